This is an optimization exercise on Yosys and OpenROAD, whose aim is small area, a short achievable clock period and few clock cycles, not a production implementation. RTL that was checked went through simulation tests only; none was proved equivalent to the original. Order is by start time. A run may have started before the one above it ended, and the first run may already hold edits. Some runs may be left out. An edit can pass the tests and still lose a function that they never use. Function not checked in runs 3 to 6: the RTL went through the layout flow alone. Power figures rest on the tool's default switching activity, not on a simulated workload.

## flow/design.v

```verilog
module MUX(
input[31:0] input1,
input[31:0] input2,
input select,
output reg[31:0] output1
);
always @ (*)
begin
	if (select == 1)
	begin
		output1 = input2;
	end
	else begin
		output1 = input1;
	end
end
endmodule
module adder(
input[31:0] input1,
input[31:0] input2,
output[31:0] output1
);
assign output1 = input1 + input2;
endmodule
`timescale 1ns / 1ps
module alu(
	input [5:0] Func_in, 
	input [31:0] A_in, 
	input [31:0] B_in,
	input upper,
	output reg [31:0] O_out,
	output reg Branch_out, 
	output reg Jump_out
);
	reg [31:0]	AdderInputB;
	reg			AdderCarryIn;
	reg [31:0]	AdderOut;
	reg [31:0] LogicOut;
	reg [31:0] SltOut;
	reg [31:0] ShiftOut;
	reg [31:0] BranchOut;
	reg Sign;
	reg Zero;
	reg LTZ;
	reg LEZ;
	reg GTZ;
	reg GEZ;
	reg Eq;
	reg DoBranch,DoJump;
	always @(*) begin
		if (Func_in[1]) begin
			AdderInputB = ~B_in;
		end else begin
			AdderInputB = B_in;
		end
		AdderOut = A_in + AdderInputB + Func_in[1];
		case (Func_in[1:0])
			2'b00:
			LogicOut = A_in & B_in;
			2'b01:
			LogicOut = A_in | B_in;
			2'b10:
			LogicOut = A_in ^ B_in;
			2'b11:
			LogicOut = ~(A_in | B_in);
		endcase
		if (Func_in[0]) begin
			SltOut = A_in < B_in;
		end else begin
			SltOut = $signed(A_in) < $signed(B_in);
		end
		BranchOut = A_in;
		Sign = A_in[31];
		Zero = A_in[31:0] == 32'b0;
		LTZ = Sign;
		LEZ = Sign || Zero;
		GTZ = ~Sign && ~Zero;
		GEZ = ~Sign;
		Eq = A_in == B_in;
		DoBranch = 1'b0;
		DoJump = 1'b0;
		case (Func_in[2:0])
			3'b000:  
				DoBranch = LTZ;
			3'b001:  
				DoBranch = GEZ;
			3'b010:  
				DoJump = 1'b1;
			3'b011:  
				DoJump = 1'b1;
			3'b100:  
				DoBranch = Eq;
			3'b101:  
				DoBranch = ~Eq;
			3'b110:  
				DoBranch = LEZ;
			3'b111:  
				DoBranch = GTZ;
			default:
				DoBranch = 1'b0;
		endcase
		case (Func_in[1:0])
			2'b00:  
				ShiftOut = B_in << A_in[4:0];
			2'b01:  
				ShiftOut = B_in >> A_in[4:0];
			2'b11:  
				ShiftOut = $signed(B_in) >>> A_in[4:0];
			default:
				ShiftOut = B_in;
		endcase
		Branch_out = 1'b0;
		Jump_out = 1'b0;
		if (Func_in[5:2] == 4'b1000) begin
			O_out = AdderOut;
		end else if (Func_in[5:2] == 4'b1001) begin
			O_out = LogicOut;
		end else if (Func_in[5:3] == 3'b101) begin
			O_out = SltOut;
		end else if (Func_in[5:3] == 3'b110) begin
			O_out = ShiftOut;
		end else if (Func_in[5:3] == 3'b111) begin
			O_out = BranchOut;
			Branch_out = DoBranch;
			Jump_out = DoJump;
		end else begin
			O_out = B_in;
		end
		if (upper)
		begin
			O_out = AdderOut << 16;
		end
	end
endmodule
module controlunit(
	input[31:0] instruction,
	output reg[5:0] Func_in,
	output reg mux1Select,
	output reg mux2Select,
	output reg mux3Select,
	output reg muxShiftSelect,
	output reg re_in,
	output reg we_in,
	output reg i_Write_Enable,
	output reg linkReg,
	output reg jumpReg,
	output reg upper,
	output reg lhunsigned_out,
	output reg lhsigned_out,
	output reg lbunsigned_out,
	output reg lbsigned_out,
	output reg signExtendEnable,
	output reg [1:0] size_in
);
wire [5:0] Opcode = instruction[31:26];
wire [5:0] Func = instruction[5:0];
always @ (*)
begin
	jumpReg <= 0;
	re_in <= 0;
	we_in <= 0;
	i_Write_Enable <= 1;
	linkReg <= 0;
	mux1Select <= 0;
	mux2Select <= 0;
	mux3Select <= 0;
	Func_in <= 6'b000000;
	muxShiftSelect <= 0;
	upper <= 0;
	lhunsigned_out <= 0;
	lhsigned_out <= 0;
	lbunsigned_out <= 0;
	lbsigned_out <= 0;
	signExtendEnable <= 1;
	size_in <= 3;
	case(Opcode)
		6'h0:   
		begin
		case (Func)
				6'h20:  
				begin
					Func_in <= 6'b100000;
					mux1Select <= 1;
					mux2Select <= 0;
					mux3Select <= 0;
				end
				6'h21:  
				begin
					Func_in <= 6'b100000;
					mux1Select <= 1;
					mux2Select <= 0;
					mux3Select <= 0;
				end
				6'h22:  
				begin
					Func_in <= 6'b100010;
					mux1Select <= 1;
					mux2Select <= 0;
					mux3Select <= 0;
				end
				6'h23:  
				begin
					Func_in <= 6'b100010;
					mux1Select <= 1;
					mux2Select <= 0;
					mux3Select <= 0;				
				end
				6'h24:  
				begin
					Func_in <= 6'b100100;
					mux1Select <= 1;
					mux2Select <= 0;
					mux3Select <= 0;
				end
				6'h25:  
				begin
					Func_in <= 6'b100101;
					mux1Select <= 1;
					mux2Select <= 0;
					mux3Select <= 0;
				end
				6'h26:  
				begin
					Func_in <= 6'b100110;
					mux1Select <= 1;
					mux2Select <= 0;
					mux3Select <= 0;
				end
				6'h27:  
				begin
					Func_in <= 6'b100111;
					mux1Select <= 1;
					mux2Select <= 0;
					mux3Select <= 0;
				end
				6'h00:  
				begin
					if (instruction != 0)
					begin
						Func_in <= 6'b110000;
						mux1Select <= 1;
						mux2Select <= 0;
						mux3Select <= 0;
						muxShiftSelect <= 1;
					end
				end
				6'h02:  
				begin
					Func_in <= 6'b110001;
					mux1Select <= 1;
					mux2Select <= 0;
					mux3Select <= 0;
					muxShiftSelect <= 1;
				end
				6'h03:  
				begin
					Func_in <= 6'b110011;
					mux1Select <= 1;
					mux2Select <= 0;
					mux3Select <= 0;
					muxShiftSelect <= 1;
				end
				6'h04:  
				begin
					Func_in <= 6'b110000;
					mux1Select <= 1;
					mux2Select <= 0;
					mux3Select <= 0;				
				end
				6'h06:  
				begin
					Func_in <= 6'b110001;
					mux1Select <= 1;
					mux2Select <= 0;
					mux3Select <= 0;					
				end
				6'h07:  
				begin
					Func_in <= 6'b110011;
					mux1Select <= 1;
					mux2Select <= 0;
					mux3Select <= 0;						
				end
				6'h2a:  
				begin
					Func_in <= 6'b101000;
					mux1Select <= 1;
					mux2Select <= 0;
					mux3Select <= 0;
				end
				6'h2b:  
				begin
					Func_in <= 6'b101001;
					mux1Select <= 1;
					mux2Select <= 0;
					mux3Select <= 0;
				end
				6'h08: 	 
				begin
					jumpReg <= 1;
					Func_in <= 6'b111010;
					i_Write_Enable <= 0;
				end
				6'h09: 
				begin   
					mux1Select <= 1;
					mux2Select <= 0;
					mux3Select <= 0;
					jumpReg <= 1;
					Func_in <= 6'b111010;
					linkReg <= 1;
				end
				6'h18:   
				begin
				end
				6'h19:   
				begin
				end
				6'h1a:   
				begin
				end
				6'h1b:   
				begin
				end
				default:
				begin
					i_Write_Enable <= 0;
				end
			endcase
		end
		6'h08:  		 
		begin
			Func_in <= 6'b100000;
			mux1Select <= 0;
			mux2Select <= 1;
			mux3Select <= 0;
		end
		6'h09:   
		begin
			Func_in <= 6'b100000;
			mux1Select <= 0;
			mux2Select <= 1;
			mux3Select <= 0;
		end	
		6'h0c:   
		begin
			Func_in <= 6'b100100;
			signExtendEnable <= 0;
			mux1Select <= 0;
			mux2Select <= 1;
			mux3Select <= 0;
		end							
		6'h0d:   
		begin
			Func_in <= 6'b100101;
			signExtendEnable <= 0;
			mux1Select <= 0;
			mux2Select <= 1;
			mux3Select <= 0;
		end			
		6'h0e:   
		begin
			Func_in <= 6'b100110;
			signExtendEnable <= 0;
			mux1Select <= 0;
			mux2Select <= 1;
			mux3Select <= 0;
		end			
		6'h0a:   
		begin
			Func_in <= 6'b101000;
			mux1Select <= 0;
			mux2Select <= 1;
			mux3Select <= 0;
		end			
		6'h0b:   
		begin
			Func_in <= 6'b101001;
			mux1Select <= 0;
			mux2Select <= 1;
			mux3Select <= 0;
		end	
		6'h0f:   
		begin
			Func_in <= 6'b100000;
			mux1Select <= 0;
			mux2Select <= 1;
			mux3Select <= 0;
			upper <= 1;
		end			
		6'h04:   
		begin
			Func_in <= 6'b111100;
			mux1Select <= 0;
			mux2Select <= 0;
			mux3Select <= 0;
			i_Write_Enable <= 0;
		end
		6'h05:   
		begin
			Func_in <= 6'b111101;
			mux1Select <= 0;
			mux2Select <= 0;
			mux3Select <= 0;
			i_Write_Enable <= 0;
		end
		6'h06:   
		begin
			Func_in <= 6'b111110;
			mux1Select <= 0;
			mux2Select <= 0;
			mux3Select <= 0;
			i_Write_Enable <= 0;
		end
		6'h01:   
		begin	
			mux1Select <= 0;
			mux2Select <= 0;
			mux3Select <= 0;
			i_Write_Enable <= 0;
			if (instruction[19:16] == 1) begin
				Func_in <= 6'b111001;
			end
			else begin
				Func_in <= 6'b111000;
			end
		end
		6'h07:   
		begin
			Func_in <= 6'b111111;
			mux1Select <= 0;
			mux2Select <= 0;
			mux3Select <= 0;
			i_Write_Enable <= 0;
		end				
		6'h02:   
		begin
			Func_in <= 6'b111010;
			i_Write_Enable <= 0;
		end
		6'h03:   
		begin
			Func_in <= 6'b111010;
			linkReg <= 1;
		end
		6'h20:  
		begin
			Func_in <= 6'b100000;
			mux1Select <= 0;
			mux2Select <= 1;
			mux3Select <= 1;
			re_in <= 1;
			we_in <= 0;
			lbsigned_out <= 1;
		end
		6'h24:  
		begin
			Func_in <= 6'b100000;
			mux1Select <= 0;
			mux2Select <= 1;
			mux3Select <= 1;
			re_in <= 1;
			we_in <= 0;
			lbunsigned_out <= 1;
		end
		6'h21:  
		begin
			Func_in <= 6'b100000;
			mux1Select <= 0;
			mux2Select <= 1;
			mux3Select <= 1;
			re_in <= 1;
			we_in <= 0;
			lhsigned_out <= 1;
		end
		6'h25:  
		begin
			Func_in <= 6'b100000;
			mux1Select <= 0;
			mux2Select <= 1;
			mux3Select <= 1;
			re_in <= 1;
			we_in <= 0;
			lhunsigned_out <= 1;
		end
		6'h23:  
		begin
			Func_in <= 6'b100000;
			mux1Select <= 0;
			mux2Select <= 1;
			mux3Select <= 1;
			re_in <= 1;
			we_in <= 0;
		end
		6'h28:   
		begin
			Func_in <= 6'b100000;
			mux1Select <= 0;
			mux2Select <= 1;
			mux3Select <= 0;
			re_in <= 0;
			we_in <= 1;
			i_Write_Enable <= 0;
			size_in <= 0;
		end
		6'h29:   
		begin
			Func_in <= 6'b100000;
			mux1Select <= 0;
			mux2Select <= 1;
			mux3Select <= 0;
			re_in <= 0;
			we_in <= 1;
			i_Write_Enable <= 0;
			size_in <= 1;
		end
		6'h2b:   
		begin
			Func_in <= 6'b100000;
			mux1Select <= 0;
			mux2Select <= 1;
			mux3Select <= 0;
			re_in <= 0;
			we_in <= 1;
			i_Write_Enable <= 0;
		end
	endcase
end
endmodule
module regfile	#(	parameter DATA_WIDTH = 32,
					parameter REG_ADDR_WIDTH = 5
			)
			(	 
				input i_Clk,
				input reset,
				input [REG_ADDR_WIDTH-1:0] i_RS_Addr,
				input [REG_ADDR_WIDTH-1:0] i_RT_Addr,
				input i_Write_Enable,
				input [REG_ADDR_WIDTH-1:0] i_Write_Addr,
				input [DATA_WIDTH-1:0] i_Write_Data,
				output [DATA_WIDTH-1:0] o_RS_Data,
				output [DATA_WIDTH-1:0] o_RT_Data
			);
	reg [DATA_WIDTH-1:0] Register[0:(2**REG_ADDR_WIDTH)-1];
	assign o_RS_Data = (i_RS_Addr == 0) ? 0 : Register[i_RS_Addr];
	assign o_RT_Data = (i_RT_Addr == 0) ? 0 : Register[i_RT_Addr];
	always @(posedge i_Clk)
	begin
		if( i_Write_Enable && (i_Write_Addr != 0) )
		begin
			Register[i_Write_Addr] <= i_Write_Data;
		end
	end
endmodule
module signextender(
input enable,
input[15:0] input1,
output reg [31:0] output1
);
always @ (*)
begin
	output1[15:0] = input1;
	output1[31:16] = 0;
	if (enable)
	begin
		output1[31:16] = {16{input1[15]}};
	end
end
endmodule
module hazardDetectionNoStall(
input[4:0] writeReg2,
input[4:0] writeReg3,
input[4:0] reg1,
input[4:0] reg2,
input[5:0] opcode,
input[5:0] func,
output reg hazardReg1,
output reg hazardReg2
);
wire[4:0] writeRegI = (opcode == 6'h03) ? 5'd31 : writeReg2;
always @(*)
begin
	hazardReg1 <= 0;
	hazardReg2 <= 0;
	if (opcode == 0) begin
		if (func != 0) begin
			if (func != 8) begin
				if (writeReg3 != 0 && reg1 == writeReg3)
				begin
					hazardReg1 <= 1;
				end
				if (writeReg3 != 0 && reg2 == writeReg3)
				begin
					hazardReg2 <= 1;
				end
			end
		end
		else begin
			if (writeReg3 != 0 && reg1 == writeReg3)
			begin
				hazardReg1 <= 1;
			end
			if (writeReg3 != 0 && reg2 == writeReg3)
			begin
				hazardReg2 <= 1;
			end
		end
	end
	else begin
		if (	opcode[5:2] != 4'b1010 && opcode != 6'h02 && 
				opcode != 6'h04 && opcode != 6'h05 && opcode != 6'h06 && 
				opcode != 6'h07 && opcode != 6'h01) 
		begin
			if (writeRegI != 0 && reg1 == writeRegI)
			begin
				hazardReg1 <= 1;
			end
			if (writeRegI != 0 && reg2 == writeRegI)
			begin
				hazardReg2 <= 1;
			end
		end
	end
end
endmodule
module hazardDetectionStall(
input[4:0] reg2write,
input[4:0] reg1,
input[4:0] reg2,
input[5:0] opcodeWrite,
input[5:0] opcodeRead,
input[5:0] funcRead,
output reg stall
);
wire loadWrite = (opcodeWrite == 6'h20) || (opcodeWrite == 6'h21) || (opcodeWrite == 6'h23) ||
                 (opcodeWrite == 6'h24) || (opcodeWrite == 6'h25);
wire readsRT = (opcodeRead == 6'h00) || (opcodeRead[5:3] == 3'b101) ||
               (opcodeRead == 6'h04) || (opcodeRead == 6'h05);
always @(*)
begin
	stall = 0;
	if (loadWrite) 
	begin
		if (reg1 == reg2write)
		begin
			stall = 1;
		end
		if (readsRT)
		begin
			if (reg2 == reg2write)
			begin
				stall = 1;
			end
		end
	end
end
endmodule
module programcounter(
input clock,
input reset,
input stall,
input[31:0] input1,
output reg[31:0] output1
);
always @(posedge clock or posedge reset)
begin
	if (reset == 1)
	begin
		output1 <= 32'h003FFFFC;
	end
	else
	begin
		if (!stall) begin
			output1 <= input1;
		end
		else
		begin
			output1 <= output1;
		end
	end
end
endmodule
`timescale 1ns / 1ps
module inst_rom #(
	parameter ADDR_WIDTH=8,
	parameter INIT_PROGRAM=""
)
(
	input	clock,
	input reset,
	input stall,
	input [31:0] addr_in,
	output [31:0] data_out,
	output [ADDR_WIDTH+1:2] rom_addr,
	input [31:0] rom_data
);
	reg [31:0] out;
	wire[31:0] addr_inMinus4;
	assign data_out = {out[7:0],out[15:8],out[23:16],out[31:24]}; 
	assign addr_inMinus4 = addr_in - 4;
	assign rom_addr = stall ? addr_inMinus4[ADDR_WIDTH+1:2] : addr_in[ADDR_WIDTH+1:2];
	always @(posedge clock) begin
		if (reset) begin
			out <= 32'h00000000;
		end else begin
			out <= rom_data;
		end
	end
endmodule
`timescale 1ns / 1ps
module data_memory(
	input clock,
	input reset,
	input		[31:0]	addr_in,
	input		[31:0]	writedata_in,
	input					re_in,
	input					we_in,
	input		[1:0]		size_in,
	input 				lhunsigned_outEXMEM,
	input 				lhsigned_outEXMEM,
	input 				lbunsigned_outEXMEM,
	input 				lbsigned_outEXMEM,
	output	reg [31:0]	readdata_out,
	output	[31:0]	mem_addr,
	output	[31:0]	mem_wdata,
	output	[3:0]		mem_wstrb,
	input		[31:0]	mem_rdata
);
	wire [1:0] lsbs = addr_in[1:0];
	assign mem_addr = addr_in;
	always @(*) begin
		readdata_out = mem_rdata;
		if (lhunsigned_outEXMEM)
		begin
			readdata_out = readdata_out >> (16 * lsbs[1]);
			readdata_out[31:16] = 0;
		end
		if (lhsigned_outEXMEM) 
		begin
			readdata_out = readdata_out >> (16 * lsbs[1]);
			readdata_out[31:16] = {16{readdata_out[15]}};
		end
		if (lbunsigned_outEXMEM) 
		begin
			readdata_out = readdata_out >> (8 * lsbs);
			readdata_out[31:8] = 0;
		end
		if (lbsigned_outEXMEM) 
		begin
			readdata_out = readdata_out >> (8 * lsbs);
			readdata_out[31:8] = {24{readdata_out[7]}};
		end
	end
	reg [3:0] rowWE;
	always @(*) begin
		case(size_in)
			2'b00: rowWE = { addr_in[1:0] == 3, addr_in[1:0] == 2, addr_in[1:0] == 1, addr_in[1:0] == 0 };
			2'b01: rowWE = { {2{addr_in[1:0] == 2}}, {2{addr_in[1:0]==0}}};
			2'b10: rowWE = 4'b0000;  
			2'b11: rowWE = { {4{addr_in[1:0] == 0}} };
		endcase
	end
	reg	[31:0]	write_data;
	always @(*) begin
		case(size_in)
			2'b00: write_data = {writedata_in[7:0], writedata_in[7:0], writedata_in[7:0], writedata_in[7:0]};
			2'b01: write_data = {writedata_in[15:0], writedata_in[15:0]};
			default: write_data = writedata_in[31:0];
		endcase
	end
	assign mem_wdata = write_data;
	assign mem_wstrb = we_in ? rowWE : 4'b0000;
endmodule
module IFIDPipe(
input clock,
input reset,
input stall,
input[31:0] instructionROMOut,
input[31:0] pcPlus4,
input Branch_out,
input Jump_out,
input prediction,
output reg[31:0] instructionROMOutIFID,
output reg[31:0] pcPlus4IFID,
output reg predictionIFID
);
always @(posedge clock or posedge reset)
begin
	if (reset == 1)
	begin
		instructionROMOutIFID <= 0;
		pcPlus4IFID <= 0;
		predictionIFID <= 0;
	end
	else begin 
		if (Branch_out == 1)
		begin
			instructionROMOutIFID <= 0;
			pcPlus4IFID <= 0;
			predictionIFID <= 0;
		end
		else begin
			if (Jump_out == 1)
			begin
				instructionROMOutIFID <= 0;
				pcPlus4IFID <= 0;
				predictionIFID <= 0;
			end
			else
			begin
				if (!stall) begin
					instructionROMOutIFID <= instructionROMOut;
					pcPlus4IFID <= pcPlus4;
					predictionIFID <= prediction;
				end
			end
		end
	end
end
endmodule
module IDEXPipe(
input clock,
input reset,
input stall,
input[31:0] pcPlus4IFID,
input[5:0] Func_in,
input mux1Select,
input mux2Select,
input mux3Select,
input re_in,
input we_in,
input i_Write_Enable,
input linkReg,
input jumpReg,
input[31:0] o_RS_Data,
input[31:0] o_RT_Data,
input [4:0] reg1,
input [4:0] reg2,
input [4:0] reg3,
input[31:0] signextended,
input[31:0] jumpAddress,
input[31:0] branchAddress,
input[31:0] instructionROMOutIFID,
input Branch_out,
input Jump_out,
input muxShiftSelect,
input upper,
input predictionIFID,
input lhunsigned_out,
input lhsigned_out,
input lbunsigned_out,
input lbsigned_out,
input [1:0] size_in,
output reg[31:0] pcPlus4IDEX,
output reg[5:0] Func_inIDEX,
output reg mux1SelectIDEX,
output reg mux2SelectIDEX,
output reg mux3SelectIDEX,
output reg re_inIDEX,
output reg we_inIDEX,
output reg i_Write_EnableIDEX,
output reg linkRegIDEX,
output reg jumpRegIDEX,
output reg[31:0] o_RS_DataIDEX,
output reg[31:0] o_RT_DataIDEX,
output reg[4:0] reg1IDEX,
output reg[4:0] reg2IDEX,
output reg[4:0] reg3IDEX,
output reg[31:0] signextendedIDEX,
output reg[31:0] jumpAddressIDEX,
output reg[31:0] branchAddressIDEX,
output reg[31:0] instructionROMOutIDEX,
output reg muxShiftSelectIDEX,
output reg upperIDEX,
output reg predictionIDEX,
output reg lhunsigned_outIDEX,
output reg lhsigned_outIDEX,
output reg lbunsigned_outIDEX,
output reg lbsigned_outIDEX,
output reg [1:0] size_inIDEX
);
parameter DELAY_SLOT_ENABLE = 0;
always @(posedge clock or posedge reset)
begin
	if (reset)
	begin
		pcPlus4IDEX <= 0;
		Func_inIDEX <= 0;
		mux1SelectIDEX <= 0;
		mux2SelectIDEX <= 0;
		mux3SelectIDEX <= 0;
		re_inIDEX <= 0;
		we_inIDEX <= 0;
		i_Write_EnableIDEX <= 0;
		linkRegIDEX <= 0;
		jumpRegIDEX <= 0;
		o_RS_DataIDEX <= 0;
		o_RT_DataIDEX <= 0;
		reg1IDEX <= 0;
		reg2IDEX <= 0;
		reg3IDEX <= 0;
		signextendedIDEX <= 0;
		jumpAddressIDEX <= 0;
		branchAddressIDEX <= 0;
		instructionROMOutIDEX <= 0;
		muxShiftSelectIDEX <= 0;
		upperIDEX <= 0;
		predictionIDEX <= 0;
		lhunsigned_outIDEX <= 0;
		lhsigned_outIDEX <= 0;
		lbunsigned_outIDEX <= 0;
		lbsigned_outIDEX <= 0;
		size_inIDEX <= 0;
	end
	else begin 
		if (stall)
		begin
			pcPlus4IDEX <= 0;
			Func_inIDEX <= 0;
			mux1SelectIDEX <= 0;
			mux2SelectIDEX <= 0;
			mux3SelectIDEX <= 0;
			re_inIDEX <= 0;
			we_inIDEX <= 0;
			i_Write_EnableIDEX <= 0;
			linkRegIDEX <= 0;
			jumpRegIDEX <= 0;
			o_RS_DataIDEX <= 0;
			o_RT_DataIDEX <= 0;
			reg1IDEX <= 0;
			reg2IDEX <= 0;
			reg3IDEX <= 0;
			signextendedIDEX <= 0;
			jumpAddressIDEX <= 0;
			branchAddressIDEX <= 0;
			instructionROMOutIDEX <= 0;
			muxShiftSelectIDEX <= 0;
			upperIDEX <= 0;
			predictionIDEX <= 0;
			lhunsigned_outIDEX <= 0;
			lhsigned_outIDEX <= 0;
			lbunsigned_outIDEX <= 0;
			lbsigned_outIDEX <= 0;
			size_inIDEX <= 0;
		end
		else begin
			if (Branch_out && !DELAY_SLOT_ENABLE)
			begin
				pcPlus4IDEX <= 0;
				Func_inIDEX <= 0;
				mux1SelectIDEX <= 0;
				mux2SelectIDEX <= 0;
				mux3SelectIDEX <= 0;
				re_inIDEX <= 0;
				we_inIDEX <= 0;
				i_Write_EnableIDEX <= 0;
				linkRegIDEX <= 0;
				jumpRegIDEX <= 0;
				o_RS_DataIDEX <= 0;
				o_RT_DataIDEX <= 0;
				reg1IDEX <= 0;
				reg2IDEX <= 0;
				reg3IDEX <= 0;
				signextendedIDEX <= 0;
				jumpAddressIDEX <= 0;
				branchAddressIDEX <= 0;
				instructionROMOutIDEX <= 0;
				muxShiftSelectIDEX <= 0;
				upperIDEX <= 0;
				predictionIDEX <= 0;
				lhunsigned_outIDEX <= 0;
				lhsigned_outIDEX <= 0;
				lbunsigned_outIDEX <= 0;
				lbsigned_outIDEX <= 0;
				size_inIDEX <= 0;
			end
			else begin
				if (Jump_out && !DELAY_SLOT_ENABLE)
				begin
					pcPlus4IDEX <= 0;
					Func_inIDEX <= 0;
					mux1SelectIDEX <= 0;
					mux2SelectIDEX <= 0;
					mux3SelectIDEX <= 0;
					re_inIDEX <= 0;
					we_inIDEX <= 0;
					i_Write_EnableIDEX <= 0;
					linkRegIDEX <= 0;
					jumpRegIDEX <= 0;
					o_RS_DataIDEX <= 0;
					o_RT_DataIDEX <= 0;
					reg1IDEX <= 0;
					reg2IDEX <= 0;
					reg3IDEX <= 0;
					signextendedIDEX <= 0;
					jumpAddressIDEX <= 0;
					branchAddressIDEX <= 0;
					instructionROMOutIDEX <= 0;
					muxShiftSelectIDEX <= 0;
					upperIDEX <= 0;
					predictionIDEX <= 0;
					lhunsigned_outIDEX <= 0;
					lhsigned_outIDEX <= 0;
					lbunsigned_outIDEX <= 0;
					lbsigned_outIDEX <= 0;
					size_inIDEX <= 0;
				end
				else begin
					pcPlus4IDEX <= pcPlus4IFID;
					Func_inIDEX <= Func_in;
					mux1SelectIDEX <= mux1Select;
					mux2SelectIDEX <= mux2Select;
					mux3SelectIDEX <= mux3Select;
					re_inIDEX <= re_in;
					we_inIDEX <= we_in;
					i_Write_EnableIDEX <= i_Write_Enable;
					linkRegIDEX <= linkReg;
					jumpRegIDEX <= jumpReg;
					o_RS_DataIDEX <= o_RS_Data;
					o_RT_DataIDEX <= o_RT_Data;
					reg1IDEX <= reg1;
					reg2IDEX <= reg2;
					reg3IDEX <= reg3;
					signextendedIDEX <= signextended;
					jumpAddressIDEX <= jumpAddress;
					branchAddressIDEX <= branchAddress;
					instructionROMOutIDEX <= instructionROMOutIFID;
					muxShiftSelectIDEX <= muxShiftSelect;
					upperIDEX <= upper;
					predictionIDEX <= predictionIFID;
					lhunsigned_outIDEX <= lhunsigned_out;
					lhsigned_outIDEX <= lhsigned_out;
					lbunsigned_outIDEX <= lbunsigned_out;
					lbsigned_outIDEX <= lbsigned_out;
					size_inIDEX <= size_in;
				end
			end
	end
	end
end
endmodule
module EXMEMPipe(
input clock,
input reset,
input[31:0] O_out,
input[31:0] o_RT_DataIDEX,
input re_inIDEX,
input we_inIDEX,
input[4:0] reg2IDEX,
input[4:0] reg3IDEX,
input mux1SelectIDEX,
input mux3SelectIDEX,
input linkRegIDEX,
input[31:0] pcPlus4IDEX,
input[31:0] instructionROMOutIDEX,
input i_Write_EnableIDEX,
input lhunsigned_outIDEX,
input lhsigned_outIDEX,
input lbunsigned_outIDEX,
input lbsigned_outIDEX,
input [1:0] size_inIDEX,
output reg[31:0] O_outEXMEM,
output reg[31:0] o_RT_DataEXMEM,
output reg re_inEXMEM,
output reg we_inEXMEM,
output reg[4:0] reg2EXMEM,
output reg[4:0] reg3EXMEM,
output reg mux1SelectEXMEM,
output reg mux3SelectEXMEM,
output reg linkRegEXMEM,
output reg[31:0] pcPlus4EXMEM,
output reg[31:0] instructionROMOutEXMEM,
output reg i_Write_EnableEXMEM,
output reg lhunsigned_outEXMEM,
output reg lhsigned_outEXMEM,
output reg lbunsigned_outEXMEM,
output reg lbsigned_outEXMEM,
output reg[1:0] size_inEXMEM
);
always @(posedge clock or posedge reset)
begin
	if (reset)
	begin
		O_outEXMEM <= 0;
		o_RT_DataEXMEM <= 0;
		re_inEXMEM <= 0;
		we_inEXMEM <= 0;
		reg2EXMEM <= 0;
		reg3EXMEM <= 0;
		mux1SelectEXMEM <= 0;
		mux3SelectEXMEM <= 0;
		linkRegEXMEM <= 0;
		pcPlus4EXMEM <= 0;
		instructionROMOutEXMEM <= 0;
		i_Write_EnableEXMEM <= 0;
		lhunsigned_outEXMEM <= 0;
		lhsigned_outEXMEM <= 0;
		lbunsigned_outEXMEM <= 0;
		lbsigned_outEXMEM <= 0;
		size_inEXMEM <= 0;
	end
	else 
	begin
		O_outEXMEM <= O_out;
		o_RT_DataEXMEM <= o_RT_DataIDEX;
		re_inEXMEM <= re_inIDEX;
		we_inEXMEM <= we_inIDEX;
		reg2EXMEM <= reg2IDEX;
		reg3EXMEM <= reg3IDEX;
		mux1SelectEXMEM <= mux1SelectIDEX;
		mux3SelectEXMEM <= mux3SelectIDEX;
		linkRegEXMEM <= linkRegIDEX;
		pcPlus4EXMEM <= pcPlus4IDEX;
		instructionROMOutEXMEM <= instructionROMOutIDEX;
		i_Write_EnableEXMEM <= i_Write_EnableIDEX;
		lhunsigned_outEXMEM <= lhunsigned_outIDEX;
		lhsigned_outEXMEM <= lhsigned_outIDEX;
		lbunsigned_outEXMEM <= lbunsigned_outIDEX;
		lbsigned_outEXMEM <= lbsigned_outIDEX;
		size_inEXMEM <= size_inIDEX;
	end
end
endmodule
module MEMWBPipe(
input clock,
input reset,
input[31:0] O_outEXMEM,
input[31:0] o_RT_DataEXMEM,
input[4:0] reg2EXMEM,
input[4:0] reg3EXMEM,
input mux1SelectEXMEM,
input mux3SelectEXMEM,
input linkRegEXMEM,
input[31:0] pcPlus4EXMEM,
input[31:0] instructionROMOutEXMEM,
input i_Write_EnableEXMEM,
input[31:0] readdata_out,
output reg[31:0] O_outMEMWB,
output reg[31:0] o_RT_DataMEMWB,
output reg[4:0] reg2MEMWB,
output reg[4:0] reg3MEMWB,
output reg mux1SelectMEMWB,
output reg mux3SelectMEMWB,
output reg linkRegMEMWB,
output reg[31:0] pcPlus4MEMWB,
output reg[31:0] instructionROMOutMEMWB,
output reg i_Write_EnableMEMWB,
output reg[31:0] readdata_outMEMWB
);
always @(posedge clock or posedge reset)
begin
	if (reset)
	begin
		O_outMEMWB <= 0;
		o_RT_DataMEMWB <= 0;
		reg2MEMWB <= 0;
		reg3MEMWB <= 0;
		mux1SelectMEMWB <= 0;
		mux3SelectMEMWB <= 0;
		linkRegMEMWB <= 0;
		pcPlus4MEMWB <= 0;
		instructionROMOutMEMWB <= 0;
		i_Write_EnableMEMWB <= 0;
		readdata_outMEMWB <= 0;
	end
	else
	begin
		O_outMEMWB <= O_outEXMEM;
		o_RT_DataMEMWB <= o_RT_DataEXMEM;
		reg2MEMWB <= reg2EXMEM;
		reg3MEMWB <= reg3EXMEM;
		mux1SelectMEMWB <= mux1SelectEXMEM;
		mux3SelectMEMWB <= mux3SelectEXMEM;
		linkRegMEMWB <= linkRegEXMEM;
		pcPlus4MEMWB <= pcPlus4EXMEM;
		instructionROMOutMEMWB <= instructionROMOutEXMEM;
		i_Write_EnableMEMWB <= i_Write_EnableEXMEM;
		readdata_outMEMWB <= readdata_out;
	end
end
endmodule
module processor(
input clock,
input reset,
output [11:2] imem_addr,
input [31:0] imem_rdata,
output [31:0] dmem_addr,
output [31:0] dmem_wdata,
output [3:0] dmem_wstrb,
input [31:0] dmem_rdata,
output wb_en,
output [4:0] wb_reg,
output [31:0] wb_data
);
localparam DELAY_SLOT_ENABLE = 1;
wire stall;
wire EXhazardReg1;
wire EXhazardReg2;
wire[31:0] forwardReg1;
wire[31:0] forwardReg2;
wire[31:0] memForwardReg1;
wire[31:0] memForwardReg2;
wire[31:0] pcIn;
wire[31:0] pcPlus4;
wire[31:0] pcOut;
wire[31:0] instructionROMOut;
wire[4:0] reg1;
wire[4:0] reg2;
wire[4:0] reg3;
wire mux1Select;
wire mux2Select;
wire mux3Select;
wire muxShiftSelect;
wire muxShiftSelectIDEX;
wire[4:0] writeReg;
wire[4:0] writeRegOr31;
wire[31:0] writeData;
wire[31:0] writeDataOrPC;
wire[31:0] o_RT_Data;
wire[31:0] o_RS_Data;
wire[31:0] signextended;
wire[31:0] aluInput2;
wire[31:0] aluInput1;
wire[31:0] readdata_out;
wire[31:0] O_out;
wire[5:0] Func_in;
wire Branch_out;
wire Jump_out;
wire re_in;
wire we_in;
wire[1:0] size_in;
wire[1:0] size_inIDEX;
wire[1:0] size_inEXMEM;
wire i_Write_Enable;
wire[31:0] branchAddress;
wire[31:0] mux5in;
wire linkReg;
wire jumpReg;
wire[31:0] mux8out;
wire lhunsigned_out;
wire lhsigned_out;
wire lbunsigned_out;
wire lbsigned_out;
wire[31:0] pcPlus4IFID;
wire[31:0] instructionROMOutIFID;
wire[31:0] pcPlus4IDEX;
wire[5:0] Func_inIDEX;
wire mux1SelectIDEX;
wire mux2SelectIDEX;
wire mux3SelectIDEX;
wire re_inIDEX;
wire we_inIDEX;
wire i_Write_EnableIDEX;
wire linkRegIDEX;
wire jumpRegIDEX;
wire[31:0] o_RS_DataIDEX;
wire[31:0] o_RT_DataIDEX;
wire[4:0] reg1IDEX;
wire[4:0] reg2IDEX;
wire[4:0] reg3IDEX;
wire[31:0] signextendedIDEX;
wire[31:0] jumpAddressIDEX;
wire[31:0] branchAddressIDEX;
wire[31:0] instructionROMOutIDEX;
wire lhunsigned_outIDEX;
wire lhsigned_outIDEX;
wire lbunsigned_outIDEX;
wire lbsigned_outIDEX;
wire[31:0] O_outEXMEM;
wire[31:0] o_RT_DataEXMEM;
wire re_inEXMEM;
wire we_inEXMEM;
wire[4:0] reg2EXMEM;
wire[4:0] reg3EXMEM;
wire mux1SelectEXMEM;
wire mux3SelectEXMEM;
wire linkRegEXMEM;
wire[31:0] pcPlus4EXMEM;
wire[31:0] instructionROMOutEXMEM;
wire i_Write_EnableEXMEM;
wire lhunsigned_outEXMEM;
wire lhsigned_outEXMEM;
wire lbunsigned_outEXMEM;
wire lbsigned_outEXMEM;
wire[31:0] O_outMEMWB;
wire[31:0] o_RT_DataMEMWB;
wire[4:0] reg2MEMWB;
wire[4:0] reg3MEMWB;
wire mux1SelectMEMWB;
wire mux3SelectMEMWB;
wire linkRegMEMWB;
wire[31:0] pcPlus4MEMWB;
wire[31:0] instructionROMOutMEMWB;
wire i_Write_EnableMEMWB;
wire[31:0] readdata_outMEMWB;
wire MEMHazardReg1;
wire MEMHazardReg2;
wire WBHazardReg1;
wire WBHazardReg2;
wire[31:0] forwardFromMemReg1;
wire[31:0] forwardFromMemReg2;
wire[31:0] forwardFromWBReg1;
wire[31:0] forwardFromWBReg2;
wire upper;
wire upperIDEX;
assign reg1 = instructionROMOutIFID[25:21];
assign reg2 = instructionROMOutIFID[20:16];
assign reg3 = instructionROMOutIFID[15:11];
programcounter pc(
.clock(clock),
.reset(reset),
.stall(stall),
.input1(pcIn),
.output1(pcOut)
);
adder adder(
.input1(pcOut),
.input2(4),
.output1(pcPlus4)
);
inst_rom #(
	.ADDR_WIDTH(10)
) myInstructionROM(
	.clock(clock),
	.reset(reset),
	.stall(stall),
	.addr_in(pcIn),
	.data_out(instructionROMOut),
	.rom_addr(imem_addr),
	.rom_data(imem_rdata)
);
wire prediction;
wire predictionIFID;
wire predictionIDEX;
wire branchoutcome;
wire signExtendEnable;
assign prediction = 1'b0;
MUX mux4(
	.input1(pcPlus4),
	.input2(branchAddressIDEX),
	.select(Branch_out),
	.output1(mux5in)
);
MUX mux8(
	.input1(jumpAddressIDEX),
	.input2(aluInput1),
	.select(jumpRegIDEX),
	.output1(mux8out)
);
MUX mux5(
	.input1(mux5in),
	.input2(mux8out),
	.select(Jump_out),
	.output1(pcIn)
);
IFIDPipe IFIDPipe(
	.clock(clock),
	.reset(reset),
	.stall(stall),
	.instructionROMOut(instructionROMOut),
	.pcPlus4(pcPlus4),
	.Jump_out(Jump_out),
	.Branch_out(Branch_out),
	.prediction(prediction),
	.instructionROMOutIFID(instructionROMOutIFID),
	.pcPlus4IFID(pcPlus4IFID),
	.predictionIFID(predictionIFID)
);
controlunit controlunit(
	.instruction(instructionROMOutIFID),
	.Func_in(Func_in),
	.mux1Select(mux1Select),
	.mux2Select(mux2Select),
	.mux3Select(mux3Select),
	.muxShiftSelect(muxShiftSelect),
	.re_in(re_in),
	.we_in(we_in),
	.i_Write_Enable(i_Write_Enable),
	.linkReg(linkReg),
	.jumpReg(jumpReg),
	.upper(upper),
	.lhunsigned_out(lhunsigned_out),
	.lhsigned_out(lhsigned_out),
	.lbunsigned_out(lbunsigned_out),
	.lbsigned_out(lbsigned_out),
	.signExtendEnable(signExtendEnable),
	.size_in(size_in)
);
regfile regfile(
	.i_Clk(clock),
	.reset(reset),
	.i_RS_Addr(reg1),
	.i_RT_Addr(reg2),
	.i_Write_Addr(writeRegOr31),
	.i_Write_Data(writeDataOrPC),
	.i_Write_Enable(i_Write_EnableMEMWB),
	.o_RS_Data(o_RS_Data),
	.o_RT_Data(o_RT_Data)
);
signextender signextender(
	.enable(signExtendEnable),
	.input1(instructionROMOutIFID[15:0]),
	.output1(signextended)
);
adder adder2(
.input1(pcPlus4IFID),
.input2({signextended[29:0], 2'b00}),
.output1(branchAddress)
);
hazardDetectionNoStall hdns(
	.writeReg2(writeRegOr31),
	.writeReg3(writeRegOr31),
	.reg1(reg1),
	.reg2(reg2),
	.opcode(instructionROMOutMEMWB[31:26]),
	.func(instructionROMOutMEMWB[5:0]),
	.hazardReg1(EXhazardReg1),
	.hazardReg2(EXhazardReg2)
);
MUX mux9(
	.input1(o_RS_Data),
	.input2(writeDataOrPC),
	.select(EXhazardReg1),
	.output1(forwardReg1)
);
MUX mux10(
	.input1(o_RT_Data),
	.input2(writeDataOrPC),
	.select(EXhazardReg2),
	.output1(forwardReg2)
);
hazardDetectionStall hds(
	.reg2write(reg2IDEX),
	.reg1(reg1),
	.reg2(reg2),
	.opcodeWrite(instructionROMOutIDEX[31:26]),
	.opcodeRead(instructionROMOutIFID[31:26]),
	.funcRead(instructionROMOutIFID[5:0]),
	.stall(stall)
);
IDEXPipe#(
	.DELAY_SLOT_ENABLE(DELAY_SLOT_ENABLE)
) IDEXPipe(
	.clock(clock),
	.reset(reset),
	.stall(stall),
	.pcPlus4IFID(pcPlus4IFID),
	.Func_in(Func_in),
	.mux1Select(mux1Select),
	.mux2Select(mux2Select),
	.mux3Select(mux3Select),
	.re_in(re_in),
	.we_in(we_in),
	.i_Write_Enable(i_Write_Enable),
	.linkReg(linkReg),
	.jumpReg(jumpReg),
	.o_RS_Data(forwardReg1),
	.o_RT_Data(forwardReg2),
	.reg1(reg1),
	.reg2(reg2),
	.reg3(reg3),
	.signextended(signextended),
	.jumpAddress({{4{instructionROMOutIFID[25]}}, instructionROMOutIFID[25:0], 2'b00}),
	.branchAddress(branchAddress),
	.instructionROMOutIFID(instructionROMOutIFID),
	.muxShiftSelect(muxShiftSelect),
	.upper(upper),
	.predictionIFID(predictionIFID),
	.lhunsigned_out(lhunsigned_out),
	.lhsigned_out(lhsigned_out),
	.lbunsigned_out(lbunsigned_out),
	.lbsigned_out(lbsigned_out),
	.size_in(size_in),
	.Branch_out(Branch_out),
	.Jump_out(Jump_out),
	.pcPlus4IDEX(pcPlus4IDEX),
	.Func_inIDEX(Func_inIDEX),
	.mux1SelectIDEX(mux1SelectIDEX),
	.mux2SelectIDEX(mux2SelectIDEX),
	.mux3SelectIDEX(mux3SelectIDEX),
	.re_inIDEX(re_inIDEX),
	.we_inIDEX(we_inIDEX),
	.i_Write_EnableIDEX(i_Write_EnableIDEX),
	.linkRegIDEX(linkRegIDEX),
	.jumpRegIDEX(jumpRegIDEX),
	.o_RS_DataIDEX(o_RS_DataIDEX),
	.o_RT_DataIDEX(o_RT_DataIDEX),
	.reg1IDEX(reg1IDEX),
	.reg2IDEX(reg2IDEX),
	.reg3IDEX(reg3IDEX),
	.signextendedIDEX(signextendedIDEX),
	.jumpAddressIDEX(jumpAddressIDEX),
	.branchAddressIDEX(branchAddressIDEX),
	.instructionROMOutIDEX(instructionROMOutIDEX),
	.muxShiftSelectIDEX(muxShiftSelectIDEX),
	.upperIDEX(upperIDEX),
	.predictionIDEX(predictionIDEX),
	.lhunsigned_outIDEX(lhunsigned_outIDEX),
	.lhsigned_outIDEX(lhsigned_outIDEX),
	.lbunsigned_outIDEX(lbunsigned_outIDEX),
	.lbsigned_outIDEX(lbsigned_outIDEX),
	.size_inIDEX(size_inIDEX)
);
hazardDetectionNoStall hdnsWB(
	.writeReg2(writeRegOr31),
	.writeReg3(writeRegOr31),
	.reg1(reg1IDEX),
	.reg2(reg2IDEX),
	.opcode(instructionROMOutMEMWB[31:26]),
	.func(instructionROMOutMEMWB[5:0]),
	.hazardReg1(WBHazardReg1),
	.hazardReg2(WBHazardReg2)
);
MUX mux102(
	.input1(o_RS_DataIDEX),
	.input2(writeDataOrPC),
	.select(WBHazardReg1),
	.output1(forwardFromWBReg1)
);
MUX mux103(
	.input1(o_RT_DataIDEX),
	.input2(writeDataOrPC),
	.select(WBHazardReg2),
	.output1(forwardFromWBReg2)
);
hazardDetectionNoStall hdnsMEM(
	.writeReg2(reg2EXMEM),
	.writeReg3(reg3EXMEM),
	.reg1(reg1IDEX),
	.reg2(reg2IDEX),
	.opcode(instructionROMOutEXMEM[31:26]),
	.func(instructionROMOutEXMEM[5:0]),
	.hazardReg1(MEMHazardReg1),
	.hazardReg2(MEMHazardReg2)
);
MUX mux100(
	.input1(forwardFromWBReg1),
	.input2(O_outEXMEM),
	.select(MEMHazardReg1),
	.output1(forwardFromMemReg1)
);
MUX mux101(
	.input1(forwardFromWBReg2),
	.input2(O_outEXMEM),
	.select(MEMHazardReg2),
	.output1(forwardFromMemReg2)
);
MUX mux2(
	.input1(forwardFromMemReg2),
	.input2(signextendedIDEX),
	.select(mux2SelectIDEX),
	.output1(aluInput2)
);
wire [26:0] zero;
assign zero = 0;
MUX muxShift1(
	.input1(forwardFromMemReg1),
	.input2({zero,instructionROMOutIDEX[10:6]}),
	.select(muxShiftSelectIDEX),
	.output1(aluInput1)
);
alu alu(
	.Func_in(Func_inIDEX),
	.A_in(aluInput1),
	.B_in(aluInput2),
	.upper(upperIDEX),
	.O_out(O_out),
	.Branch_out(branchoutcome),
	.Jump_out(Jump_out)
);
assign Branch_out = branchoutcome; 
wire[31:0] O_outLink;
assign O_outLink = linkRegIDEX ? (pcPlus4IDEX + 4) : O_out;
EXMEMPipe EXMEMPipe(	
	.clock(clock),
	.reset(reset),
	.O_out(O_outLink),
	.o_RT_DataIDEX(forwardFromMemReg2),
	.re_inIDEX(re_inIDEX),
	.we_inIDEX(we_inIDEX),
	.reg2IDEX(reg2IDEX),
	.reg3IDEX(reg3IDEX),
	.mux1SelectIDEX(mux1SelectIDEX),
	.mux3SelectIDEX(mux3SelectIDEX),
	.linkRegIDEX(linkRegIDEX),
	.pcPlus4IDEX(pcPlus4IDEX),
	.instructionROMOutIDEX(instructionROMOutIDEX),
	.i_Write_EnableIDEX(i_Write_EnableIDEX),
	.lhunsigned_outIDEX(lhunsigned_outIDEX),
	.lhsigned_outIDEX(lhsigned_outIDEX),
	.lbunsigned_outIDEX(lbunsigned_outIDEX),
	.lbsigned_outIDEX(lbsigned_outIDEX),
	.size_inIDEX(size_inIDEX),
	.O_outEXMEM(O_outEXMEM),
	.o_RT_DataEXMEM(o_RT_DataEXMEM),
	.re_inEXMEM(re_inEXMEM),
	.we_inEXMEM(we_inEXMEM),
	.reg2EXMEM(reg2EXMEM),
	.reg3EXMEM(reg3EXMEM),
	.mux1SelectEXMEM(mux1SelectEXMEM),
	.mux3SelectEXMEM(mux3SelectEXMEM),
	.linkRegEXMEM(linkRegEXMEM),
	.pcPlus4EXMEM(pcPlus4EXMEM),
	.instructionROMOutEXMEM(instructionROMOutEXMEM),
	.i_Write_EnableEXMEM(i_Write_EnableEXMEM),
	.lhunsigned_outEXMEM(lhunsigned_outEXMEM),
	.lhsigned_outEXMEM(lhsigned_outEXMEM),
	.lbunsigned_outEXMEM(lbunsigned_outEXMEM),
	.lbsigned_outEXMEM(lbsigned_outEXMEM),
	.size_inEXMEM(size_inEXMEM)
);
data_memory dmem
(
	.clock(clock),
	.reset(reset),
	.addr_in(O_outEXMEM),
	.writedata_in(o_RT_DataEXMEM),
	.re_in(re_inEXMEM),
	.we_in(we_inEXMEM),
	.size_in(size_inEXMEM),
	.readdata_out(readdata_out),
	.lhunsigned_outEXMEM(lhunsigned_outEXMEM),
	.lhsigned_outEXMEM(lhsigned_outEXMEM),
	.lbunsigned_outEXMEM(lbunsigned_outEXMEM),
	.lbsigned_outEXMEM(lbsigned_outEXMEM),
	.mem_addr(dmem_addr),
	.mem_wdata(dmem_wdata),
	.mem_wstrb(dmem_wstrb),
	.mem_rdata(dmem_rdata)
);
MEMWBPipe MEMWBPipe(
	.clock(clock),
	.reset(reset),
	.O_outEXMEM(O_outEXMEM),
	.o_RT_DataEXMEM(o_RT_DataEXMEM),
	.reg2EXMEM(reg2EXMEM),
	.reg3EXMEM(reg3EXMEM),
	.mux1SelectEXMEM(mux1SelectEXMEM),
	.mux3SelectEXMEM(mux3SelectEXMEM),
	.linkRegEXMEM(linkRegEXMEM),
	.pcPlus4EXMEM(pcPlus4EXMEM),
	.instructionROMOutEXMEM(instructionROMOutEXMEM),
	.i_Write_EnableEXMEM(i_Write_EnableEXMEM),
	.readdata_out(readdata_out),
	.O_outMEMWB(O_outMEMWB),
	.o_RT_DataMEMWB(o_RT_DataMEMWB),
	.reg2MEMWB(reg2MEMWB),
	.reg3MEMWB(reg3MEMWB),
	.mux1SelectMEMWB(mux1SelectMEMWB),
	.mux3SelectMEMWB(mux3SelectMEMWB),
	.linkRegMEMWB(linkRegMEMWB),
	.pcPlus4MEMWB(pcPlus4MEMWB),
	.instructionROMOutMEMWB(instructionROMOutMEMWB),
	.i_Write_EnableMEMWB(i_Write_EnableMEMWB),
	.readdata_outMEMWB(readdata_outMEMWB)
);
MUX mux1(
	.input1(reg2MEMWB),
	.input2(reg3MEMWB),
	.select(mux1SelectMEMWB),
	.output1(writeReg)
);
MUX mux3(
	.input1(O_outMEMWB),
	.input2(readdata_outMEMWB),
	.select(mux3SelectMEMWB),
	.output1(writeData)
);
MUX mux6(
	.input1(writeReg),
	.input2(31),
	.select(linkRegMEMWB && (instructionROMOutMEMWB[31:26] != 0)),
	.output1(writeRegOr31)
);
reg [31:0] pcPlus8MEMWB;
always @(*)
begin
	if (DELAY_SLOT_ENABLE)
	begin
		pcPlus8MEMWB = pcPlus4MEMWB + 4;
	end
	else
	begin
		pcPlus8MEMWB = pcPlus4MEMWB;
	end
end
MUX mux7(
	.input1(writeData),
	.input2(pcPlus8MEMWB),
	.select(linkRegMEMWB),
	.output1(writeDataOrPC)
);
assign wb_en = i_Write_EnableMEMWB && (writeRegOr31 != 0);
assign wb_reg = writeRegOr31;
assign wb_data = writeDataOrPC;
endmodule
```

## flow/run.sh

```bash
#!/bin/bash
# synth_recipe.tcl (not shown) runs the flow's synth.tcl, then flattens the netlist and writes it again
# the make line also repeats each setting of config.mk as NAME=value (left out here)
make -C /OpenROAD-flow-scripts/flow DESIGN_CONFIG=/design/flow/config.mk WORK_HOME=/design/flow/orfs CLKGATE_MAP_FILE= SYNTH_SCRIPT=/design/flow/synth_recipe.tcl finish
```

## flow/config.mk

```make
export PLATFORM = sky130hd
export DESIGN_NAME = processor
export DESIGN_NICKNAME = processor
export VERILOG_FILES = /design/flow/design.v
export SDC_FILE = /design/flow/constraint.sdc
export NUM_CORES = 4
export LEC_CHECK = 0
export CAP_MARGIN = 20
export CORE_MARGIN = 2
export CORE_UTILIZATION = 40
export PLACE_DENSITY = 0.6
export SLEW_MARGIN = 20
```

## flow/constraint.sdc

```tcl
create_clock -name core_clock -period 10.5 [get_ports {clock}]
set_input_delay 2.1000 -clock core_clock [delete_from_list [all_inputs] [get_ports {clock}]]
set_output_delay 2.1000 -clock core_clock [all_outputs]
set_load 0.01 [all_outputs]
```

==> results of run 1 <==
## cell families after synthesis
group,count (synthesis)
AND/OR/NAND/NOR,1576
AO/OA/AOI/OAI,1295
flip-flops,1583
multiplexers,985
XOR/XNOR,211
buffers and inverters,632
other,1
adder cells (fa/ha/maj),160
## flip-flops by register name, indices dropped and copies added (netlist names), 22 cells and up
| register | cells |
|---|---|
| IDEXPipe.branchAddressIDEX | 32 |
| MEMWBPipe.pcPlus4MEMWB | 32 |
| EXMEMPipe.pcPlus4EXMEM | 32 |
| regfile.Register | 1024 |
| IFIDPipe.instructionROMOutIFID | 32 |
| IDEXPipe.o_RS_DataIDEX | 32 |
| IDEXPipe.o_RT_DataIDEX | 32 |
| pc.output1 | 32 |
| EXMEMPipe.O_outEXMEM | 32 |
| IDEXPipe.pcPlus4IDEX | 30 |
| IFIDPipe.pcPlus4IFID | 32 |
| EXMEMPipe.o_RT_DataEXMEM | 32 |
| myInstructionROM.out | 32 |
| MEMWBPipe.O_outMEMWB | 32 |
| MEMWBPipe.readdata_outMEMWB | 32 |
| MEMWBPipe.instructionROMOutMEMWB | 22 |
## power groups by stage
stage               logic [uW]  registers (uW)  clock network, uW
finish                    8930            8860               6250
floorplan                 4720            8410                  0
CTS                       8560            8820               6310
global route              9260            8870               6560
global placement          8490            8930                  0
detailed placement        8490            8940                  0
## how the worst max path moves through the flow
stage | from | end | slack (ns) | depth (start not counted)
after floorplan | MEMWBPipe.mux3SelectMEMWB | imem_addr[11] | 0.76 | 25
after global placement | MEMWBPipe.mux1SelectMEMWB | imem_addr[11] | 0.40 | 27
after detailed placement | MEMWBPipe.mux1SelectMEMWB | imem_addr[11] | 0.35 | 27
after CTS | MEMWBPipe.instructionROMOutMEMWB[29] | imem_addr[11] | 0.008 | 27
after global routing | MEMWBPipe.instructionROMOutMEMWB[29] | imem_addr[11] | -0.008 | 26
final | MEMWBPipe.instructionROMOutMEMWB[29] | imem_addr[11] | 0.29 | 18
## worst register-to-register path: cells and delay by family, from the launching register on
kind                       cells  cell delay, ns
buffers and inverters          6            2.77
adders and majority gates      1            0.46
DFF                            1            0.45
AOI/OAI and AO/OA             14            4.65
xor gates and xnor gates       1            0.23
and+or+nand+nor                2            0.26
## routing by layer
metal  GRT usage  share of wire  up-vias
met1       0.457           0.41    32300
met5           0        0.00035        -
met2       0.471           0.43     4033
met4       0.140          0.050       20
met3      0.0782           0.11      752
li1            -              -    25300
## per-stage QoR
stage                     hold slack [ns]  instances
after global routing                0.360       9573
after floorplan                     0.331       6474
after global placement              0.336       9246
final                               0.349       9590
after CTS                           0.341       9562
after detailed placement            0.337       9246
## placed cells by master (no fill, tap or decap), drive strengths merged, types with 32 or more instances in the layout
| cell type | count |
|---|---|
| mux2 | 121 |
| a211oi | 110 |
| nor3 | 112 |
| nor2b | 116 |
| mux4 | 612 |
| a31oi | 38 |
| o211ai | 39 |
| nand3 | 113 |
| nor4 | 35 |
| o21ai | 340 |
| nand2 | 438 |
| clkbuf | 224 |
| xnor2 | 146 |
| inv | 150 |
| nand4 | 33 |
| clkinv | 59 |
| and3 | 36 |
| o221ai | 33 |
| a221oi | 48 |
| xor2 | 65 |
| a21oi | 348 |
| o22ai | 64 |
| a22oi | 42 |
| edfxtp | 1024 |
| ha | 158 |
| mux2i | 252 |
| and2 | 87 |
| dfrtp | 507 |
| conb | 32 |
| dfxtp | 32 |
| clkdlybuf4s50 | 181 |
| buf | 283 |
| nor2 | 483 |
## cell type report
type / count / area, sq um / share of cell area
well taps: 2805 / 3510 / 0.0362
diodes: 18 / 45.0 / 0.000464
multi-input cells: 4260 / 38300 / 0.395
inverters: 145 / 548 / 0.00565
repair buffers: 466 / 4150 / 0.0428
flip-flops and latches: 1583 / 44600 / 0.460
clock buffers: 222 / 4650 / 0.0480
clock inverters: 91 / 1090 / 0.0113
## what timing repair did
item                                    in CTS  in global routing
setup buffers                                2                  7
gates cloned                                 1                  1
resized for setup                            9                 56
pin swaps                                    3                  6
endpoints found under the setup margin      10                 10
==> impl_metrics.env, run 1 <==
export IMPL_fillCellCount=18600
export IMPL_r2r_end="EXMEMPipe.O_outEXMEM[30]"
export IMPL_p_int_uw=14500
export IMPL_peakVddDrop_mv=0.239
export IMPL_synth_adder_area_share=0.0239
export IMPL_worstSetupPathType="reg -> out"
export IMPL_cp_max_fo=10
export IMPL_synth_top_area_share=0.365
export IMPL_drtIter0Drc=9046
export IMPL_clock_sinks=1583
export IMPL_r2r_start="MEMWBPipe.linkRegMEMWB"
export IMPL_power_density_nw_per_um2=248
export IMPL_core_area_sq_um=210000
export IMPL_synthMuxAreaShare=0.210
export IMPL_grt_total_usage=0.322
export IMPL_pre_cts_slack_ns=0.354
export IMPL_fin_crit_sh=0.973
export IMPL_viasPerCell=6.51
export IMPL_syn_inst=6443
export IMPL_cp_cell_sequence="or4_4 > or2_4 > a31oi_1 > a31oi_4 > or4_4 > buf_4 > and4_1 > or3_2 > nor3_2 > o211a_2 > nand4_1 > mux2i_1 > o21ai_0 > a211oi_2 > nand3_1 > nor4_2 > xnor2_1 > clkdlybuf4s50_1"
export IMPL_finalPower_uw=24000
export IMPL_drt_antenna_violating_nets=0
export IMPL_power_leakage_uw=0.0345
export IMPL_fin_setup_tns_ns=0
export IMPL_syn_cell_area_sq_um=84300
export IMPL_finalCriticalPeriod_ns=10.21
export IMPL_cts_root_buf="clkbuf_16"
export IMPL_r2r_cells=24
export IMPL_status="timing/DRC/antenna clean"
export IMPL_hold_path_class="reg -> reg"
export IMPL_grt_max_degree=138
export IMPL_crit_required_ns=8.40
export IMPL_yosysTopAreaCell="edfxtp_1"
export IMPL_hold_viol_final=0
export IMPL_slowest_stage="nor3_2"
export IMPL_end_kind="output pin"
export IMPL_path_clk_slew_ns=0.06
export IMPL_synth_simple_area_share=0.0881
export IMPL_async_reset_ff_frac=0.333
export IMPL_max_freq_ghz=0.0979
export IMPL_cts_buffers=170
export IMPL_wl_per_cell_microns=36.7
export IMPL_wirelength_mm=352
export IMPL_synth_compound_area_frac=0.0980
export IMPL_cts_htree_levels=4
export IMPL_cpPeakStageDelay_ns=0.75
export IMPL_swShare=0.397
export IMPL_areaGrowthSynthToFinish_pct=15.1
export IMPL_vias=62400
export IMPL_ctsLongestPathBuffers=3
export IMPL_crit_path_frequent_cell="or4_4"
export IMPL_synth_warnings=20
export IMPL_cts_tree="done"
export IMPL_insertion_delay_ns=0.85
export IMPL_synth_seq_area_share=0.529
export IMPL_placed_area_sq_um=90700
export IMPL_holdBufCountCts=0
export IMPL_hold_depth=0
export IMPL_path_buf_inv=2
export IMPL_start_util=0.402
export IMPL_dieWidth_microns=463
export IMPL_rows=168
export IMPL_setup_ws_ns=0.288
export IMPL_dp_hpwl_mm=238
export IMPL_synth_edf_count=1024
export IMPL_yosysMostFrequentCell="edfxtp_1"
export IMPL_crit_arrival_ns=8.11
export IMPL_combinationalPowerShare=0.371
export IMPL_grt_overflow=0
export IMPL_dieArea_sq_um=214000
export IMPL_synth_xor_area_share=0.0219
export IMPL_portBuffers=181
export IMPL_clkPwrFrac=0.260
export IMPL_fin_nets=6852
export IMPL_worst_clock_skew_ns=0.0534
export IMPL_start_kind="flip-flop"
export IMPL_ys_flop_type="edfxtp_1"
export IMPL_crit_family="simple AND/OR/NAND/NOR gates"
export IMPL_finalSetupViolCount=0
export IMPL_synth_cell_type_count=97
export IMPL_drc=0
export IMPL_grt_pass1_vias=60400
export IMPL_r2r_setup_slack_ns=1.55
export IMPL_drv_cap=0
export IMPL_synth_seq_cells=1583
export IMPL_place_congestion=1.05
export IMPL_grt_pass1_wl_mm=487
export IMPL_dr_pass1_iters=6
export IMPL_final_util=0.463
export IMPL_tightest_slew_ns=1.28
export IMPL_seq_power_share=0.369
export IMPL_relSlewSlack=0.144
export IMPL_pin_count=182
export IMPL_drive_gt1_frac=0.219
export IMPL_whs_endpoint="MEMWBPipe.i_Write_EnableMEMWB"
export IMPL_maxSlewViolCount=0
export IMPL_synth_top_family_by_area="multiplexers"
export IMPL_p_switching_uw=9560
export IMPL_syn_avg_cell_area_sq_um=13.1
export IMPL_antenna_found_initial=37
export IMPL_worstHoldStart="EXMEMPipe.i_Write_EnableEXMEM"
export IMPL_yosys_top_cells_count="1024 x edfxtp_1, 612 x mux4_2, 507 x dfrtp_1"
export IMPL_fin_area_sq_um=97000
export IMPL_die_h_microns=463
export IMPL_synthTopCellsByArea="edfxtp_1 36%, mux4_2 16%, dfrtp_1 15%"
Testbench counts, summed over its fixed seeds: cycles 105,376.
==> run 2, diff against run 1 <==
==> flow/design.v (replaced) <==
module processor(
input clock,
input reset,
output [11:2] imem_addr,
input [31:0] imem_rdata,
output [31:0] dmem_addr,
output [31:0] dmem_wdata,
output [3:0] dmem_wstrb,
input [31:0] dmem_rdata,
output wb_en,
output [4:0] wb_reg,
output [31:0] wb_data
);
reg  [31:0] ir;         
reg         vD;         
reg  [31:2] pcD;        
reg  [31:0] aE, bE;     
reg  [31:0] immE;       
reg  [31:2] tgtE;       
reg  [4:0]  rdE;        
reg         weE;        
reg         fwdA, fwdB; 
reg         useImmE;    
reg         subE;       
reg         unsE;       
reg         selAdd, selLogic, selSlt, selShift, selLink, selLoad;
reg  [1:0]  logicE;     
reg         shLeftE, shArithE, shVarE;
reg         stE;        
reg  [1:0]  sizeE;      
reg         ldSignE;    
reg         jE;         
reg         jrE;        
reg         beqE, bneE, blezE, bgtzE, bltzE, bgezE;
reg         wEn;
reg  [4:0]  wReg;
reg  [31:0] wData;
reg  [31:0] rf [1:31];
wire [5:0] op  = ir[31:26];
wire [4:0] rs  = ir[25:21];
wire [4:0] rt  = ir[20:16];
wire [4:0] rd  = ir[15:11];
wire [5:0] fn  = ir[5:0];
wire [15:0] imm = ir[15:0];
wire rtype   = (op == 6'h00);
wire regimm  = (op == 6'h01);
wire isJ     = (op == 6'h02);
wire isJal   = (op == 6'h03);
wire isBeq   = (op == 6'h04);
wire isBne   = (op == 6'h05);
wire isBlez  = (op == 6'h06);
wire isBgtz  = (op == 6'h07);
wire isAddi  = (op == 6'h08) || (op == 6'h09);
wire isSlti  = (op == 6'h0a);
wire isSltiu = (op == 6'h0b);
wire isAndi  = (op == 6'h0c);
wire isOri   = (op == 6'h0d);
wire isXori  = (op == 6'h0e);
wire isLui   = (op == 6'h0f);
wire isLoad  = (op[5:3] == 3'b100);
wire isStore = (op[5:3] == 3'b101);
wire rAdd   = rtype && (fn[5:2] == 4'b1000);             
wire rLogic = rtype && (fn[5:2] == 4'b1001);             
wire rSlt   = rtype && (fn[5:1] == 5'b10101);            
wire rShift = rtype && (fn[5:3] == 3'b000) && (fn != 6'h01) && (fn != 6'h05);
wire rJr    = rtype && (fn == 6'h08);
wire rJalr  = rtype && (fn == 6'h09);
wire immOp  = isAddi || isSlti || isSltiu || isAndi || isOri || isXori || isLui || isLoad || isStore;
wire zext   = isAndi || isOri || isXori;
reg  [4:0] dst;
always @(*) begin
	dst = 5'd0;
	if (rAdd || rLogic || rSlt || rShift || rJalr) dst = rd;
	else if (isAddi || isSlti || isSltiu || isAndi || isOri || isXori || isLui || isLoad) dst = rt;
	else if (isJal) dst = 5'd31;
end
wire we = vD && (dst != 5'd0);
wire [31:0] rsRf = (rs == 5'd0) ? 32'd0 : rf[rs];
wire [31:0] rtRf = (rt == 5'd0) ? 32'd0 : rf[rt];
wire [31:0] rsVal = (wEn && wReg == rs) ? wData : rsRf;
wire [31:0] rtVal = (wEn && wReg == rt) ? wData : rtRf;
wire [31:0] immX = isLui ? {imm, 16'd0} : zext ? {16'd0, imm} : {{16{imm[15]}}, imm};
wire [31:2] brTgt = pcD + 30'd1 + {{14{imm[15]}}, imm};
wire [31:2] jTgt  = {{4{ir[25]}}, ir[25:0]};
wire [31:0] A  = fwdA ? wData : aE;
wire [31:0] Bv = fwdB ? wData : bE;
wire [31:0] B  = useImmE ? immE : Bv;
wire [31:0] Bx = subE ? ~B : B;
wire [32:0] sum = {1'b0, A} + {1'b0, Bx} + {32'd0, subE};
wire ltu = ~sum[32];
wire lts = (A[31] ^ B[31]) ? A[31] : sum[31];
wire lt  = unsE ? ltu : lts;
reg [31:0] logicR;
always @(*) begin
	case (logicE)
		2'd0: logicR = A & B;
		2'd1: logicR = A | B;
		2'd2: logicR = A ^ B;
		default: logicR = ~(A | B);
	endcase
end
wire [4:0] shamt = shVarE ? A[4:0] : immE[10:6];
wire [31:0] shIn, shR;
wire [32:0] shOut = $signed({shArithE & Bv[31], shIn}) >>> shamt;
genvar gi;
generate for (gi = 0; gi < 32; gi = gi + 1) begin : rev
	assign shIn[gi] = shLeftE ? Bv[31-gi] : Bv[gi];
	assign shR[gi]  = shLeftE ? shOut[31-gi] : shOut[gi];
end endgenerate
wire [31:2] pcInc = pcD + 30'd1;    
wire [1:0] ba = sum[1:0];
wire [31:0] ldW = dmem_rdata;
wire [15:0] ldH = ba[1] ? ldW[31:16] : ldW[15:0];
wire [7:0]  ldB = ba[0] ? ldH[15:8] : ldH[7:0];
reg  [31:0] ldR;
always @(*) begin
	case (sizeE)
		2'd0: ldR = {{24{ldSignE & ldB[7]}}, ldB};
		2'd1: ldR = {{16{ldSignE & ldH[15]}}, ldH};
		default: ldR = ldW;
	endcase
end
wire [31:0] res = ({32{selAdd}}   & sum[31:0])
                | ({32{selLogic}} & logicR)
                | ({32{selSlt}}   & {31'd0, lt})
                | ({32{selShift}} & shR)
                | ({32{selLink}}  & {pcInc, 2'b00})
                | ({32{selLoad}}  & ldR);
reg [3:0] strb;
always @(*) begin
	case (sizeE)
		2'd0: strb = 4'b0001 << ba;
		2'd1: strb = ba[1] ? 4'b1100 : 4'b0011;
		default: strb = 4'b1111;
	endcase
end
assign dmem_addr  = sum[31:0];
assign dmem_wdata = (sizeE == 2'd0) ? {4{Bv[7:0]}} : (sizeE == 2'd1) ? {2{Bv[15:0]}} : Bv;
assign dmem_wstrb = stE ? strb : 4'b0000;
wire eq = (A == Bv);
wire taken = jE | jrE | (beqE & eq) | (bneE & ~eq) | (blezE & (A[31] | eq)) |
             (bgtzE & ~A[31] & ~eq) | (bltzE & A[31]) | (bgezE & ~A[31]);
wire [31:2] nf = taken ? (jrE ? A[31:2] : tgtE) : pcInc;
assign imem_addr = nf[11:2];
assign wb_en   = wEn;
assign wb_reg  = wReg;
assign wb_data = wData;
always @(posedge clock)
	if (wEn) rf[wReg] <= wData;
always @(posedge clock or posedge reset) begin
	if (reset) begin
		vD  <= 1'b0;
		pcD <= 30'h000FFFFF;    
		weE <= 1'b0; stE <= 1'b0;
		jE <= 1'b0; jrE <= 1'b0;
		beqE <= 1'b0; bneE <= 1'b0; blezE <= 1'b0; bgtzE <= 1'b0; bltzE <= 1'b0; bgezE <= 1'b0;
		wEn <= 1'b0;
	end else begin
		vD  <= 1'b1;
		pcD <= nf;
		weE <= we;
		stE <= vD && isStore;
		jE  <= vD && (isJ || isJal);
		jrE <= vD && (rJr || rJalr);
		beqE  <= vD && isBeq;
		bneE  <= vD && isBne;
		blezE <= vD && isBlez;
		bgtzE <= vD && isBgtz;
		bltzE <= vD && regimm && !rt[0];
		bgezE <= vD && regimm && rt[0];
		wEn <= weE;
	end
end
always @(posedge clock) begin
	ir <= {imem_rdata[7:0], imem_rdata[15:8], imem_rdata[23:16], imem_rdata[31:24]};
	aE <= rsVal;
	bE <= rtVal;
	immE <= immX;
	tgtE <= (isJ || isJal) ? jTgt : brTgt;
	rdE <= dst;
	fwdA <= weE && (rdE == rs);
	fwdB <= weE && (rdE == rt);
	useImmE <= immOp;
	subE <= (rAdd && fn[1]) || rSlt || isSlti || isSltiu;
	unsE <= (rSlt && fn[0]) || isSltiu;
	selAdd <= rAdd || isAddi;
	selLogic <= rLogic || isAndi || isOri || isXori || isLui;
	logicE <= rLogic ? fn[1:0] : isAndi ? 2'd0 : isXori ? 2'd2 : 2'd1;
	selSlt <= rSlt || isSlti || isSltiu;
	selShift <= rShift;
	selLink <= isJal || rJalr;
	selLoad <= isLoad;
	shLeftE <= (fn[1:0] == 2'b00);
	shArithE <= fn[0];
	shVarE <= fn[2];
	sizeE <= op[1:0];
	ldSignE <= !op[2];
	wReg <= rdE;
	wData <= res;
end
endmodule
==> run 2 against run 1 <==
Still clean. Sequential power down 33%. Critical path depth down 3. Global-route usage down 3.7 points. Wire length down 31%. Power down 40%. First-iteration DRC count down 30%. Flip-flop and latch count down 330. Utilization down 0.59 points. Largest power group is now sequential cells.
==> impl_metrics.env, run 2 <==
export IMPL_maxSlewViolCount=0
export IMPL_place_congestion=0.971
export IMPL_relSlewSlack=0.134
export IMPL_final_common_cell="edfxtp_1"
export IMPL_die_h_microns=411
export IMPL_drv_cap=0
export IMPL_met1_usage=0.380
export IMPL_hold_path_class="reg -> reg"
export IMPL_holdBufCountCts=0
export IMPL_cts_tree="done"
export IMPL_worstSetupPathType="reg -> out"
export IMPL_dr_pass1_iters=9
export IMPL_grt_pass1_wl_mm=337
export IMPL_area_sequential_sq_um=35300
export IMPL_insertion_delay_ns=0.83
export IMPL_synth_cell_type_count=88
export IMPL_worst_clock_skew_ns=0.0594
export IMPL_r2r_end="wData[9]"
export IMPL_ys_flop_type="edfxtp_1"
export IMPL_synth_seq_area_share=0.532
export IMPL_r2r_cells=13
export IMPL_path_clk_slew_ns=0.06
export IMPL_wl_per_cell_microns=34.7
export IMPL_rsz0062_at_grt="no"
export IMPL_startpoint="fwdB"
export IMPL_drt_antenna_violating_nets=0
export IMPL_yosysMostFrequentCell="edfxtp_1"
export IMPL_hold_viol_final=0
export IMPL_core_area_sq_um=165000
export IMPL_cts_htree_levels=4
export IMPL_rows=149
export IMPL_async_reset_ff_frac=0.0335
export IMPL_finalPower_uw=14400
export IMPL_synth_seq_cells=1253
export IMPL_fin_crit_sh=0.781
export IMPL_post_cts_buffers=0
export IMPL_synth_edf_count=992
export IMPL_synth_top_area_share=0.450
export IMPL_largest_reg_flops=992
export IMPL_viasPerCell=6.37
export IMPL_fin_setup_tns_ns=0
export IMPL_yosys_top_cells_count="992 x edfxtp_1, 581 x mux4_2, 297 x nor2_1"
export IMPL_top_register="rf"
export IMPL_tightest_slew_ns=1.28
export IMPL_peakVddDrop_mv=0.193
export IMPL_max_freq_ghz=0.122
export IMPL_grt_met3_usage=0.0649
export IMPL_syn_cell_area_sq_um=66300
export IMPL_grtUsageMet2=0.443
export IMPL_crit_required_ns=8.40
export IMPL_yosysTopAreaCell="edfxtp_1"
export IMPL_cts_root_buf="clkbuf_16"
export IMPL_clock_sinks=1253
export IMPL_grt_pass1_vias=43500
export IMPL_ctsLongestPathBuffers=3
export IMPL_drive_gt1_frac=0.230
export IMPL_drtIter0Drc=6322
export IMPL_syn_avg_cell_area_sq_um=14.4
export IMPL_drc=0
export IMPL_fillCellCount=14500
export IMPL_fin_nets=4895
export IMPL_antenna_found_initial=11
export IMPL_finalCriticalPeriod_ns=8.20
export IMPL_worstHoldStart="rdE[4]"
export IMPL_power_density_nw_per_um2=192
export IMPL_crit_arrival_ns=6.10
export IMPL_grt_max_degree=120
export IMPL_fin_area_sq_um=75300
export IMPL_grt_total_usage=0.285
export IMPL_dieArea_sq_um=169000
export IMPL_dp_hpwl_mm=158
export IMPL_grt_overflow=0
export IMPL_placed_area_sq_um=70800
export IMPL_end_kind="output pin"
export IMPL_synth_warnings=1
export IMPL_busiest_layer="met2"
export IMPL_setup_worst_path_end="dmem_addr[30]"
export IMPL_r2r_start="fwdB"
export IMPL_pin_count=182
export IMPL_cts_resized=0
export IMPL_syn_inst=4589
export IMPL_finalSetupViolCount=0
export IMPL_dieWidth_microns=411
export IMPL_final_cell_mix="992 x edfxtp_1, 581 x mux4_2, 296 x mux2i_1"
export IMPL_wirelength_mm=243
export IMPL_areaGrowthSynthToFinish_pct=13.6
export IMPL_holdWs_ns=0.395
export IMPL_power_leakage_uw=0.0262
export IMPL_status="timing/DRC/antenna clean"
export IMPL_start_kind="flip-flop"
export IMPL_r2r_setup_slack_ns=4.12
export IMPL_cp_max_fo=50
export IMPL_vias=44700
export IMPL_synthTopCellsByArea="edfxtp_1 45%, mux4_2 20%, dfxtp_1 6.6%"
export IMPL_multiInputGateArea_sq_um=29300
export IMPL_portBuffers=181
export IMPL_start_util=0.402
export IMPL_cts_buffers=140
[run 2: cell types whose count changed after synthesis, sizes merged, moves of 51 or more]
cell,change
nor2,-186
o21ai,-118
nor2b,-73
clkbuf,-114
nand3,-72
and2,-79
nor3,-85
a21oi,-121
mux2i,+51
dfrtp,-485
nand2,-220
a211oi,-59
dfxtp,+187
[run 2: power by group]
part / total [uW] / switching [uW] / leakage [uW] / internal (uW)
Combinational: 3700 / 2280 / 0.0125 / 1420
Sequential: 5900 / 228 / 0.0115 / 5670
Clock: 4850 / 2140 / 0.00221 / 2710
Total: 14400 / 4650 / 0.0262 / 9800
[run 2: layer usage]
metal  vias up  wire length [microns]
met5         -                     59
met4         8                  12600
met3       490                  23200
met2      2496                 112000
met1     23300                  95300
li1      18400                      -
[run 2: worst min-delay path by stage]
stage	endpoint	slack, ns	cells past startpoint
5_1_grt	wReg[4]	0.40	0
6_report	wReg[4]	0.39	0
3_3_place_gp	wReg[2]	0.38	0
2_1_floorplan	sizeE[0]	0.33	0
3_5_place_dp	wReg[4]	0.38	0
4_1_cts	wReg[4]	0.40	0
[run 2: worst max-delay path, cell delays in order, from the launching register on]
cell,delay [ns]
dfxtp_2,0.54
buf_4,0.61
mux2_2,0.51
or3_1,0.35
and3_1,0.20
fa_1,0.46
a21o_1,0.21
a31oi_1,0.28
o211ai_1,0.26
nand3_1,0.17
a21boi_0,0.23
o21ai_0,0.38
nand2_1,0.16
a21boi_0,0.23
xnor2_1,0.15
clkdlybuf4s50_1,0.56
[run 2: per-stage QoR]
stage,std cells,worst slack (ns),utilization
final,7011,2.30,0.457
after global routing,7009,2.04,0.457
after floorplan,4589,4.26,-
after CTS,7009,2.37,0.457
after detailed placement,6749,3.23,0.429
after global placement,6748,3.24,0.429
[run 2: kinds of logic after synthesis]
logic type | synth area share
other cells | 0.0000566
xor+xnor | 0.0255
buf+inv | 0.0299
simple gates | 0.0510
flops | 0.532
mux | 0.261
fa+ha+maj | 0.0242
compound gates | 0.0766
[run 2: cell type report]
cell class / count / area share
repair buffers: 322 / 0.0389
clock buffers: 179 / 0.0502
multi-input cells: 2853 / 0.389
clock inverters: 81 / 0.00985
flip-flops and latches: 1253 / 0.469
well taps: 2189 / 0.0364
diodes: 2 / 0.0000665
inverters: 132 / 0.00658
Testbench counts for the RTL of run 2, summed over its fixed seeds: cycles 92,298.
==> run 3, diff against run 2 <==
--- a/flow/design.v
+++ b/flow/design.v
@@ -17,7 +17,7 @@
 reg  [31:0] aE, bE;     
-reg  [31:0] immE;       
-reg  [31:2] tgtE;       
+reg  [25:0] iE;         
+reg         luiE;       
+reg         sextE;      
 reg  [4:0]  rdE;        
 reg         weE;        
-reg         fwdA, fwdB; 
 reg         useImmE;    
@@ -77,11 +77,15 @@
 wire we = vD && (dst != 5'd0);
-wire [31:0] rsRf = (rs == 5'd0) ? 32'd0 : rf[rs];
-wire [31:0] rtRf = (rt == 5'd0) ? 32'd0 : rf[rt];
-wire [31:0] rsVal = (wEn && wReg == rs) ? wData : rsRf;
-wire [31:0] rtVal = (wEn && wReg == rt) ? wData : rtRf;
-wire [31:0] immX = isLui ? {imm, 16'd0} : zext ? {16'd0, imm} : {{16{imm[15]}}, imm};
-wire [31:2] brTgt = pcD + 30'd1 + {{14{imm[15]}}, imm};
-wire [31:2] jTgt  = {{4{ir[25]}}, ir[25:0]};
-wire [31:0] A  = fwdA ? wData : aE;
-wire [31:0] Bv = fwdB ? wData : bE;
+reg  [31:0] rsRf, rtRf;
+integer k;
+always @(*) begin
+	rsRf = 32'd0;
+	rtRf = 32'd0;
+	for (k = 1; k < 32; k = k + 1) begin
+		rsRf = rsRf | ({32{rs == k}} & rf[k]);
+		rtRf = rtRf | ({32{rt == k}} & rf[k]);
+	end
+end
+wire [31:0] A  = aE;
+wire [31:0] Bv = bE;
+wire [31:0] immE = luiE ? {iE[15:0], 16'd0} : {{16{sextE & iE[15]}}, iE[15:0]};
 wire [31:0] B  = useImmE ? immE : Bv;
@@ -142,3 +146,5 @@
              (bgtzE & ~A[31] & ~eq) | (bltzE & A[31]) | (bgezE & ~A[31]);
-wire [31:2] nf = taken ? (jrE ? A[31:2] : tgtE) : pcInc;
+wire [31:2] brTgt = pcD + {{14{iE[15]}}, iE[15:0]};
+wire [31:2] jTgt  = {{4{iE[25]}}, iE[25:0]};
+wire [31:2] nf = taken ? (jrE ? A[31:2] : jE ? jTgt : brTgt) : pcInc;
 assign imem_addr = nf[11:2];
@@ -148,3 +154,3 @@
 always @(posedge clock)
-	if (wEn) rf[wReg] <= wData;
+	if (weE) rf[rdE] <= res;
 always @(posedge clock or posedge reset) begin
@@ -175,9 +181,8 @@
 	ir <= {imem_rdata[7:0], imem_rdata[15:8], imem_rdata[23:16], imem_rdata[31:24]};
-	aE <= rsVal;
-	bE <= rtVal;
-	immE <= immX;
-	tgtE <= (isJ || isJal) ? jTgt : brTgt;
+	aE <= (weE && rdE == rs) ? res : rsRf;
+	bE <= (weE && rdE == rt) ? res : rtRf;
+	iE <= ir[25:0];
+	luiE <= isLui;
+	sextE <= !zext;
 	rdE <= dst;
-	fwdA <= weE && (rdE == rs);
-	fwdB <= weE && (rdE == rt);
 	useImmE <= immOp;
==> run 3 against run 2 <==
Wire length is 28% higher. Final area shrank 7.8%. Highest routed layer unchanged. Clock-buffer cell count decreased by 29. Global-route usage increased by 11 points. Die area down 9.4%.
==> impl_metrics.env, run 3 <==
export IMPL_status="timing/DRC/antenna clean"
export IMPL_insertion_delay_ns=0.81
export IMPL_viasPerCell=7.46
export IMPL_stdcell_count=7174
export IMPL_p_switching_uw=4550
export IMPL_grt_max_degree=78
export IMPL_pin_count=182
export IMPL_cp_max_fo=8
export IMPL_ys_flop_type="edfxtp_1"
export IMPL_place_congestion=1.01
export IMPL_pre_cts_slack_ns=3.17
export IMPL_hold_path_class="reg -> reg"
export IMPL_largest_reg_flops=992
export IMPL_path_clk_slew_ns=0.07
export IMPL_placed_cells=6935
export IMPL_start_util=0.401
export IMPL_top_register="rf"
export IMPL_worst_clock_skew_ns=0.103
export IMPL_dr_pass1_iters=8
export IMPL_synth_top_area_share=0.497
export IMPL_clock_sinks=1215
export IMPL_holdBufCountCts=0
export IMPL_swShare=0.325
export IMPL_dieWidth_microns=391
export IMPL_die_h_microns=391
export IMPL_dieArea_sq_um=153000
export IMPL_worstSetupPathType="reg -> out"
export IMPL_fin_setup_tns_ns=0
export IMPL_dp_hpwl_mm=186
export IMPL_start_kind="flip-flop"
export IMPL_grt_total_usage=0.392
export IMPL_drv_cap=0
export IMPL_syn_cell_area_sq_um=60000
export IMPL_core_area_sq_um=149000
export IMPL_synthTopCellsByArea="edfxtp_1 50%, dfxtp_1 6.0%, a221oi_1 5.1%"
export IMPL_clkPwrFrac=0.347
export IMPL_slowest_stage="a2111oi_0"
export IMPL_cts_tree="done"
export IMPL_drtIter0Drc=12000
export IMPL_path_buf_inv=3
export IMPL_drc=0
export IMPL_drive_gt1_frac=0.123
export IMPL_cts_resized=0
export IMPL_grt_pass1_vias=49200
export IMPL_max_freq_ghz=0.121
export IMPL_synth_seq_area_share=0.575
export IMPL_synth_cell_type_count=97
export IMPL_wirelength_mm=310
export IMPL_synth_seq_cells=1215
export IMPL_fin_nets=5236
export IMPL_grt_pass1_wl_mm=413
export IMPL_grt_overflow=0
export IMPL_finalCriticalPeriod_ns=8.25
export IMPL_yosysTopAreaCell="edfxtp_1"
export IMPL_drt_antenna_violating_nets=0
export IMPL_hold_viol_final=0
export IMPL_tightest_slew_ns=1.30
export IMPL_setup_ws_ns=2.25
export IMPL_power_density_nw_per_um2=202
export IMPL_cts_htree_levels=3
export IMPL_areaGrowthSynthToFinish_pct=15.7
export IMPL_highest_layer="met5"
export IMPL_antenna_found_initial=16
export IMPL_dr_wl_met3_mm=50.0
export IMPL_crit_required_ns=8.40
export IMPL_async_reset_ff_frac=0.0346
export IMPL_end_kind="output pin"
export IMPL_fin_crit_sh=0.786
export IMPL_relSlewSlack=0.135
export IMPL_cp_cell_sequence="clkinv_1 > nor2_1 > a22oi_1 > xnor2_1 > ha_1 > a21oi_1 > a31oi_1 > a2111oi_0 > or3_1 > and2_1 > xor2_1 > inv_1 > clkdlybuf4s50_1"
export IMPL_crit_family="compound AO/OA/AOI/OAI gates"
export IMPL_yosys_top_cells_count="992 x edfxtp_1, 351 x a221oi_1, 332 x a22o_1"
export IMPL_rows=142
export IMPL_syn_avg_cell_area_sq_um=12.1
export IMPL_post_cts_buffers=0
export IMPL_portBuffers=181
export IMPL_ctsLongestPathBuffers=3
export IMPL_final_cell_mix="992 x edfxtp_1, 351 x a221oi_1, 332 x a22o_1"
export IMPL_p_int_uw=9460
export IMPL_synth_edf_count=992
export IMPL_yosysMostFrequentCell="edfxtp_1"
export IMPL_peakVddDrop_mv=0.182
export IMPL_crit_arrival_ns=6.15
export IMPL_cpPeakStageDelay_ns=0.75
export IMPL_route_met2_wl_mm=127
export IMPL_m1WireLength_mm=107
export IMPL_cts_buffers=121
export IMPL_vias=53500
export IMPL_seq_power_share=0.412
export IMPL_rsz0062_at_grt="no"
export IMPL_finalSetupViolCount=0
export IMPL_maxSlewViolCount=0
export IMPL_power_leakage_uw=0.0239
export IMPL_synth_warnings=1
export IMPL_cts_root_buf="clkbuf_16"
export IMPL_combinationalPowerShare=0.241
export IMPL_final_common_cell="edfxtp_1"
export IMPL_syn_inst=4951
export IMPL_wl_per_cell_microns=43.3
-- run 3: cell count changes after synthesis, moves of 38 or more --
cell      delta
dfxtp_1     -38
nand4_1    +143
mux2i_1    -197
o21a_1      +42
a222oi_1    +68
mux4_2     -561
o21ai_0     -83
a22oi_1    +242
nor2_1      -59
nor3_1      +72
clkbuf_1    +83
a221oi_1   +340
a22o_1     +329
nand3_1     +54
-- run 3: cell type report --
class | count | area, sq um
fillers | 13300 | 80000
flip-flops and latches | 1215 | 34500
multi-input cells | 3190 | 24100
clock buffers | 150 | 3440
repair buffers | 360 | 3150
well taps | 2016 | 2520
clock inverters | 81 | 1050
inverters | 155 | 582
diodes | 7 | 17.5
-- run 3: logic make-up after synthesis --
family / count (synthesis) / share of synthesized area
xor+xnor: 149 / 0.0218
flops: 1215 / 0.575
simple gates: 1035 / 0.0868
buf+inv: 546 / 0.0361
compound gates: 1715 / 0.221
other cells: 1 / 0.0000625
mux: 163 / 0.0323
fa+ha+maj: 127 / 0.0267
-- run 3: layer usage --
| layer | vias to the layer above | GRT usage |
|---|---|---|
| met3 | 1597 | 0.159 |
| met4 | 20 | 0.261 |
| met5 | - | 0.000319 |
| li1 | 20400 | - |
| met2 | 5662 | 0.563 |
| met1 | 25900 | 0.483 |
-- run 3: stage by stage --
| stage | total power, uW | hold WS (ns) | utilization | instance area (sq um) |
|---|---|---|---|---|
| floorplan | 7610 | 0.310 | - | 60000 |
| detailed placement | 9090 | 0.342 | 0.434 | 64800 |
| global route | 14300 | 0.376 | 0.464 | 69400 |
| finish | 14000 | 0.372 | 0.464 | 69400 |
| global placement | 9090 | 0.377 | 0.434 | 64800 |
| CTS | 13800 | 0.367 | 0.464 | 69300 |
-- run 3: path summary, 6_finish.rpt --
path / startpoint / end / slack, ns / cells past startpoint
setup / recovery: useImmE / dmem_addr[22] / 2.25 / 13
hold reg to reg: ir[7] / iE[7] / 0.37 / 0
min in group asynchronous: reset / weE / 1.82 / 3
max in group asynchronous: reset / jE / 8.18 / 3
setup reg to reg: useImmE / rf[23][21] / 3.84 / 13
hold / removal: ir[7] / iE[7] / 0.37 / 0
-- run 3: power by group through the flow --
stage	combinational, uW	sequential [uW]	clock [uW]
after floorplan	1930	5680	0
after global placement	3240	5850	0
after detailed placement	3230	5850	0
after CTS	3250	5750	4840
after global routing	3520	5770	5020
final	3380	5770	4860
==> run 4, diff against run 3 <==
--- a/flow/config.mk
+++ b/flow/config.mk
@@ -11,2 +11,4 @@
 export PLACE_DENSITY = 0.6
+export SETUP_SLACK_MARGIN = 5
 export SLEW_MARGIN = 20
+export TNS_END_PERCENT = 100
==> run 4 against run 3 <==
Still clean on timing, DRC and antenna. Via count increased by 2.5%. Critical path depth up 2. Clock-buffer cell count rose by 28. Utilization grew 2.1 points. Sequential power hardly changed. Non-clock buffer count increased by 171. Critical path type unchanged. Largest cell class unchanged.
==> impl_metrics.env, run 4 <==
export IMPL_status="timing/DRC/antenna clean"
export IMPL_synth_seq_cells=1215
export IMPL_cts_buffers=130
export IMPL_final_cell_mix="992 x edfxtp_1, 349 x a221oi_1, 332 x a22o_1"
export IMPL_cts_htree_levels=4
export IMPL_wl_per_cell_microns=43.0
export IMPL_ctsLongestPathBuffers=3
export IMPL_placed_area_sq_um=64900
export IMPL_drtIter0Drc=12100
export IMPL_relSlewSlack=0.0994
export IMPL_synth_adder_area_share=0.0267
export IMPL_portBuffers=181
export IMPL_drive_gt1_frac=0.196
export IMPL_dieArea_sq_um=153000
export IMPL_swShare=0.323
export IMPL_grt_met3_usage=0.160
export IMPL_yosysTopAreaCell="edfxtp_1"
export IMPL_holdWs_ns=0.347
export IMPL_drc=0
export IMPL_clock_sinks=1215
export IMPL_antenna_found_initial=14
export IMPL_p_switching_uw=4690
export IMPL_wirelength_mm=317
export IMPL_synth_cell_type_count=97
export IMPL_ys_flop_type="edfxtp_1"
export IMPL_p_int_uw=9850
export IMPL_crit_arrival_ns=4.16
export IMPL_met1_usage=0.490
export IMPL_busiest_layer="met2"
export IMPL_synth_xor_area_share=0.0218
export IMPL_syn_avg_cell_area_sq_um=12.1
export IMPL_start_kind="flip-flop"
export IMPL_power_leakage_uw=0.0253
export IMPL_multiInputGateArea_sq_um=25400
export IMPL_areaGrowthSynthToFinish_pct=20.8
export IMPL_syn_inst=4951
export IMPL_top_register="rf"
export IMPL_insertion_delay_ns=0.81
export IMPL_yosys_top_cells_count="992 x edfxtp_1, 351 x a221oi_1, 332 x a22o_1"
export IMPL_viasPerCell=7.46
export IMPL_maxSlewViolCount=0
export IMPL_hold_path_class="reg -> reg"
export IMPL_dieWidth_microns=391
export IMPL_place_congestion=1.01
export IMPL_rows=142
export IMPL_crit_required_ns=8.40
export IMPL_grt_overflow=0
export IMPL_finalSetupViolCount=0
export IMPL_worst_clock_skew_ns=0.0472
export IMPL_drt_antenna_violating_nets=0
export IMPL_cpPeakStageDelay_ns=0.43
export IMPL_synth_compound_area_frac=0.221
export IMPL_drv_cap=0
export IMPL_yosysMostFrequentCell="edfxtp_1"
export IMPL_slowest_stage="dfxtp_4"
export IMPL_synth_top_family_by_area="compound AO/OA/AOI/OAI gates"
export IMPL_worstSetupPathType="reg -> out"
export IMPL_area_sequential_sq_um=34600
export IMPL_hold_viol_final=0
export IMPL_peakVddDrop_mv=0.177
export IMPL_syn_cell_area_sq_um=60000
export IMPL_fin_area_sq_um=72500
export IMPL_vias=54900
export IMPL_tightest_slew_ns=1.34
export IMPL_seq_power_share=0.396
export IMPL_pre_cts_slack_ns=2.96
export IMPL_cts_tree="done"
export IMPL_dr_pass1_iters=12
export IMPL_finalCriticalPeriod_ns=6.26
export IMPL_fin_crit_sh=0.596
export IMPL_end_kind="output pin"
export IMPL_grtUsageMet2=0.572
export IMPL_clkPwrFrac=0.339
export IMPL_async_reset_ff_frac=0.0346
export IMPL_synth_edf_count=992
export IMPL_cp_cell_sequence="buf_12 > nor3_4 > a21oi_2 > xnor2_2 > inv_1 > fa_2 > nor2b_4 > o21bai_4 > a31oi_4 > a2111oi_4 > or3_4 > a2111o_1 > a21o_1 > and2_4 > buf_6"
export IMPL_path_clk_slew_ns=0.06
export IMPL_combinationalPowerShare=0.265
export IMPL_synth_simple_area_share=0.0868
export IMPL_fin_nets=5419
export IMPL_largest_reg_flops=992
export IMPL_start_util=0.401
export IMPL_synth_warnings=1
export IMPL_fin_setup_tns_ns=0
export IMPL_synth_top_area_share=0.497
export IMPL_placed_cells=6940
export IMPL_grt_pass1_wl_mm=422
export IMPL_core_area_sq_um=149000
export IMPL_rsz0062_at_grt="yes"
export IMPL_synth_seq_area_share=0.575
export IMPL_max_freq_ghz=0.160
export IMPL_grt_total_usage=0.400
export IMPL_setup_ws_ns=4.24
export IMPL_power_density_nw_per_um2=201
export IMPL_fillCellCount=13200
export IMPL_dp_hpwl_mm=184
export IMPL_synthTopCellsByArea="edfxtp_1 50%, dfxtp_1 6.0%, a221oi_1 5.1%"
export IMPL_final_common_cell="edfxtp_1"
export IMPL_grt_pass1_vias=50700
export IMPL_synthMuxAreaShare=0.0323
export IMPL_grt_max_degree=74
export IMPL_pin_count=182
export IMPL_stdcell_count=7359
export IMPL_cp_max_fo=5
export IMPL_cts_root_buf="clkbuf_16"
export IMPL_die_h_microns=391
[run 4: cell counts after synthesis]
No cell type changed its count.
[run 4: worst paths after layout]
| check | start | slack (ns) | end | depth (start not counted) |
|---|---|---|---|---|
| worst max-delay path | luiE | 4.24 | dmem_addr[30] | 15 |
| worst min-delay path | ir[7] | 0.35 | iE[7] | 0 |
| worst max register to register | luiE | 5.16 | rf[27][22] | 11 |
| worst min register to register | ir[7] | 0.35 | iE[7] | 0 |
| max in group asynchronous | reset | 8.21 | jE | 3 |
| min in group asynchronous | reset | 1.81 | wEn | 3 |
[run 4: repair_timing]
item                                    CTS  global route
hold buffers                              0             0
cloned                                    9             1
endpoints found under the setup margin  544           159
pin swaps                                85            66
setup buffers                           100            60
gates resized for setup                 391           119
[run 4: final cells by class]
type                       count  area share
timing repair buffer         531      0.0660
antenna                        8    0.000276
timing repair inverter         2    0.000294
multi-input combinational   3191       0.350
sequential                  1215       0.478
clock buffer                 178      0.0498
clock inverter                63      0.0131
inverter                     155     0.00829
tap                         2016      0.0348
[run 4: metrics by stage]
step	total power, uW	util
6_report	14500	0.485
4_1_cts	14200	0.479
2_1_floorplan	7610	-
3_3_place_gp	9060	0.434
3_5_place_dp	9060	0.435
5_1_grt	14900	0.485
[run 4: logic make-up (layout without fill, tap and decap cells)]
group / Yosys count / after routing
muxes: 163 / 163
other: 1 / 9
and+or+nand+nor: 1035 / 1036
DFF: 1215 / 1215
xor gates and xnor gates: 149 / 149
buffers and inverters: 546 / 929
adders and majority gates: 127 / 127
AOI/OAI and AO/OA: 1715 / 1715
[run 4: power by group through the flow]
stage,Clock (uW),Sequential (uW),Combinational (uW)
global placement,0,5840,3220
global route,5110,5760,4010
CTS,4920,5740,3520
floorplan,0,5680,1930
detailed placement,0,5830,3230
finish,4930,5750,3850
[run 4: critical path, delay by kind of cell, from the launching register on]
kind / cells / cell delay, ns
flip-flops: 1 / 0.43
XOR/XNOR: 1 / 0.16
adder cells (fa/ha/maj): 1 / 0.40
buffers and inverters: 3 / 0.37
AO/OA/AOI/OAI: 6 / 1.29
AND/OR/NAND/NOR: 4 / 0.73
[run 4: metal layers]
| layer | up-vias | wire [microns] |
|---|---|---|
| met5 | - | 819 |
| met4 | 26 | 28900 |
| met3 | 1674 | 50700 |
| met2 | 5879 | 129000 |
| met1 | 26600 | 107000 |
| li1 | 20700 | - |
==> run 5, diff against run 4 <==
==> flow/design.v (replaced) <==
module processor(
input clock,
input reset,
output [11:2] imem_addr,
input [31:0] imem_rdata,
output [31:0] dmem_addr,
output [31:0] dmem_wdata,
output [3:0] dmem_wstrb,
input [31:0] dmem_rdata,
output wb_en,
output [4:0] wb_reg,
output [31:0] wb_data
);
reg  [31:2] pc;         
reg  [31:0] ir;         
reg         vD;         
reg  [31:2] pcD;        
reg  [31:0] aE;         
reg  [31:0] bE;         
reg  [31:0] sE;         
reg  [15:0] iE;         
reg  [4:0]  rdE;        
reg         weE;        
reg         ldE;        
reg         subE;       
reg         unsE;       
reg         selAdd, selLogic, selSlt, selShift, selLink;
reg  [1:0]  logicE;     
reg         shLeftE, shArithE;
reg         stE;        
reg  [1:0]  sizeE;      
reg         ldSignE;    
reg         brE;        
reg         predE;      
reg         beqE, bneE, blezE, bgtzE, bltzE, bgezE;
reg  [31:0] mRes;       
reg  [31:0] mData;      
reg  [3:0]  mStrb;      
reg         mLoad, mSign;
reg  [1:0]  mSize;
reg         mWe;
reg  [4:0]  mRd;
reg         wEn;
reg  [4:0]  wReg;
reg  [31:0] wData;
reg  [31:0] rf [1:31];
wire [31:0] resE;       
wire [31:0] mVal;       
wire        redirect;   
wire [31:2] redirPc;
wire [5:0] op  = ir[31:26];
wire [4:0] rs  = ir[25:21];
wire [4:0] rt  = ir[20:16];
wire [4:0] rd  = ir[15:11];
wire [5:0] fn  = ir[5:0];
wire [15:0] imm = ir[15:0];
wire rtype   = (op == 6'h00);
wire regimm  = (op == 6'h01);
wire isJ     = (op == 6'h02);
wire isJal   = (op == 6'h03);
wire isBeq   = (op == 6'h04);
wire isBne   = (op == 6'h05);
wire isBlez  = (op == 6'h06);
wire isBgtz  = (op == 6'h07);
wire isAddi  = (op == 6'h08) || (op == 6'h09);
wire isSlti  = (op == 6'h0a);
wire isSltiu = (op == 6'h0b);
wire isAndi  = (op == 6'h0c);
wire isOri   = (op == 6'h0d);
wire isXori  = (op == 6'h0e);
wire isLui   = (op == 6'h0f);
wire isLoad  = (op[5:3] == 3'b100);
wire isStore = (op[5:3] == 3'b101);
wire isBr    = regimm || isBeq || isBne || isBlez || isBgtz;
wire rAdd   = rtype && (fn[5:2] == 4'b1000);             
wire rLogic = rtype && (fn[5:2] == 4'b1001);             
wire rSlt   = rtype && (fn[5:1] == 5'b10101);            
wire rShift = rtype && (fn[5:3] == 3'b000) && (fn != 6'h01) && (fn != 6'h05);
wire rShImm = rShift && !fn[2];                          
wire rJr    = rtype && (fn == 6'h08);
wire rJalr  = rtype && (fn == 6'h09);
wire isJr   = rJr || rJalr;
wire immOp  = isAddi || isSlti || isSltiu || isAndi || isOri || isXori || isLui || isLoad || isStore;
wire zext   = isAndi || isOri || isXori;
wire sub    = (rAdd && fn[1]) || rSlt || isSlti || isSltiu;
wire useRs  = !(isJ || isJal || isLui || rShImm);
wire useRt  = rtype || isBeq || isBne || isStore;
reg  [4:0] dst;
always @(*) begin
	dst = 5'd0;
	if (rAdd || rLogic || rSlt || rShift || rJalr) dst = rd;
	else if (isAddi || isSlti || isSltiu || isAndi || isOri || isXori || isLui || isLoad) dst = rt;
	else if (isJal) dst = 5'd31;
end
reg  [31:0] rsRf, rtRf;
integer k;
always @(*) begin
	rsRf = 32'd0;
	rtRf = 32'd0;
	for (k = 1; k < 32; k = k + 1) begin
		rsRf = rsRf | ({32{rs == k}} & rf[k]);
		rtRf = rtRf | ({32{rt == k}} & rf[k]);
	end
end
wire eRs = weE && (rdE == rs);
wire eRt = weE && (rdE == rt);
wire mRs = mWe && (mRd == rs);
wire mRt = mWe && (mRd == rt);
wire stall = vD && ((ldE && ((eRs && useRs) || (eRt && useRt))) || (isJr && eRs));
wire [31:0] rsM   = mRs ? mVal : rsRf;
wire [31:0] rsVal = eRs ? resE : rsM;
wire [31:0] rtVal = eRt ? resE : (mRt ? mVal : rtRf);
wire [31:0] immX = isLui ? {imm, 16'd0} : zext ? {16'd0, imm} : {{16{imm[15]}}, imm};
wire [31:0] opB  = immOp ? immX : rtVal;
wire [31:2] pcInc = pc + 30'd1;
wire [31:2] brTgtD = pcD + 30'd1 + {{14{imm[15]}}, imm};
wire [31:2] jTgtD  = {{4{ir[25]}}, ir[25:0]};
wire predTaken = isBr && imm[15];           
reg  [31:2] nextPc;
always @(*) begin
	if (redirect) nextPc = redirPc;
	else if (stall) nextPc = pc;
	else if (vD && (isJ || isJal)) nextPc = jTgtD;
	else if (vD && isJr) nextPc = rsM[31:2];
	else if (vD && predTaken) nextPc = brTgtD;
	else nextPc = pcInc;
end
assign imem_addr = pc[11:2];
wire [31:0] A = aE;
wire [31:0] B = bE;
wire [32:0] sum;
wire [31:0] pg0 = A ^ B;
wire [31:0] gs [0:5];
wire [31:0] ps [0:5];
assign gs[0] = A & B;
assign ps[0] = pg0;
genvar lv, bi;
generate for (lv = 0; lv < 5; lv = lv + 1) begin : ks
	for (bi = 0; bi < 32; bi = bi + 1) begin : b
		if (bi >= (1 << lv)) begin : c
			assign gs[lv+1][bi] = gs[lv][bi] | (ps[lv][bi] & gs[lv][bi - (1 << lv)]);
			assign ps[lv+1][bi] = ps[lv][bi] & ps[lv][bi - (1 << lv)];
		end else begin : p
			assign gs[lv+1][bi] = gs[lv][bi];
			assign ps[lv+1][bi] = ps[lv][bi];
		end
	end
end endgenerate
wire [31:0] cy = gs[5] | (ps[5] & {32{subE}});
assign sum[31:0] = pg0 ^ {cy[30:0], subE};
assign sum[32] = cy[31];
wire ltu = ~sum[32];
wire lts = (A[31] == B[31]) ? A[31] : sum[31];
wire lt  = unsE ? ltu : lts;
reg [31:0] logicR;
always @(*) begin
	case (logicE)
		2'd0: logicR = A & B;
		2'd1: logicR = A | B;
		2'd2: logicR = A ^ B;
		default: logicR = ~(A | B);
	endcase
end
wire [4:0] shamt = A[4:0];
wire [31:0] shIn, shR;
wire [32:0] shOut = $signed({shArithE & sE[31], shIn}) >>> shamt;
genvar gi;
generate for (gi = 0; gi < 32; gi = gi + 1) begin : rev
	assign shIn[gi] = shLeftE ? sE[31-gi] : sE[gi];
	assign shR[gi]  = shLeftE ? shOut[31-gi] : shOut[gi];
end endgenerate
wire [31:2] pcDInc = pcD + 30'd1;
assign resE = ({32{selAdd}}   & sum[31:0])
            | ({32{selLogic}} & logicR)
            | ({32{selSlt}}   & {31'd0, lt})
            | ({32{selShift}} & shR)
            | ({32{selLink}}  & {pcDInc, 2'b00});
wire eq = (A == sE);
wire taken = (beqE & eq) | (bneE & ~eq) | (blezE & (A[31] | eq)) |
             (bgtzE & ~A[31] & ~eq) | (bltzE & A[31]) | (bgezE & ~A[31]);
assign redirect = brE && (taken != predE);
assign redirPc  = taken ? (pcD + {{14{iE[15]}}, iE}) : pcDInc;
reg [3:0] strb;
always @(*) begin
	case (sizeE)
		2'd0: strb = 4'b0001 << sum[1:0];
		2'd1: strb = sum[1] ? 4'b1100 : 4'b0011;
		default: strb = 4'b1111;
	endcase
end
assign dmem_addr  = mRes;
assign dmem_wdata = mData;
assign dmem_wstrb = mStrb;
wire [31:0] ldW = dmem_rdata;
wire [15:0] ldH = mRes[1] ? ldW[31:16] : ldW[15:0];
wire [7:0]  ldB = mRes[0] ? ldH[15:8] : ldH[7:0];
reg  [31:0] ldR;
always @(*) begin
	case (mSize)
		2'd0: ldR = {{24{mSign & ldB[7]}}, ldB};
		2'd1: ldR = {{16{mSign & ldH[15]}}, ldH};
		default: ldR = ldW;
	endcase
end
assign mVal = mLoad ? ldR : mRes;
always @(posedge clock)
	if (mWe) rf[mRd] <= mVal;
assign wb_en   = wEn;
assign wb_reg  = wReg;
assign wb_data = wData;
wire go = vD && !stall;     
always @(posedge clock or posedge reset) begin
	if (reset) begin
		pc  <= 30'h00100000;    
		vD  <= 1'b0;
		weE <= 1'b0; stE <= 1'b0; ldE <= 1'b0; brE <= 1'b0;
		mStrb <= 4'd0; mWe <= 1'b0; mLoad <= 1'b0;
		wEn <= 1'b0;
	end else begin
		pc  <= nextPc;
		vD  <= !redirect;
		weE <= go && (dst != 5'd0);
		stE <= go && isStore;
		ldE <= go && isLoad;
		brE <= go && isBr;
		mStrb <= stE ? strb : 4'd0;
		mWe <= weE;
		mLoad <= ldE;
		wEn <= mWe;
	end
end
always @(posedge clock) begin
	if (!stall) begin
		ir  <= {imem_rdata[7:0], imem_rdata[15:8], imem_rdata[23:16], imem_rdata[31:24]};
		pcD <= pc;
	end
	aE <= rShImm ? {27'd0, ir[10:6]} : rsVal;
	bE <= sub ? ~opB : opB;
	sE <= rtVal;
	iE <= imm;
	rdE <= dst;
	subE <= sub;
	unsE <= (rSlt && fn[0]) || isSltiu;
	selAdd <= rAdd || isAddi || isLoad || isStore;
	selLogic <= rLogic || isAndi || isOri || isXori || isLui;
	logicE <= rLogic ? fn[1:0] : isAndi ? 2'd0 : isXori ? 2'd2 : 2'd1;
	selSlt <= rSlt || isSlti || isSltiu;
	selShift <= rShift;
	selLink <= isJal || rJalr;
	shLeftE <= (fn[1:0] == 2'b00);
	shArithE <= fn[0];
	sizeE <= op[1:0];
	ldSignE <= !op[2];
	predE <= predTaken;
	beqE  <= isBeq;
	bneE  <= isBne;
	blezE <= isBlez;
	bgtzE <= isBgtz;
	bltzE <= regimm && !rt[0];
	bgezE <= regimm && rt[0];
	mRes  <= resE;
	mData <= (sizeE == 2'd0) ? {4{sE[7:0]}} : (sizeE == 2'd1) ? {2{sE[15:0]}} : sE;
	mSize <= sizeE;
	mSign <= ldSignE;
	mRd   <= rdE;
	wReg  <= mRd;
	wData <= mVal;
end
endmodule
==> run 5 against run 4 <==
Sequential share of layout area is essentially flat. Wire length grew 12%. Non-clock buffer count shrank 113. Die area grew 14%. Largest power group unchanged.
==> impl_metrics.env, run 5 <==
export IMPL_antenna_found_initial=22
export IMPL_drv_cap=0
export IMPL_relSlewSlack=0.0669
export IMPL_grt_pass1_wl_mm=477
export IMPL_peakVddDrop_mv=0.155
export IMPL_synth_cell_type_count=93
export IMPL_rows=151
export IMPL_cpPeakStageDelay_ns=1.02
export IMPL_multiInputGateArea_sq_um=29300
export IMPL_start_util=0.404
export IMPL_stdcell_count=8583
export IMPL_die_h_microns=418
export IMPL_setup_ws_ns=5.09
export IMPL_r2r_setup_slack_ns=5.09
export IMPL_drt_antenna_violating_nets=0
export IMPL_viasPerCell=7.33
export IMPL_place_congestion=1.03
export IMPL_drtIter0Drc=13200
export IMPL_vias=62900
export IMPL_cp_cell_sequence="buf_4 > clkinv_1 > buf_4 > ha_1 > and3_1 > a2111o_1 > a31o_2 > a2111oi_1 > nor4b_1 > o211ai_1 > a211oi_1 > and2_1 > o21ai_0"
export IMPL_grt_total_usage=0.394
export IMPL_grt_max_degree=95
export IMPL_cts_buffers=145
export IMPL_synth_xor_area_share=0.0248
export IMPL_max_freq_ghz=0.185
export IMPL_synth_top_area_share=0.462
export IMPL_hold_viol_final=0
export IMPL_path_buf_inv=3
export IMPL_portBuffers=181
export IMPL_synth_compound_area_frac=0.172
export IMPL_dp_hpwl_mm=218
export IMPL_post_cts_buffers=0
export IMPL_drc=0
export IMPL_final_cell_mix="1054 x edfxtp_1, 568 x a22oi_1, 496 x nand3_1"
export IMPL_dieArea_sq_um=175000
export IMPL_syn_cell_area_sq_um=68500
export IMPL_dieWidth_microns=418
export IMPL_power_leakage_uw=0.0287
export IMPL_end_kind="flip-flop"
export IMPL_finalCriticalPeriod_ns=5.41
export IMPL_pre_cts_slack_ns=4.69
export IMPL_crit_required_ns=11.17
export IMPL_yosys_top_cells_count="1054 x edfxtp_1, 568 x a22oi_1, 497 x nand3_1"
export IMPL_slowest_stage="a2111oi_1"
export IMPL_core_area_sq_um=170000
export IMPL_synth_warnings=1
export IMPL_tightest_slew_ns=1.39
export IMPL_final_common_cell="edfxtp_1"
export IMPL_largest_reg_flops=992
export IMPL_pin_count=182
export IMPL_syn_avg_cell_area_sq_um=11.2
export IMPL_crit_path_frequent_cell="buf_4"
export IMPL_fin_nets=6424
export IMPL_synth_top_family_by_area="compound AO/OA/AOI/OAI gates"
export IMPL_crit_arrival_ns=6.08
export IMPL_grt_pass1_vias=58100
export IMPL_maxSlewViolCount=0
export IMPL_areaGrowthSynthToFinish_pct=15.1
export IMPL_synth_edf_count=1054
export IMPL_path_clk_slew_ns=0.06
export IMPL_power_density_nw_per_um2=217
export IMPL_grt_overflow=0
export IMPL_finalSetupViolCount=0
export IMPL_yosysMostFrequentCell="edfxtp_1"
export IMPL_wirelength_mm=356
export IMPL_dr_pass1_iters=13
export IMPL_drive_gt1_frac=0.123
export IMPL_cts_tree="done"
export IMPL_cts_htree_levels=4
export IMPL_worstSetupPathType="reg -> reg"
export IMPL_wl_per_cell_microns=41.4
export IMPL_syn_inst=6142
export IMPL_placed_cells=8302
export IMPL_top_register="rf"
export IMPL_synth_seq_cells=1342
export IMPL_worst_clock_skew_ns=0.0527
export IMPL_synthTopCellsByArea="edfxtp_1 46%, dfxtp_1 7.2%, a22oi_1 6.2%"
export IMPL_fin_setup_tns_ns=0
export IMPL_fillCellCount=15400
export IMPL_start_kind="flip-flop"
export IMPL_hold_path_class="reg -> reg"
export IMPL_async_reset_ff_frac=0.0313
export IMPL_yosysTopAreaCell="edfxtp_1"
export IMPL_ys_flop_type="edfxtp_1"
export IMPL_area_sequential_sq_um=37600
export IMPL_clock_sinks=1342
export IMPL_holdBufCountCts=0
export IMPL_synth_seq_area_share=0.549
export IMPL_ctsLongestPathBuffers=3
export IMPL_cts_root_buf="clkbuf_16"
export IMPL_synth_simple_area_share=0.155
export IMPL_cp_max_fo=31
export IMPL_rsz0062_at_grt="no"
export IMPL_insertion_delay_ns=0.84
export IMPL_fin_crit_sh=0.516
export IMPL_status="timing/DRC/antenna clean"
export IMPL_synth_adder_area_share=0.0235
export IMPL_synthMuxAreaShare=0.0411
export IMPL_crit_family="compound AO/OA/AOI/OAI gates"
run 5: cell count changes after synthesis, sizes merged, moves of 62 or more:
cell / change
nand2: +127
a221oi: -328
a22oi: +310
nand3: +402
and3: +269
clkbuf: +99
dfxtp: +65
a2111oi: +76
edfxtp: +62
a22o: -310
run 5: logic make-up after synthesis:
family | count (synthesis)
simple gates | 2045
compound gates | 1614
flops | 1342
buf+inv | 618
mux | 202
xor+xnor | 194
fa+ha+maj | 127
run 5: path summary, 6_finish.rpt:
kind	from	end	depth (start not counted)
hold / removal	ldSignE	mSign	0
setup / recovery	aE[3]	sE[25]	13
max in group asynchronous	reset	mStrb[0]	3
min in group asynchronous	reset	stE	3
hold reg to reg	ldSignE	mSign	0
setup reg to reg	aE[3]	sE[25]	13
run 5: area by class of cell:
class                   instances  area share
flip-flops and latches       1342       0.477
multi-input cells            4182       0.372
clock buffers                 188      0.0507
repair buffers                418      0.0458
well taps                    2218      0.0352
clock inverters                77      0.0121
inverters                     142     0.00679
diodes                         16    0.000508
run 5: power breakdown:
part,total (uW),internal (uW),switching (uW)
Combinational,4710,1660,3050
Sequential,6990,6370,619
Clock,5430,3090,2340
run 5: metrics by stage:
step	util	instance area, sq um	hold slack (ns)	power, uW
2_1_floorplan	-	68500	0.310	9500
3_3_place_gp	0.435	73800	0.314	11500
3_5_place_dp	0.435	73800	0.322	11600
4_1_cts	0.464	78800	0.334	16900
5_1_grt	0.465	78800	0.337	17500
6_report	0.465	78900	0.331	17100
run 5: per-layer routing:
layer,global-route usage,share of wire,vias to the layer above
met2,0.564,0.41,6183
met1,0.465,0.33,30500
met3,0.167,0.16,1791
met5,0.00139,0.00061,-
li1,-,-,24400
met4,0.304,0.098,20
run 5: timing repair:
action,in CTS,in global routing
hold endpoints to repair,0,0
endpoints found under the setup margin,0,1
gates resized for setup,0,1
==> run 6, diff against run 5 <==
==> flow/flow/run.sh (new file) <==
#!/bin/bash
set -euo pipefail
MARGIN=$(cat flow/margin.txt)
bash standard.sh SETUP_SLACK_MARGIN="$MARGIN" finish > flow_make.log 2>&1
==> flow/flow/margin.txt (new file) <==
6.5
==> flow/standard.sh (new file) <==
#!/bin/bash
# synth_recipe.tcl (not shown) runs the flow's synth.tcl, then flattens the netlist and writes it again
# the make line also repeats each setting of config.mk as NAME=value (left out here)
make -C /OpenROAD-flow-scripts/flow DESIGN_CONFIG=/design/flow/config.mk WORK_HOME=/design/flow/orfs CLKGATE_MAP_FILE= SYNTH_SCRIPT=/design/flow/synth_recipe.tcl "${@:-finish}"
--- a/flow/config.mk
+++ b/flow/config.mk
@@ -11,3 +11,2 @@
 export PLACE_DENSITY = 0.6
-export SETUP_SLACK_MARGIN = 5
 export SLEW_MARGIN = 20
removed: flow/run.sh
==> run 6 against run 5 <==
Flip-flop and latch count did not move. Clock power fell by 0.7%. Area after synthesis did not move. Clock-buffer cell count rose by 19. Via count rose by 3.0%. Global-route usage rose by 1.1 points. Critical path depth fell by 1. Non-clock buffer count rose by 86. Combinational power rose by 12%. Largest cell class unchanged.
==> impl_metrics.env, run 6 <==
export IMPL_final_util=0.481
export IMPL_combinationalPowerShare=0.298
export IMPL_cp_cell_sequence="buf_6 > nor3b_2 > buf_6 > and2_1 > buf_6 > a22oi_1 > and4_1 > and4_1 > a211oi_2 > o211ai_1 > a211o_1 > nand3_1"
export IMPL_cts_root_buf="clkbuf_16"
export IMPL_hold_path_class="reg -> reg"
export IMPL_relSlewSlack=0.181
export IMPL_drv_cap=0
export IMPL_finalCriticalPeriod_ns=4.18
export IMPL_largest_reg_flops=992
export IMPL_power_leakage_uw=0.0295
export IMPL_place_congestion=0.997
export IMPL_final_cell_mix="1054 x edfxtp_1, 568 x a22oi_1, 493 x nand3_1"
export IMPL_grt_pass1_vias=59500
export IMPL_rows=151
export IMPL_dr_pass1_iters=11
export IMPL_synth_seq_area_share=0.549
export IMPL_grt_overflow=0
export IMPL_drive_gt1_frac=0.167
export IMPL_cts_tree="done"
export IMPL_p_switching_uw=6210
export IMPL_start_util=0.404
export IMPL_start_kind="flip-flop"
export IMPL_antenna_found_initial=26
export IMPL_fin_nets=6535
export IMPL_r2r_start="ir[24]"
export IMPL_crit_required_ns=11.25
export IMPL_yosys_top_cells_count="1054 x edfxtp_1, 568 x a22oi_1, 497 x nand3_1"
export IMPL_synth_cell_type_count=93
export IMPL_dieArea_sq_um=175000
export IMPL_areaGrowthSynthToFinish_pct=19.2
export IMPL_rsz0062_at_grt="yes"
export IMPL_maxSlewViolCount=0
export IMPL_slowest_stage="buf_6"
export IMPL_syn_cell_area_sq_um=68500
export IMPL_cts_htree_levels=4
export IMPL_yosysMostFrequentCell="edfxtp_1"
export IMPL_power_density_nw_per_um2=216
export IMPL_r2r_setup_slack_ns=6.32
export IMPL_synth_seq_cells=1342
export IMPL_worstHoldStart="ldSignE"
export IMPL_startpoint="ir[24]"
export IMPL_grt_pass1_wl_mm=490
export IMPL_ys_flop_type="edfxtp_1"
export IMPL_clock_sinks=1342
export IMPL_path_clk_slew_ns=0.06
export IMPL_swShare=0.353
export IMPL_worst_clock_skew_ns=0.0570
export IMPL_dp_hpwl_mm=215
export IMPL_cp_max_fo=46
export IMPL_grt_max_degree=95
export IMPL_drc=0
export IMPL_clkPwrFrac=0.306
export IMPL_status="timing/DRC/antenna clean"
export IMPL_insertion_delay_ns=0.84
export IMPL_core_area_sq_um=170000
export IMPL_p_int_uw=11400
export IMPL_wirelength_mm=366
export IMPL_fin_crit_sh=0.398
export IMPL_pin_count=182
export IMPL_peakVddDrop_mv=0.166
export IMPL_grt_total_usage=0.405
export IMPL_tightest_slew_ns=1.22
export IMPL_seq_power_share=0.396
export IMPL_r2r_cells=12
export IMPL_worstSetupPathType="reg -> reg"
export IMPL_synthTopCellsByArea="edfxtp_1 46%, dfxtp_1 7.2%, a22oi_1 6.2%"
export IMPL_dieWidth_microns=418
export IMPL_yosysTopAreaCell="edfxtp_1"
export IMPL_crit_path_frequent_cell="buf_6"
export IMPL_hold_viol_final=0
export IMPL_drt_antenna_violating_nets=0
export IMPL_portBuffers=181
export IMPL_ctsLongestPathBuffers=3
export IMPL_viasPerCell=7.44
export IMPL_drtIter0Drc=14000
export IMPL_synth_warnings=1
export IMPL_fin_setup_tns_ns=0
export IMPL_top_register="rf"
export IMPL_final_common_cell="edfxtp_1"
export IMPL_vias=64800
export IMPL_syn_inst=6142
export IMPL_crit_arrival_ns=4.92
export IMPL_synth_edf_count=1054
export IMPL_wl_per_cell_microns=42.0
export IMPL_r2r_end="pc[26]"
export IMPL_holdWs_ns=0.373
export IMPL_die_h_microns=418
export IMPL_syn_avg_cell_area_sq_um=11.2
export IMPL_cts_buffers=147
export IMPL_setup_worst_path_end="pc[26]"
export IMPL_end_kind="flip-flop"
export IMPL_max_freq_ghz=0.239
export IMPL_cpPeakStageDelay_ns=0.50
export IMPL_synth_top_area_share=0.462
export IMPL_async_reset_ff_frac=0.0313
export IMPL_finalSetupViolCount=0
run 6: cell counts after synthesis:
Identical to the previous run, type by type.
run 6: worst min-delay path by stage:
stage / to / slack, ns / cells past startpoint
floorplan: mSign / 0.31 / 0
global placement: mSign / 0.38 / 0
detailed placement: mSign / 0.37 / 0
CTS: mSign / 0.38 / 0
global route: mSign / 0.38 / 0
finish: mSign / 0.37 / 0
run 6: through the flow:
stage,cells,power (uW),cell area [sq um],worst slack (ns)
final,8708,17600,81600,6.32
after detailed placement,8278,11500,73800,4.69
after global placement,8278,11500,73700,4.72
after CTS,8637,17200,80600,6.46
after global routing,8688,18000,81600,6.44
after floorplan,6142,9520,68700,6.22
run 6: per-layer routing:
| layer | up-vias | global-route usage | share of wire |
|---|---|---|---|
| met5 | - | 0.00667 | 0.00075 |
| met2 | 6734 | 0.570 | 0.40 |
| met3 | 1988 | 0.184 | 0.16 |
| met4 | 20 | 0.322 | 0.10 |
| met1 | 31300 | 0.473 | 0.33 |
| li1 | 24700 | - | - |
run 6: logic make-up (layout without fill, tap and decap cells):
group	count (synthesis)	after routing	synth area share
fa+ha+maj	127	127	0.0235
xor+xnor	194	194	0.0248
compound gates	1614	1630	0.172
buf+inv	618	920	0.0347
other cells	0	25	0
mux	202	202	0.0411
simple gates	2045	2050	0.155
flops	1342	1342	0.549
run 6: worst max-delay path: cells and delay by family, from the launching register on:
kind            cells  cell delay [ns]
buf+inv             3             1.30
simple gates        5             1.24
compound gates      4             1.05
flops               1             0.34
run 6: power groups by stage:
| stage | logic (uW) | registers (uW) | clock network (uW) |
|---|---|---|---|
| 4_1_cts | 4870 | 6950 | 5370 |
| 3_3_place_gp | 4460 | 7060 | 0 |
| 5_1_grt | 5460 | 6970 | 5580 |
| 3_5_place_dp | 4490 | 7050 | 0 |
| 6_report | 5260 | 6970 | 5390 |
| 2_1_floorplan | 2760 | 6760 | 0 |
run 6: cell type report:
cell class              count  area [sq um]
repair buffers            504          4560
well taps                2218          2780
flip-flops and latches   1342         37700
repair inverters            2          12.5
clock buffers             207          4080
multi-input cells        4203         31100
inverters                 142           572
clock inverters            65           830
diodes                     25          62.6
fillers                 15200         88000
run 6: what timing repair did:
item | CTS | global route
pin swaps | 40 | 29
endpoints found under the setup margin | 312 | 73
hold buffers | 0 | 0
gates resized for setup | 251 | 119
buffers inserted | 67 | 43
gates cloned | 20 | 3
==> run 7, diff against run 6 <==
--- a/flow/design.v
+++ b/flow/design.v
@@ -38,4 +38,9 @@
 reg  [3:0]  mStrb;      
-reg         mLoad, mSign;
-reg  [1:0]  mSize;
+reg         mLoad;      
+reg  [3:0]  mB0;        
+reg  [1:0]  mB1;        
+reg         mW;         
+reg         mX8;        
+reg         mX16;       
+reg         mSB, mSH;   
 reg         mWe;
@@ -108,6 +113,9 @@
 wire mRt = mWe && (mRd == rt);
-wire stall = vD && ((ldE && ((eRs && useRs) || (eRt && useRt))) || (isJr && eRs));
-wire [31:0] rsM   = mRs ? mVal : rsRf;
-wire [31:0] rsVal = eRs ? resE : rsM;
-wire [31:0] rtVal = eRt ? resE : (mRt ? mVal : rtRf);
+wire wRs = wEn && (wReg == rs);
+wire wRt = wEn && (wReg == rt);
+wire stall = vD && ((ldE && ((eRs && useRs) || (eRt && useRt))) || (isJr && (eRs || mRs)));
+wire [31:0] rsBase = wRs ? wData : rsRf;
+wire [31:0] rtBase = wRt ? wData : rtRf;
+wire [31:0] rsVal = eRs ? resE : mRs ? mVal : rsBase;
+wire [31:0] rtVal = eRt ? resE : mRt ? mVal : rtBase;
 wire [31:0] immX = isLui ? {imm, 16'd0} : zext ? {16'd0, imm} : {{16{imm[15]}}, imm};
@@ -123,3 +131,3 @@
 	else if (vD && (isJ || isJal)) nextPc = jTgtD;
-	else if (vD && isJr) nextPc = rsM[31:2];
+	else if (vD && isJr) nextPc = rsBase[31:2];
 	else if (vD && predTaken) nextPc = brTgtD;
@@ -193,16 +201,15 @@
 assign dmem_wstrb = mStrb;
-wire [31:0] ldW = dmem_rdata;
-wire [15:0] ldH = mRes[1] ? ldW[31:16] : ldW[15:0];
-wire [7:0]  ldB = mRes[0] ? ldH[15:8] : ldH[7:0];
-reg  [31:0] ldR;
-always @(*) begin
-	case (mSize)
-		2'd0: ldR = {{24{mSign & ldB[7]}}, ldB};
-		2'd1: ldR = {{16{mSign & ldH[15]}}, ldH};
-		default: ldR = ldW;
-	endcase
-end
-assign mVal = mLoad ? ldR : mRes;
+wire [7:0] L0 = dmem_rdata[7:0];
+wire [7:0] L1 = dmem_rdata[15:8];
+wire [7:0] L2 = dmem_rdata[23:16];
+wire [7:0] L3 = dmem_rdata[31:24];
+wire [7:0] ldB0 = ({8{mB0[0]}} & L0) | ({8{mB0[1]}} & L1) | ({8{mB0[2]}} & L2) | ({8{mB0[3]}} & L3);
+wire [7:0] ldB1 = ({8{mB1[0]}} & L1) | ({8{mB1[1]}} & L3);
+wire ext = (mSB & ldB0[7]) | (mSH & ldB1[7]);
+wire nl = !mLoad;
+assign mVal[7:0]   = ldB0 | ({8{nl}} & mRes[7:0]);
+assign mVal[15:8]  = ldB1 | ({8{mX8 & ext}}) | ({8{nl}} & mRes[15:8]);
+assign mVal[31:16] = ({16{mW}} & {L3, L2}) | ({16{mX16 & ext}}) | ({16{nl}} & mRes[31:16]);
 always @(posedge clock)
-	if (mWe) rf[mRd] <= mVal;
+	if (wEn) rf[wReg] <= wData;
 assign wb_en   = wEn;
@@ -262,4 +269,10 @@
 	mData <= (sizeE == 2'd0) ? {4{sE[7:0]}} : (sizeE == 2'd1) ? {2{sE[15:0]}} : sE;
-	mSize <= sizeE;
-	mSign <= ldSignE;
+	mB0   <= {4{ldE}} & ((sizeE == 2'd0) ? (4'b0001 << sum[1:0]) :
+	                     (sizeE == 2'd1) ? {1'b0, sum[1], 1'b0, !sum[1]} : 4'b0001);
+	mB1   <= {2{ldE}} & ((sizeE == 2'd1) ? {sum[1], !sum[1]} : (sizeE == 2'd3) ? 2'b01 : 2'b00);
+	mW    <= ldE && (sizeE == 2'd3);
+	mX8   <= ldE && (sizeE == 2'd0);
+	mX16  <= ldE && (sizeE != 2'd3);
+	mSB   <= ldE && ldSignE && (sizeE == 2'd0);
+	mSH   <= ldE && ldSignE && (sizeE == 2'd1);
 	mRd   <= rdE;
==> run 7 against run 6 <==
Flip-flop and latch count increased by 8. Global-route usage decreased by 1.6 points. Area after synthesis shrank 2.3%. Fmax is 0.17% lower. Final cell count shrank 3.5%. Via count is 6.1% lower. Synthesized cell count fell by 4.4%. Hold slack improved by 0.016 ns. Die area is 2.3% lower. Clock-buffer cell count is 18 lower. Sequential share of layout area increased by 1.8 points. First-iteration DRC count down 3.0%. Critical path type unchanged. Largest cell class unchanged. Highest routed layer unchanged.
==> impl_metrics.env, run 7 <==
export IMPL_place_congestion=0.996
export IMPL_yosysTopAreaCell="edfxtp_1"
export IMPL_holdBufCountCts=0
export IMPL_synthTopCellsByArea="edfxtp_1 47%, a22oi_1 9.7%, dfxtp_1 7.6%"
export IMPL_wl_per_cell_microns=40.9
export IMPL_r2r_cells=13
export IMPL_dr_pass1_iters=11
export IMPL_cts_root_buf="clkbuf_16"
export IMPL_grt_max_degree=65
export IMPL_swShare=0.354
export IMPL_fin_setup_tns_ns=0
export IMPL_synth_edf_count=1054
export IMPL_syn_avg_cell_area_sq_um=11.4
export IMPL_combinationalPowerShare=0.299
export IMPL_finalCriticalPeriod_ns=4.18
export IMPL_fin_nets=6265
export IMPL_die_h_microns=413
export IMPL_dp_hpwl_mm=202
export IMPL_synth_warnings=1
export IMPL_cp_max_fo=19
export IMPL_yosysMostFrequentCell="edfxtp_1"
export IMPL_wirelength_mm=344
export IMPL_power_leakage_uw=0.0283
export IMPL_cts_tree="done"
export IMPL_syn_inst=5871
export IMPL_worst_clock_skew_ns=0.0494
export IMPL_drc=0
export IMPL_finalSetupViolCount=0
export IMPL_cts_htree_levels=4
export IMPL_vias=60800
export IMPL_start_kind="flip-flop"
export IMPL_synth_top_area_share=0.473
export IMPL_clock_sinks=1350
export IMPL_grt_pass1_vias=56300
export IMPL_path_clk_slew_ns=0.06
export IMPL_placed_cells=8017
export IMPL_syn_cell_area_sq_um=66900
export IMPL_drv_cap=0
export IMPL_worstSetupPathType="reg -> reg"
export IMPL_pin_count=182
export IMPL_max_freq_ghz=0.239
export IMPL_p_switching_uw=6220
export IMPL_power_density_nw_per_um2=223
export IMPL_ys_flop_type="edfxtp_1"
export IMPL_hold_viol_final=0
export IMPL_insertion_delay_ns=0.83
export IMPL_relSlewSlack=0.170
export IMPL_end_kind="flip-flop"
export IMPL_start_util=0.402
export IMPL_p_int_uw=11300
export IMPL_peakVddDrop_mv=0.196
export IMPL_setup_ws_ns=6.32
export IMPL_synth_seq_cells=1350
export IMPL_seq_power_share=0.404
export IMPL_grt_total_usage=0.389
export IMPL_yosys_top_cells_count="1054 x edfxtp_1, 867 x a22oi_1, 526 x nand2_1"
export IMPL_final_common_cell="edfxtp_1"
export IMPL_fin_crit_sh=0.398
export IMPL_areaGrowthSynthToFinish_pct=17.9
export IMPL_tightest_slew_ns=1.25
export IMPL_final_cell_mix="1054 x edfxtp_1, 867 x a22oi_1, 523 x nand2_1"
export IMPL_synth_seq_area_share=0.564
export IMPL_clkPwrFrac=0.297
export IMPL_async_reset_ff_frac=0.0311
export IMPL_hold_depth=0
export IMPL_antenna_found_initial=27
export IMPL_grt_overflow=0
export IMPL_stdcell_count=8407
export IMPL_cts_buffers=145
export IMPL_top_register="rf"
export IMPL_drt_antenna_violating_nets=0
export IMPL_maxSlewViolCount=0
export IMPL_grt_pass1_wl_mm=459
export IMPL_drtIter0Drc=13600
export IMPL_drive_gt1_frac=0.146
export IMPL_synth_cell_type_count=93
export IMPL_hold_path_class="reg -> reg"
export IMPL_viasPerCell=7.24
export IMPL_rows=150
export IMPL_pre_cts_slack_ns=5.19
export IMPL_dieWidth_microns=413
export IMPL_largest_reg_flops=992
export IMPL_rsz0062_at_grt="yes"
export IMPL_ctsLongestPathBuffers=3
export IMPL_dieArea_sq_um=171000
export IMPL_crit_arrival_ns=4.87
export IMPL_core_area_sq_um=167000
export IMPL_crit_required_ns=11.19
export IMPL_status="timing/DRC/antenna clean"
export IMPL_portBuffers=181
## run 7: changes by cell type after synthesis, moves of 29 or more
cell       before  now
buf_2           8   37
nand4_1       180  108
a2111oi_0      84   21
nand3_1       497  186
a211oi_1       54   90
a22oi_1       568  867
nand2_1       365  526
and3_1        298   81
clkbuf_1      416  326
nor2_1        292  348
## run 7: power by group through the flow
stage          combinational [uW]  sequential [uW]  clock [uW]
2_1_floorplan                2620             7020           0
3_3_place_gp                 4500             7160           0
3_5_place_dp                 4520             7170           0
4_1_cts                      4800             7070        5210
5_1_grt                      5470             7100        5410
6_report                     5240             7090        5220
## run 7: layout make-up
type	instances	area [sq um]
fillers	15000	87800
flip-flops and latches	1350	37900
multi-input cells	3965	28400
repair buffers	471	4490
clock buffers	189	3970
well taps	2204	2760
clock inverters	74	793
inverters	138	547
diodes	15	37.5
repair inverters	1	5.00
## run 7: path summary, 6_finish.rpt
kind / start / to / slack, ns
max: ir[17] / bE[16] / 6.32
min: mRd[1] / wReg[1] / 0.39
max reg2reg: ir[17] / bE[16] / 6.32
min reg2reg: mRd[1] / wReg[1] / 0.39
max in group asynchronous: reset / pc[3] / 8.09
min in group asynchronous: reset / pc[31] / 1.82
## run 7: critical path, stage by stage, from the launching register on
cell,delay [ns]
edfxtp_1,0.42
buf_12,0.18
nor3b_2,0.54
buf_4,0.36
and2_4,0.46
buf_6,0.44
a22oi_1,0.12
nand3_1,0.12
nor4_1,0.07
a21oi_1,0.73
a211oi_1,0.11
a21oi_1,0.21
o21ai_1,0.09
xnor2_1,0.13
## run 7: logic make-up after synthesis
| group | Yosys count | synth area share |
|---|---|---|
| multiplexers | 186 | 0.0380 |
| AND/OR/NAND/NOR | 1599 | 0.113 |
| buffers and inverters | 561 | 0.0336 |
| AO/OA/AOI/OAI | 1840 | 0.199 |
| flip-flops | 1350 | 0.564 |
| XOR/XNOR | 208 | 0.0272 |
| adder cells (fa/ha/maj) | 127 | 0.0241 |
## run 7: routing by layer
layer / vias to the layer above / part of all wire / GRT usage
met3: 1688 / 0.16 / 0.167
met4: 22 / 0.092 / 0.279
met1: 29500 / 0.34 / 0.471
met5: - / 0.0013 / 0.0136
li1: 23500 / - / -
met2: 6131 / 0.41 / 0.549
## run 7: metrics by stage
stage | hold WS [ns] | util | area, sq um | total power (uW)
2_1_floorplan | 0.329 | - | 66900 | 9630
3_3_place_gp | 0.383 | 0.431 | 71800 | 11700
3_5_place_dp | 0.382 | 0.431 | 71800 | 11700
4_1_cts | 0.386 | 0.467 | 77900 | 17100
5_1_grt | 0.402 | 0.473 | 78900 | 18000
6_report | 0.389 | 0.473 | 78900 | 17600
## run 7: timing repair
| action | CTS | global route |
|---|---|---|
| setup endpoints to repair | 268 | 90 |
| pin swaps | 16 | 27 |
| cloned | 8 | 3 |
| resized for setup | 255 | 128 |
| setup buffers | 45 | 55 |
Testbench counts for the RTL of run 7, summed over its fixed seeds: cycles 99,900.
==> run 8, diff against run 7 <==
--- a/flow/design.v
+++ b/flow/design.v
@@ -17,2 +17,3 @@
 reg  [31:2] pcD;        
+reg  [31:1] rsOH, rtOH; 
 reg  [31:0] aE;         
@@ -105,4 +106,4 @@
 	for (k = 1; k < 32; k = k + 1) begin
-		rsRf = rsRf | ({32{rs == k}} & rf[k]);
-		rtRf = rtRf | ({32{rt == k}} & rf[k]);
+		rsRf = rsRf | ({32{rsOH[k]}} & rf[k]);
+		rtRf = rtRf | ({32{rtOH[k]}} & rf[k]);
 	end
@@ -126,11 +127,12 @@
 wire predTaken = isBr && imm[15];           
-reg  [31:2] nextPc;
-always @(*) begin
-	if (redirect) nextPc = redirPc;
-	else if (stall) nextPc = pc;
-	else if (vD && (isJ || isJal)) nextPc = jTgtD;
-	else if (vD && isJr) nextPc = rsBase[31:2];
-	else if (vD && predTaken) nextPc = brTgtD;
-	else nextPc = pcInc;
-end
+reg  [31:2] pcOther;
+always @(*) begin
+	if (redirect) pcOther = redirPc;
+	else if (stall) pcOther = pc;
+	else if (vD && (isJ || isJal)) pcOther = jTgtD;
+	else if (vD && predTaken) pcOther = brTgtD;
+	else pcOther = pcInc;
+end
+wire selJr = vD && isJr && !redirect && !stall;
+wire [31:2] nextPc = selJr ? rsBase[31:2] : pcOther;
 assign imem_addr = pc[11:2];
@@ -217,2 +219,5 @@
 assign wb_data = wData;
+wire [4:0] fRs = {imem_rdata[1:0], imem_rdata[15:13]};
+wire [4:0] fRt = imem_rdata[12:8];
+integer j;
 wire go = vD && !stall;     
@@ -242,2 +247,6 @@
 		pcD <= pc;
+		for (j = 1; j < 32; j = j + 1) begin
+			rsOH[j] <= (fRs == j);
+			rtOH[j] <= (fRt == j);
+		end
 	end
==> flow/flow/run.sh (replaced) <==
#!/bin/bash
set -euo pipefail
MARGIN=$(cat flow/margin.txt)
bash standard.sh SETUP_SLACK_MARGIN="$MARGIN" "BUFFER_PORTS_ARGS=-buffer_cell sky130_fd_sc_hd__buf_2" finish > flow_make.log 2>&1
==> flow/flow/margin.txt (replaced) <==
7.0
==> run 8 against run 7 <==
Wire length increased by 4.6%. Power increased by 11%. Clock skew increased by 0.0026 ns. Setup slack improved by 0.42 ns. Sequential power increased by 3.5%. Global-route usage increased by 0.64 points. Non-clock buffer count increased by 226. Final area increased by 6.3%. Clock power increased by 5.4%.
==> impl_metrics.env, run 8 <==
export IMPL_antenna_found_initial=27
export IMPL_ctsLongestPathBuffers=3
export IMPL_status="timing/DRC/antenna clean"
export IMPL_grt_overflow=0
export IMPL_drt_antenna_violating_nets=0
export IMPL_fin_crit_sh=0.358
export IMPL_core_area_sq_um=170000
export IMPL_area_sequential_sq_um=39900
export IMPL_yosysTopAreaCell="edfxtp_1"
export IMPL_crit_required_ns=11.25
export IMPL_holdWs_ns=0.392
export IMPL_vias=63500
export IMPL_pin_count=182
export IMPL_dieWidth_microns=418
export IMPL_grt_pass1_vias=58300
export IMPL_combinationalPowerShare=0.343
export IMPL_relSlewSlack=0.217
export IMPL_cts_tree="done"
export IMPL_place_congestion=1.02
export IMPL_path_clk_slew_ns=0.06
export IMPL_dr_pass1_iters=13
export IMPL_p_int_uw=12500
export IMPL_synth_warnings=1
export IMPL_die_h_microns=418
export IMPL_max_freq_ghz=0.266
export IMPL_synth_edf_count=1116
export IMPL_grt_total_usage=0.395
export IMPL_syn_avg_cell_area_sq_um=12.2
export IMPL_seq_power_share=0.376
export IMPL_clock_sinks=1412
export IMPL_setup_ws_ns=6.74
export IMPL_crit_arrival_ns=4.52
export IMPL_final_cell_mix="1116 x edfxtp_1, 420 x buf_4, 351 x a22o_1"
export IMPL_drv_cap=0
export IMPL_synth_seq_cells=1412
export IMPL_ys_flop_type="edfxtp_1"
export IMPL_fin_area_sq_um=83800
export IMPL_pre_cts_slack_ns=5.43
export IMPL_cts_buffers=151
export IMPL_cts_htree_levels=4
export IMPL_dieArea_sq_um=175000
export IMPL_drive_gt1_frac=0.234
export IMPL_worstSetupPathType="reg -> reg"
export IMPL_swShare=0.358
export IMPL_wirelength_mm=360
export IMPL_finalCriticalPeriod_ns=3.76
export IMPL_worst_clock_skew_ns=0.0521
export IMPL_rsz0062_at_grt="yes"
export IMPL_syn_inst=5639
export IMPL_cp_max_fo=4
export IMPL_yosys_top_cells_count="1116 x edfxtp_1, 360 x clkbuf_1, 354 x a221oi_1"
export IMPL_clkPwrFrac=0.282
export IMPL_power_leakage_uw=0.0299
export IMPL_final_common_cell="edfxtp_1"
export IMPL_drc=0
export IMPL_grt_pass1_wl_mm=478
export IMPL_areaGrowthSynthToFinish_pct=22.2
export IMPL_finalSetupViolCount=0
export IMPL_hold_path_class="reg -> reg"
export IMPL_insertion_delay_ns=0.84
export IMPL_start_kind="flip-flop"
export IMPL_grt_max_degree=72
export IMPL_hold_viol_final=0
export IMPL_final_util=0.494
export IMPL_fillCellCount=14700
export IMPL_p_switching_uw=7000
export IMPL_peakVddDrop_mv=0.157
export IMPL_hold_depth=0
export IMPL_cts_root_buf="clkbuf_16"
export IMPL_syn_cell_area_sq_um=68600
export IMPL_r2r_cells=15
export IMPL_dp_hpwl_mm=200
export IMPL_maxSlewViolCount=0
export IMPL_portBuffers=181
export IMPL_synthTopCellsByArea="edfxtp_1 49%, dfxtp_1 7.4%, a221oi_1 4.5%"
export IMPL_fin_nets=6261
export IMPL_viasPerCell=7.53
export IMPL_synth_top_area_share=0.489
export IMPL_multiInputGateArea_sq_um=29000
export IMPL_fin_setup_tns_ns=0
export IMPL_start_util=0.404
export IMPL_placed_area_sq_um=72500
export IMPL_async_reset_ff_frac=0.0297
export IMPL_power_density_nw_per_um2=233
export IMPL_largest_reg_flops=992
export IMPL_tightest_slew_ns=1.17
export IMPL_wl_per_cell_microns=42.6
export IMPL_top_register="rf"
export IMPL_synth_cell_type_count=97
export IMPL_synth_seq_area_share=0.578
export IMPL_yosysMostFrequentCell="edfxtp_1"
export IMPL_end_kind="flip-flop"
export IMPL_drtIter0Drc=14100
export IMPL_rows=151
[run 8: changes by cell type in the layout (fill, tap and decap cells not counted), moves of 143 or more]
cell / change
clkdlybuf4s50_1: -143
nand2_1: -233
a22oi_1: -636
a22o_1: +317
a221oi_1: +316
buf_4: +204
[run 8: worst paths after layout]
kind / to / start / slack, ns
max in group asynchronous: pc[2] / reset / 8.37
setup reg to reg: pc[30] / pcD[5] / 6.74
hold reg to reg: wReg[2] / mRd[2] / 0.39
min in group asynchronous: wEn / reset / 1.52
hold / removal: wReg[2] / mRd[2] / 0.39
setup / recovery: pc[30] / pcD[5] / 6.74
[run 8: logic make-up (layout without fill, tap and decap cells)]
kind of cell | count (synthesis) | count (layout) | synth area share
AOI/OAI and AO/OA | 1882 | 1882 | 0.212
xor gates and xnor gates | 199 | 199 | 0.0254
adders and majority gates | 127 | 127 | 0.0235
buffers and inverters | 568 | 1118 | 0.0325
DFF | 1412 | 1412 | 0.578
muxes | 175 | 175 | 0.0369
other | 0 | 24 | 0
and+or+nand+nor | 1276 | 1278 | 0.0912
[run 8: critical path, cell delays in order (launching register included)]
cell and delay (ns):
edfxtp_1 0.39, nand4_1 0.18, buf_4 0.19, buf_4 0.13, o31a_1 0.31, or2_4 0.29, ha_4 0.31, nand2_4 0.06
a211oi_4 0.23, a21oi_2 0.11, a311o_1 0.40, a31oi_4 0.26, o211ai_1 0.13, mux2_4 0.33, o2111ai_4 0.21, a31o_2 0.18
[run 8: through the flow]
stage | power, uW | cells
floorplan | 10200 | 5639
global placement | 12100 | 7817
detailed placement | 12100 | 7819
CTS | 18900 | 8324
global route | 19900 | 8412
finish | 19500 | 8433
[run 8: per-layer routing]
layer  GRT usage  vias to the layer above  wire [microns]
li1            -                    23800               -
met1       0.466                    30700          117000
met2       0.559                     6930          145000
met3       0.187                     2100           61400
met4       0.289                       26           36100
met5      0.0103                        -             394
[run 8: timing repair]
| item | 4_1_cts | 5_1_grt |
|---|---|---|
| gates resized for setup | 528 | 174 |
| setup buffers | 193 | 82 |
| cloned | 36 | 2 |
| pin swaps | 70 | 80 |
| hold buffers | 0 | 0 |
| setup endpoints to repair | 348 | 175 |
[run 8: area by class of cell]
cell class	count	share of cell area
Timing Repair inverter	1	0.000134
Inverter	144	0.00699
Multi-Input combinational cell	3661	0.346
Sequential cell	1412	0.476
Timing Repair Buffer	697	0.0783
Tap cell	2218	0.0331
Clock inverter	89	0.0115
Clock buffer	187	0.0480
Antenna cell	24	0.000716
[run 8: power groups by stage]
| stage | Combinational (uW) | Sequential (uW) | Clock [uW] |
|---|---|---|---|
| after floorplan | 2800 | 7350 | 0 |
| after global placement | 4680 | 7440 | 0 |
| final | 6700 | 7340 | 5500 |
| after global routing | 6890 | 7340 | 5690 |
| after CTS | 6110 | 7290 | 5450 |
| after detailed placement | 4700 | 7440 | 0 |
Testbench counts for the RTL of run 8, summed over its fixed seeds: cycles 99,900.
==> run 9, diff against run 8 <==
--- a/flow/design.v
+++ b/flow/design.v
@@ -21,3 +21,3 @@
 reg  [31:0] sE;         
-reg  [15:0] iE;         
+reg  [31:2] tgtE;       
 reg  [4:0]  rdE;        
@@ -124,3 +124,3 @@
 wire [31:2] pcInc = pc + 30'd1;
-wire [31:2] brTgtD = pcD + 30'd1 + {{14{imm[15]}}, imm};
+wire [31:2] brTgtD = pc + {{14{imm[15]}}, imm};
 wire [31:2] jTgtD  = {{4{ir[25]}}, ir[25:0]};
@@ -191,3 +191,3 @@
 assign redirect = brE && (taken != predE);
-assign redirPc  = taken ? (pcD + {{14{iE[15]}}, iE}) : pcDInc;
+assign redirPc  = taken ? tgtE : pcDInc;
 reg [3:0] strb;
@@ -255,3 +255,3 @@
 	sE <= rtVal;
-	iE <= imm;
+	tgtE <= brTgtD;
 	rdE <= dst;
==> run 9 against run 8 <==
Utilization fell by 0.65 points. Largest cell class unchanged. Area after synthesis fell by 1.7%. Register-to-register slack got worse by 0.06 ns. Final area fell by 2.8%. Sequential power rose by 2%. Combinational power fell by 16%. Via count fell by 2.0%. Critical path type unchanged. Power fell by 3.4%. Critical endpoint is now aE[4]. Fmax fell by 1.5%. Non-clock buffer count fell by 73. Wire length rose by 1.3%.
==> impl_metrics.env, run 9 <==
export IMPL_drv_cap=0
export IMPL_fin_crit_sh=0.364
export IMPL_cpPeakStageDelay_ns=0.74
export IMPL_status="timing/DRC/antenna clean"
export IMPL_end_kind="flip-flop"
export IMPL_peakVddDrop_mv=0.206
export IMPL_max_freq_ghz=0.262
export IMPL_yosysTopAreaCell="edfxtp_1"
export IMPL_maxSlewViolCount=0
export IMPL_ys_flop_type="edfxtp_1"
export IMPL_rows=150
export IMPL_core_area_sq_um=167000
export IMPL_final_cell_mix="1116 x edfxtp_1, 359 x a22o_1, 356 x buf_4"
export IMPL_insertion_delay_ns=0.84
export IMPL_grt_pass1_wl_mm=483
export IMPL_slowest_stage="edfxtp_1"
export IMPL_cts_tree="done"
export IMPL_finalCriticalPeriod_ns=3.82
export IMPL_dieArea_sq_um=172000
export IMPL_power_leakage_uw=0.0292
export IMPL_synth_edf_count=1116
export IMPL_synth_top_area_share=0.497
export IMPL_fillCellCount=14500
export IMPL_power_density_nw_per_um2=232
export IMPL_cp_cell_sequence="buf_4 > buf_4 > a222oi_1 > nand4_1 > nor3_1 > a21oi_2 > mux2i_1 > a21oi_1 > o21ai_0 > nand2_1"
export IMPL_syn_cell_area_sq_um=67400
export IMPL_grt_max_degree=69
export IMPL_fin_area_sq_um=81400
export IMPL_cts_root_buf="clkbuf_16"
export IMPL_largest_reg_flops=992
export IMPL_holdBufCountCts=0
export IMPL_antenna_found_initial=32
export IMPL_wl_per_cell_microns=44.5
export IMPL_viasPerCell=7.59
export IMPL_hold_viol_final=0
export IMPL_fin_setup_tns_ns=0
export IMPL_drt_antenna_violating_nets=0
export IMPL_grt_total_usage=0.407
export IMPL_vias=62200
export IMPL_crit_path_frequent_cell="buf_4"
export IMPL_worst_clock_skew_ns=0.0538
export IMPL_synthTopCellsByArea="edfxtp_1 50%, dfxtp_1 8.0%, a221oi_1 4.7%"
export IMPL_fin_nets=6001
export IMPL_start_util=0.403
export IMPL_path_clk_slew_ns=0.06
export IMPL_crit_required_ns=11.26
export IMPL_start_kind="flip-flop"
export IMPL_dr_pass1_iters=13
export IMPL_stdcell_count=8194
export IMPL_finalPower_uw=18900
export IMPL_synth_seq_cells=1427
export IMPL_final_common_cell="edfxtp_1"
export IMPL_die_h_microns=414
export IMPL_dieWidth_microns=414
export IMPL_grt_overflow=0
export IMPL_path_buf_inv=2
export IMPL_areaGrowthSynthToFinish_pct=20.9
export IMPL_worstSetupPathType="reg -> reg"
export IMPL_ctsLongestPathBuffers=3
export IMPL_crit_arrival_ns=4.58
export IMPL_hold_path_class="reg -> reg"
export IMPL_portBuffers=181
export IMPL_synth_seq_area_share=0.593
export IMPL_drtIter0Drc=14800
export IMPL_cp_max_fo=17
export IMPL_crit_family="compound AO/OA/AOI/OAI gates"
export IMPL_rsz0062_at_grt="yes"
export IMPL_syn_avg_cell_area_sq_um=12.3
export IMPL_cts_buffers=150
export IMPL_cts_htree_levels=4
export IMPL_tightest_slew_ns=1.25
export IMPL_synth_warnings=1
export IMPL_syn_inst=5470
export IMPL_placed_area_sq_um=71500
export IMPL_placed_cells=7669
export IMPL_wirelength_mm=364
export IMPL_yosys_top_cells_count="1116 x edfxtp_1, 360 x a221oi_1, 359 x a22o_1"
export IMPL_relSlewSlack=0.155
export IMPL_place_congestion=1.03
export IMPL_async_reset_ff_frac=0.0294
export IMPL_grt_pass1_vias=57000
export IMPL_pin_count=182
export IMPL_clock_sinks=1427
export IMPL_drc=0
export IMPL_top_register="rf"
export IMPL_drive_gt1_frac=0.210
export IMPL_yosysMostFrequentCell="edfxtp_1"
export IMPL_finalSetupViolCount=0
export IMPL_synth_cell_type_count=87
export IMPL_dp_hpwl_mm=210
run 9: cell types whose count changed in the layout (fill, tap and decap cells not counted), moves of 14 or more:
cell	before	now
o21ai_0	142	126
ha_4	18	1
inv_1	136	115
nand2_1	290	276
mux2i_1	71	106
dfxtp_4	50	64
buf_4	420	356
run 9: final timing paths:
| check | slack, ns | start | endpoint | depth (start not counted) |
|---|---|---|---|---|
| setup / recovery | 6.68 | rsOH[5] | aE[4] | 10 |
| setup reg to reg | 6.68 | rsOH[5] | aE[4] | 10 |
| hold reg to reg | 0.38 | mRd[0] | wReg[0] | 0 |
| min in group asynchronous | 1.50 | reset | pc[28] | 3 |
| hold / removal | 0.38 | mRd[0] | wReg[0] | 0 |
| max in group asynchronous | 8.42 | reset | pc[4] | 3 |
run 9: kinds of logic after synthesis:
family                     synth area share
AOI/OAI and AO/OA                     0.207
xor gates and xnor gates             0.0230
adders and majority gates            0.0182
buffers and inverters                0.0314
DFF                                   0.593
muxes                                0.0395
and+or+nand+nor                      0.0880
run 9: per-layer routing:
layer / vias up / part of all wire / track usage
li1: 23000 / - / -
met1: 30000 / 0.32 / 0.469
met2: 7022 / 0.40 / 0.568
met3: 2191 / 0.18 / 0.205
met4: 22 / 0.11 / 0.321
met5: - / 0.00088 / 0.00639
run 9: area by class of cell:
| class | count | area [sq um] | share of cell area |
|---|---|---|---|
| antenna | 29 | 72.6 | 0.000891 |
| clock buffer | 183 | 4030 | 0.0495 |
| clock inverter | 92 | 1210 | 0.0149 |
| inverter | 126 | 517 | 0.00635 |
| multi-input combinational | 3506 | 26600 | 0.327 |
| sequential | 1427 | 40200 | 0.494 |
| tap | 2204 | 2760 | 0.0339 |
| timing repair buffer | 624 | 6000 | 0.0737 |
| timing repair inverter | 3 | 18.8 | 0.000230 |
run 9: what timing repair did:
action,CTS,global route
setup endpoints to repair,350,172
pin swaps,17,30
buffers inserted,137,43
gates resized for setup,429,104
cloned,37,3
run 9: per-stage QoR:
step                      hold WS (ns)   util  setup WS (ns)
after global routing             0.386  0.487           6.89
after floorplan                  0.329      -           6.71
after global placement           0.384  0.427           5.42
final                            0.381  0.487           6.68
after detailed placement         0.383  0.428           5.39
after CTS                        0.381  0.481           6.94
run 9: where the power goes:
group	switching [uW]	total (uW)	internal, uW
clock	2460	5730	3270
sequential	601	7520	6920
combinational	3450	5610	2160
total	6520	18900	12300
Testbench counts for the RTL of run 9, summed over its fixed seeds: cycles 99,900.
==> run 10, diff against run 9 <==
--- a/flow/config.mk
+++ b/flow/config.mk
@@ -10,2 +10,4 @@
 export CORE_UTILIZATION = 40
+export CTS_CLUSTER_DIAMETER = 80
+export CTS_CLUSTER_SIZE = 20
 export PLACE_DENSITY = 0.6
==> run 10 against run 9 <==
Critical path depth is 1 higher. Final area shrank 3.4%. Area after synthesis is the same. Fmax grew 3.3%. Still clean on timing, DRC and antenna. Die area did not move. Hold slack better by 0.0043 ns. Via count is 0.77% lower. Clock skew up 0.0083 ns. Utilization shrank 1.7 points. Flip-flop and latch count unchanged. Combinational power down 1%.
==> impl_metrics.env, run 10 <==
export IMPL_fin_area_sq_um=78700
export IMPL_cts_root_buf="clkbuf_16"
export IMPL_final_cell_mix="1116 x edfxtp_1, 359 x a22o_1, 353 x a221oi_1"
export IMPL_multiInputGateArea_sq_um=26600
export IMPL_synth_warnings=1
export IMPL_crit_arrival_ns=4.32
export IMPL_rows=150
export IMPL_yosysTopAreaCell="edfxtp_1"
export IMPL_final_common_cell="edfxtp_1"
export IMPL_synthTopCellsByArea="edfxtp_1 50%, dfxtp_1 8.0%, a221oi_1 4.7%"
export IMPL_drive_gt1_frac=0.195
export IMPL_cts_buffers=87
export IMPL_synth_edf_count=1116
export IMPL_pin_count=182
export IMPL_start_kind="flip-flop"
export IMPL_grt_overflow=0
export IMPL_drc=0
export IMPL_antenna_found_initial=42
export IMPL_synth_seq_area_share=0.593
export IMPL_fin_nets=5930
export IMPL_syn_cell_area_sq_um=67400
export IMPL_fin_setup_tns_ns=0
export IMPL_p_switching_uw=6100
export IMPL_insertion_delay_ns=0.78
export IMPL_finalSetupViolCount=0
export IMPL_core_area_sq_um=167000
export IMPL_viasPerCell=7.68
export IMPL_syn_inst=5470
export IMPL_wl_per_cell_microns=45.1
export IMPL_dieWidth_microns=414
export IMPL_synth_seq_cells=1427
export IMPL_max_freq_ghz=0.270
export IMPL_drt_antenna_violating_nets=0
export IMPL_drv_cap=0
export IMPL_holdBufCountCts=0
export IMPL_grt_total_usage=0.403
export IMPL_place_congestion=1.03
export IMPL_end_kind="flip-flop"
export IMPL_top_register="rf"
export IMPL_power_density_nw_per_um2=213
export IMPL_crit_required_ns=11.12
export IMPL_finalPower_uw=16800
export IMPL_peakVddDrop_mv=0.143
export IMPL_path_clk_slew_ns=0.09
export IMPL_hold_viol_final=0
export IMPL_largest_reg_flops=992
export IMPL_grt_pass1_wl_mm=479
export IMPL_maxSlewViolCount=0
export IMPL_worstSetupPathType="reg -> reg"
export IMPL_finalCriticalPeriod_ns=3.70
export IMPL_fin_crit_sh=0.352
export IMPL_die_h_microns=414
export IMPL_vias=61700
export IMPL_relSlewSlack=0.161
export IMPL_seq_power_share=0.449
export IMPL_syn_avg_cell_area_sq_um=12.3
export IMPL_synth_top_area_share=0.497
export IMPL_r2r_setup_slack_ns=6.80
export IMPL_yosys_top_cells_count="1116 x edfxtp_1, 360 x a221oi_1, 359 x a22o_1"
export IMPL_status="timing/DRC/antenna clean"
export IMPL_cts_htree_levels=3
export IMPL_placed_area_sq_um=71500
export IMPL_dp_hpwl_mm=210
export IMPL_cp_max_fo=18
export IMPL_ys_flop_type="edfxtp_1"
export IMPL_rsz0062_at_grt="yes"
export IMPL_hold_path_class="reg -> reg"
export IMPL_dr_pass1_iters=13
export IMPL_tightest_slew_ns=1.25
export IMPL_async_reset_ff_frac=0.0294
export IMPL_areaGrowthSynthToFinish_pct=16.7
export IMPL_drtIter0Drc=14600
export IMPL_grt_pass1_vias=56100
export IMPL_power_leakage_uw=0.0279
export IMPL_fillCellCount=14800
export IMPL_grt_max_degree=69
export IMPL_worst_clock_skew_ns=0.0621
export IMPL_p_int_uw=10700
export IMPL_start_util=0.403
export IMPL_synth_cell_type_count=87
export IMPL_swShare=0.364
export IMPL_wirelength_mm=362
export IMPL_ctsLongestPathBuffers=3
export IMPL_combinationalPowerShare=0.331
export IMPL_portBuffers=181
export IMPL_cts_tree="done"
export IMPL_yosysMostFrequentCell="edfxtp_1"
export IMPL_clkPwrFrac=0.220
export IMPL_area_sequential_sq_um=40200
export IMPL_clock_sinks=1427
export IMPL_dieArea_sq_um=172000
## run 10: changes by cell type in the layout (fill, tap and decap cells not counted), sizes merged
cell,previous run,this run
buf,588,580
inv,125,130
clkinvlp,17,6
clkinv,59,15
clkbuf,185,104
bufinv,20,2
diode,29,30
## run 10: logic make-up (layout without fill, tap and decap cells)
group	Yosys count	count (layout)	share of synthesized area
other cells	0	30	0
compound gates	1807	1807	0.207
fa+ha+maj	97	97	0.0182
flops	1427	1427	0.593
simple gates	1221	1222	0.0880
buf+inv	538	871	0.0314
xor+xnor	177	177	0.0230
mux	203	203	0.0395
## run 10: routing by layer
layer	share of wire	GRT usage
met5	0.0011	0.0128
met4	0.11	0.315
met3	0.17	0.202
met2	0.40	0.563
met1	0.32	0.466
## run 10: final timing paths
kind / depth (start not counted) / startpoint / endpoint
min reg2reg: 0 / mRd[0] / wReg[0]
min in group asynchronous: 3 / reset / pc[28]
max: 11 / rtOH[24] / bE[11]
max reg2reg: 11 / rtOH[24] / bE[11]
min: 0 / mRd[0] / wReg[0]
max in group asynchronous: 3 / reset / pc[8]
## run 10: area by class of cell
cell class              instances  area share
flip-flops and latches       1427       0.511
multi-input cells            3506       0.338
repair buffers                617      0.0745
well taps                    2204      0.0351
clock buffers                 101      0.0290
inverters                     126     0.00649
clock inverters                25     0.00436
diodes                         30    0.000954
repair inverters                2    0.000175
## run 10: worst max-delay path, stage by stage (launching register included)
cell and delay, ns:
edfxtp_1 0.34, buf_4 0.51, buf_4 0.59, a22o_1 0.24, a221oi_1 0.05, nand4_1 0.16, nor3_1 0.07, nor3_2 0.59
a211oi_4 0.12, a21oi_1 0.47, a21oi_1 0.17, xnor2_1 0.14
## run 10: power by group through the flow
stage               registers, uW  clock network (uW)  logic, uW
finish                       7530                3690       5540
global route                 7540                3850       5680
CTS                          7500                3650       5090
detailed placement           7610                   0       4170
global placement             7610                   0       4160
floorplan                    7500                   0       2350
## run 10: timing repair
action	in CTS	in global routing
gates cloned	37	1
hold endpoints to repair	0	0
pin swaps	16	29
resized for setup	403	108
setup endpoints to repair	349	151
buffers inserted	121	52
## run 10: metrics by stage
stage                     worst slack, ns   util  hold WS (ns)  cells
after detailed placement             5.39  0.428         0.383   7669
final                                6.80  0.470         0.385   8038
after global placement               5.42  0.427         0.384   7668
after CTS                            6.93  0.464         0.386   7953
after floorplan                      6.71      -         0.329   5470
after global routing                 6.84  0.470         0.392   8019

-- port drivers added, routing unchanged --
The flow's constraints put no driver on any port. The routed layouts listed below were extracted and timed again, unchanged, in two steps. Step 1 sets driving cells, clkbuf_16 on the clock port and buf_2 on the other inputs (assumed; they add their load-dependent delay and slew). Step 2 times the ports against the registers' clock, not the clock port: input delays grow and output delays shrink by t, the midpoint of the rising clock arrivals with the driver on. Slacks: ideal ports / drivers / drivers and shift; pairs: ideal ports / drivers.
run	t, ns	slack for setup (ns)	worst register clock-pin slew, ns
run 1	0.913	0.288 / 0.199 / 1.112	0.07 / 0.07
run 2	0.887	2.300 / 2.212 / 3.099	0.07 / 0.07
run 3	0.837	2.245 / 2.168 / 3.005	0.07 / 0.07
run 4	0.865	4.237 / 4.157 / 4.475	0.07 / 0.07
run 5	0.901	5.087 / 5.087 / 4.560	0.07 / 0.07
run 6	0.905	6.323 / 6.323 / 5.621	0.07 / 0.07
run 7	0.895	6.316 / 6.316 / 5.633	0.07 / 0.07
run 8	0.909	6.736 / 6.736 / 6.055	0.07 / 0.07
run 9	0.901	6.678 / 6.678 / 6.165	0.07 / 0.07
run 10	0.835	6.801 / 6.801 / 6.188	0.09 / 0.09
After both steps setup and hold are still met in every run listed. For run 6, which loses most, drivers alone change the setup slack by 0.000 ns; drivers and shift together by -0.702 ns.
